This is an optimization exercise on Yosys and OpenROAD, whose aim is small area, not a production implementation. Where RTL was checked, it was by simulation tests only, not by an equivalence proof against the original. Runs are listed by start time; runs that overlapped did not see each other's results, and the first one shown may already differ from the original design. The series may have gaps, and a smaller design here may also do less where the tests do not look. For runs 19 and 23, only the layout was checked, not whether the RTL still works. The clock cells of runs 12 to 23 come from the design's own scripts or RTL, not from TritonCTS. The flow treats the clock pin as an ideal source. Dropping or thinning the clock tree relies on that and would not hold on a real chip. No activity file was given, so power comes from the tool's default toggle rates.

`design.v`:
```
module wmtop (
	clk,
	rst,
	start,
	waterfull,
	accelerate,
	stateindic,
	index_n,
	fourdigit,
	lastdigit
);
input clk, rst;
input start;
input accelerate;
input waterfull;
output [5:0] stateindic;
output [3:0] index_n;
output [7:0] fourdigit;
output [6:0] lastdigit;
function [6:0] seg7_n;
	input [3:0] v;
	reg w, x, y, z;
	begin
		{w, x, y, z} = v;
		seg7_n[6] = ~((w | y | x & z) | (~x & ~z));
		seg7_n[5] = ~((~x | y & z) | (~y & ~z));
		seg7_n[4] = ~(x | ~y | z);
		seg7_n[3] = ~(w | (~x & ~z) | (y & ~z) | (~x & y) | (x & ~y & z));
		seg7_n[2] = ~(~z & (~x | y));
		seg7_n[1] = ~(w | (~y & ~z) | (x & ~y) | (x & ~z));
		seg7_n[0] = ~((w | (y & ~z) | x & ~y) | (~x & y));
	end
endfunction
reg reset;
always @(posedge clk)
	reset <= rst;
reg [2:0] a;
reg [2:0] z;
reg [4:0] q;
reg f1;
wire e4 = a[1] & a[0];			 
wire e40 = e4 & a[2] & z[2];		 
wire q24 = q[4] & q[3];			 
always @(posedge clk)
begin
	a[0] <= ~rst | ~a[0];
	a[1] <= ~rst | (a[1] ^ a[0]);
	a[2] <= ~rst | (a[2] ^ e4);
	z[0] <= rst & (z[0] ^ (e4 & ~z[2]));
	z[1] <= rst & (z[1] ^ (e4 & z[0]));
	z[2] <= ~rst | (z[2] ^ (e4 & (z[2] | z[1] & z[0])));
	q[0] <= rst & (q[0] ^ (e40 & ~q24));
	q[1] <= rst & (q[1] ^ (e40 & q[0]));
	q[2] <= rst & (q[2] ^ (e40 & q[0] & q[1]));
	q[3] <= ~rst | (q[3] ^ (e40 & (q[0] & q[1] & q[2] | q24)));
	q[4] <= ~rst | (q[4] ^ (e40 & (q[0] & q[1] & q[2] & q[3] | q24)));
	f1 <= ~rst | (f1 ^ (e40 & q24));
end
wire f100 = z[2] | z[1] & (z[0] | a[1]);
wire scan_tick = a[2] & ~a[1] & ~a[0];
reg clk_reg;
reg clk_reg_d;
always @(posedge clk)
begin
	clk_reg <= accelerate ? f100 : f1;
	clk_reg_d <= clk_reg;
end
wire tick = clk_reg & ~clk_reg_d;
reg [5:0] s_n;
reg done;	 
wire sclr = ~(rst & reset);
assign stateindic = s_n;
always @(posedge clk)
begin
	s_n[0] <= ~sclr & ~(~s_n[0] & start | ~s_n[5] & done);
	s_n[1] <= sclr | ~(~s_n[0] & ~start | ~s_n[1] & waterfull);
	s_n[2] <= sclr | ~(~s_n[1] & ~waterfull | ~s_n[2] & ~done);
	s_n[3] <= sclr | ~(~s_n[2] & done | ~s_n[3] & ~done);
	s_n[4] <= sclr | ~(~s_n[3] & done | ~s_n[4] & ~done);
	s_n[5] <= sclr | ~(~s_n[4] & done | ~s_n[5] & ~done);
end
reg [3:0] t;
reg [3:0] s1;
reg [2:0] st;
reg [3:0] m;
wire run = rst & s_n[0] & s_n[1];	 
wire fin = (~s_n[2] & m[3] & m[1])	 
	| (~s_n[3] & st[1] & st[0])	 
	| (~s_n[4] & m[2] & m[0])	 
	| (~s_n[5] & st[0]);		 
wire e0 = tick & ~fin;			 
wire e1 = e0 & t[3] & t[0];		 
wire e2 = e1 & s1[3] & s1[0];		 
wire e3 = e2 & st[2] & st[0];		 
wire k = run & ~(tick & fin);		 
always @(posedge clk)
begin
	done <= run & tick & fin;
	t[0] <= run & (t[0] ^ e0);
	t[1] <= run & (t[1] ^ (e0 & t[0] & ~t[3]));
	t[2] <= run & (t[2] ^ (e0 & t[0] & t[1]));
	t[3] <= run & (t[3] ^ (e0 & t[0] & (t[3] | t[1] & t[2])));
	s1[0] <= run & (s1[0] ^ e1);
	s1[1] <= run & (s1[1] ^ (e1 & s1[0] & ~s1[3]));
	s1[2] <= run & (s1[2] ^ (e1 & s1[0] & s1[1]));
	s1[3] <= run & (s1[3] ^ (e1 & s1[0] & (s1[3] | s1[1] & s1[2])));
	st[0] <= k & (st[0] ^ e2);
	st[1] <= k & (st[1] ^ (e2 & st[0] & ~st[2]));
	st[2] <= k & (st[2] ^ (e2 & st[0] & (st[1] | st[2])));
	m[0] <= k & (m[0] ^ e3);
	m[1] <= k & (m[1] ^ (e3 & m[0]));
	m[2] <= k & (m[2] ^ (e3 & m[0] & m[1]));
	m[3] <= k & (m[3] ^ (e3 & m[0] & m[1] & m[2]));
end
reg [3:0] idx_n;	 
reg [3:0] number;
wire dflt = idx_n[0] & idx_n[1] & idx_n[2];
wire [3:0] sel;
assign sel[3] = ~idx_n[1] & m[3] & ~m[1] | dflt & s1[3];
assign sel[2] = ~idx_n[0] & st[2] | ~idx_n[1] & m[2] | dflt & s1[2];
assign sel[1] = ~idx_n[0] & st[1] | ~idx_n[1] & m[1] & ~m[3] | dflt & s1[1];
assign sel[0] = ~idx_n[0] & st[0] | ~idx_n[1] & m[0] | ~idx_n[2] & m[3] & m[1] | dflt & s1[0];
assign index_n = idx_n;
assign fourdigit = {seg7_n(number), 1'b1};
assign lastdigit = seg7_n(t);
always @(posedge clk)
begin
	idx_n <= ~rst ? 4'b1111 : scan_tick ? {idx_n[2:0], ~dflt} : idx_n;
	number <= ~rst ? 4'd0 : scan_tick ? sel : number;
end
endmodule
```
`flow/run.sh`:
```
#!/bin/bash
# Standard layout, but with the smallest buffer on the ports.
set -euo pipefail
export BUFFER_PORTS_ARGS="-buffer_cell sky130_fd_sc_hd__buf_1"
bash standard.sh "BUFFER_PORTS_ARGS=-buffer_cell sky130_fd_sc_hd__buf_1" finish > standard.log 2>&1
```
`standard.sh`:
```
#!/bin/bash
# synth_recipe.tcl (not shown) runs the flow's synth.tcl, then flattens the netlist and writes it again
# the make line also repeats each setting of config.mk as NAME=value (left out here)
make -C /OpenROAD-flow-scripts/flow DESIGN_CONFIG=/design/flow/config.mk WORK_HOME=/design/flow/orfs CLKGATE_MAP_FILE= SYNTH_SCRIPT=/design/flow/synth_recipe.tcl "${@:-finish}"
```
`config.mk`:
```
export PLATFORM = sky130hd
export DESIGN_NAME = wmtop
export DESIGN_NICKNAME = wmtop
export VERILOG_FILES = /design/flow/design.v
export SDC_FILE = /design/flow/constraint.sdc
export NUM_CORES = 4
export LEC_CHECK = 0
export ABC_AREA = 1
export CAP_MARGIN = 20
export CORE_MARGIN = 2
export CORE_UTILIZATION = 40
export SLEW_MARGIN = 20
```
`constraint.sdc`:
```
create_clock -name core_clock -period 20.0 [get_ports {clk}]
set_input_delay 4.0000 -clock core_clock [delete_from_list [all_inputs] [get_ports {clk}]]
set_output_delay 4.0000 -clock core_clock [all_outputs]
set_load 0.01 [all_outputs]
```
==> run summary, run 1 <==
Cells after DPL = 364
Worst-Skew Late Latency = 290 ps
EDFF count, synth = 0
Status = no timing/DRC/antenna violations
Global-route wire length before repair = 6490 µm
Die height = 74.8 µm
CTS Buffer Depth = 2
Period utilization = 26.5%
Critical path class = register to output port
Gp weighted congestion = 0.765
Dpl cell area = 0.00217 mm²
Clock sinks = 45
Filler Cells Inserted = 515
Non-Filler Instances = 372
Critical Path, Cell by Cell = inv_1 -> nand2_1 -> nand3_1 -> o21ai_0 -> buf_1
Nets = 318
Distinct cells, synth = 28
GR Layer Usage met2 = 23.8%
Largest family of logic cells by synthesized area = simple AND/OR/NAND/NOR gates
RSZ-0062 raised after global routing = no
DRC = 0
Min-delay worst type = register to register
Post-CTS sizing = 0
M1 GR Usage = 20.2%
GRT Max-Usage Layer = met2
Gr ovfl total = 0
Startpoint Class = register
Area of the multi-input gates = 910 µm²
DR WL/cell = 10.2 µm
Simple-gate share of the synthesized area = 25.0%
Tmin final = 5300 ps
Hold Vio Cnt, Final = 0
Synth Area in XOR/XNOR = 0.874%
Max reg flops = 6
Row cnt = 25
Synth Area per Inst = 7.34 µm²
CTS tree = yes
Die footprint = 0.00559 mm²
Post-CTS setup buffers = 0
Worst setup EP type = output port
Main synth FF type = dfxtp_1
Worst stage delay on the critical path = 450 ps
Slowest cell on crit path = dfxtp_1
Worst Clk Skew = 3.82 ps
Max Cap Viol = 0
Starting Density = 41.9%
Via count = 1705
VDD IR-drop max = 0.0000465 V
Post-cts hold buffer count = 0
Number of port buffers = 28
First-pass DRT Iterations = 4
Diodes inserted = 0
FMAX = 0.189 GHz
Flops & latches, synth = 45
Synth Area in Adders = 5.62%
Cell Area, Synth = 0.00200 mm²
Root buffer cell = clkbuf_8
Setup TNS = 0 ps
Final Max Tran Viols = 0
Total GRT Usage = 15.0%
Vias in the first global route = 1532
Clock slew at reported path FFs = 80 ps
WP data required = 16000 ps
Mux cell area share after synthesis = 0%
WL final = 3780 µm
Setup violators final = 0
Initial antenna violation count = 0
Met3 usage = 3.61%
Leakage = 0.000989 µW
Area fraction in compound gates after synthesis = 13.7%
Fin area = 0.00225 mm²
Seq/Total Area, Yosys = 44.9%
Post-Synthesis Cells = 273
Synthesis Warnings = 1
Die width = 74.8 µm
Pin count of the biggest net entering global routing = 16
CP Data Arrival Time = 1300 ps
H-Tree Depth = 2
Top-level I/O count = 30
Via-to-Cell Ratio = 4.58
Sequential cell area = 901 µm²
Worst-Margin Slew = 731 ps
Biggest register = s_n
Power Dens Cells = 75.1 mW/mm²
Fraction of registers with async set/reset = 0%
Dpl hpwl = 2880 µm
Worst slew margin = 51.3%
Reg2Reg Depth = 10
Layout cells sized above 1 = 5.57%
Core area = 0.00479 mm²
Total CTS buffers = 5
Hold Crit Depth = 0
Top Registers = s_n: 6 flops, q: 5 flops
Post-DRT Antenna Nets = 0
Detailed Route Iter0 Violations = 96
Post-synthesis net count = 287
Syn-to-layout area delta = 12.3%
Crit Path Max Fanout = 7
cell families (layout without fill, tap and decap cells):
family / Yosys count / after routing
DFF: 45 / 45
and+or+nand+nor: 118 / 118
AOI/OAI and AO/OA: 49 / 49
other: 1 / 1
buffers and inverters: 49 / 81
adders and majority gates: 9 / 9
xor gates and xnor gates: 2 / 2
critical path, delay by kind of cell, from the launching register on:
kind,cells,cell delay (ps)
DFF,1,450
buffers and inverters,2,240
and+or+nand+nor,2,180
AOI/OAI and AO/OA,1,140
final cells by class:
| type | instances | area share (%) |
|---|---|---|
| clock buffers | 6 | 3.22 |
| multi-input cells | 179 | 40.4 |
| inverters | 45 | 7.50 |
| repair buffers | 28 | 4.67 |
| flip-flops and latches | 45 | 40.0 |
| well taps | 67 | 3.72 |
| clock inverters | 2 | 0.445 |
per-layer routing:
layer  part of all wire [%]  wire length [µm]
met5                      0                 0
met4                    1.0                38
met2                     45              1700
met1                     51              1910
met3                    3.4               128
synth_stat cells (2+ instances only):
cell      instances  area (µm²)
inv_2             4        15.0
nand3_1          11        55.1
xnor2_1           2        17.5
o21ai_1           6        30.0
a21oi_1          24         120
or2_1             3        18.8
inv_1            41         154
o21ai_0           8        40.0
nor3_1            5        25.0
ha_1              9         113
nand4_1           3        18.8
o22ai_1           2        12.5
nand2_2           2        12.5
nor2_1           36         135
buf_4             2        15.0
nand2_1          55         206
buf_2             2        10.0
o211ai_1          4        30.0
dfxtp_1          45         901
report_power, final:
group	internal [µW]	switching, µW	total, µW
clock network	24.2	28.3	52.5
registers	94.2	3.53	97.7
logic	6.97	11.9	18.9
path summary, 6_finish.rpt:
path	startpoint	to	slack, ps
worst max-delay path	t[0]$_DFF_P_	lastdigit[3]	14700
worst max register to register	m[1]$_DFF_P_	m[3]$_DFF_P_	18290
worst min-delay path	clk_reg$_DFF_P_	clk_reg_d$_DFF_P_	360
worst min register to register	clk_reg$_DFF_P_	clk_reg_d$_DFF_P_	360
placed cells by master, fill, tap and decap left out, types with 2 or more instances in the layout:
cell type / netlist / routed
a21oi_1: 24 / 24
buf_1: 0 / 28
clkbuf_8: 0 / 5
clkinv_2: 0 / 2
dfxtp_1: 45 / 45
ha_1: 9 / 9
inv_1: 41 / 41
inv_2: 4 / 4
nand2_1: 55 / 55
nand2_2: 2 / 2
nand3_1: 11 / 11
nand4_1: 3 / 3
nor2_1: 36 / 36
nor3_1: 5 / 5
o211ai_1: 4 / 4
o21ai_0: 8 / 8
o21ai_1: 6 / 6
o22ai_1: 2 / 2
or2_1: 3 / 3
xnor2_1: 2 / 2
metrics by stage:
| stage | total power [µW] | setup WS, ps | hold slack (ps) | util, % |
|---|---|---|---|---|
| 3_3_place_gp | 119 | 14680 | 334 | 45.3 |
| 2_1_floorplan | 114 | 15110 | 331 | - |
| 6_report | 169 | 14700 | 355 | 47.0 |
| 5_1_grt | 179 | 14500 | 362 | 47.0 |
| 3_5_place_dp | 119 | 14650 | 341 | 45.3 |
| 4_1_cts | 172 | 14670 | 357 | 47.0 |
==> run 2: changes to the inputs <==
--- a/config.mk
+++ b/config.mk
@@ -10,3 +10,4 @@
 export CORE_MARGIN = 2
 export CORE_UTILIZATION = 40
+export CTS_BUF_LIST = sky130_fd_sc_hd__clkbuf_2 sky130_fd_sc_hd__clkbuf_4
 export SLEW_MARGIN = 20
==> run 2 against run 1 <==
  * Still clean
  * Power is 5.8% lower
  * Clock power down 19%
  * Wire length is 2.0% higher
  * Critical endpoint unchanged
  * Largest cell class unchanged
  * Largest power group unchanged
==> run summary, run 2 <==
Switching share of power = 27.2% (+1.3 points)
Worst-Margin Slew = 731 ps (+0.183 ps)
Worst R2R End = m[3]$_DFF_P_
Syn-to-layout area delta = 10.9%
First-pass DRT Iterations = 4 (unchanged)
Vias in the first global route = 1536 (+0.26%)
Period utilization = 26.9% (+0.40 points)
Distinct cells, synth = 28 (unchanged)
Die footprint = 0.00559 mm² (unchanged)
Delay-heaviest family, CP = flip-flops
Buf/Inv on CP = 2 (unchanged)
Diodes inserted = 0 (unchanged)
Most frequent cell after synthesis = nand2_1
Most common cell after layout, fill and taps aside = nand2_1
Status = no timing/DRC/antenna violations
Reg-to-reg setup timing slack = 18280 ps (about the same)
Pwr Total = 159 µW (-5.8%)
Internal power = 116 µW (-7.5%)
Power Dens Cells = 71.7 mW/mm² (-4.6%)
Gr ovfl total = 0 (unchanged)
Final Max Tran Viols = 0 (unchanged)
Clock power share = 26.8% (-4.3 points)
Die width = 74.8 µm (unchanged)
Via count = 1716 (+0.65%)
Combinational Power Share = 11.8% (+0.6 points)
Post-synthesis net count = 287 (unchanged)
Detailed Route Iter0 Violations = 55 (-43%)
Worst stage delay on the critical path = 460 ps (about the same)
Seq/Total Area, Yosys = 44.9% (unchanged)
Flops & latches, synth = 45 (unchanged)
Worst Hold Path EP = clk_reg_d$_DFF_P_
FMAX = 0.186 GHz (-1.5%)
Reg2Reg Depth = 10 (unchanged)
Post-cts hold buffer count = 0 (unchanged)
Total GRT Usage = 15.2% (+0.17 points)
Hold Crit Depth = 0 (unchanged)
Area of the multi-input gates = 910 µm² (unchanged)
Worst-Skew Late Latency = 350 ps (+60 ps)
Sequential share of power = 61.4% (+3.6 points)
Critical path class = register to output port
Startpoint Class = register
Tmin final = 5380 ps (+79.9 ps)
Max reg flops = 6 (unchanged)
EDFF count, synth = 0 (unchanged)
Max Cap Viol = 0 (unchanged)
Number of port buffers = 28 (unchanged)
Clock slew at reported path FFs = 130 ps (+50 ps)
Placement Setup Slack = 14650 ps (unchanged)
Cell Area, Synth = 0.00200 mm² (unchanged)
Hold Crit Start = clk_reg$_DFF_P_
Filler Cells Inserted = 515 (unchanged)
Post-CTS sizing = 0 (unchanged)
DR WL/cell = 10.3 µm (+2.0%)
Hold Vio Cnt, Final = 0 (unchanged)
Dpl hpwl = 2880 µm (unchanged)
Top Registers = s_n: 6 flops, q: 5 flops
Worst setup margin = 14620 ps (-79.9 ps)
Leakage = 0.000980 µW (-0.96%)
Layout cells sized above 1 = 5.90% (+0.33 points)
Starting Density = 41.9% (unchanged)
CTS Buffer Depth = 2 (unchanged)
H-Tree Depth = 2 (unchanged)
Commonest cells after routing, fill and taps aside = nand2_1 (55), dfxtp_1 (45), inv_1 (41), nor2_1 (36), buf_1 (28)
Crit Path Max Fanout = 7 (unchanged)
Sequential cell area = 901 µm² (unchanged)
Via-to-Cell Ratio = 4.61 (+0.65%)
Fraction of registers with async set/reset = 0% (unchanged)
Top-level I/O count = 30 (unchanged)
Core area = 0.00479 mm² (unchanged)
Min-delay worst type = register to register
CTS tree = yes
Post-DRT Antenna Nets = 0 (unchanged)
Die height = 74.8 µm (unchanged)
Biggest register = s_n
DRC = 0 (unchanged)
WL final = 3850 µm (+2.0%)
Synth area leaders = dfxtp_1 (45%), nand2_1 (10%), inv_1 (7.7%)
Setup TNS = 0 ps (unchanged)
Row cnt = 25 (unchanged)
Total CTS buffers = 5 (unchanged)
Setup violators final = 0 (unchanged)
Top-area cell type share of the netlist area = 44.9% (unchanged)
Post-Synthesis Cells = 273 (unchanged)
Clock sinks = 45 (unchanged)
Initial antenna violation count = 0 (unchanged)
Reg2reg start = m[1]$_DFF_P_
RSZ-0062 raised after global routing = no
Nets = 318 (unchanged)
Worst slew margin = 51.3% (about the same)
Critical Path, Cell by Cell = inv_1 -> nand2_1 -> nand3_1 -> o21ai_0 -> buf_1
Slowest cell on crit path = dfxtp_1
Switching pwr = 43.3 µW (-1.0%)
Synth Area per Inst = 7.34 µm² (unchanged)
Post-CTS setup buffers = 0 (unchanged)
Main synth FF type = dfxtp_1
Global-route wire length before repair = 6530 µm (+0.63%)
Root buffer cell = clkbuf_4
Worst Clk Skew = 5.72 ps (+1.90 ps)
Synth area leader = dfxtp_1
Gp weighted congestion = 0.765 (unchanged)
CP Data Arrival Time = 1380 ps (+80 ps)
Top post-synthesis cells by count = nand2_1 (55), dfxtp_1 (45), inv_1 (41)
VDD IR-drop max = 0.0000388 V (-16%)
WP data required = 16000 ps (about the same)
Synthesis Warnings = 1 (unchanged)
Pin count of the biggest net entering global routing = 16 (unchanged)
Worst setup EP type = output port
run 2: worst max path at each step:
stage / slack, ps / start / endpoint / cells past startpoint
floorplan: 15110 / t[0]$_DFF_P_ / lastdigit[3] / 4
global placement: 14680 / rst / st[2]$_DFF_P_ / 5
detailed placement: 14650 / rst / st[2]$_DFF_P_ / 5
CTS: 14580 / t[0]$_DFF_P_ / lastdigit[3] / 5
global route: 14410 / t[0]$_DFF_P_ / lastdigit[3] / 5
finish: 14620 / t[0]$_DFF_P_ / lastdigit[3] / 5
run 2: layout make-up:
| class | instances | share of cell area [%] |
|---|---|---|
| clock buffers | 6 | 2.03 |
| clock inverters | 2 | 0.450 |
| inverters | 45 | 7.60 |
| multi-input cells | 179 | 40.9 |
| flip-flops and latches | 45 | 40.5 |
| well taps | 67 | 3.77 |
| repair buffers | 28 | 4.73 |
run 2: kinds of logic (layout without fill, tap and decap cells):
group           after synthesis  in the layout  synth area share [%]
xor+xnor                      2              2                 0.874
flops                        45             45                  44.9
compound gates               49             49                  13.7
fa+ha+maj                     9              9                  5.62
simple gates                118            118                  25.0
buf+inv                      49             81                  9.68
other cells                   1              1                 0.187
run 2: metrics by stage:
step / hold WS [ps] / utilization (%) / cell area (µm²) / cells
4_1_cts: 363 / 46.5 / 2220 / 372
6_report: 360 / 46.5 / 2220 / 372
5_1_grt: 368 / 46.5 / 2220 / 372
3_3_place_gp: 334 / 45.3 / 2170 / 364
2_1_floorplan: 331 / - / 2000 / 273
3_5_place_dp: 341 / 45.3 / 2170 / 364
run 2: worst reg2reg max path: cells and delay by family (launching register included):
kind	cells	cell delay, ps
adder cells (fa/ha/maj)	3	540
flip-flops	1	420
XOR/XNOR	1	130
AND/OR/NAND/NOR	6	530
run 2: power by group through the flow:
stage	Clock, µW	Combinational (µW)	Sequential (µW)
floorplan	0	14.4	99.4
global placement	0	18.9	99.9
detailed placement	0	19.1	99.9
CTS	44.6	19.1	97.9
global route	47.7	22.1	98.7
finish	42.7	18.9	97.8
run 2: metal layers:
layer | wire, µm | vias up | GRT usage [%] | share of wire, %
li1 | - | 937 | - | -
met1 | 1980 | 753 | 20.4 | 52
met2 | 1720 | 22 | 23.9 | 45
met3 | 103 | 4 | 3.61 | 2.7
met4 | 45 | 0 | 5.36 | 1.2
met5 | 0 | - | 0 | 0
==> run 3: changes to the inputs <==
==> flow/run.sh (replaced) <==
#!/bin/bash
# Layout flow: the standard synthesis, then the combinational logic is
# mapped again with a stronger ABC script (the flip-flops, their names and
# cell types are kept exactly as the standard synthesis made them), then the
# standard ORFS layout from that netlist, with the smallest buffer on the ports.
set -euo pipefail
W=$PWD
R=$W/orfs/results/$FLOW_PLATFORM/wmtop/base
YOSYS=$(command -v yosys || echo "$FLOW_HOME/../tools/install/yosys/bin/yosys")
LIB=$FLOW_HOME/platforms/$FLOW_PLATFORM/lib/sky130_fd_sc_hd__tt_025C_1v80.lib

bash standard.sh synth > synth.log 2>&1
cp "$R/1_2_yosys.v" std_netlist.v

printf 'set_driving_cell sky130_fd_sc_hd__buf_1\nset_load 5\n' > abc.constr
cat > resyn.ys <<EOS
read_liberty -ignore_miss_func $LIB
read_verilog std_netlist.v
hierarchy -top $FLOW_TOP
setattr -mod -set keep_hierarchy 1 sky130_fd_sc_hd__df*
flatten
opt_clean -purge
abc -script $W/flow/resyn.abc -liberty $LIB $(cat flow/dont_use.txt) -constr $W/abc.constr -D 20000
opt_clean -purge
hilomap -singleton -hicell sky130_fd_sc_hd__conb_1 HI -locell sky130_fd_sc_hd__conb_1 LO
splitnets
opt_clean -purge
select $FLOW_TOP
write_verilog -selected -noattr -noexpr -nohex -nodec $W/resyn_netlist.v
select -clear
tee -o $W/resyn_stat.txt stat -liberty $LIB
EOS
"$YOSYS" -s resyn.ys > resyn.log 2>&1

cp resyn_netlist.v "$R/1_2_yosys.v"
rm -f "$R/1_synth.odb" "$R/1_synth.sdc"
bash standard.sh "BUFFER_PORTS_ARGS=-buffer_cell sky130_fd_sc_hd__buf_1" finish > standard.log 2>&1
==> flow/dont_use.txt (new file) <==
-dont_use sky130_fd_sc_hd__lpflow_bleeder_1 -dont_use sky130_fd_sc_hd__lpflow_clkbufkapwr_1 -dont_use sky130_fd_sc_hd__lpflow_clkbufkapwr_16 -dont_use sky130_fd_sc_hd__lpflow_clkbufkapwr_2 -dont_use sky130_fd_sc_hd__lpflow_clkbufkapwr_4 -dont_use sky130_fd_sc_hd__lpflow_clkbufkapwr_8 -dont_use sky130_fd_sc_hd__lpflow_clkinvkapwr_1 -dont_use sky130_fd_sc_hd__lpflow_clkinvkapwr_16 -dont_use sky130_fd_sc_hd__lpflow_clkinvkapwr_2 -dont_use sky130_fd_sc_hd__lpflow_clkinvkapwr_4 -dont_use sky130_fd_sc_hd__lpflow_clkinvkapwr_8 -dont_use sky130_fd_sc_hd__lpflow_decapkapwr_12 -dont_use sky130_fd_sc_hd__lpflow_decapkapwr_3 -dont_use sky130_fd_sc_hd__lpflow_decapkapwr_4 -dont_use sky130_fd_sc_hd__lpflow_decapkapwr_6 -dont_use sky130_fd_sc_hd__lpflow_decapkapwr_8 -dont_use sky130_fd_sc_hd__lpflow_inputiso0n_1 -dont_use sky130_fd_sc_hd__lpflow_inputiso0p_1 -dont_use sky130_fd_sc_hd__lpflow_inputiso1n_1 -dont_use sky130_fd_sc_hd__lpflow_inputiso1p_1 -dont_use sky130_fd_sc_hd__lpflow_inputisolatch_1 -dont_use sky130_fd_sc_hd__lpflow_isobufsrc_1 -dont_use sky130_fd_sc_hd__lpflow_isobufsrc_16 -dont_use sky130_fd_sc_hd__lpflow_isobufsrc_2 -dont_use sky130_fd_sc_hd__lpflow_isobufsrc_4 -dont_use sky130_fd_sc_hd__lpflow_isobufsrc_8 -dont_use sky130_fd_sc_hd__lpflow_isobufsrckapwr_16 -dont_use sky130_fd_sc_hd__lpflow_lsbuf_lh_hl_isowell_tap_1 -dont_use sky130_fd_sc_hd__lpflow_lsbuf_lh_hl_isowell_tap_2 -dont_use sky130_fd_sc_hd__lpflow_lsbuf_lh_hl_isowell_tap_4 -dont_use sky130_fd_sc_hd__lpflow_lsbuf_lh_isowell_4 -dont_use sky130_fd_sc_hd__lpflow_lsbuf_lh_isowell_tap_1 -dont_use sky130_fd_sc_hd__lpflow_lsbuf_lh_isowell_tap_2 -dont_use sky130_fd_sc_hd__lpflow_lsbuf_lh_isowell_tap_4 -dont_use sky130_fd_sc_hd__probe_p_8 -dont_use sky130_fd_sc_hd__probec_p_8 
==> flow/resyn.abc (new file) <==
strash; &get -n; &deepsyn -T 20; &put; dch -f; amap; topo; dnsize -c
--- a/config.mk
+++ b/config.mk
@@ -10,4 +10,3 @@
 export CORE_MARGIN = 2
 export CORE_UTILIZATION = 40
-export CTS_BUF_LIST = sky130_fd_sc_hd__clkbuf_2 sky130_fd_sc_hd__clkbuf_4
 export SLEW_MARGIN = 20
==> run 3 against run 2 <==
  * Fmax down 6.1%
  * Critical endpoint unchanged
  * Critical path depth increased by 2
  * Non-clock buffer count is the same
  * Critical path type unchanged
==> run summary, run 3 <==
Reg-to-reg setup timing slack = 17140 ps (-1140 ps)
Post-Synthesis Cells = 227 (-17%)
Met2 WL = 1510 µm (-12%)
Max Cap Viol = 0 (unchanged)
CTS tree = yes
Hold Vio Cnt, Final = 0 (unchanged)
Status = no timing/DRC/antenna violations
Via count = 1527 (-11%)
Startpoint Class = register
Most common cell after layout, fill and taps aside = dfxtp_1
Gr ovfl total = 0 (unchanged)
Post-CTS setup buffers = 0 (unchanged)
Slowest cell on crit path = dfxtp_1
FMAX = 0.175 GHz (-6.1%)
Setup TNS = 0 ps (unchanged)
CTS Buffer Depth = 2 (unchanged)
Worst setup margin = 14270 ps (-349 ps)
Pin count of the biggest net entering global routing = 13 (-3)
Diodes inserted = 0 (unchanged)
Worst R2R End = m[3]$_DFF_P_
RSZ-0062 raised after global routing = no
Hold Crit Start = clk_reg$_DFF_P_
Total CTS buffers = 5 (unchanged)
Tmin final = 5730 ps (+349 ps)
Commonest cells after routing, fill and taps aside = dfxtp_1 (45), clkinv_1 (42), nor2_1 (37), buf_1 (28), nor3_1 (18)
H-Tree Depth = 2 (unchanged)
Row cnt = 24 (-4.0%)
Dpl hpwl = 2640 µm (-8.5%)
First-pass DRT Iterations = 4 (unchanged)
Delay-heaviest family, CP = simple AND/OR/NAND/NOR gates
Via-to-Cell Ratio = 4.86 (+5.4%)
Top Metal Used = met4
Vias in the first global route = 1446 (-5.9%)
Critical path depth = 7 (+2)
Post-CTS sizing = 0 (unchanged)
Synthesis Warnings = 1 (unchanged)
Worst-Skew Late Latency = 290 ps (-60 ps)
WP data required = 16000 ps (about the same)
Worst Hold Path EP = clk_reg_d$_DFF_P_
Worst Clk Skew = 4.65 ps (-1.08 ps)
Filler Cells Inserted = 451 (-12%)
Post-DRT Antenna Nets = 0 (unchanged)
Die width = 71.0 µm (-5.0%)
Cell Area, Synth = 0.00180 mm² (-10%)
Leakage = 0.000691 µW (-29%)
Top-level I/O count = 30 (unchanged)
Top Registers = s_n: 6 flops, q: 5 flops
Biggest register = s_n
Detailed Route Iter0 Violations = 89 (+62%)
Crit Path Max Fanout = 7 (unchanged)
WL final = 3400 µm (-12%)
Synth Area per Inst = 7.92 µm² (+7.8%)
Power Dens Cells = 77.8 mW/mm² (+8.6%)
Starting Density = 41.3% (-0.62 points)
Gp weighted congestion = 0.765 (about the same)
Root buffer cell = clkbuf_8
Setup violators final = 0 (unchanged)
Cells after DPL = 307 (-16%)
Period utilization = 28.6% (+1.7 points)
Syn-to-layout area delta = 14.3%
Placement Setup Slack = 14330 ps (-315 ps)
Post-cts hold buffer count = 0 (unchanged)
Post-Route M1 WL = 1730 µm (-13%)
Post-synthesis net count = 232 (-19%)
Worst stage delay on the critical path = 440 ps (-20 ps)
Critical Path, Cell by Cell = clkinv_1 -> nor2_1 -> o22ai_1 -> o21a_1 -> nor3b_1 -> nand2b_1 -> buf_1
DRC = 0 (unchanged)
Clock slew at reported path FFs = 80 ps (-50 ps)
CP Data Arrival Time = 1730 ps (+350 ps)
Met3 Routed Length = 106 µm (+2.9%)
Min-delay worst type = register to register
Reg2reg start = s_n[4]$_DFF_P_
Buf/Inv on CP = 2 (unchanged)
Critical path class = register to output port
Global-route wire length before repair = 6130 µm (-6.1%)
Max reg flops = 6 (unchanged)
VDD IR-drop max = 0.0000404 V (+4.0%)
Die height = 71.0 µm (-5.0%)
Nets = 267 (-16%)
Hold Crit Depth = 0 (unchanged)
Final Max Tran Viols = 0 (unchanged)
Layout cells sized above 1 = 2.29% (-3.6 points)
Reg2Reg Depth = 15 (+5)
Die footprint = 0.00504 mm² (-9.8%)
Number of port buffers = 28 (unchanged)
Clock sinks = 45 (unchanged)
Worst setup EP type = output port
Core area = 0.00435 mm² (-9.0%)
Non-Filler Instances = 314 (-16%)
Total GRT Usage = 15.0% (-0.19 points)
DR WL/cell = 10.8 µm (+4.5%)
Initial antenna violation count = 0 (unchanged)
[run 3: how the worst max path moves through the flow]
stage	start	endpoint
2_1_floorplan	t[1]$_DFF_P_	lastdigit[3]
4_1_cts	t[1]$_DFF_P_	lastdigit[3]
3_3_place_gp	rst	m[1]$_DFF_P_
5_1_grt	t[1]$_DFF_P_	lastdigit[3]
3_5_place_dp	rst	st[1]$_DFF_P_
6_report	t[1]$_DFF_P_	lastdigit[3]
[run 3: area by class of cell]
cell class              instances  area (µm²)  area share [%]
flip-flops and latches         45         901            43.9
multi-input cells             140         738            36.0
inverters                      42         158            7.68
repair buffers                 28         105            5.12
clock buffers                   7        86.3            4.20
well taps                      52        65.1            3.17
[run 3: metrics by stage]
stage	utilization, %	area (µm²)	total power, µW	hold WS, ps
after floorplan	-	1800	104	338
after global placement	45.2	1970	107	343
after detailed placement	45.2	1970	107	351
after CTS	47.2	2050	162	361
after global routing	47.2	2050	168	381
final	47.2	2050	160	356
[run 3: report_power, final]
part	switching, µW	internal [µW]
Clock	27.2	27.4
Combinational	6.83	3.50
Sequential	1.95	92.9
Total	36.0	124
[run 3: layer usage]
layer / GRT usage, % / up-vias
met3: 4.27 / 5
li1: - / 843
met4: 6.29 / 0
met1: 18.9 / 655
met2: 24.0 / 24
met5: 0 / -
[run 3: worst register-to-register path, delay by kind of cell, from the launching register on]
family | cells | cell delay, ps
buffers and inverters | 1 | 80
AO/OA/AOI/OAI | 3 | 360
AND/OR/NAND/NOR | 11 | 1980
flip-flops | 1 | 380
==> run 4: changes to the inputs <==
==> flow/run.sh (replaced) <==
#!/bin/bash
# Standard layout, but with the smallest buffer on the ports.
set -euo pipefail
export BUFFER_PORTS_ARGS="-buffer_cell sky130_fd_sc_hd__buf_1"
bash standard.sh "BUFFER_PORTS_ARGS=-buffer_cell sky130_fd_sc_hd__buf_1" finish > standard.log 2>&1
--- a/config.mk
+++ b/config.mk
@@ -10,3 +10,5 @@
 export CORE_MARGIN = 2
 export CORE_UTILIZATION = 40
+export CTS_BUF_LIST = sky130_fd_sc_hd__clkbuf_4
+export CTS_CLUSTER_SIZE = 10
 export SLEW_MARGIN = 20
removed: flow/dont_use.txt
removed: flow/resyn.abc
==> run 4 against run 3 <==
  * Still clean
  * Worst hold slack better by 4.5 ps
  * Wire length up 13%
  * Die area up 11%
  * Sequential cell count unchanged
  * Clock-buffer cell count down 1
  * Clock skew up 1.1 ps
  * Final area up 8.3%
  * Via count up 12%
  * Setup slack better by 350 ps
  * Sequential power up 3.2%
  * Critical path type unchanged
  * Critical endpoint unchanged
  * Largest cell class is now multi-input gates
==> run summary, run 4 <==
Status = no timing/DRC/antenna violations
Post-CTS setup buffers = 0 (unchanged)
Worst slew margin = 51.3%
H-Tree Depth = 2 (unchanged)
Top-level I/O count = 30 (unchanged)
Main synth FF type = dfxtp_1
Synthesis Warnings = 1 (unchanged)
Worst setup EP type = output port
Startpoint Class = register
Post-synthesis net count = 287 (+24%)
Worst-Skew Late Latency = 350 ps (+60 ps)
Die height = 74.8 µm (+5.3%)
Critical path class = register to output port
Flops & latches, synth = 45
Number of port buffers = 28 (unchanged)
Top-area cell type share of the netlist area = 44.9%
Distinct cells, synth = 28
Root buffer cell = clkbuf_4
DRC = 0 (unchanged)
Starting Density = 41.9% (+0.62 points)
Most common cell after layout, fill and taps aside = nand2_1
Clock sinks = 45 (unchanged)
Post-CTS sizing = 0 (unchanged)
Worst-Margin Slew = 731 ps
CP Data Arrival Time = 1380 ps (-350 ps)
Nets = 318 (+19%)
Worst Clk Skew = 5.72 ps (+1.08 ps)
Power Dens Cells = 71.7 mW/mm² (-7.9%)
Initial antenna violation count = 0 (unchanged)
Via-to-Cell Ratio = 4.61 (-5.1%)
Cells after DPL = 364 (+19%)
Pin count of the biggest net entering global routing = 16 (+3)
Mux cell area share after synthesis = 0%
Gp weighted congestion = 0.765 (about the same)
Post-DRT Antenna Nets = 0 (unchanged)
Area fraction in compound gates after synthesis = 13.7%
Crit Path Max Fanout = 7 (unchanged)
WP data required = 16000 ps (about the same)
Non-Filler Instances = 372 (+18%)
Final Max Tran Viols = 0 (unchanged)
Post-cts hold buffer count = 0 (unchanged)
Fraction of registers with async set/reset = 0%
Pwr Total = 159 µW (-0.26%)
Global-route wire length before repair = 6530 µm (+6.5%)
Simple-gate share of the synthesized area = 25.0%
Gr ovfl total = 0 (unchanged)
Leakage = 0.000980 µW (+42%)
RSZ-0062 raised after global routing = no
Max Cap Viol = 0 (unchanged)
Top Registers = s_n: 6 flops, q: 5 flops
Clock slew at reported path FFs = 130 ps (+50 ps)
Layout cells sized above 1 = 5.90% (+3.6 points)
WL final = 3850 µm (+13%)
Synth area leader = dfxtp_1
Min-delay worst type = register to register
Detailed Route Iter0 Violations = 55 (-38%)
Setup TNS = 0 ps (unchanged)
Post-Synthesis Cells = 273 (+20%)
Diodes inserted = 0 (unchanged)
First-pass DRT Iterations = 4 (unchanged)
Worst setup margin = 14620 ps (+349 ps)
Dpl hpwl = 2880 µm (+9.2%)
DR WL/cell = 10.3 µm (-4.3%)
Total GRT Usage = 15.2% (+0.19 points)
Top post-synthesis cells by count = nand2_1 (55), dfxtp_1 (45), inv_1 (41)
Post-Route Utilization = 46.5% (-0.70 points)
Biggest register = s_n
Largest family of logic cells by synthesized area = simple AND/OR/NAND/NOR gates
Die width = 74.8 µm (+5.3%)
Commonest cells after routing, fill and taps aside = nand2_1 (55), dfxtp_1 (45), inv_1 (41), nor2_1 (36), buf_1 (28)
Synth Area per Inst = 7.34 µm² (-7.2%)
Hold Vio Cnt, Final = 0 (unchanged)
Total CTS buffers = 5 (unchanged)
Setup violators final = 0 (unchanged)
Max reg flops = 6 (unchanged)
Tmin final = 5380 ps (-349 ps)
Filler Cells Inserted = 515 (+14%)
Reg-to-reg setup timing slack = 18280 ps (+1140 ps)
Period utilization = 26.9% (-1.7 points)
Die footprint = 0.00559 mm² (+11%)
VDD IR-drop max = 0.0000388 V (-3.8%)
FMAX = 0.186 GHz (+6.5%)
Core area = 0.00479 mm² (+9.9%)
EDFF count, synth = 0
Cell Area, Synth = 0.00200 mm² (+12%)
Via count = 1716 (+12%)
Synth Area in Adders = 5.62%
Most frequent cell after synthesis = nand2_1
Vias in the first global route = 1536 (+6.2%)
Synth Area in XOR/XNOR = 0.874%
Syn-to-layout area delta = 10.9%
Seq/Total Area, Yosys = 44.9%
Placement Setup Slack = 14650 ps (+315 ps)
CTS tree = yes
Synth area leaders = dfxtp_1 (45%), nand2_1 (10%), inv_1 (7.7%)
CTS Buffer Depth = 2 (unchanged)
Row cnt = 25 (+4.2%)
[run 4: worst paths after layout]
kind | from | end | cells past startpoint
setup / recovery | t[0]$_DFF_P_ | lastdigit[3] | 5
hold / removal | clk_reg$_DFF_P_ | clk_reg_d$_DFF_P_ | 0
setup reg to reg | m[1]$_DFF_P_ | m[3]$_DFF_P_ | 10
hold reg to reg | clk_reg$_DFF_P_ | clk_reg_d$_DFF_P_ | 0
[run 4: logic make-up (layout without fill, tap and decap cells)]
family                     count (synthesis)  after routing
and+or+nand+nor                          118            118
adders and majority gates                  9              9
buffers and inverters                     49             81
AOI/OAI and AO/OA                         49             49
xor gates and xnor gates                   2              2
DFF                                       45             45
other                                      1              1
[run 4: power by group]
part	internal [µW]	switching [µW]	leakage, µW
Sequential	94.3	3.52	0.000367
Clock	14.8	27.9	0.0000354
Combinational	6.97	11.9	0.000577
Total	116	43.3	0.000980
[run 4: layer usage]
metal | vias to the layer above | wire length (µm) | GRT usage, %
li1 | 937 | - | -
met5 | - | 0 | 0
met3 | 4 | 103 | 3.61
met2 | 22 | 1720 | 23.9
met4 | 0 | 45 | 5.36
met1 | 753 | 1980 | 20.4
[run 4: final cells by class]
class                      count  area, µm²  share of cell area [%]
inverter                      45        169                    7.60
clock buffer                   6       45.0                    2.03
timing repair buffer          28        105                    4.73
clock inverter                 2       10.0                   0.450
tap                           67       83.8                    3.77
multi-input combinational    179        910                    40.9
sequential                    45        901                    40.5
[run 4: stage by stage]
step                      cell area (µm²)  hold slack (ps)
after floorplan                      2000              331
after global placement               2170              334
after detailed placement             2170              341
after CTS                            2220              363
after global routing                 2220              368
final                                2220              360
[run 4: critical path: stages, from the launching register on]
cell,delay (ps)
dfxtp_1,460
inv_1,80
nand2_1,90
nand3_1,90
o21ai_0,140
buf_1,160
==> run 5: changes to the inputs <==
==> flow/run.sh (replaced) <==
#!/bin/bash
# Layout flow: the standard synthesis, then the combinational logic is
# mapped again with a stronger ABC script (the flip-flops, their names and
# cell types are kept exactly as the standard synthesis made them), then the
# standard ORFS layout from that netlist, with the smallest buffer on the ports.
set -euo pipefail
W=$PWD
R=$W/orfs/results/$FLOW_PLATFORM/wmtop/base
YOSYS=$(command -v yosys || echo "$FLOW_HOME/../tools/install/yosys/bin/yosys")
LIB=$FLOW_HOME/platforms/$FLOW_PLATFORM/lib/sky130_fd_sc_hd__tt_025C_1v80.lib

bash standard.sh synth > synth.log 2>&1
cp "$R/1_2_yosys.v" std_netlist.v

printf 'set_driving_cell sky130_fd_sc_hd__buf_1\nset_load 5\n' > abc.constr
cat > resyn.ys <<EOY
read_liberty -ignore_miss_func $LIB
read_verilog std_netlist.v
hierarchy -top $FLOW_TOP
setattr -mod -set keep_hierarchy 1 sky130_fd_sc_hd__df*
flatten
opt_clean -purge
abc -script $W/flow/resyn.abc -liberty $LIB $(cat flow/dont_use.txt) -constr $W/abc.constr -D 20000
opt_clean -purge
hilomap -singleton -hicell sky130_fd_sc_hd__conb_1 HI -locell sky130_fd_sc_hd__conb_1 LO
splitnets
opt_clean -purge
select $FLOW_TOP
write_verilog -selected -noattr -noexpr -nohex -nodec $W/resyn_netlist.v
select -clear
tee -o $W/resyn_stat.txt stat -liberty $LIB
EOY
"$YOSYS" -s resyn.ys > resyn.log 2>&1

cp resyn_netlist.v "$R/1_2_yosys.v"
rm -f "$R/1_synth.odb" "$R/1_synth.sdc"
bash standard.sh "BUFFER_PORTS_ARGS=-buffer_cell sky130_fd_sc_hd__buf_1" "CTS_ARGS=-sink_clustering_enable -repair_clock_nets -sink_clustering_size 50 -sink_clustering_max_diameter 500 -buf_list sky130_fd_sc_hd__clkbuf_8 -root_buf sky130_fd_sc_hd__clkbuf_8" finish > standard.log 2>&1
==> flow/dont_use.txt (new file) <==
-dont_use sky130_fd_sc_hd__lpflow_bleeder_1 -dont_use sky130_fd_sc_hd__lpflow_clkbufkapwr_1 -dont_use sky130_fd_sc_hd__lpflow_clkbufkapwr_16 -dont_use sky130_fd_sc_hd__lpflow_clkbufkapwr_2 -dont_use sky130_fd_sc_hd__lpflow_clkbufkapwr_4 -dont_use sky130_fd_sc_hd__lpflow_clkbufkapwr_8 -dont_use sky130_fd_sc_hd__lpflow_clkinvkapwr_1 -dont_use sky130_fd_sc_hd__lpflow_clkinvkapwr_16 -dont_use sky130_fd_sc_hd__lpflow_clkinvkapwr_2 -dont_use sky130_fd_sc_hd__lpflow_clkinvkapwr_4 -dont_use sky130_fd_sc_hd__lpflow_clkinvkapwr_8 -dont_use sky130_fd_sc_hd__lpflow_decapkapwr_12 -dont_use sky130_fd_sc_hd__lpflow_decapkapwr_3 -dont_use sky130_fd_sc_hd__lpflow_decapkapwr_4 -dont_use sky130_fd_sc_hd__lpflow_decapkapwr_6 -dont_use sky130_fd_sc_hd__lpflow_decapkapwr_8 -dont_use sky130_fd_sc_hd__lpflow_inputiso0n_1 -dont_use sky130_fd_sc_hd__lpflow_inputiso0p_1 -dont_use sky130_fd_sc_hd__lpflow_inputiso1n_1 -dont_use sky130_fd_sc_hd__lpflow_inputiso1p_1 -dont_use sky130_fd_sc_hd__lpflow_inputisolatch_1 -dont_use sky130_fd_sc_hd__lpflow_isobufsrc_1 -dont_use sky130_fd_sc_hd__lpflow_isobufsrc_16 -dont_use sky130_fd_sc_hd__lpflow_isobufsrc_2 -dont_use sky130_fd_sc_hd__lpflow_isobufsrc_4 -dont_use sky130_fd_sc_hd__lpflow_isobufsrc_8 -dont_use sky130_fd_sc_hd__lpflow_isobufsrckapwr_16 -dont_use sky130_fd_sc_hd__lpflow_lsbuf_lh_hl_isowell_tap_1 -dont_use sky130_fd_sc_hd__lpflow_lsbuf_lh_hl_isowell_tap_2 -dont_use sky130_fd_sc_hd__lpflow_lsbuf_lh_hl_isowell_tap_4 -dont_use sky130_fd_sc_hd__lpflow_lsbuf_lh_isowell_4 -dont_use sky130_fd_sc_hd__lpflow_lsbuf_lh_isowell_tap_1 -dont_use sky130_fd_sc_hd__lpflow_lsbuf_lh_isowell_tap_2 -dont_use sky130_fd_sc_hd__lpflow_lsbuf_lh_isowell_tap_4 -dont_use sky130_fd_sc_hd__probe_p_8 -dont_use sky130_fd_sc_hd__probec_p_8 
==> flow/resyn.abc (new file) <==
strash; &get -n; &deepsyn -T 10; &put; &get -n; &dch -f; &nf -R 1000; &put; topo; dnsize -c
--- a/config.mk
+++ b/config.mk
@@ -6,9 +6,6 @@
 export NUM_CORES = 4
 export LEC_CHECK = 0
-export ABC_AREA = 1
 export CAP_MARGIN = 20
 export CORE_MARGIN = 2
 export CORE_UTILIZATION = 40
-export CTS_BUF_LIST = sky130_fd_sc_hd__clkbuf_4
-export CTS_CLUSTER_SIZE = 10
 export SLEW_MARGIN = 20
==> run 5 against run 4 <==
  * Critical endpoint unchanged
  * Critical path depth rose by 2
  * Sequential power down 2%
  * Wire length is 16% lower
==> run summary, run 5 <==
Worst stage delay on the critical path = 470 ps (about the same)
Critical Path, Cell by Cell = nor2b_1 -> a21oi_1 -> o21a_1 -> nor3_1 -> nand2_1 -> nand2_1 -> buf_1
Initial antenna violation count = 0 (unchanged)
Worst slew margin = 50.5% (-0.78 points)
Post-DRT Antenna Nets = 0 (unchanged)
Layout cells sized above 1 = 2.50% (-3.4 points)
Setup TNS = 0 ps (unchanged)
Placement Setup Slack = 14280 ps (-372 ps)
Critical path class = register to output port
Hold Crit Depth = 0 (unchanged)
Most common cell after layout, fill and taps aside = dfxtp_1
Worst R2R End = m[3]$_DFF_P_
Via count = 1463 (-15%)
Max Cap Viol = 0 (unchanged)
Hold Slack = 376 ps (+15.4 ps)
Period utilization = 28.0% (+1.1 points)
Number of port buffers = 28 (unchanged)
Pin count of the biggest net entering global routing = 20 (+4)
Nets = 245 (-23%)
DRC = 0 (unchanged)
Row cnt = 24 (-4.0%)
Top-level I/O count = 30 (unchanged)
Pwr Total = 159 µW (about the same)
Slowest cell on crit path = dfxtp_1
Worst-Skew Late Latency = 290 ps (-60 ps)
Setup violators final = 0 (unchanged)
Buf/Inv on CP = 1 (-1)
Clock slew at reported path FFs = 70 ps (-60 ps)
Reg-to-reg setup timing slack = 17250 ps (-1030 ps)
Commonest cells after routing, fill and taps aside = dfxtp_1 (45), buf_1 (28), nor2_1 (27), nand2_1 (23), a21oi_1 (14)
Worst setup margin = 14400 ps (-224 ps)
WL final = 3250 µm (-16%)
CP Data Arrival Time = 1600 ps (+220 ps)
RSZ-0062 raised after global routing = no
Power Dens Cells = 78.7 mW/mm² (+9.7%)
Worst-Margin Slew = 743 ps (+11.8 ps)
Hold Vio Cnt, Final = 0 (unchanged)
Hold Crit Start = clk_reg$_DFF_P_
Synth Area per Inst = 8.64 µm² (+18%)
Root buffer cell = clkbuf_8
Vias in the first global route = 1321 (-14%)
Delay-heaviest family, CP = simple AND/OR/NAND/NOR gates
Total GRT Usage = 14.1% (-1.0 points)
CTS Buffer Depth = 2 (unchanged)
Max reg flops = 6 (unchanged)
Gp weighted congestion = 0.837 (+9.5%)
Biggest register = s_n
Diodes inserted = 0 (unchanged)
Tmin final = 5600 ps (+224 ps)
Detailed Route Iter0 Violations = 68 (+24%)
Clock sinks = 45 (unchanged)
Top Registers = s_n: 6 flops, q: 5 flops
Post-CTS setup buffers = 0 (unchanged)
Total CTS buffers = 5 (unchanged)
Synthesis Warnings = 1 (unchanged)
Die height = 70.5 µm (-5.7%)
Starting Density = 41.2% (-0.65 points)
Reg2reg start = s_n[5]$_DFF_P_
Crit path top cell by count = nand2_1
Status = no timing/DRC/antenna violations
Global-route wire length before repair = 5690 µm (-13%)
CTS tree = yes
H-Tree Depth = 2 (unchanged)
FMAX = 0.178 GHz (-4.0%)
Min-delay worst type = register to register
WP data required = 16000 ps (about the same)
Gr ovfl total = 0 (unchanged)
Final Max Tran Viols = 0 (unchanged)
Syn-to-layout area delta = 14.5%
Crit Path Max Fanout = 9 (+2)
Via-to-Cell Ratio = 5.01 (+8.6%)
Die footprint = 0.00497 mm² (-11%)
Worst Hold Path EP = clk_reg_d$_DFF_P_
Post-synthesis net count = 210 (-27%)
First-pass DRT Iterations = 4 (unchanged)
Cell Area, Synth = 0.00177 mm² (-12%)
VDD IR-drop max = 0.0000486 V (+25%)
Post-cts hold buffer count = 0 (unchanged)
Post-Route Utilization = 47.2% (+0.75 points)
DR WL/cell = 11.1 µm (+7.6%)
Core area = 0.00429 mm² (-10%)
Startpoint Class = register
Reg2Reg Depth = 12 (+2)
Post-CTS sizing = 0 (unchanged)
Worst Clk Skew = 4.38 ps (-1.35 ps)
Post-Synthesis Cells = 205 (-25%)
Dpl hpwl = 2350 µm (-19%)
Die width = 70.5 µm (-5.7%)
Leakage = 0.000738 µW (-25%)
Worst setup EP type = output port
-- run 5: final cells by class --
type | instances | area (µm²)
timing repair buffer | 28 | 105
clock buffer | 6 | 82.6
clock inverter | 1 | 3.75
fill | 434 | 2270
inverter | 7 | 26.3
tap | 52 | 65.1
sequential | 45 | 901
multi-input combinational | 153 | 843
-- run 5: power breakdown --
group          switching (µW)  internal (µW)  leakage, µW  total [µW]
clock network            27.4           26.9    0.0000485        54.3
logic                    5.33           3.89     0.000323        9.21
registers                2.81           93.1     0.000366        95.9
-- run 5: worst max path at each step --
stage | slack [ps] | startpoint | endpoint | depth (start not counted)
floorplan | 14860 | number[1]$_SDFFE_PN0P_ | fourdigit[4] | 4
global route | 14200 | t[1]$_DFF_P_ | lastdigit[3] | 7
detailed placement | 14280 | rst | m[2]$_DFF_P_ | 4
CTS | 14370 | t[1]$_DFF_P_ | lastdigit[3] | 7
global placement | 14310 | rst | m[2]$_DFF_P_ | 4
finish | 14400 | t[1]$_DFF_P_ | lastdigit[3] | 7
-- run 5: metal layers --
layer / part of all wire, % / vias up / GRT usage (%)
met5: 0 / - / 0
met4: 1.6 / 0 / 5.03
met3: 4.4 / 6 / 5.13
met2: 42 / 26 / 21.3
met1: 52 / 635 / 18.8
li1: - / 796 / -
-- run 5: stage by stage --
| step | std cells | cell area, µm² |
|---|---|---|
| 3_5_place_dp | 285 | 1940 |
| 4_1_cts | 292 | 2030 |
| 2_1_floorplan | 205 | 1770 |
| 5_1_grt | 292 | 2030 |
| 6_report | 292 | 2030 |
| 3_3_place_gp | 285 | 1940 |
==> run 6: changes to the inputs <==
--- a/flow/run.sh
+++ b/flow/run.sh
@@ -35,3 +35,3 @@
 cp resyn_netlist.v "$R/1_2_yosys.v"
 rm -f "$R/1_synth.odb" "$R/1_synth.sdc"
-bash standard.sh "BUFFER_PORTS_ARGS=-buffer_cell sky130_fd_sc_hd__buf_1" "CTS_ARGS=-sink_clustering_enable -repair_clock_nets -sink_clustering_size 50 -sink_clustering_max_diameter 500 -buf_list sky130_fd_sc_hd__clkbuf_8 -root_buf sky130_fd_sc_hd__clkbuf_8" finish > standard.log 2>&1
+bash standard.sh "BUFFER_PORTS_ARGS=-buffer_cell sky130_fd_sc_hd__buf_1" finish > standard.log 2>&1
--- a/config.mk
+++ b/config.mk
@@ -9,3 +9,5 @@
 export CORE_MARGIN = 2
 export CORE_UTILIZATION = 40
+export CTS_CLUSTER_DIAMETER = 500
+export CTS_CLUSTER_SIZE = 50
 export SLEW_MARGIN = 20
==> run 6 against run 5 <==
  * Synthesized cell count did not move
  * Highest routed layer unchanged
  * Power rose by 0.27%
  * Still clean on timing, DRC and antenna
  * Non-clock buffer count did not move
  * Sequential share of layout area did not move
  * Final cell count did not move
  * Global-route usage did not move
  * Die area did not move
  * Largest cell class unchanged
==> run summary, run 6 <==
Initial antenna violation count = 0 (unchanged)
Period utilization = 28.0% (about the same)
Die footprint = 0.00497 mm² (unchanged)
Via-to-Cell Ratio = 5.01 (about the same)
Number of port buffers = 28 (unchanged)
Synth Area per Inst = 8.64 µm² (unchanged)
Core area = 0.00429 mm² (unchanged)
Pin count of the biggest net entering global routing = 20 (unchanged)
Clock sinks = 45 (unchanged)
Max Cap Viol = 0 (unchanged)
Filler Cells Inserted = 434 (unchanged)
Sequential share of power = 60.0% (-0.2 points)
Worst-Skew Late Latency = 290 ps (about the same)
Status = no timing/DRC/antenna violations
Setup TNS = 0 ps (unchanged)
Synthesis Warnings = 1 (unchanged)
Clock slew at reported path FFs = 70 ps (about the same)
Tmin final = 5600 ps (-0.100 ps)
Syn-to-layout area delta = 14.5% (unchanged)
Worst setup EP type = output port
Leakage = 0.000734 µW (-0.56%)
Crit Path Max Fanout = 9 (unchanged)
Cell Area, Synth = 0.00177 mm² (unchanged)
Critical path class = register to output port
Post-DRT Antenna Nets = 0 (unchanged)
Via count = 1464 (+0.068%)
Commonest cells after routing, fill and taps aside = dfxtp_1 (45), buf_1 (28), nor2_1 (27), nand2_1 (23), a21oi_1 (14)
Post-Synthesis Cells = 205 (unchanged)
CTS tree = yes
Root buffer cell = clkbuf_8
Post-cts hold buffer count = 0 (unchanged)
Power Dens Cells = 78.9 mW/mm² (+0.27%)
Worst Clk Skew = 4.38 ps (-0.000120 ps)
Nets = 245 (unchanged)
Placement Setup Slack = 14280 ps (unchanged)
Gp weighted congestion = 0.837 (unchanged)
Most common cell after layout, fill and taps aside = dfxtp_1
Post-CTS setup buffers = 0 (unchanged)
Hold Vio Cnt, Final = 0 (unchanged)
Max reg flops = 6 (unchanged)
FMAX = 0.178 GHz (about the same)
H-Tree Depth = 2 (unchanged)
Post-synthesis net count = 210 (unchanged)
Final Max Tran Viols = 0 (unchanged)
Min-delay worst type = register to register
Biggest register = s_n
Global-route wire length before repair = 5690 µm (unchanged)
Internal power = 124 µW (+0.41%)
Total CTS buffers = 5 (unchanged)
First-pass DRT Iterations = 4 (unchanged)
Clock power share = 34.2% (+0.2 points)
RSZ-0062 raised after global routing = no
Vias in the first global route = 1321 (unchanged)
Pwr Total = 160 µW (+0.27%)
WP data required = 16000 ps (about the same)
Setup violators final = 0 (unchanged)
Startpoint Class = register
Layout cells sized above 1 = 2.50% (unchanged)
Die height = 70.5 µm (unchanged)
Combinational Power Share = 5.8% (about the same)
CTS Buffer Depth = 2 (unchanged)
Row cnt = 24 (unchanged)
WL final = 3250 µm (about the same)
DR WL/cell = 11.1 µm (about the same)
Gr ovfl total = 0 (unchanged)
Top Registers = s_n: 6 flops, q: 5 flops
Total GRT Usage = 14.1% (unchanged)
CP Data Arrival Time = 1600 ps (about the same)
VDD IR-drop max = 0.0000499 V (+2.6%)
DRC = 0 (unchanged)
Starting Density = 41.2% (unchanged)
Worst setup margin = 14400 ps (+0.100 ps)
Dpl hpwl = 2350 µm (unchanged)
Switching pwr = 35.5 µW (-0.21%)
Die width = 70.5 µm (unchanged)
Worst-Margin Slew = 743 ps (unchanged)
Switching share of power = 22.2% (-0.11 points)
Worst slew margin = 50.5% (unchanged)
Top-level I/O count = 30 (unchanged)
Post-CTS sizing = 0 (unchanged)
Detailed Route Iter0 Violations = 68 (unchanged)
Diodes inserted = 0 (unchanged)
run 6: layout make-up:
type,instances,area (µm²),area share (%)
sequential,45,901,44.4
multi-input combinational,153,843,41.6
timing repair buffer,28,105,5.19
clock buffer,7,86.3,4.26
tap,52,65.1,3.21
inverter,7,26.3,1.30
run 6: worst paths after layout:
check | slack (ps) | startpoint | cells after the start | end
min reg2reg | 380 | clk_reg$_DFF_P_ | 0 | clk_reg_d$_DFF_P_
min | 380 | clk_reg$_DFF_P_ | 0 | clk_reg_d$_DFF_P_
max reg2reg | 17250 | s_n[5]$_DFF_P_ | 12 | m[3]$_DFF_P_
max | 14400 | t[1]$_DFF_P_ | 7 | lastdigit[3]
run 6: critical path: stages, from the launching register on:
cell	delay, ps
dfxtp_1	470
nor2b_1	190
a21oi_1	70
o21a_1	130
nor3_1	140
nand2_1	90
nand2_1	70
buf_1	150
run 6: stage by stage:
step	util, %	area (µm²)	std cells	hold WS, ps
global placement	45.2	1940	285	357
detailed placement	45.2	1940	285	360
global route	47.2	2030	292	392
floorplan	-	1770	205	344
CTS	47.2	2030	292	372
finish	47.2	2030	292	376
run 6: layer usage:
metal / share of wire (%) / GRT usage, % / vias up
li1: - / - / 796
met1: 52 / 18.8 / 636
met2: 42 / 21.3 / 26
met3: 4.4 / 5.13 / 6
met4: 1.6 / 5.03 / 0
met5: 0 / 0 / -
run 6: power by group through the flow:
stage,sequential [µW],clock (µW),combinational (µW)
final,95.9,54.7,9.22
after global routing,96.5,60.5,10.6
after CTS,95.9,57.0,9.34
after detailed placement,98.0,0,9.30
after global placement,98.0,0,9.14
after floorplan,97.5,0,6.81
==> run 7: changes to the inputs <==
--- a/flow/run.sh
+++ b/flow/run.sh
@@ -35,3 +35,3 @@
 cp resyn_netlist.v "$R/1_2_yosys.v"
 rm -f "$R/1_synth.odb" "$R/1_synth.sdc"
-bash standard.sh "BUFFER_PORTS_ARGS=-buffer_cell sky130_fd_sc_hd__buf_1" finish > standard.log 2>&1
+bash standard.sh "BUFFER_PORTS_ARGS=-buffer_cell sky130_fd_sc_hd__buf_1" "CTS_ARGS=-sink_clustering_enable -repair_clock_nets -sink_clustering_size 50 -sink_clustering_max_diameter 500 -sink_buffer_max_cap_derate 1.0 -buf_list sky130_fd_sc_hd__clkbuf_8 -root_buf sky130_fd_sc_hd__clkbuf_8" finish > standard.log 2>&1
--- a/config.mk
+++ b/config.mk
@@ -9,5 +9,3 @@
 export CORE_MARGIN = 2
 export CORE_UTILIZATION = 40
-export CTS_CLUSTER_DIAMETER = 500
-export CTS_CLUSTER_SIZE = 50
 export SLEW_MARGIN = 20
==> run 7 against run 6 <==
  * Largest power group unchanged
  * Sequential share of layout area unchanged
  * Die area unchanged
  * Clock-buffer cell count is 1 lower
  * Worst hold slack unchanged
  * Register-to-register slack about the same
  * Wire length barely moved
  * Power fell by 0.27%
  * Clock power is 0.7% lower
  * Synthesized cell count is the same
  * Critical path depth stayed put
  * Final cell count is the same
  * Final area stayed put
==> run summary, run 7 <==
CTS tree = yes
Reg2Reg Depth = 12 (unchanged)
Biggest register = s_n
Buf/Inv on CP = 1 (unchanged)
Row cnt = 24 (unchanged)
Combinational Power Share = 5.8% (about the same)
Min-delay worst type = register to register
Crit path top cell by count = nand2_1
Critical path origin = t[1]$_DFF_P_
Hold Vio Cnt, Final = 0 (unchanged)
Internal power = 124 µW (-0.41%)
Delay-heaviest family, CP = simple AND/OR/NAND/NOR gates
Gr ovfl total = 0 (unchanged)
Switching share of power = 22.3% (+0.11 points)
Dpl hpwl = 2350 µm (unchanged)
Clock power share = 34.0% (-0.2 points)
Post-CTS sizing = 0 (unchanged)
Crit Path Max Fanout = 9 (unchanged)
DRC = 0 (unchanged)
Tmin final = 5600 ps (+0.100 ps)
Global-route wire length before repair = 5690 µm (unchanged)
Post-CTS setup buffers = 0 (unchanged)
Worst-Margin Slew = 743 ps (unchanged)
Worst-Skew Late Latency = 290 ps (about the same)
Nets = 245 (unchanged)
Detailed Route Iter0 Violations = 68 (unchanged)
Worst Clk Skew = 4.38 ps (+0.000120 ps)
Critical path class = register to output port
Max reg flops = 6 (unchanged)
Root buffer cell = clkbuf_8
VDD IR-drop max = 0.0000486 V (-2.5%)
Die height = 70.5 µm (unchanged)
Initial antenna violation count = 0 (unchanged)
Gp weighted congestion = 0.837 (unchanged)
Die footprint = 0.00497 mm² (unchanged)
Reg-to-reg setup timing slack = 17250 ps (about the same)
Critical Path, Cell by Cell = nor2b_1 -> a21oi_1 -> o21a_1 -> nor3_1 -> nand2_1 -> nand2_1 -> buf_1
Slowest cell on crit path = dfxtp_1
Post-synthesis net count = 210 (unchanged)
Post-DRT Antenna Nets = 0 (unchanged)
Reg2reg start = s_n[5]$_DFF_P_
Most common cell after layout, fill and taps aside = dfxtp_1
Syn-to-layout area delta = 14.5% (unchanged)
Via-to-Cell Ratio = 5.01 (about the same)
Starting Density = 41.2% (unchanged)
CP endpoint = lastdigit[3]
Top Registers = s_n: 6 flops, q: 5 flops
FMAX = 0.178 GHz (about the same)
Max Cap Viol = 0 (unchanged)
Total GRT Usage = 14.1% (unchanged)
DR WL/cell = 11.1 µm (about the same)
RSZ-0062 raised after global routing = no
Clock sinks = 45 (unchanged)
Clock slew at reported path FFs = 70 ps (about the same)
WL final = 3250 µm (about the same)
Leakage = 0.000738 µW (+0.56%)
Synth Area per Inst = 8.64 µm² (unchanged)
Worst stage delay on the critical path = 470 ps (about the same)
Die width = 70.5 µm (unchanged)
Sequential share of power = 60.2% (+0.2 points)
Vias in the first global route = 1321 (unchanged)
Status = no timing/DRC/antenna violations
Period utilization = 28.0% (about the same)
Via count = 1463 (-0.068%)
Power Dens Cells = 78.7 mW/mm² (-0.27%)
Synthesis Warnings = 1 (unchanged)
Cells after DPL = 285 (unchanged)
Diodes inserted = 0 (unchanged)
CTS Buffer Depth = 2 (unchanged)
WP data required = 16000 ps (about the same)
Switching pwr = 35.5 µW (+0.21%)
Pwr Total = 159 µW (-0.27%)
Top-level I/O count = 30 (unchanged)
Pin count of the biggest net entering global routing = 20 (unchanged)
Total CTS buffers = 5 (unchanged)
Post-Synthesis Cells = 205 (unchanged)
Critical path depth = 7 (unchanged)
H-Tree Depth = 2 (unchanged)
CP Data Arrival Time = 1600 ps (about the same)
Final Max Tran Viols = 0 (unchanged)
Number of port buffers = 28 (unchanged)
Startpoint Class = register
First-pass DRT Iterations = 4 (unchanged)
Commonest cells after routing, fill and taps aside = dfxtp_1 (45), buf_1 (28), nor2_1 (27), nand2_1 (23), a21oi_1 (14)
Worst setup EP type = output port
Setup TNS = 0 ps (unchanged)
Post-cts hold buffer count = 0 (unchanged)
Non-Filler Instances = 292 (unchanged)
Worst slew margin = 50.5% (unchanged)
Setup violators final = 0 (unchanged)
Core area = 0.00429 mm² (unchanged)
Cell Area, Synth = 0.00177 mm² (unchanged)
Layout cells sized above 1 = 2.50% (unchanged)
Worst R2R End = m[3]$_DFF_P_
-- run 7: power by group through the flow --
stage               sequential (µW)  combinational, µW  clock [µW]
finish                         95.9               9.21        54.3
global placement               98.0               9.14           0
floorplan                      97.5               6.81           0
CTS                            95.9               9.34        56.5
detailed placement             98.0               9.30           0
global route                   96.5               10.6        60.1
-- run 7: area by class of cell --
cell class	instances	area (µm²)
multi-input combinational	153	843
tap	52	65.1
clock inverter	1	3.75
sequential	45	901
clock buffer	6	82.6
fill	434	2270
inverter	7	26.3
timing repair buffer	28	105
-- run 7: worst min-delay path by stage --
stage	from	to	slack [ps]	depth (start not counted)
6_report	clk_reg$_DFF_P_	clk_reg_d$_DFF_P_	380	0
5_1_grt	clk_reg$_DFF_P_	clk_reg_d$_DFF_P_	390	0
4_1_cts	clk_reg$_DFF_P_	clk_reg_d$_DFF_P_	370	0
3_5_place_dp	clk_reg$_DFF_P_	clk_reg_d$_DFF_P_	360	0
3_3_place_gp	clk_reg$_DFF_P_	clk_reg_d$_DFF_P_	360	0
2_1_floorplan	clk_reg$_DFF_P_	clk_reg_d$_DFF_P_	340	0
-- run 7: through the flow --
step                      hold WS [ps]  instance area (µm²)  setup slack [ps]  util, %
after detailed placement           360                 1940             14280     45.2
after global routing               392                 2030             14200     47.2
after CTS                          372                 2030             14370     47.2
after global placement             357                 1940             14310     45.2
after floorplan                    344                 1770             14860        -
final                              376                 2030             14400     47.2
-- run 7: worst register-to-register path: cells and delay by family, from the launching register on --
kind,cells,cell delay [ps]
buffers and inverters,1,90
AND/OR/NAND/NOR,8,1740
AO/OA/AOI/OAI,2,290
flip-flops,1,360
XOR/XNOR,1,140
-- run 7: per-layer routing --
layer,global-route usage [%],part of all wire [%],vias to the layer above
met3,5.13,4.4,6
met2,21.3,42,26
met4,5.03,1.6,0
li1,-,-,796
met1,18.8,52,635
met5,0,0,-
==> run 8: changes to the inputs <==
--- a/flow/run.sh
+++ b/flow/run.sh
@@ -35,3 +35,3 @@
 cp resyn_netlist.v "$R/1_2_yosys.v"
 rm -f "$R/1_synth.odb" "$R/1_synth.sdc"
-bash standard.sh "BUFFER_PORTS_ARGS=-buffer_cell sky130_fd_sc_hd__buf_1" "CTS_ARGS=-sink_clustering_enable -repair_clock_nets -sink_clustering_size 50 -sink_clustering_max_diameter 500 -sink_buffer_max_cap_derate 1.0 -buf_list sky130_fd_sc_hd__clkbuf_8 -root_buf sky130_fd_sc_hd__clkbuf_8" finish > standard.log 2>&1
+bash standard.sh "BUFFER_PORTS_ARGS=-buffer_cell sky130_fd_sc_hd__buf_1" "CTS_ARGS=-repair_clock_nets -buf_list sky130_fd_sc_hd__clkbuf_16 -root_buf sky130_fd_sc_hd__clkbuf_16" finish > standard.log 2>&1
==> run 8 against run 7 <==
  * Via count increased by 0.21%
  * Power increased by 12%
  * Highest routed layer unchanged
  * Setup slack improved by 21 ps
  * Combinational power about the same
  * Clock power increased by 36%
  * Critical path depth unchanged
==> run summary, run 8 <==
Power Dens Cells = 86.4 mW/mm² (+9.9%)
Core area = 0.00429 mm² (unchanged)
Hold Crit Depth = 0 (unchanged)
Gr ovfl total = 0 (unchanged)
Hold Slack = 365 ps (-10.4 ps)
Die height = 70.5 µm (unchanged)
Die width = 70.5 µm (unchanged)
Clock power share = 41.3% (+7.3 points)
Clock slew at reported path FFs = 50 ps (-20 ps)
Via-to-Cell Ratio = 5.02 (+0.21%)
Top-level I/O count = 30 (unchanged)
FMAX = 0.179 GHz (+0.37%)
Syn-to-layout area delta = 17.1%
Top Registers = s_n: 6 flops, q: 5 flops
Worst R2R End = m[3]$_DFF_P_
DRC = 0 (unchanged)
Synth Area per Inst = 8.64 µm² (unchanged)
Total CTS buffers = 5 (unchanged)
Max Cap Viol = 0 (unchanged)
VDD IR-drop max = 0.0000631 V (+30%)
Biggest register = s_n
Die footprint = 0.00497 mm² (unchanged)
Worst-Margin Slew = 743 ps (-0.246 ps)
Post-synthesis net count = 210 (unchanged)
First-pass DRT Iterations = 4 (unchanged)
Nets = 245 (unchanged)
RSZ-0062 raised after global routing = no
Starting Density = 41.2% (unchanged)
Row cnt = 24 (unchanged)
Dpl hpwl = 2350 µm (unchanged)
Worst setup margin = 14420 ps (+20.8 ps)
Switching share of power = 20.9% (-1.4 points)
Detailed Route Iter0 Violations = 68 (unchanged)
Worst-Skew Late Latency = 280 ps (about the same)
Min-delay worst type = register to register
Diodes inserted = 0 (unchanged)
Critical path class = register to output port
Hold Vio Cnt, Final = 0 (unchanged)
Final Max Tran Viols = 0 (unchanged)
Leakage = 0.000758 µW (+2.7%)
Reg2reg start = s_n[5]$_DFF_P_
Max reg flops = 6 (unchanged)
Post-CTS setup buffers = 0 (unchanged)
Hold Crit Start = clk_reg$_DFF_P_
Worst Clk Skew = 3.27 ps (-1.11 ps)
Synthesis Warnings = 1 (unchanged)
Commonest cells after routing, fill and taps aside = dfxtp_1 (45), buf_1 (28), nor2_1 (27), nand2_1 (23), a21oi_1 (14)
WL final = 3260 µm (+0.25%)
Layout cells sized above 1 = 2.08% (-0.42 points)
CTS Buffer Depth = 2 (unchanged)
Startpoint Class = register
Filler Cells Inserted = 427 (-1.6%)
Worst slew margin = 50.5% (about the same)
Pin count of the biggest net entering global routing = 20 (unchanged)
Post-CTS sizing = 0 (unchanged)
DR WL/cell = 11.2 µm (+0.25%)
Setup violators final = 0 (unchanged)
Sequential share of power = 53.6% (-6.6 points)
Total GRT Usage = 14.3% (+0.15 points)
Internal power = 142 µW (+14%)
Tmin final = 5580 ps (-20.8 ps)
Post-cts hold buffer count = 0 (unchanged)
Placement Setup Slack = 14280 ps (unchanged)
Period utilization = 27.9% (-0.10 points)
Vias in the first global route = 1304 (-1.3%)
Most common cell after layout, fill and taps aside = dfxtp_1
Combinational Power Share = 5.1% (-0.7 points)
Gp weighted congestion = 0.837 (unchanged)
Setup TNS = 0 ps (unchanged)
Number of port buffers = 28 (unchanged)
Pwr Total = 179 µW (+12%)
CP Data Arrival Time = 1580 ps (-20 ps)
Via count = 1466 (+0.21%)
Status = no timing/DRC/antenna violations
Cell Area, Synth = 0.00177 mm² (unchanged)
Crit Path Max Fanout = 9 (unchanged)
Reg2Reg Depth = 12 (unchanged)
Switching pwr = 37.5 µW (+5.4%)
Root buffer cell = clkbuf_16
CTS tree = yes
Worst Hold Path EP = clk_reg_d$_DFF_P_
Clock sinks = 45 (unchanged)
Reg-to-reg setup timing slack = 17260 ps (about the same)
Worst setup EP type = output port
Post-Synthesis Cells = 205 (unchanged)
Post-DRT Antenna Nets = 0 (unchanged)
Initial antenna violation count = 0 (unchanged)
H-Tree Depth = 2 (unchanged)
WP data required = 16000 ps (about the same)
Global-route wire length before repair = 5730 µm (+0.72%)
run 8: power by group through the flow:
stage	sequential (µW)	clock [µW]	combinational, µW
floorplan	97.5	0	6.81
detailed placement	98.0	0	9.30
global placement	98.0	0	9.14
CTS	96.1	76.1	9.35
global route	96.6	80.4	10.5
finish	96.1	73.9	9.21
run 8: stage by stage:
step,cells,utilization (%),instance area (µm²)
6_report,292,48.3,2070
5_1_grt,292,48.3,2070
4_1_cts,292,48.3,2070
3_5_place_dp,285,45.2,1940
3_3_place_gp,285,45.2,1940
2_1_floorplan,205,-,1770
run 8: worst max-delay path by stage:
stage / start / end / slack [ps] / depth (start not counted)
final: t[1]$_DFF_P_ / lastdigit[3] / 14420 / 7
after global routing: t[1]$_DFF_P_ / lastdigit[3] / 14220 / 7
after CTS: t[1]$_DFF_P_ / lastdigit[3] / 14390 / 7
after detailed placement: rst / m[2]$_DFF_P_ / 14280 / 4
after global placement: rst / m[2]$_DFF_P_ / 14310 / 4
after floorplan: number[1]$_SDFFE_PN0P_ / fourdigit[4] / 14860 / 4
run 8: final cells by class:
cell class | count | area (µm²) | area share (%)
inverters | 7 | 26.3 | 1.27
clock inverters | 2 | 7.51 | 0.362
clock buffers | 5 | 125 | 6.03
repair buffers | 28 | 105 | 5.07
flip-flops and latches | 45 | 901 | 43.5
multi-input cells | 153 | 843 | 40.7
well taps | 52 | 65.1 | 3.14
run 8: worst max-delay path: stages, from the launching register on:
cell and delay (ps):
dfxtp_1 460, nor2b_1 190, a21oi_1 70, o21a_1 130, nor3_1 140, nand2_1 90, nand2_1 70, buf_1 150
run 8: routing by layer:
metal / vias to the layer above / wire length, µm / global-route usage (%)
met5: - / 0 / 0
met4: 0 / 46 / 5.03
met3: 4 / 112 / 5.13
met2: 25 / 1420 / 21.7
met1: 637 / 1680 / 18.9
li1: 800 / - / -
==> run 9: changes to the inputs <==
--- a/flow/run.sh
+++ b/flow/run.sh
@@ -35,3 +35,3 @@
 cp resyn_netlist.v "$R/1_2_yosys.v"
 rm -f "$R/1_synth.odb" "$R/1_synth.sdc"
-bash standard.sh "BUFFER_PORTS_ARGS=-buffer_cell sky130_fd_sc_hd__buf_1" "CTS_ARGS=-repair_clock_nets -buf_list sky130_fd_sc_hd__clkbuf_16 -root_buf sky130_fd_sc_hd__clkbuf_16" finish > standard.log 2>&1
+bash standard.sh "BUFFER_PORTS_ARGS=-buffer_cell sky130_fd_sc_hd__buf_1" finish > standard.log 2>&1
==> run 9 against run 8 <==
  * Utilization shrank 1.1 points
  * Fmax fell by 0.37%
  * Setup slack got worse by 21 ps
  * Critical path depth unchanged
  * Clock power decreased by 26%
  * Final area shrank 2.2%
  * Power decreased by 11%
  * Synthesized cell count unchanged
  * Die area did not move
  * Non-clock buffer count unchanged
  * Still clean
  * Combinational power about the same
  * Worst hold slack better by 10 ps
==> run summary, run 9 <==
Status = no timing/DRC/antenna violations
Worst stage delay on the critical path = 470 ps (about the same)
Post-cts hold buffer count = 0 (unchanged)
CTS Buffer Depth = 2 (unchanged)
Power Dens Cells = 78.9 mW/mm² (-8.8%)
Crit Path Max Fanout = 9 (unchanged)
Post-Synthesis Cells = 205 (unchanged)
Non-Filler Instances = 292 (unchanged)
Post-CTS setup buffers = 0 (unchanged)
Gp weighted congestion = 0.837 (unchanged)
DR WL/cell = 11.1 µm (-0.34%)
Post-Route Utilization = 47.2% (-1.1 points)
Slowest cell on crit path = dfxtp_1
Core area = 0.00429 mm² (unchanged)
CP Data Arrival Time = 1600 ps (+20 ps)
CTS tree = yes
Max Cap Viol = 0 (unchanged)
WL final = 3250 µm (-0.34%)
Commonest cells after routing, fill and taps aside = dfxtp_1 (45), buf_1 (28), nor2_1 (27), nand2_1 (23), a21oi_1 (14)
Crit path top cell by count = nand2_1
Nets = 245 (unchanged)
Vias in the first global route = 1321 (+1.3%)
Period utilization = 28.0% (+0.10 points)
Combinational Power Share = 5.8% (+0.7 points)
Filler Cells Inserted = 434 (+1.6%)
Global-route wire length before repair = 5690 µm (-0.72%)
VDD IR-drop max = 0.0000499 V (-21%)
Pin count of the biggest net entering global routing = 20 (unchanged)
Gr ovfl total = 0 (unchanged)
RSZ-0062 raised after global routing = no
Top-level I/O count = 30 (unchanged)
First-pass DRT Iterations = 4 (unchanged)
Post-DRT Antenna Nets = 0 (unchanged)
Leakage = 0.000734 µW (-3.2%)
Min-delay worst type = register to register
Final Max Tran Viols = 0 (unchanged)
Hold Vio Cnt, Final = 0 (unchanged)
Cell Area, Synth = 0.00177 mm² (unchanged)
Via count = 1464 (-0.14%)
Starting Density = 41.2% (unchanged)
Internal power = 124 µW (-12%)
Total GRT Usage = 14.1% (-0.15 points)
Dpl cell area = 0.00194 mm² (unchanged)
Worst slew margin = 50.5% (about the same)
Top Registers = s_n: 6 flops, q: 5 flops
Most common cell after layout, fill and taps aside = dfxtp_1
Worst setup EP type = output port
Setup TNS = 0 ps (unchanged)
Critical path class = register to output port
Pwr Total = 160 µW (-11%)
Dpl hpwl = 2350 µm (unchanged)
Worst-Margin Slew = 743 ps (+0.246 ps)
Tmin final = 5600 ps (+20.7 ps)
Max reg flops = 6 (unchanged)
Clock slew at reported path FFs = 70 ps (+20 ps)
Post-CTS sizing = 0 (unchanged)
Layout cells sized above 1 = 2.50% (+0.42 points)
Worst Clk Skew = 4.38 ps (+1.11 ps)
Synthesis Warnings = 1 (unchanged)
Sequential share of power = 60.0% (+6.4 points)
Clock power share = 34.2% (-7.1 points)
Number of port buffers = 28 (unchanged)
Startpoint Class = register
Via-to-Cell Ratio = 5.01 (-0.14%)
Detailed Route Iter0 Violations = 68 (unchanged)
Biggest register = s_n
WP data required = 16000 ps (about the same)
Die footprint = 0.00497 mm² (unchanged)
Diodes inserted = 0 (unchanged)
Worst-Skew Late Latency = 290 ps (about the same)
Initial antenna violation count = 0 (unchanged)
Setup violators final = 0 (unchanged)
Hold Crit Depth = 0 (unchanged)
Row cnt = 24 (unchanged)
Cells after DPL = 285 (unchanged)
Fin area = 0.00203 mm² (-2.2%)
Root buffer cell = clkbuf_8
Syn-to-layout area delta = 14.5%
Switching pwr = 35.5 µW (-5.3%)
Synth Area per Inst = 8.64 µm² (unchanged)
Switching share of power = 22.2% (+1.3 points)
H-Tree Depth = 2 (unchanged)
FMAX = 0.178 GHz (-0.37%)
Die height = 70.5 µm (unchanged)
DRC = 0 (unchanged)
Total CTS buffers = 5 (unchanged)
Post-synthesis net count = 210 (unchanged)
Clock sinks = 45 (unchanged)
Reg2Reg Depth = 12 (unchanged)
Critical Path, Cell by Cell = nor2b_1 -> a21oi_1 -> o21a_1 -> nor3_1 -> nand2_1 -> nand2_1 -> buf_1
Die width = 70.5 µm (unchanged)
run 9: power by group through the flow:
stage	clock [µW]	combinational [µW]	sequential, µW
after detailed placement	0	9.30	98.0
after global placement	0	9.14	98.0
after CTS	57.0	9.34	95.9
after floorplan	0	6.81	97.5
final	54.7	9.22	95.9
after global routing	60.5	10.6	96.5
run 9: worst paths after layout:
| kind | endpoint | slack (ps) | startpoint |
|---|---|---|---|
| max | lastdigit[3] | 14400 | t[1]$_DFF_P_ |
| min | clk_reg_d$_DFF_P_ | 380 | clk_reg$_DFF_P_ |
| max reg2reg | m[3]$_DFF_P_ | 17250 | s_n[5]$_DFF_P_ |
| min reg2reg | clk_reg_d$_DFF_P_ | 380 | clk_reg$_DFF_P_ |
run 9: metal layers:
layer | part of all wire (%) | GRT usage [%] | up-vias
met1 | 52 | 18.8 | 636
met2 | 42 | 21.3 | 26
met4 | 1.6 | 5.03 | 0
li1 | - | - | 796
met5 | 0 | 0 | -
met3 | 4.4 | 5.13 | 6
run 9: final cells by class:
type / instances / area (µm²) / share of cell area, %
Multi-Input combinational cell: 153 / 843 / 41.6
Tap cell: 52 / 65.1 / 3.21
Inverter: 7 / 26.3 / 1.30
Clock buffer: 7 / 86.3 / 4.26
Timing Repair Buffer: 28 / 105 / 5.19
Sequential cell: 45 / 901 / 44.4
run 9: per-stage QoR:
| stage | worst slack [ps] | hold WS [ps] |
|---|---|---|
| floorplan | 14860 | 344 |
| global placement | 14310 | 357 |
| detailed placement | 14280 | 360 |
| CTS | 14370 | 372 |
| global route | 14200 | 392 |
| finish | 14400 | 376 |
run 9: worst max-delay path, delay by kind of cell, from the launching register on:
family | cells | cell delay [ps]
flops | 1 | 470
buf+inv | 1 | 150
compound gates | 2 | 200
simple gates | 4 | 490
==> run 10: changes to the inputs <==
--- a/design.v
+++ b/design.v
@@ -32,7 +32,4 @@
 	end
 endfunction
-reg reset;
-always @(posedge clk)
-	reset <= rst;
 reg [2:0] a;
 reg [2:0] z;
@@ -47,7 +44,7 @@
 	a[1] <= ~rst | (a[1] ^ a[0]);
 	a[2] <= ~rst | (a[2] ^ e4);
-	z[0] <= rst & (z[0] ^ (e4 & ~z[2]));
-	z[1] <= rst & (z[1] ^ (e4 & z[0]));
-	z[2] <= ~rst | (z[2] ^ (e4 & (z[2] | z[1] & z[0])));
+	z[0] <= ~rst | (e4 ? ~(z[0] | z[2]) : z[0]);
+	z[1] <= rst & (e4 ? (z[1] ^ z[0]) & ~z[2] : z[1]);
+	z[2] <= ~rst | (e4 ? z[1] & z[0] : z[2]);
 	q[0] <= rst & (q[0] ^ (e40 & ~q24));
 	q[1] <= rst & (q[1] ^ (e40 & q[0]));
@@ -67,16 +64,19 @@
 end
 wire tick = clk_reg & ~clk_reg_d;
-reg [5:0] s_n;
+reg [2:0] b;
 reg done;	 
-wire sclr = ~(rst & reset);
-assign stateindic = s_n;
+wire sclr = ~rst | z[2] & z[0];	 
+wire st_idle  = ~b[2] & ~b[1];
+wire st_water = b[1] & b[0];
+wire st_rinse = ~b[2] & ~b[0];
+wire st_drain = b[2] & b[1];
+wire st_dry   = ~b[1] & ~b[0];
+wire st_alert = b[2] & b[0];
+assign stateindic = ~{st_alert, st_dry, st_drain, st_rinse, st_water, st_idle};
 always @(posedge clk)
 begin
-	s_n[0] <= ~sclr & ~(~s_n[0] & start | ~s_n[5] & done);
-	s_n[1] <= sclr | ~(~s_n[0] & ~start | ~s_n[1] & waterfull);
-	s_n[2] <= sclr | ~(~s_n[1] & ~waterfull | ~s_n[2] & ~done);
-	s_n[3] <= sclr | ~(~s_n[2] & done | ~s_n[3] & ~done);
-	s_n[4] <= sclr | ~(~s_n[3] & done | ~s_n[4] & ~done);
-	s_n[5] <= sclr | ~(~s_n[4] & done | ~s_n[5] & ~done);
+	b[0] <= sclr | (b[0] ? ~(st_water & ~waterfull) : st_dry & done);
+	b[1] <= ~sclr & (b[1] ? ~(st_drain & done) : st_idle & ~start);
+	b[2] <= ~sclr & (b[2] ? ~(st_alert & done) : st_rinse & done);
 end
 reg [3:0] t;
@@ -84,9 +84,9 @@
 reg [2:0] st;
 reg [3:0] m;
-wire run = rst & s_n[0] & s_n[1];	 
-wire fin = (~s_n[2] & m[3] & m[1])	 
-	| (~s_n[3] & st[1] & st[0])	 
-	| (~s_n[4] & m[2] & m[0])	 
-	| (~s_n[5] & st[0]);		 
+wire run = rst & (~b[0] | b[2]);	 
+wire fin = (st_rinse & m[3] & m[1])	 
+	| (st_drain & st[1] & st[0])	 
+	| (st_dry & m[2] & m[0])	 
+	| (st_alert & st[0]);		 
 wire e0 = tick & ~fin;			 
 wire e1 = e0 & t[3] & t[0];		 
==> run 10 against run 9 <==
  * Global-route usage up 0.61 points
  * Sequential cell count decreased by 4
  * Critical path depth decreased by 1
  * Clock-buffer cell count unchanged
  * Via count rose by 0.89%
  * Utilization up 1.5 points
  * Clock power up 5.7%
  * Setup slack lost 280 ps
  * First-iteration DRC count increased by 4.4%
  * Area after synthesis down 4.5%
  * Wire length is essentially flat
==> run summary, run 10 <==
First-pass DRT Iterations = 4 (unchanged)
FMAX = 0.170 GHz (-4.7%)
Tmin final = 5880 ps (+275 ps)
Pin count of the biggest net entering global routing = 17 (-15%)
Worst slew margin = 35.0% (-15 points)
Clock sinks = 41 (-8.9%)
Core area = 0.00403 mm² (-6.2%)
Max Cap Viol = 0 (unchanged)
RSZ-0062 raised after global routing = no
Gr ovfl total = 0 (unchanged)
Number of port buffers = 28 (unchanged)
Worst-Skew Late Latency = 280 ps (about the same)
Global-route wire length before repair = 5870 µm (+3.1%)
Critical Path, Cell by Cell = clkinv_1 -> maj3_1 -> a21boi_0 -> nor4_1 -> a21o_1 -> buf_1
Max reg flops = 5 (-1)
WL final = 3250 µm (about the same)
Worst stage delay on the critical path = 390 ps (-80 ps)
Power Dens Cells = 80.3 mW/mm² (+1.8%)
Worst setup EP type = output port
Biggest register = q
CTS tree = yes
Hold Crit Start = clk_reg$_DFF_P_
Cells after DPL = 285 (unchanged)
Worst-Margin Slew = 965 ps (+222 ps)
Post-CTS sizing = 0 (unchanged)
Synthesis Warnings = 1 (unchanged)
Post-Synthesis Cells = 207 (+0.98%)
Most common cell after layout, fill and taps aside = dfxtp_1
Crit Path Max Fanout = 5 (-4)
Final Max Tran Viols = 0 (unchanged)
Initial antenna violation count = 0 (unchanged)
Reg2Reg Depth = 12 (unchanged)
Starting Density = 42.0% (+0.76 points)
Row cnt = 23 (-4.2%)
Slowest cell on crit path = maj3_1
Leakage = 0.000750 µW (+2.2%)
Dpl hpwl = 2390 µm (+1.7%)
Worst R2R End = m[3]$_DFF_P_
Cell Area, Synth = 0.00169 mm² (-4.5%)
Sequential cell area = 821 µm² (-8.9%)
Setup TNS = 0 ps (unchanged)
Startpoint Class = register
Min-delay worst type = register to register
Detailed Route Iter0 Violations = 71 (+4.4%)
Gp weighted congestion = 0.731 (-13%)
Hold Crit Depth = 0 (unchanged)
Vias in the first global route = 1340 (+1.4%)
Delay-heaviest family, CP = adder cells
Critical path class = register to output port
Die height = 69.0 µm (-2.1%)
Setup violators final = 0 (unchanged)
Status = no timing/DRC/antenna violations
Reg-to-reg setup timing slack = 17100 ps (-150 ps)
Post-DRT Antenna Nets = 0 (unchanged)
CP Data Arrival Time = 1880 ps (+280 ps)
CTS Buffer Depth = 2 (unchanged)
Layout cells sized above 1 = 3.29% (+0.79 points)
Syn-to-layout area delta = 15.9%
Filler Cells Inserted = 402 (-7.4%)
Clock slew at reported path FFs = 70 ps (about the same)
VDD IR-drop max = 0.0000472 V (-5.5%)
Area of the multi-input gates = 845 µm² (+0.15%)
Worst Hold Path EP = clk_reg_d$_DFF_P_
Commonest cells after routing, fill and taps aside = dfxtp_1 (41), nor2_1 (40), buf_1 (28), nand2_1 (25), nor3_1 (12)
Post-Route Utilization = 48.7% (+1.5 points)
Period utilization = 29.4% (+1.4 points)
Non-Filler Instances = 293 (+0.34%)
Top-level I/O count = 30 (unchanged)
Total CTS buffers = 5 (unchanged)
Buf/Inv on CP = 2 (+1)
Worst Clk Skew = 2.49 ps (-1.89 ps)
Total GRT Usage = 14.7% (+0.61 points)
Nets = 247 (+0.82%)
Diodes inserted = 0 (unchanged)
Hold Slack = 377 ps (+1.62 ps)
H-Tree Depth = 2 (unchanged)
Hold Vio Cnt, Final = 0 (unchanged)
Die width = 69.0 µm (-2.1%)
DRC = 0 (unchanged)
Post-cts hold buffer count = 0 (unchanged)
Root buffer cell = clkbuf_8
Synth Area per Inst = 8.17 µm² (-5.4%)
Post-CTS setup buffers = 0 (unchanged)
Via count = 1477 (+0.89%)
Post-synthesis net count = 212 (+0.95%)
Die footprint = 0.00477 mm² (-4.2%)
Reg2reg start = b[0]$_DFF_P_
WP data required = 16000 ps (about the same)
Via-to-Cell Ratio = 5.04 (+0.54%)
DR WL/cell = 11.1 µm (-0.28%)
[run 10: layer usage]
layer  track usage (%)  up-vias  share of wire, %
met3              3.51        4               3.4
met5                 0        -                 0
met1              20.2      644                52
met2              22.6       25                44
met4              5.23        0               1.2
li1                  -      804                 -
[run 10: final cells by class]
cell class	count	share of cell area, %
inverter	7	1.34
clock inverter	1	0.255
tap	50	3.19
multi-input combinational	159	43.1
sequential	41	41.9
timing repair buffer	28	5.36
clock buffer	7	4.91
[run 10: worst max path at each step]
stage / startpoint / endpoint / slack (ps) / depth (start not counted)
finish: number[1]$_SDFFE_PN0P_ / fourdigit[4] / 14120 / 6
global route: number[1]$_SDFFE_PN0P_ / fourdigit[4] / 13930 / 6
CTS: number[1]$_SDFFE_PN0P_ / fourdigit[4] / 14110 / 6
detailed placement: rst / number[0]$_SDFFE_PN0P_ / 14250 / 6
global placement: rst / number[0]$_SDFFE_PN0P_ / 14300 / 6
floorplan: number[1]$_SDFFE_PN0P_ / fourdigit[4] / 14360 / 5
[run 10: power by group]
group          internal, µW  switching (µW)
clock                  31.2            26.7
combinational          4.56            6.06
sequential             85.6            3.38
total                   121            36.1
[run 10: stage by stage]
| step | setup WS [ps] | area, µm² | power (µW) |
|---|---|---|---|
| 2_1_floorplan | 14360 | 1690 | 98.2 |
| 5_1_grt | 13930 | 1960 | 165 |
| 4_1_cts | 14110 | 1960 | 159 |
| 3_3_place_gp | 14300 | 1860 | 101 |
| 3_5_place_dp | 14250 | 1860 | 101 |
| 6_report | 14120 | 1960 | 157 |
[run 10: worst register-to-register path: stages (launching register included)]
cell and delay [ps]:
dfxtp_1 460, or2_0 180, o221ai_1 160, nor3b_1 400
nand2_1 120, nor2_1 180, and2_0 340, and3_1 250
and3_1 210, and2_0 210, nand2_1 100, xor2_1 140
nor2_1 50
==> run 11: changes to the inputs <==
--- a/config.mk
+++ b/config.mk
@@ -8,4 +8,4 @@
 export CAP_MARGIN = 20
 export CORE_MARGIN = 2
-export CORE_UTILIZATION = 40
+export CORE_UTILIZATION = 70
 export SLEW_MARGIN = 20
==> run 11 against run 10 <==
  * Synthesized cell count is the same
  * Global-route usage rose by 17 points
  * Combinational power is 5% higher
  * Setup slack got worse by 200 ps
  * Die area fell by 41%
  * Highest routed layer unchanged
  * Utilization rose by 36 points
  * Critical path type unchanged
  * Sequential power is essentially flat
==> run summary, run 11 <==
Worst setup EP type = output port
Syn-to-layout area delta = 13.3%
Core area = 0.00225 mm² (-44%)
CP Data Arrival Time = 2080 ps (+200 ps)
Clock sinks = 41 (unchanged)
Detailed Route Iter0 Violations = 54 (-24%)
RSZ-0062 raised after global routing = no
Worst stage delay on the critical path = 390 ps (about the same)
Layout cells sized above 1 = 2.88% (-0.41 points)
Worst-Skew Late Latency = 360 ps (+80 ps)
Most common cell after layout, fill and taps aside = dfxtp_1
Tmin final = 6080 ps (+203 ps)
Via count = 1616 (+9.4%)
Total CTS buffers = 5 (unchanged)
Dpl cell area = 0.00183 mm² (-1.5%)
Critical Path, Cell by Cell = clkinv_1 -> maj3_1 -> a21boi_0 -> nor4_1 -> a21o_1 -> buf_1
Number of port buffers = 28 (unchanged)
Row cnt = 17 (-26%)
Vias in the first global route = 1491 (+11%)
WP data required = 16000 ps (about the same)
Diodes inserted = 0 (unchanged)
Nets = 247 (unchanged)
CTS Buffer Depth = 2 (unchanged)
Status = no timing/DRC/antenna violations
Biggest register = q
Post-synthesis net count = 212 (unchanged)
Clock slew at reported path FFs = 110 ps (+40 ps)
Global-route wire length before repair = 6290 µm (+7.2%)
H-Tree Depth = 2 (unchanged)
Max reg flops = 5 (unchanged)
Worst Clk Skew = 12.1 ps (+9.58 ps)
Worst-Margin Slew = 1040 ps (+72.3 ps)
Total GRT Usage = 31.8% (+17 points)
Post-Synthesis Cells = 207 (unchanged)
Startpoint Class = register
Cell Area, Synth = 0.00169 mm² (unchanged)
FMAX = 0.164 GHz (-3.3%)
Post-CTS sizing = 0 (unchanged)
Pin count of the biggest net entering global routing = 17 (unchanged)
Setup violators final = 0 (unchanged)
VDD IR-drop max = 0.0000754 V (+60%)
Dpl hpwl = 2720 µm (+14%)
Post-Route Utilization = 85.0% (+36 points)
Critical path class = register to output port
Fin area = 0.00192 mm² (-2.2%)
Worst slew margin = 30.1% (-4.9 points)
CTS tree = yes
Synth Area per Inst = 8.17 µm² (unchanged)
Hold Vio Cnt, Final = 0 (unchanged)
Commonest cells after routing, fill and taps aside = dfxtp_1 (41), nor2_1 (40), buf_1 (28), nand2_1 (25), nor3_1 (12)
Post-DRT Antenna Nets = 0 (unchanged)
Setup TNS = 0 ps (unchanged)
First-pass DRT Iterations = 4 (unchanged)
Via-to-Cell Ratio = 5.96 (+18%)
Gp weighted congestion = 0.867 (+19%)
Slowest cell on crit path = dfxtp_1
Root buffer cell = clkbuf_4
Starting Density = 75.0% (+33 points)
Post-cts hold buffer count = 0 (unchanged)
Period utilization = 30.4% (+1.0 points)
Die height = 53.2 µm (-23%)
Gr ovfl total = 0 (unchanged)
Final Max Tran Viols = 0 (unchanged)
Min-delay worst type = register to register
Top-level I/O count = 30 (unchanged)
Power Dens Cells = 81.5 mW/mm² (+1.5%)
DRC = 0 (unchanged)
Delay-heaviest family, CP = flip-flops
Synthesis Warnings = 1 (unchanged)
WL final = 3850 µm (+18%)
Die footprint = 0.00283 mm² (-41%)
Post-CTS setup buffers = 0 (unchanged)
Initial antenna violation count = 0 (unchanged)
DR WL/cell = 14.2 µm (+28%)
Buf/Inv on CP = 2 (unchanged)
Leakage = 0.000741 µW (-1.2%)
Crit Path Max Fanout = 5 (unchanged)
Max Cap Viol = 0 (unchanged)
Die width = 53.2 µm (-23%)
[run 11: cell types whose count changed in the layout (fill, tap and decap cells not counted), sizes merged]
cell,before,now
clkinv,8,7
bufinv,0,1
[run 11: cell type report]
| type | count | area, µm² |
|---|---|---|
| tap | 28 | 35.0 |
| inverter | 7 | 26.3 |
| timing repair buffer | 28 | 105 |
| clock buffer | 7 | 55.1 |
| clock inverter | 1 | 30.0 |
| multi-input combinational | 159 | 845 |
| fill | 137 | 338 |
| sequential | 41 | 821 |
[run 11: report_power, final]
| group | switching [µW] | internal (µW) |
|---|---|---|
| clock network | 26.1 | 29.8 |
| logic | 6.55 | 4.57 |
| registers | 3.53 | 85.6 |
[run 11: worst register-to-register path, cell delays in order (launching register included)]
cell and delay [ps]:
dfxtp_1 480, or2_0 210, o221ai_1 170, nor3b_1 400, nand2_1 130, nor2_1 180, and2_0 370, and3_1 250
and3_1 210, and2_0 210, nand2_1 100, xor2_1 160, nor2_1 50
[run 11: worst paths after layout]
path,from,to,slack (ps),cells after the start
worst min register to register,clk_reg$_DFF_P_,clk_reg_d$_DFF_P_,380,0
worst max-delay path,number[1]$_SDFFE_PN0P_,fourdigit[4],13920,6
worst min-delay path,clk_reg$_DFF_P_,clk_reg_d$_DFF_P_,380,0
worst max register to register,b[0]$_DFF_P_,m[3]$_DFF_P_,16990,12
[run 11: metrics by stage]
| step | worst slack (ps) | total power [µW] | hold WS, ps | cells |
|---|---|---|---|---|
| after detailed placement | 14220 | 102 | 361 | 263 |
| after global placement | 14400 | 101 | 355 | 263 |
| after floorplan | 14360 | 98.2 | 344 | 207 |
| after global routing | 13830 | 162 | 389 | 271 |
| final | 13920 | 156 | 380 | 271 |
| after CTS | 13970 | 157 | 376 | 271 |
[run 11: layer usage]
layer,wire length [µm],global-route usage [%],vias to the layer above
met1,1610,34.4,751
met5,0,0,-
met3,202,9.89,11
li1,-,-,795
met2,1970,55.2,59
met4,68,16.7,0
==> run 12: changes to the inputs <==
--- a/flow/run.sh
+++ b/flow/run.sh
@@ -35,3 +35,4 @@
 cp resyn_netlist.v "$R/1_2_yosys.v"
 rm -f "$R/1_synth.odb" "$R/1_synth.sdc"
+export PRE_CTS_TCL=$W/flow/pre_cts.tcl CLK_PORT_NAME=clk CLK_LEAVES=4 CLK_LEAF_CELL=sky130_fd_sc_hd__clkbuf_4 CLK_ROOT_CELL=sky130_fd_sc_hd__clkbuf_4
 bash standard.sh "BUFFER_PORTS_ARGS=-buffer_cell sky130_fd_sc_hd__buf_1" finish > standard.log 2>&1
==> flow/pre_cts.tcl (new file) <==
# Clock tree in place of TritonCTS's: the registers are split by place into
# CLK_LEAVES groups of about equal size, each driven by a CLK_LEAF_CELL at the
# centre of its group; one CLK_ROOT_CELL, driven by the clock port, drives the
# leaf buffers. Every register thus sees the same two buffers on its clock path.
rename clock_tree_synthesis triton_clock_tree_synthesis

proc cts_centre { items } {
  set sx 0; set sy 0
  foreach it $items {
    set sx [expr {$sx + [lindex $it 1]}]
    set sy [expr {$sy + [lindex $it 2]}]
  }
  set n [llength $items]
  return [list [expr {$sx / $n}] [expr {$sy / $n}]]
}

# split items ({iterm x y}) into k groups by recursive halving along the wider side
proc cts_split { items k } {
  if { $k <= 1 } { return [list $items] }
  set xs [lsort -integer [lmap it $items {lindex $it 1}]]
  set ys [lsort -integer [lmap it $items {lindex $it 2}]]
  set idx [expr {([lindex $xs end] - [lindex $xs 0]) >= ([lindex $ys end] - [lindex $ys 0]) ? 1 : 2}]
  set sorted [lsort -integer -index $idx $items]
  set k1 [expr {$k / 2}]
  set n1 [expr {([llength $items] * $k1) / $k}]
  set a [lrange $sorted 0 [expr {$n1 - 1}]]
  set b [lrange $sorted $n1 end]
  return [concat [cts_split $a $k1] [cts_split $b [expr {$k - $k1}]]]
}

proc cts_buffer { block master name innet outnet x y } {
  set inst [odb::dbInst_create $block $master $name]
  [$inst findITerm A] connect $innet
  [$inst findITerm X] connect $outnet
  $inst setLocation $x $y
  $inst setPlacementStatus PLACED
  return $inst
}

proc clock_tree_synthesis { args } {
  set block [ord::get_db_block]
  set db [ord::get_db]
  set clknet [$block findNet $::env(CLK_PORT_NAME)]
  set leaf [$db findMaster $::env(CLK_LEAF_CELL)]
  set root [$db findMaster $::env(CLK_ROOT_CELL)]
  set items {}
  foreach iterm [$clknet getITerms] {
    set bbox [[$iterm getInst] getBBox]
    lappend items [list $iterm [expr {([$bbox xMin] + [$bbox xMax]) / 2}] \
      [expr {([$bbox yMin] + [$bbox yMax]) / 2}]]
  }
  set groups [cts_split $items $::env(CLK_LEAVES)]
  set rootnet [odb::dbNet_create $block clknet_root]
  $rootnet setSigType CLOCK
  set centres {}
  set i 0
  foreach g $groups {
    set net [odb::dbNet_create $block clknet_leaf_$i]
    $net setSigType CLOCK
    foreach it $g {
      set iterm [lindex $it 0]
      $iterm disconnect
      $iterm connect $net
    }
    lassign [cts_centre $g] x y
    cts_buffer $block $leaf clkbuf_leaf_$i $rootnet $net $x $y
    lappend centres [list {} $x $y]
    puts "clock leaf $i: $::env(CLK_LEAF_CELL) drives [llength $g] registers"
    incr i
  }
  lassign [cts_centre $centres] x y
  cts_buffer $block $root clkbuf_root $clknet $rootnet $x $y
  set_propagated_clock [all_clocks]
}
--- a/config.mk
+++ b/config.mk
@@ -8,4 +8,4 @@
 export CAP_MARGIN = 20
 export CORE_MARGIN = 2
-export CORE_UTILIZATION = 70
+export CORE_UTILIZATION = 40
 export SLEW_MARGIN = 20
==> run 12 against run 11 <==
  * Setup slack improved by 120 ps
  * Synthesized cell count did not move
  * Sequential power barely moved
  * Final cell count rose by 7.0%
  * Wire length fell by 15%
  * Still clean
  * First-iteration DRC count rose by 1.9%
  * Register-to-register slack improved by 120 ps
  * Clock power fell by 35%
  * Global-route usage fell by 18 points
  * Largest cell class unchanged
  * Worst hold slack got worse by 15 ps
==> run summary, run 12 <==
Most common cell after layout, fill and taps aside = dfxtp_1
Worst-Margin Slew = 979 ps (-58.2 ps)
Post-synthesis net count = 212 (unchanged)
Filler Cells Inserted = 410 (+200%)
Gp weighted congestion = 0.731 (-16%)
Global-route wire length before repair = 5900 µm (-6.2%)
Min-delay worst type = register to register
Commonest cells after routing, fill and taps aside = dfxtp_1 (41), nor2_1 (40), buf_1 (28), nand2_1 (25), nor3_1 (12)
Number of port buffers = 28 (unchanged)
Pin count of the biggest net entering global routing = 17 (unchanged)
Die footprint = 0.00477 mm² (+69%)
Total GRT Usage = 13.9% (-18 points)
Tmin final = 5960 ps (-121 ps)
WP data required = 16000 ps (about the same)
DRC = 0 (unchanged)
Synthesis Warnings = 1 (unchanged)
Post-Route Utilization = 47.1% (-38 points)
Worst-Skew Late Latency = 350 ps (about the same)
Period utilization = 29.8% (-0.61 points)
CP Data Arrival Time = 1960 ps (-120 ps)
Reg2Reg Depth = 12 (unchanged)
Top-level I/O count = 30 (unchanged)
Worst setup EP type = output port
Crit Path Max Fanout = 5 (unchanged)
Syn-to-layout area delta = 12.1%
Status = no timing/DRC/antenna violations
Core area = 0.00403 mm² (+79%)
Reg-to-reg setup timing slack = 17110 ps (+120 ps)
Post-CTS sizing = 0 (unchanged)
Setup violators final = 0 (unchanged)
Post-DRT Antenna Nets = 0 (unchanged)
Reg2reg start = b[0]$_DFF_P_
FMAX = 0.168 GHz (+2.0%)
Worst R2R End = m[3]$_DFF_P_
Area of the multi-input gates = 845 µm² (unchanged)
Nets = 247 (unchanged)
Synth Area per Inst = 8.17 µm² (unchanged)
Cell Area, Synth = 0.00169 mm² (unchanged)
Via count = 1485 (-8.1%)
Leakage = 0.000718 µW (-3.0%)
Gr ovfl total = 0 (unchanged)
Max reg flops = 5 (unchanged)
Setup TNS = 0 ps (unchanged)
Post-Synthesis Cells = 207 (unchanged)
Fin area = 0.00190 mm² (-1.0%)
WL final = 3280 µm (-15%)
Dpl hpwl = 2390 µm (-12%)
Via-to-Cell Ratio = 5.12 (-14%)
Sequential cell area = 821 µm² (unchanged)
RSZ-0062 raised after global routing = no
Clock slew at reported path FFs = 110 ps (about the same)
DR WL/cell = 11.3 µm (-20%)
VDD IR-drop max = 0.0000536 V (-29%)
Worst slew margin = 34.0% (+3.9 points)
Die height = 69.0 µm (+30%)
First-pass DRT Iterations = 6 (+2)
Critical path class = register to output port
Biggest register = q
CP endpoint = fourdigit[4]
Power Dens Cells = 71.5 mW/mm² (-12%)
Diodes inserted = 0 (unchanged)
Worst Clk Skew = 15.7 ps (+3.67 ps)
Layout cells sized above 1 = 2.08% (-0.80 points)
Final Max Tran Viols = 0 (unchanged)
Starting Density = 42.0% (-33 points)
Max Cap Viol = 0 (unchanged)
Vias in the first global route = 1336 (-10%)
Die width = 69.0 µm (+30%)
Row cnt = 23 (+6)
Startpoint Class = register
Detailed Route Iter0 Violations = 55 (+1.9%)
Hold Vio Cnt, Final = 0 (unchanged)
Post-CTS setup buffers = 0 (unchanged)
Post-cts hold buffer count = 0 (unchanged)
Dpl cell area = 0.00186 mm² (+1.5%)
Critical path origin = number[1]$_SDFFE_PN0P_
Initial antenna violation count = 0 (unchanged)
==> run 12: area by class of cell <==
type                            instances  share of cell area (%)
Buffer                                  5                    1.98
Inverter                                7                    1.39
Sequential cell                        41                    43.3
Timing Repair Buffer                   28                    5.54
Tap cell                               50                    3.30
Multi-Input combinational cell        159                    44.5
==> run 12: through the flow <==
stage,setup slack [ps],std cells,hold WS (ps),total power [µW]
2_1_floorplan,14360,207,344,98.2
3_3_place_gp,14300,285,368,101
3_5_place_dp,14250,285,364,101
4_1_cts,14020,290,373,137
5_1_grt,13830,290,383,144
6_report,14040,290,365,136
==> run 12: power by group <==
| group | leakage [µW] | internal, µW | switching (µW) |
|---|---|---|---|
| clock | 0.0000230 | 11.8 | 24.3 |
| combinational | 0.000362 | 4.56 | 6.06 |
| sequential | 0.000334 | 85.6 | 3.42 |
==> run 12: critical path: stages (launching register included) <==
cell	delay [ps]
dfxtp_1	380
clkinv_1	150
maj3_1	390
a21boi_0	150
nor4_1	280
a21o_1	130
buf_1	140
==> run 12: how the worst min path moves through the flow <==
stage / start / endpoint / slack, ps / cells past startpoint
finish: clk_reg$_DFF_P_ / clk_reg_d$_DFF_P_ / 360 / 0
global route: clk_reg$_DFF_P_ / clk_reg_d$_DFF_P_ / 380 / 0
CTS: clk_reg$_DFF_P_ / clk_reg_d$_DFF_P_ / 370 / 0
detailed placement: clk_reg$_DFF_P_ / clk_reg_d$_DFF_P_ / 360 / 0
global placement: clk_reg$_DFF_P_ / clk_reg_d$_DFF_P_ / 370 / 0
floorplan: clk_reg$_DFF_P_ / clk_reg_d$_DFF_P_ / 340 / 0
==> run 12: routing by layer <==
| layer | track usage [%] | part of all wire (%) | vias up |
|---|---|---|---|
| met5 | 0 | 0 | - |
| li1 | - | - | 804 |
| met2 | 22.8 | 43 | 26 |
| met4 | 1.96 | 1.7 | 0 |
| met1 | 20.2 | 51 | 650 |
| met3 | 1.75 | 4.2 | 5 |
==> run 13: changes to the inputs <==
--- a/flow/run.sh
+++ b/flow/run.sh
@@ -35,4 +35,4 @@
 cp resyn_netlist.v "$R/1_2_yosys.v"
 rm -f "$R/1_synth.odb" "$R/1_synth.sdc"
-export PRE_CTS_TCL=$W/flow/pre_cts.tcl CLK_PORT_NAME=clk CLK_LEAVES=4 CLK_LEAF_CELL=sky130_fd_sc_hd__clkbuf_4 CLK_ROOT_CELL=sky130_fd_sc_hd__clkbuf_4
+export PRE_CTS_TCL=$W/flow/pre_cts.tcl CLK_PORT_NAME=clk CLK_LEAVES=5 CLK_LEAF_CELL=sky130_fd_sc_hd__clkbuf_4 CLK_ROOT_CELL=sky130_fd_sc_hd__clkbuf_4
 bash standard.sh "BUFFER_PORTS_ARGS=-buffer_cell sky130_fd_sc_hd__buf_1" finish > standard.log 2>&1
==> run 13 against run 12 <==
  * Critical endpoint unchanged
  * Power up 2.2%
  * Global-route usage up 0.092 points
  * Register-to-register slack better by 30 ps
  * Critical path type unchanged
  * Setup slack better by 6.2 ps
  * Largest power group unchanged
  * Clock skew down 0.93 ps
==> run summary, run 13 <==
Hold Crit Depth = 0 (unchanged)
Reg-to-reg setup timing slack = 17140 ps (+30 ps)
Setup violators final = 0 (unchanged)
Initial antenna violation count = 0 (unchanged)
WP data required = 16000 ps (about the same)
Worst-Margin Slew = 973 ps (-6.39 ps)
Area of the multi-input gates = 845 µm² (unchanged)
Worst Hold Path EP = clk_reg_d$_DFF_P_
Tmin final = 5950 ps (-6.20 ps)
Power Dens Cells = 72.8 mW/mm² (+1.8%)
Layout cells sized above 1 = 2.49% (+0.41 points)
Top-level I/O count = 30 (unchanged)
Filler Cells Inserted = 414 (+0.98%)
Worst setup EP type = output port
Post-Synthesis Cells = 207 (unchanged)
Gr ovfl total = 0 (unchanged)
First-pass DRT Iterations = 5 (-1)
WL final = 3300 µm (+0.85%)
Global-route wire length before repair = 5950 µm (+0.93%)
Hold Vio Cnt, Final = 0 (unchanged)
Post-cts hold buffer count = 0 (unchanged)
Total GRT Usage = 14.0% (+0.092 points)
Commonest cells after routing, fill and taps aside = dfxtp_1 (41), nor2_1 (40), buf_1 (28), nand2_1 (25), nor3_1 (12)
Die height = 69.0 µm (unchanged)
Most common cell after layout, fill and taps aside = dfxtp_1
Synthesis Warnings = 1 (unchanged)
Syn-to-layout area delta = 12.6%
Via-to-Cell Ratio = 5.11 (-0.14%)
Sequential cell area = 821 µm² (unchanged)
Final Max Tran Viols = 0 (unchanged)
Worst R2R End = m[3]$_DFF_P_
Row cnt = 23 (unchanged)
RSZ-0062 raised after global routing = no
DR WL/cell = 11.4 µm (+0.51%)
Dpl hpwl = 2390 µm (unchanged)
Post-synthesis net count = 212 (unchanged)
VDD IR-drop max = 0.0000345 V (-36%)
Die footprint = 0.00477 mm² (unchanged)
Die width = 69.0 µm (unchanged)
Biggest register = q
FMAX = 0.168 GHz (+0.10%)
Fin area = 0.00190 mm² (+0.40%)
Number of port buffers = 28 (unchanged)
Diodes inserted = 0 (unchanged)
Status = no timing/DRC/antenna violations
Dpl cell area = 0.00186 mm² (unchanged)
Pin count of the biggest net entering global routing = 17 (unchanged)
Worst-Skew Late Latency = 350 ps (about the same)
Post-DRT Antenna Nets = 0 (unchanged)
Leakage = 0.000723 µW (+0.64%)
Crit Path Max Fanout = 5 (unchanged)
Max Cap Viol = 0 (unchanged)
Synth Area per Inst = 8.17 µm² (unchanged)
Vias in the first global route = 1336 (unchanged)
Worst slew margin = 34.5% (+0.43 points)
Nets = 248 (+0.40%)
Min-delay worst type = register to register
Max reg flops = 5 (unchanged)
Starting Density = 42.0% (unchanged)
Reg2reg start = b[0]$_DFF_P_
Via count = 1488 (+0.20%)
Period utilization = 29.8% (-0.031 points)
Core area = 0.00403 mm² (unchanged)
Reg2Reg Depth = 12 (unchanged)
CP Data Arrival Time = 1950 ps (about the same)
Hold Crit Start = clk_reg$_DFF_P_
Cell Area, Synth = 0.00169 mm² (unchanged)
Post-Route Utilization = 47.3% (+0.19 points)
Clock slew at reported path FFs = 100 ps (about the same)
Post-CTS setup buffers = 0 (unchanged)
Worst Clk Skew = 14.8 ps (-0.934 ps)
Setup TNS = 0 ps (unchanged)
Detailed Route Iter0 Violations = 74 (+35%)
Gp weighted congestion = 0.731 (unchanged)
Critical path class = register to output port
Post-CTS sizing = 0 (unchanged)
DRC = 0 (unchanged)
Startpoint Class = register
-- run 13: cell type report --
class | instances | area share, %
sequential | 41 | 43.1
timing repair buffer | 28 | 5.52
tap | 50 | 3.29
buffer | 6 | 2.37
inverter | 7 | 1.38
multi-input combinational | 159 | 44.3
-- run 13: worst max-delay path by stage --
stage	from	to	slack (ps)
5_1_grt	number[1]$_SDFFE_PN0P_	fourdigit[4]	13830
2_1_floorplan	number[1]$_SDFFE_PN0P_	fourdigit[4]	14360
3_3_place_gp	rst	number[0]$_SDFFE_PN0P_	14300
3_5_place_dp	rst	number[0]$_SDFFE_PN0P_	14250
4_1_cts	number[1]$_SDFFE_PN0P_	fourdigit[4]	14020
6_report	number[1]$_SDFFE_PN0P_	fourdigit[4]	14050
-- run 13: report_power, final --
group | leakage, µW | switching (µW) | internal [µW]
clock | 0.0000276 | 25.1 | 14.0
combinational | 0.000362 | 6.09 | 4.56
sequential | 0.000334 | 3.40 | 85.5
total | 0.000723 | 34.6 | 104
-- run 13: stage by stage --
| step | hold slack (ps) | setup WS, ps | total power (µW) | instances |
|---|---|---|---|---|
| after floorplan | 344 | 14360 | 98.2 | 207 |
| after global placement | 368 | 14300 | 101 | 285 |
| after detailed placement | 364 | 14250 | 101 | 285 |
| after CTS | 369 | 14020 | 140 | 291 |
| after global routing | 390 | 13830 | 147 | 291 |
| final | 370 | 14050 | 139 | 291 |
-- run 13: worst max-delay path, cell delays in order, from the launching register on --
cell and delay (ps):
dfxtp_1 370, clkinv_1 150, maj3_1 390, a21boi_0 150, nor4_1 280, a21o_1 130, buf_1 140
-- run 13: per-layer routing --
layer / track usage, % / part of all wire (%) / vias up
met1: 20.8 / 51 / 646
met5: 0 / 0 / -
met2: 22.1 / 43 / 28
li1: - / - / 807
met3: 1.32 / 4.4 / 7
met4: 3.27 / 2.1 / 0
==> run 14: changes to the inputs <==
==> flow/resyn.abc (replaced) <==
strash; &get -n; &deepsyn -T 30; &put; &get -n; &dch -f; &nf -R 1000; &put; topo; dnsize -c
==> run 14 against run 13 <==
  * Largest power group unchanged
  * Via count is 1.3% lower
  * Sequential cell count unchanged
  * Still clean on timing, DRC and antenna
  * Highest routed layer unchanged
  * Sequential power is essentially flat
  * Largest cell class unchanged
  * Final cell count increased by 0.34%
==> run summary, run 14 <==
CP Data Arrival Time = 1590 ps (-360 ps)
Fin area = 0.00189 mm² (-0.59%)
Filler Cells Inserted = 421 (+1.7%)
Row cnt = 23 (unchanged)
Vias in the first global route = 1315 (-1.6%)
Leakage = 0.000705 µW (-2.5%)
Setup TNS = 0 ps (unchanged)
Non-Filler Instances = 292 (+0.34%)
Post-synthesis net count = 213 (+0.47%)
Syn-to-layout area delta = 12.7% (about the same)
Die footprint = 0.00474 mm² (-0.62%)
Cells after DPL = 286 (+0.35%)
Number of port buffers = 28 (unchanged)
Hold Crit Depth = 0 (unchanged)
Critical path class = register to output port
Synth Area per Inst = 8.08 µm² (-1.1%)
Post-CTS setup buffers = 0 (unchanged)
Tmin final = 5590 ps (-369 ps)
Worst-Skew Late Latency = 340 ps (about the same)
Dpl hpwl = 2370 µm (-0.66%)
Reg2reg start = b[2]$_DFF_P_
Startpoint Class = register
Reg2Reg Depth = 11 (-1)
M1 GR Usage = 20.1% (-0.71 points)
Cell Area, Synth = 0.00168 mm² (-0.67%)
Commonest cells after routing, fill and taps aside = dfxtp_1 (41), nor2_1 (38), nand2_1 (31), buf_1 (28), a21oi_1 (15)
Worst Clk Skew = 5.86 ps (-8.93 ps)
Status = no timing/DRC/antenna violations
Worst R2R End = m[3]$_DFF_P_
Hold Vio Cnt, Final = 0 (unchanged)
Nets = 249 (+0.40%)
DR WL/cell = 11.4 µm (+0.56%)
Most common cell after layout, fill and taps aside = dfxtp_1
Post-DRT Antenna Nets = 0 (unchanged)
Worst slew margin = 33.3% (-1.2 points)
Hold Crit Start = clk_reg$_DFF_P_
Gr ovfl total = 0 (unchanged)
Layout cells sized above 1 = 2.48% (-0.010 points)
Biggest register = q
Post-Synthesis Cells = 208 (+0.48%)
Max reg flops = 5 (unchanged)
DRC = 0 (unchanged)
Worst-Margin Slew = 990 ps (+17.4 ps)
Reg-to-reg setup timing slack = 17240 ps (+100 ps)
Clock slew at reported path FFs = 90 ps (about the same)
Pin count of the biggest net entering global routing = 19 (+2)
WP data required = 16000 ps (about the same)
Initial antenna violation count = 0 (unchanged)
Top-level I/O count = 30 (unchanged)
Min-delay worst type = register to register
GR Layer Usage met2 = 25.6% (+3.5 points)
Detailed Route Iter0 Violations = 93 (+26%)
Synthesis Warnings = 1 (unchanged)
Period utilization = 27.9% (-1.8 points)
Starting Density = 41.7% (-0.28 points)
Setup violators final = 0 (unchanged)
Core area = 0.00403 mm² (unchanged)
RSZ-0062 raised after global routing = no
Dpl cell area = 0.00185 mm² (-0.61%)
Gp weighted congestion = 0.725 (-0.82%)
First-pass DRT Iterations = 4 (-1)
Post-cts hold buffer count = 0 (unchanged)
GRT Max-Usage Layer = met2
Worst Hold Path EP = clk_reg_d$_DFF_P_
Post-CTS sizing = 0 (unchanged)
Global-route wire length before repair = 5640 µm (-5.2%)
Met3 usage = 1.46% (+0.15 points)
Via-to-Cell Ratio = 5.03 (-1.6%)
Die width = 68.8 µm (-0.31%)
Crit Path Max Fanout = 7 (+2)
VDD IR-drop max = 0.0000408 V (+18%)
Final Max Tran Viols = 0 (unchanged)
Die height = 68.8 µm (-0.31%)
Via count = 1469 (-1.3%)
Worst setup EP type = output port
FMAX = 0.179 GHz (+6.6%)
Total GRT Usage = 14.8% (+0.72 points)
WL final = 3330 µm (+0.91%)
Power Dens Cells = 73.4 mW/mm² (+0.78%)
Diodes inserted = 0 (unchanged)
Max Cap Viol = 0 (unchanged)
[run 14: final cells by class]
class | instances | area (µm²) | area share, %
Tap cell | 50 | 62.6 | 3.30
Multi-Input combinational cell | 163 | 845 | 44.6
Buffer | 6 | 45.0 | 2.38
Inverter | 4 | 15.0 | 0.793
Timing Repair Buffer | 28 | 105 | 5.55
Sequential cell | 41 | 821 | 43.4
[run 14: through the flow]
stage | setup WS (ps) | total power, µW | util (%) | hold slack, ps
final | 14410 | 139 | 47.0 | 375
after global routing | 14150 | 147 | 47.0 | 391
after CTS | 14390 | 141 | 47.0 | 374
after detailed placement | 14110 | 102 | 45.9 | 362
after global placement | 14190 | 102 | 45.9 | 366
after floorplan | 14790 | 98.5 | - | 344
[run 14: power breakdown]
| group | leakage (µW) | total [µW] | switching [µW] | internal, µW |
|---|---|---|---|---|
| Clock | 0.0000276 | 39.0 | 25.0 | 14.0 |
| Sequential | 0.000334 | 88.9 | 3.32 | 85.6 |
| Combinational | 0.000343 | 11.1 | 6.29 | 4.79 |
[run 14: metal layers]
| layer | up-vias | wire length (µm) |
|---|---|---|
| li1 | 793 | - |
| met1 | 636 | 1650 |
| met2 | 31 | 1460 |
| met3 | 9 | 154 |
| met4 | 0 | 71 |
| met5 | - | 0 |
[run 14: how the worst max path moves through the flow]
stage | from | to | slack [ps]
after floorplan | number[1]$_SDFFE_PN0P_ | fourdigit[4] | 14790
after global routing | rst | number[0]$_SDFFE_PN0P_ | 14150
after global placement | rst | number[1]$_SDFFE_PN0P_ | 14190
after CTS | number[1]$_SDFFE_PN0P_ | fourdigit[4] | 14390
final | number[1]$_SDFFE_PN0P_ | fourdigit[4] | 14410
after detailed placement | rst | number[1]$_SDFFE_PN0P_ | 14110
[run 14: worst max-delay path, cell delays in order (launching register included)]
cell and delay [ps]:
dfxtp_1 460, nand2_1 100, a211oi_1 370, a21o_1 170, buf_1 140
==> run 15: changes to the inputs <==
--- a/flow/run.sh
+++ b/flow/run.sh
@@ -35,4 +35,4 @@
 cp resyn_netlist.v "$R/1_2_yosys.v"
 rm -f "$R/1_synth.odb" "$R/1_synth.sdc"
-export PRE_CTS_TCL=$W/flow/pre_cts.tcl CLK_PORT_NAME=clk CLK_LEAVES=5 CLK_LEAF_CELL=sky130_fd_sc_hd__clkbuf_4 CLK_ROOT_CELL=sky130_fd_sc_hd__clkbuf_4
+export PRE_CTS_TCL=$W/flow/pre_cts.tcl CLK_PORT_NAME=clk CLK_LEAVES=4 CLK_LEAF_CELL=sky130_fd_sc_hd__clkbuf_4 CLK_ROOT_CELL=sky130_fd_sc_hd__clkbuf_2
 bash standard.sh "BUFFER_PORTS_ARGS=-buffer_cell sky130_fd_sc_hd__buf_1" finish > standard.log 2>&1
--- a/config.mk
+++ b/config.mk
@@ -8,4 +8,4 @@
 export CAP_MARGIN = 20
 export CORE_MARGIN = 2
-export CORE_UTILIZATION = 40
+export CORE_UTILIZATION = 60
 export SLEW_MARGIN = 20
==> run 15 against run 14 <==
  * Still clean
  * Power shrank 3.4%
  * Final area is 1.8% lower
  * Critical path depth is the same
  * Utilization grew 22 points
  * Highest routed layer unchanged
==> run summary, run 15 <==
Diodes inserted = 0 (unchanged)
Pin count of the biggest net entering global routing = 19 (unchanged)
Detailed Route Iter0 Violations = 82 (-12%)
Post-DRT Antenna Nets = 0 (unchanged)
Vias in the first global route = 1431 (+8.8%)
Critical path class = register to output port
Dpl cell area = 0.00182 mm² (-1.3%)
Worst Clk Skew = 11.6 ps (+5.76 ps)
Worst stage delay on the critical path = 460 ps (about the same)
Fin area = 0.00186 mm² (-1.8%)
Commonest cells after routing, fill and taps aside = dfxtp_1 (41), nor2_1 (38), nand2_1 (31), buf_1 (28), a21oi_1 (15)
Starting Density = 62.0% (+20 points)
Post-cts hold buffer count = 0 (unchanged)
Biggest register = q
Top-level I/O count = 30 (unchanged)
DRC = 0 (unchanged)
Via count = 1545 (+5.2%)
Slowest cell on crit path = dfxtp_1
Worst setup EP type = output port
WL final = 3420 µm (+2.6%)
Critical Path, Cell by Cell = nand2_1 -> a211oi_1 -> a21o_1 -> buf_1
Die width = 56.9 µm (-17%)
FMAX = 0.178 GHz (-0.83%)
WP data required = 16000 ps (about the same)
Synth Area per Inst = 8.08 µm² (unchanged)
Max Cap Viol = 0 (unchanged)
Worst slew margin = 32.7% (-0.57 points)
Met2 WL = 1710 µm (+17%)
Syn-to-layout area delta = 10.6%
Setup TNS = 0 ps (unchanged)
Crit Path Max Fanout = 7 (unchanged)
Die height = 56.9 µm (-17%)
First-pass DRT Iterations = 5 (+1)
Power Dens Cells = 72.2 mW/mm² (-1.7%)
Clock slew at reported path FFs = 110 ps (+20 ps)
Post-Route M1 WL = 1480 µm (-10%)
Synthesis Warnings = 1 (unchanged)
Post-CTS setup buffers = 0 (unchanged)
Max reg flops = 5 (unchanged)
Most common cell after layout, fill and taps aside = dfxtp_1
Top Metal Used = met4
Leakage = 0.000700 µW (-0.72%)
Layout cells sized above 1 = 2.07% (-0.40 points)
Worst-Margin Slew = 998 ps (+8.46 ps)
Die footprint = 0.00324 mm² (-32%)
Initial antenna violation count = 0 (unchanged)
Gp weighted congestion = 0.766 (+5.7%)
CP Data Arrival Time = 1630 ps (+40 ps)
Dpl hpwl = 2570 µm (+8.4%)
Cell Area, Synth = 0.00168 mm² (unchanged)
Met3 Routed Length = 127 µm (-18%)
Post-CTS sizing = 0 (unchanged)
Final Max Tran Viols = 0 (unchanged)
Row cnt = 19 (-17%)
Hold Vio Cnt, Final = 0 (unchanged)
Min-delay worst type = register to register
Number of port buffers = 28 (unchanged)
Status = no timing/DRC/antenna violations
DR WL/cell = 12.6 µm (+10%)
Total GRT Usage = 21.5% (+6.8 points)
Post-Synthesis Cells = 208 (unchanged)
Via-to-Cell Ratio = 5.68 (+13%)
RSZ-0062 raised after global routing = no
Gr ovfl total = 0 (unchanged)
Tmin final = 5630 ps (+46.5 ps)
Nets = 248 (-0.40%)
Core area = 0.00271 mm² (-33%)
VDD IR-drop max = 0.0000580 V (+42%)
Post-synthesis net count = 213 (unchanged)
Setup violators final = 0 (unchanged)
Startpoint Class = register
Worst-Skew Late Latency = 350 ps (about the same)
Global-route wire length before repair = 5890 µm (+4.3%)
Period utilization = 28.2% (+0.23 points)
[run 15: final timing paths]
kind | startpoint | slack (ps) | depth (start not counted) | endpoint
worst max register to register | b[2]$_DFF_P_ | 17230 | 11 | m[3]$_DFF_P_
worst min-delay path | clk_reg$_DFF_P_ | 370 | 0 | clk_reg_d$_DFF_P_
worst max-delay path | number[1]$_SDFFE_PN0P_ | 14370 | 4 | fourdigit[4]
worst min register to register | clk_reg$_DFF_P_ | 370 | 0 | clk_reg_d$_DFF_P_
[run 15: cell type report]
class | instances | area [µm²]
inverter | 4 | 15.0
multi-input combinational | 163 | 845
timing repair buffer | 28 | 105
fill | 227 | 851
sequential | 41 | 821
buffer | 5 | 35.0
tap | 31 | 38.8
[run 15: per-stage QoR]
stage	cells	util, %	total power [µW]	setup slack [ps]	hold slack [ps]
6_report	272	68.6	134	14370	367
5_1_grt	272	68.6	139	14240	389
4_1_cts	272	68.6	135	14400	369
3_5_place_dp	267	67.3	102	14090	361
3_3_place_gp	267	67.3	101	14250	355
2_1_floorplan	208	-	98.5	14790	344
[run 15: critical path: cells and delay by family (launching register included)]
kind | cells | cell delay (ps)
simple gates | 1 | 110
buf+inv | 1 | 140
compound gates | 2 | 560
flops | 1 | 460
[run 15: report_power, final]
part           switching, µW  internal [µW]
sequential              3.50           85.6
clock                   23.2           10.7
combinational           6.42           4.79
[run 15: layer usage]
metal | up-vias | global-route usage (%)
li1 | 794 | -
met3 | 13 | 1.84
met4 | 0 | 6.64
met1 | 704 | 25.3
met2 | 34 | 40.9
met5 | - | 0
==> run 16: changes to the inputs <==
--- a/design.v
+++ b/design.v
@@ -84,25 +84,26 @@
 reg [2:0] st;
 reg [3:0] m;
-wire run = rst & (~b[0] | b[2]);	 
-wire fin = (st_rinse & m[3] & m[1])	 
+wire run = ~b[0] | b[2];		 
+wire fin = (m[3] & m[1])		 
 	| (st_drain & st[1] & st[0])	 
 	| (st_dry & m[2] & m[0])	 
 	| (st_alert & st[0]);		 
-wire e0 = tick & ~fin;			 
+wire e0 = tick;				 
 wire e1 = e0 & t[3] & t[0];		 
 wire e2 = e1 & s1[3] & s1[0];		 
 wire e3 = e2 & st[2] & st[0];		 
 wire k = run & ~(tick & fin);		 
+wire kt = rst & k;
 always @(posedge clk)
 begin
 	done <= run & tick & fin;
-	t[0] <= run & (t[0] ^ e0);
-	t[1] <= run & (t[1] ^ (e0 & t[0] & ~t[3]));
-	t[2] <= run & (t[2] ^ (e0 & t[0] & t[1]));
-	t[3] <= run & (t[3] ^ (e0 & t[0] & (t[3] | t[1] & t[2])));
-	s1[0] <= run & (s1[0] ^ e1);
-	s1[1] <= run & (s1[1] ^ (e1 & s1[0] & ~s1[3]));
-	s1[2] <= run & (s1[2] ^ (e1 & s1[0] & s1[1]));
-	s1[3] <= run & (s1[3] ^ (e1 & s1[0] & (s1[3] | s1[1] & s1[2])));
+	t[0] <= kt & (t[0] ^ e0);
+	t[1] <= kt & (t[1] ^ (e0 & t[0] & ~t[3]));
+	t[2] <= kt & (t[2] ^ (e0 & t[0] & t[1]));
+	t[3] <= kt & (t[3] ^ (e0 & t[0] & (t[3] | t[1] & t[2])));
+	s1[0] <= k & (s1[0] ^ e1);
+	s1[1] <= k & (s1[1] ^ (e1 & s1[0] & ~s1[3]));
+	s1[2] <= k & (s1[2] ^ (e1 & s1[0] & s1[1]));
+	s1[3] <= k & (s1[3] ^ (e1 & s1[0] & (s1[3] | s1[1] & s1[2])));
 	st[0] <= k & (st[0] ^ e2);
 	st[1] <= k & (st[1] ^ (e2 & st[0] & ~st[2]));
--- a/config.mk
+++ b/config.mk
@@ -8,4 +8,4 @@
 export CAP_MARGIN = 20
 export CORE_MARGIN = 2
-export CORE_UTILIZATION = 60
+export CORE_UTILIZATION = 40
 export SLEW_MARGIN = 20
==> run 16 against run 15 <==
  * Synthesized cell count down 1.4%
  * Area after synthesis down 0.67%
  * Via count decreased by 3.1%
  * Wire length fell by 2.3%
  * Sequential cell count did not move
  * Combinational power is 9.8% lower
  * Highest routed layer unchanged
==> run summary, run 16 <==
Pin count of the biggest net entering global routing = 18 (-1)
Setup TNS = 0 ps (unchanged)
Slowest cell on crit path = maj3_1
Hold Vio Cnt, Final = 0 (unchanged)
Dpl hpwl = 2400 µm (-6.7%)
Worst setup EP type = output port
VDD IR-drop max = 0.0000273 V (-53%)
Hold Crit Depth = 0 (unchanged)
RSZ-0062 raised after global routing = no
Pwr Total = 133 µW (-1.1%)
Area of the multi-input gates = 807 µm² (-4.4%)
Critical path class = register to output port
Nets = 246 (-0.81%)
Period utilization = 30.0% (+1.8 points)
Vias in the first global route = 1294 (-9.6%)
Power Dens Cells = 70.6 mW/mm² (-2.2%)
Via count = 1497 (-3.1%)
Post-DRT Antenna Nets = 0 (unchanged)
Die width = 68.6 µm (+21%)
WL final = 3340 µm (-2.3%)
Setup violators final = 0 (unchanged)
DR WL/cell = 11.6 µm (-8.0%)
Worst slew margin = 57.4% (+25 points)
Die footprint = 0.00471 mm² (+45%)
Hold Crit Start = clk_reg$_DFF_P_
Layout cells sized above 1 = 2.51% (+0.44 points)
Worst Hold Path EP = clk_reg_d$_DFF_P_
Worst-Skew Late Latency = 380 ps (+30 ps)
Core area = 0.00400 mm² (+48%)
Commonest cells after routing, fill and taps aside = dfxtp_1 (41), nor2_1 (29), buf_1 (28), nand2_1 (27), a21oi_1 (16)
Synth Area per Inst = 8.14 µm² (+0.78%)
WP data required = 16000 ps (about the same)
Reg-to-reg setup timing slack = 17950 ps (+720 ps)
CP Data Arrival Time = 1990 ps (+360 ps)
Sequential cell area = 821 µm² (unchanged)
Delay-heaviest family, CP = adder cells
Via-to-Cell Ratio = 5.18 (-8.8%)
Filler Cells Inserted = 427 (+88%)
Top-level I/O count = 30 (unchanged)
Post-synthesis net count = 210 (-1.4%)
Row cnt = 23 (+4)
Worst Clk Skew = 9.63 ps (-1.99 ps)
Die height = 68.6 µm (+21%)
Post-CTS setup buffers = 0 (unchanged)
Reg2reg start = clk_reg$_DFF_P_
Worst-Margin Slew = 639 ps (-359 ps)
Gp weighted congestion = 0.784 (+2.4%)
Reg2Reg Depth = 8 (-3)
Critical Path, Cell by Cell = clkinv_1 -> maj3_1 -> a21boi_0 -> nor4_1 -> a21o_1 -> buf_1
Final Max Tran Viols = 0 (unchanged)
Buf/Inv on CP = 2 (+1)
Leakage = 0.000680 µW (-2.8%)
Gr ovfl total = 0 (unchanged)
Status = no timing/DRC/antenna violations
Number of port buffers = 28 (unchanged)
Worst R2R End = m[3]$_DFF_P_
Initial antenna violation count = 0 (unchanged)
Most common cell after layout, fill and taps aside = dfxtp_1
Clock slew at reported path FFs = 110 ps (about the same)
Post-Synthesis Cells = 205 (-1.4%)
Max reg flops = 5 (unchanged)
Diodes inserted = 0 (unchanged)
Total GRT Usage = 15.1% (-6.4 points)
DRC = 0 (unchanged)
FMAX = 0.167 GHz (-6.0%)
Post-CTS sizing = 0 (unchanged)
Global-route wire length before repair = 5760 µm (-2.1%)
Syn-to-layout area delta = 12.6%
Crit Path Max Fanout = 5 (-2)
Synthesis Warnings = 1 (unchanged)
Cell Area, Synth = 0.00167 mm² (-0.67%)
Biggest register = q
Max Cap Viol = 0 (unchanged)
Starting Density = 41.7% (-20 points)
Min-delay worst type = register to register
Worst stage delay on the critical path = 390 ps (-70 ps)
Startpoint Class = register
Hold Slack = 355 ps (-11.7 ps)
First-pass DRT Iterations = 4 (-1)
Tmin final = 5990 ps (+359 ps)
Detailed Route Iter0 Violations = 72 (-12%)
Post-cts hold buffer count = 0 (unchanged)
-- run 16: through the flow --
step	cell area (µm²)	instances	setup slack, ps	util (%)
after global placement	1840	284	14270	46.1
after floorplan	1670	205	14360	-
after detailed placement	1840	284	14230	46.1
after CTS	1880	289	14000	47.0
final	1880	289	14010	47.0
after global routing	1880	289	13880	47.0
-- run 16: how the worst max path moves through the flow --
stage | startpoint | to | slack (ps) | depth (start not counted)
floorplan | number[1]$_SDFFE_PN0P_ | fourdigit[4] | 14360 | 5
global route | number[1]$_SDFFE_PN0P_ | fourdigit[4] | 13880 | 6
detailed placement | rst | number[2]$_SDFFE_PN0P_ | 14230 | 5
CTS | number[1]$_SDFFE_PN0P_ | fourdigit[4] | 14000 | 6
finish | number[1]$_SDFFE_PN0P_ | fourdigit[4] | 14010 | 6
global placement | rst | number[2]$_SDFFE_PN0P_ | 14270 | 5
-- run 16: layout make-up --
| cell class | count | share of cell area, % |
|---|---|---|
| buffer | 5 | 1.86 |
| tap | 50 | 3.33 |
| timing repair buffer | 29 | 5.99 |
| sequential | 41 | 43.7 |
| inverter | 11 | 2.20 |
| multi-input combinational | 153 | 42.9 |
-- run 16: where the power goes --
part / internal (µW) / switching, µW / total (µW)
Sequential: 85.1 / 2.74 / 87.8
Clock: 10.7 / 24.1 / 34.8
Combinational: 4.05 / 6.03 / 10.1
-- run 16: metal layers --
layer  vias up  track usage (%)  share of wire (%)
met5         -                0                  0
met3         8             1.30                3.5
li1        793                -                  -
met4         0             3.00                2.3
met2        25             25.1                 43
met1       671             21.5                 52
-- run 16: worst register-to-register path, delay by kind of cell (launching register included) --
| kind | cells | cell delay, ps |
|---|---|---|
| and+or+nand+nor | 8 | 1670 |
| DFF | 1 | 330 |
==> run 17: changes to the inputs <==
--- a/flow/run.sh
+++ b/flow/run.sh
@@ -35,4 +35,4 @@
 cp resyn_netlist.v "$R/1_2_yosys.v"
 rm -f "$R/1_synth.odb" "$R/1_synth.sdc"
-export PRE_CTS_TCL=$W/flow/pre_cts.tcl CLK_PORT_NAME=clk CLK_LEAVES=4 CLK_LEAF_CELL=sky130_fd_sc_hd__clkbuf_4 CLK_ROOT_CELL=sky130_fd_sc_hd__clkbuf_2
+export PRE_CTS_TCL=$W/flow/pre_cts.tcl CLK_PORT_NAME=clk CLK_LEAVES=4 CLK_LEAF_CELL=sky130_fd_sc_hd__buf_4 CLK_ROOT_CELL=sky130_fd_sc_hd__clkbuf_2
 bash standard.sh "BUFFER_PORTS_ARGS=-buffer_cell sky130_fd_sc_hd__buf_1" finish > standard.log 2>&1
==> run 17 against run 16 <==
  * Global-route usage stayed put
  * Wire length increased by 0.21%
  * Sequential power about the same
  * Via count decreased by 0.13%
  * Sequential share of layout area unchanged
  * Clock skew decreased by 1.1 ps
  * First-iteration DRC count grew 18%
  * Critical path type unchanged
==> run summary, run 17 <==
Worst-Margin Slew = 639 ps (-0.00113 ps)
Max Cap Viol = 0 (unchanged)
Cell Area, Synth = 0.00167 mm² (unchanged)
Initial antenna violation count = 0 (unchanged)
Diodes inserted = 0 (unchanged)
Final Max Tran Viols = 0 (unchanged)
Die footprint = 0.00471 mm² (unchanged)
Clock slew at reported path FFs = 100 ps (about the same)
Worst R2R End = m[3]$_DFF_P_
Worst Hold Path EP = clk_reg_d$_DFF_P_
Reg2reg start = clk_reg$_DFF_P_
Hold Crit Start = clk_reg$_DFF_P_
Most common cell after layout, fill and taps aside = dfxtp_1
DRC = 0 (unchanged)
Total GRT Usage = 15.1% (unchanged)
First-pass DRT Iterations = 4 (unchanged)
WP data required = 16000 ps (about the same)
Core area = 0.00400 mm² (unchanged)
Detailed Route Iter0 Violations = 85 (+18%)
Hold Crit Depth = 0 (unchanged)
Starting Density = 41.7% (unchanged)
Row cnt = 23 (unchanged)
WL final = 3350 µm (+0.21%)
VDD IR-drop max = 0.0000279 V (+2.3%)
Global-route wire length before repair = 5760 µm (unchanged)
Leakage = 0.000681 µW (+0.12%)
Gp weighted congestion = 0.784 (unchanged)
Post-Synthesis Cells = 205 (unchanged)
Reg2Reg Depth = 8 (unchanged)
Pwr Total = 134 µW (+0.86%)
Pin count of the biggest net entering global routing = 18 (unchanged)
Startpoint Class = register
DR WL/cell = 11.6 µm (+0.21%)
Commonest cells after routing, fill and taps aside = dfxtp_1 (41), nor2_1 (29), buf_1 (28), nand2_1 (27), a21oi_1 (16)
Hold Vio Cnt, Final = 0 (unchanged)
Synth Area per Inst = 8.14 µm² (unchanged)
Max reg flops = 5 (unchanged)
Worst-Skew Late Latency = 350 ps (-30 ps)
Post-DRT Antenna Nets = 0 (unchanged)
Die height = 68.6 µm (unchanged)
Worst Clk Skew = 8.55 ps (-1.08 ps)
Post-CTS setup buffers = 0 (unchanged)
Top-level I/O count = 30 (unchanged)
Reg-to-reg setup timing slack = 17950 ps (about the same)
Nets = 246 (unchanged)
RSZ-0062 raised after global routing = no
Layout cells sized above 1 = 2.51% (unchanged)
Die width = 68.6 µm (unchanged)
Crit Path Max Fanout = 5 (unchanged)
Number of port buffers = 28 (unchanged)
Critical Path, Cell by Cell = clkinv_1 -> maj3_1 -> a21boi_0 -> nor4_1 -> a21o_1 -> buf_1
Gr ovfl total = 0 (unchanged)
Post-synthesis net count = 210 (unchanged)
Biggest register = q
Synthesis Warnings = 1 (unchanged)
Status = no timing/DRC/antenna violations
Setup TNS = 0 ps (unchanged)
Period utilization = 29.8% (-0.14 points)
Critical path class = register to output port
Min-delay worst type = register to register
Vias in the first global route = 1294 (unchanged)
FMAX = 0.168 GHz (+0.45%)
CP Data Arrival Time = 1960 ps (-30 ps)
Worst setup EP type = output port
Filler Cells Inserted = 427 (unchanged)
Worst stage delay on the critical path = 390 ps (about the same)
Setup violators final = 0 (unchanged)
Tmin final = 5960 ps (-27.1 ps)
Dpl hpwl = 2400 µm (unchanged)
Worst slew margin = 57.4% (about the same)
Power Dens Cells = 71.2 mW/mm² (+0.86%)
Syn-to-layout area delta = 12.6% (unchanged)
Slowest cell on crit path = maj3_1
Post-cts hold buffer count = 0 (unchanged)
Via-to-Cell Ratio = 5.17 (-0.13%)
Critical path origin = number[1]$_SDFFE_PN0P_
Via count = 1495 (-0.13%)
Post-CTS sizing = 0 (unchanged)
## run 17: how the worst max path moves through the flow
stage,to
2_1_floorplan,fourdigit[4]
3_3_place_gp,number[2]$_SDFFE_PN0P_
3_5_place_dp,number[2]$_SDFFE_PN0P_
4_1_cts,fourdigit[4]
5_1_grt,fourdigit[4]
6_report,fourdigit[4]
## run 17: report_power, final
group / switching [µW] / internal [µW] / leakage (µW)
logic: 6.04 / 4.05 / 0.000324
registers: 2.74 / 85.1 / 0.000334
clock network: 24.4 / 11.5 / 0.0000234
total: 33.2 / 101 / 0.000681
## run 17: critical path: cells and delay by family (launching register included)
kind                     cells  cell delay [ps]
AO/OA/AOI/OAI                2              270
adder cells (fa/ha/maj)      1              390
buffers and inverters        2              300
flip-flops                   1              370
AND/OR/NAND/NOR              1              260
## run 17: cell type report
type,instances,area [µm²],share of cell area (%)
multi-input combinational,153,807,42.9
buffer,5,35.0,1.86
timing repair buffer,29,113,5.99
inverter,11,41.3,2.20
tap,50,62.6,3.33
sequential,41,821,43.7
## run 17: per-stage QoR
step                cells  cell area (µm²)  utilization, %  hold WS (ps)  setup WS, ps
floorplan             205             1670               -           324         14360
global placement      284             1840            46.1           333         14270
detailed placement    284             1840            46.1           337         14230
CTS                   289             1880            47.0           357         14030
global route          289             1880            47.0           365         13910
finish                289             1880            47.0           354         14040
## run 17: per-layer routing
metal	global-route usage [%]	vias to the layer above	part of all wire (%)	routed length, µm
met1	21.5	671	52	1730
met5	0	-	0	0
met4	3.00	0	2.3	78
met3	1.30	8	3.5	116
li1	-	791	-	-
met2	25.1	25	43	1430
==> run 18: changes to the inputs <==
--- a/flow/run.sh
+++ b/flow/run.sh
@@ -14,5 +14,8 @@
 
 printf 'set_driving_cell sky130_fd_sc_hd__buf_1\nset_load 5\n' > abc.constr
-cat > resyn.ys <<EOY
+# map the logic with each script in flow/, in parallel, and keep the smallest
+for S in flow/resyn*.abc; do
+  B=$(basename $S .abc)
+  cat > $B.ys <<EOY
 read_liberty -ignore_miss_func $LIB
 read_verilog std_netlist.v
@@ -21,5 +24,5 @@
 flatten
 opt_clean -purge
-abc -script $W/flow/resyn.abc -liberty $LIB $(cat flow/dont_use.txt) -constr $W/abc.constr -D 20000
+abc -script $W/$S -liberty $LIB $(cat flow/dont_use.txt) -constr $W/abc.constr -D 20000
 opt_clean -purge
 hilomap -singleton -hicell sky130_fd_sc_hd__conb_1 HI -locell sky130_fd_sc_hd__conb_1 LO
@@ -27,9 +30,14 @@
 opt_clean -purge
 select $FLOW_TOP
-write_verilog -selected -noattr -noexpr -nohex -nodec $W/resyn_netlist.v
+write_verilog -selected -noattr -noexpr -nohex -nodec $W/$B.v
 select -clear
-tee -o $W/resyn_stat.txt stat -liberty $LIB
+tee -o $W/$B.stat stat -liberty $LIB
 EOY
-"$YOSYS" -s resyn.ys > resyn.log 2>&1
+  "$YOSYS" -s $B.ys > $B.log 2>&1 &
+done
+wait
+BEST=$(for S in flow/resyn*.abc; do B=$(basename $S .abc); A=$(grep -o "Chip area for module.*: [0-9.]*" $B.stat | awk '{print $NF}'); [ -n "$A" ] && echo "$A $B"; done | sort -n | head -1 | awk '{print $2}')
+echo "smallest mapping: $BEST" > resyn_choice.txt
+cp $BEST.v resyn_netlist.v
 
 cp resyn_netlist.v "$R/1_2_yosys.v"
==> flow/resyn0.abc (new file) <==
strash; &get -n; &deepsyn -T 30; &put; &get -n; &dch -f; &nf -R 1000; &put; topo; dnsize -c
==> flow/resyn1.abc (new file) <==
strash; &get -n; &deepsyn -T 30 -S 7; &put; &get -n; &dch -f; &nf -R 1000; &put; topo; dnsize -c
==> flow/resyn2.abc (new file) <==
strash; &get -n; &deepsyn -T 10; &put; &get -n; &dch -f; &nf -R 1000; &put; topo; dnsize -c
removed: flow/resyn.abc
==> run 18 against run 17 <==
  * Fmax unchanged
  * Die area unchanged
  * Critical path depth did not move
  * Worst hold slack did not move
  * First-iteration DRC count stayed put
  * Final area is the same
  * Critical path type unchanged
  * Register-to-register slack about the same
  * Wire length unchanged
  * Global-route usage stayed put
==> run summary, run 18 <==
Status = no timing/DRC/antenna violations
RSZ-0062 raised after global routing = no
VDD IR-drop max = 0.0000279 V (unchanged)
Global-route wire length before repair = 5760 µm (unchanged)
Worst setup EP type = output port
Die footprint = 0.00471 mm² (unchanged)
Vias in the first global route = 1294 (unchanged)
Commonest cells after routing, fill and taps aside = dfxtp_1 (41), nor2_1 (29), buf_1 (28), nand2_1 (27), a21oi_1 (16)
Gp weighted congestion = 0.784 (unchanged)
Leakage = 0.000681 µW (unchanged)
Top-level I/O count = 30 (unchanged)
Reg2Reg Depth = 8 (unchanged)
Clock power share = 26.9% (about the same)
Setup violators final = 0 (unchanged)
Max Cap Viol = 0 (unchanged)
Switching share of power = 24.8% (unchanged)
Synth Area per Inst = 8.14 µm² (unchanged)
Period utilization = 29.8% (unchanged)
DRC = 0 (unchanged)
Reg-to-reg setup timing slack = 17950 ps (about the same)
Worst stage delay on the critical path = 390 ps (about the same)
Power Dens Cells = 71.2 mW/mm² (unchanged)
Sequential cell area = 821 µm² (unchanged)
Post-cts hold buffer count = 0 (unchanged)
Via-to-Cell Ratio = 5.17 (unchanged)
Hold Vio Cnt, Final = 0 (unchanged)
Hold Crit Depth = 0 (unchanged)
Post-Synthesis Cells = 205 (unchanged)
Detailed Route Iter0 Violations = 85 (unchanged)
Slowest cell on crit path = maj3_1
Most common cell after layout, fill and taps aside = dfxtp_1
Post-CTS sizing = 0 (unchanged)
Crit Path Max Fanout = 5 (unchanged)
Dpl hpwl = 2400 µm (unchanged)
Post-Route Utilization = 47.0% (unchanged)
Syn-to-layout area delta = 12.6% (unchanged)
FMAX = 0.168 GHz (unchanged)
Die height = 68.6 µm (unchanged)
Combinational Power Share = 7.5% (about the same)
Post-synthesis net count = 210 (unchanged)
Nets = 246 (unchanged)
Post-CTS setup buffers = 0 (unchanged)
Internal power = 101 µW (unchanged)
Filler Cells Inserted = 427 (unchanged)
Biggest register = q
Post-DRT Antenna Nets = 0 (unchanged)
Worst-Margin Slew = 639 ps (unchanged)
Critical path origin = number[1]$_SDFFE_PN0P_
WP data required = 16000 ps (about the same)
Critical path class = register to output port
Starting Density = 41.7% (unchanged)
Switching pwr = 33.2 µW (unchanged)
WL final = 3350 µm (unchanged)
CP Data Arrival Time = 1960 ps (about the same)
Via count = 1495 (unchanged)
Critical Path, Cell by Cell = clkinv_1 -> maj3_1 -> a21boi_0 -> nor4_1 -> a21o_1 -> buf_1
Worst Hold Path EP = clk_reg_d$_DFF_P_
Worst slew margin = 57.4% (unchanged)
Diodes inserted = 0 (unchanged)
Gr ovfl total = 0 (unchanged)
Tmin final = 5960 ps (unchanged)
Hold Crit Start = clk_reg$_DFF_P_
Final Max Tran Viols = 0 (unchanged)
Synthesis Warnings = 1 (unchanged)
Startpoint Class = register
Row cnt = 23 (unchanged)
Layout cells sized above 1 = 2.51% (unchanged)
Worst R2R End = m[3]$_DFF_P_
Total GRT Usage = 15.1% (unchanged)
Worst Clk Skew = 8.55 ps (unchanged)
First-pass DRT Iterations = 4 (unchanged)
Pin count of the biggest net entering global routing = 18 (unchanged)
Area of the multi-input gates = 807 µm² (unchanged)
Cell Area, Synth = 0.00167 mm² (unchanged)
Worst-Skew Late Latency = 350 ps (about the same)
Clock slew at reported path FFs = 100 ps (about the same)
Sequential share of power = 65.6% (about the same)
Max reg flops = 5 (unchanged)
Number of port buffers = 28 (unchanged)
Die width = 68.6 µm (unchanged)
Min-delay worst type = register to register
DR WL/cell = 11.6 µm (unchanged)
Core area = 0.00400 mm² (unchanged)
Initial antenna violation count = 0 (unchanged)
Setup TNS = 0 ps (unchanged)
Reg2reg start = clk_reg$_DFF_P_
-- run 18: cell counts in the layout (fill, tap and decap cells not counted) --
No cell type changed its count.
-- run 18: through the flow --
stage / instance area (µm²) / hold slack, ps / instances / setup WS (ps) / total power, µW
after CTS: 1880 / 357 / 289 / 14030 / 136
after global routing: 1880 / 365 / 289 / 13910 / 142
after floorplan: 1670 / 324 / 205 / 14360 / 96.6
after global placement: 1840 / 333 / 284 / 14270 / 99.6
after detailed placement: 1840 / 337 / 284 / 14230 / 99.7
final: 1880 / 354 / 289 / 14040 / 134
-- run 18: worst max-delay path by stage --
stage | endpoint | cells after the start
final | fourdigit[4] | 6
after global routing | fourdigit[4] | 6
after CTS | fourdigit[4] | 6
after detailed placement | number[2]$_SDFFE_PN0P_ | 5
after global placement | number[2]$_SDFFE_PN0P_ | 5
after floorplan | fourdigit[4] | 5
-- run 18: routing by layer --
layer	up-vias	share of wire, %	track usage, %
met4	0	2.3	3.00
li1	791	-	-
met2	25	43	25.1
met1	671	52	21.5
met5	-	0	0
met3	8	3.5	1.30
-- run 18: worst max-delay path: cells and delay by family, from the launching register on --
family          cells  cell delay (ps)
compound gates      2              270
fa+ha+maj           1              390
flops               1              370
buf+inv             2              300
simple gates        1              260
-- run 18: power groups by stage --
stage / clock, µW / sequential [µW] / combinational [µW]
after global routing: 41.4 / 88.3 / 11.8
after CTS: 37.8 / 87.7 / 10.2
after detailed placement: 0 / 89.6 / 10.1
after global placement: 0 / 89.6 / 10.0
after floorplan: 0 / 89.0 / 7.56
final: 36.0 / 87.8 / 10.1
-- run 18: area by class of cell --
type                       count  share of cell area (%)
buffer                         5                    1.86
inverter                      11                    2.20
multi-input combinational    153                    42.9
sequential                    41                    43.7
tap                           50                    3.33
timing repair buffer          29                    5.99
==> run 19: changes to the inputs <==
--- a/design.v
+++ b/design.v
@@ -114,18 +114,17 @@
 	m[3] <= k & (m[3] ^ (e3 & m[0] & m[1] & m[2]));
 end
-reg [3:0] idx_n;	 
+reg [2:0] c;
 reg [3:0] number;
-wire dflt = idx_n[0] & idx_n[1] & idx_n[2];
-wire [3:0] sel;
-assign sel[3] = ~idx_n[1] & m[3] & ~m[1] | dflt & s1[3];
-assign sel[2] = ~idx_n[0] & st[2] | ~idx_n[1] & m[2] | dflt & s1[2];
-assign sel[1] = ~idx_n[0] & st[1] | ~idx_n[1] & m[1] & ~m[3] | dflt & s1[1];
-assign sel[0] = ~idx_n[0] & st[0] | ~idx_n[1] & m[0] | ~idx_n[2] & m[3] & m[1] | dflt & s1[0];
-assign index_n = idx_n;
+assign index_n = ~{c[2] & c[1], ~c[2] & ~c[0], c[1] & c[0], ~c[2] & ~c[1]};
+wire m10 = m[3] & m[1];
+wire [3:0] m_ones = {m[3] & ~m[1], m[2], m[1] & ~m[3], m[0]};
+wire [3:0] sel = c[2] ? s1 : c[1] ? (c[0] ? m_ones : {3'b000, m10}) : {1'b0, st};
 assign fourdigit = {seg7_n(number), 1'b1};
 assign lastdigit = seg7_n(t);
 always @(posedge clk)
 begin
-	idx_n <= ~rst ? 4'b1111 : scan_tick ? {idx_n[2:0], ~dflt} : idx_n;
+	c[0] <= ~rst | (scan_tick ? c[0] & ~c[1] | c[2] & c[1] : c[0]);
+	c[1] <= rst & (scan_tick ? ~c[2] : c[1]);
+	c[2] <= ~rst | (scan_tick ? ~c[2] & ~c[0] : c[2]);
 	number <= ~rst ? 4'd0 : scan_tick ? sel : number;
 end
==> flow/resyn3.abc (new file) <==
strash; &get -n; &deepsyn -T 30; &put; &get -n; &dch -f; &nf -a -A 4 -p -R 1000; &put; topo; dnsize -c
==> run 19 against run 18 <==
  * Still clean
  * Register-to-register slack worse by 60 ps
  * Final area grew 0.27%
  * Die area up 0.29%
  * Fmax rose by 2.3%
  * Wire length shrank 2.8%
  * Combinational power hardly changed
  * Sequential cell count decreased by 1
  * Synthesized cell count increased by 2.9%
  * First-iteration DRC count fell by 20%
  * Worst hold slack barely moved
==> run summary, run 19 <==
Post-Route Utilization = 47.1% (+0.13 points)
Hold Slack = 353 ps (-0.0800 ps)
Die footprint = 0.00472 mm² (+0.29%)
Post-DRT Antenna Nets = 0 (unchanged)
Slowest cell on crit path = dfxtp_1
Setup violators final = 0 (unchanged)
Leakage = 0.000661 µW (-2.8%)
Buf/Inv on CP = 1 (-1)
Dpl hpwl = 2410 µm (+0.33%)
Detailed Route Iter0 Violations = 68 (-20%)
FMAX = 0.172 GHz (+2.3%)
Synthesis Warnings = 1 (unchanged)
Via-to-Cell Ratio = 5.11 (-1.3%)
Nets = 252 (+2.4%)
Worst-Skew Late Latency = 350 ps (about the same)
Critical path class = register to output port
Die height = 68.7 µm (+0.15%)
Post-CTS setup buffers = 0 (unchanged)
Status = no timing/DRC/antenna violations
Tmin final = 5830 ps (-135 ps)
Row cnt = 23 (unchanged)
Final Max Tran Viols = 0 (unchanged)
Worst stage delay on the critical path = 380 ps (about the same)
Worst R2R End = m[3]$_DFF_P_
DR WL/cell = 11.0 µm (-4.8%)
Diodes inserted = 0 (unchanged)
Commonest cells after routing, fill and taps aside = dfxtp_1 (40), nand2_1 (29), nor2_1 (28), buf_1 (28), a21oi_1 (17)
RSZ-0062 raised after global routing = no
Pin count of the biggest net entering global routing = 20 (+2)
Post-cts hold buffer count = 0 (unchanged)
Number of port buffers = 28 (unchanged)
Hold Vio Cnt, Final = 0 (unchanged)
Gr ovfl total = 0 (unchanged)
CP endpoint = lastdigit[0]
Sequential cell area = 801 µm² (-2.4%)
Power Dens Cells = 69.8 mW/mm² (-2.0%)
Area of the multi-input gates = 825 µm² (+2.2%)
Initial antenna violation count = 0 (unchanged)
Post-synthesis net count = 216 (+2.9%)
Reg2Reg Depth = 8 (unchanged)
Max Cap Viol = 0 (unchanged)
Worst setup EP type = output port
Pwr Total = 132 µW (-1.7%)
Cell Area, Synth = 0.00167 mm² (+0.30%)
Die width = 68.7 µm (+0.15%)
Vias in the first global route = 1286 (-0.62%)
Top-level I/O count = 30 (unchanged)
Post-CTS sizing = 0 (unchanged)
Clock slew at reported path FFs = 90 ps (about the same)
Critical path origin = t[2]$_DFF_P_
Worst-Margin Slew = 691 ps (+51.3 ps)
VDD IR-drop max = 0.0000428 V (+53%)
Core area = 0.00400 mm² (unchanged)
WP data required = 16000 ps (about the same)
Filler Cells Inserted = 431 (+0.94%)
Gp weighted congestion = 0.748 (-4.7%)
Total GRT Usage = 14.8% (-0.34 points)
Startpoint Class = register
Min-delay worst type = register to register
Via count = 1506 (+0.74%)
Reg2reg start = clk_reg$_DFF_P_
Critical path depth = 6 (unchanged)
DRC = 0 (unchanged)
Max reg flops = 5 (unchanged)
WL final = 3250 µm (-2.8%)
Post-Synthesis Cells = 211 (+2.9%)
Delay-heaviest family, CP = simple AND/OR/NAND/NOR gates
Period utilization = 29.1% (-0.68 points)
Global-route wire length before repair = 5620 µm (-2.5%)
Reg-to-reg setup timing slack = 17890 ps (-60 ps)
Most common cell after layout, fill and taps aside = dfxtp_1
Synth Area per Inst = 7.93 µm² (-2.6%)
Crit Path Max Fanout = 5 (unchanged)
First-pass DRT Iterations = 6 (+2)
Worst slew margin = 54.0% (-3.4 points)
Syn-to-layout area delta = 12.6% (about the same)
Worst Clk Skew = 11.8 ps (+3.30 ps)
Critical Path, Cell by Cell = nor2b_1 -> or2_0 -> nand2_1 -> and2_0 -> nor4_1 -> buf_1
CP Data Arrival Time = 1830 ps (-130 ps)
Setup TNS = 0 ps (unchanged)
Hold Crit Start = clk_reg$_DFF_P_
Biggest register = q
Layout cells sized above 1 = 2.45% (-0.061 points)
Starting Density = 41.9% (+0.13 points)
-- run 19: cell type report --
| type | count | share of cell area, % |
|---|---|---|
| multi-input cells | 158 | 43.8 |
| flip-flops and latches | 40 | 42.5 |
| repair buffers | 29 | 5.98 |
| well taps | 50 | 3.32 |
| inverters | 13 | 2.59 |
| plain buffers | 5 | 1.86 |
-- run 19: worst min-delay path by stage --
stage | to | slack (ps) | depth (start not counted)
finish | clk_reg_d$_DFF_P_ | 350 | 0
global route | clk_reg_d$_DFF_P_ | 360 | 0
CTS | clk_reg_d$_DFF_P_ | 360 | 0
detailed placement | clk_reg_d$_DFF_P_ | 340 | 0
global placement | clk_reg_d$_DFF_P_ | 330 | 0
floorplan | clk_reg_d$_DFF_P_ | 320 | 0
-- run 19: per-stage QoR --
stage	instance area, µm²	cells	setup slack (ps)
after global routing	1880	295	14000
after floorplan	1670	211	14460
after CTS	1880	295	14130
after global placement	1850	290	14420
after detailed placement	1850	290	14390
final	1880	295	14170
-- run 19: routing by layer --
metal	global-route usage (%)	wire length [µm]	vias up
met5	0	0	-
met4	3.43	80	0
met3	1.62	157	8
met2	25.0	1390	32
met1	20.3	1620	663
li1	-	-	803
-- run 19: power breakdown --
| group | internal, µW | total (µW) | switching (µW) |
|---|---|---|---|
| combinational | 4.19 | 10.4 | 6.22 |
| clock | 11.5 | 35.2 | 23.7 |
| sequential | 83.1 | 85.9 | 2.78 |
-- run 19: worst reg2reg max path, stage by stage (launching register included) --
cell and delay, ps:
dfxtp_1 330, nor2b_1 240, and2_0 350, and3_1 340
and3_1 230, and3_1 250, and3_1 200, nor2_1 50
nor2_1 80
==> run 20: changes to the inputs <==
--- a/design.v
+++ b/design.v
@@ -114,17 +114,18 @@
 	m[3] <= k & (m[3] ^ (e3 & m[0] & m[1] & m[2]));
 end
-reg [2:0] c;
+reg [3:0] idx_n;	 
 reg [3:0] number;
-assign index_n = ~{c[2] & c[1], ~c[2] & ~c[0], c[1] & c[0], ~c[2] & ~c[1]};
-wire m10 = m[3] & m[1];
-wire [3:0] m_ones = {m[3] & ~m[1], m[2], m[1] & ~m[3], m[0]};
-wire [3:0] sel = c[2] ? s1 : c[1] ? (c[0] ? m_ones : {3'b000, m10}) : {1'b0, st};
+wire dflt = idx_n[0] & idx_n[1] & idx_n[2];
+wire [3:0] sel;
+assign sel[3] = ~idx_n[1] & m[3] & ~m[1] | dflt & s1[3];
+assign sel[2] = ~idx_n[0] & st[2] | ~idx_n[1] & m[2] | dflt & s1[2];
+assign sel[1] = ~idx_n[0] & st[1] | ~idx_n[1] & m[1] & ~m[3] | dflt & s1[1];
+assign sel[0] = ~idx_n[0] & st[0] | ~idx_n[1] & m[0] | ~idx_n[2] & m[3] & m[1] | dflt & s1[0];
+assign index_n = idx_n;
 assign fourdigit = {seg7_n(number), 1'b1};
 assign lastdigit = seg7_n(t);
 always @(posedge clk)
 begin
-	c[0] <= ~rst | (scan_tick ? c[0] & ~c[1] | c[2] & c[1] : c[0]);
-	c[1] <= rst & (scan_tick ? ~c[2] : c[1]);
-	c[2] <= ~rst | (scan_tick ? ~c[2] & ~c[0] : c[2]);
+	idx_n <= ~rst ? 4'b1111 : scan_tick ? {idx_n[2:0], ~dflt} : idx_n;
 	number <= ~rst ? 4'd0 : scan_tick ? sel : number;
 end
==> flow/resyn1.abc (replaced) <==
strash; &get -n; &deepsyn -T 10; &put; &get -n; &dch -f; &nf -R 1000; &put; topo; dnsize -c
==> flow/resyn2.abc (replaced) <==
strash; &get -n; &deepsyn -T 30; &put; &get -n; &dch -f; &nf -a -A 4 -p -R 1000; &put; topo; dnsize -c
==> flow/resyn3.abc (replaced) <==
strash; &get -n; &deepsyn -T 30; &put; &get -n; &dch -f; &nf -p -F 8 -R 1000; &put; topo; dnsize -c
==> flow/resyn4.abc (new file) <==
strash; &get -n; &deepsyn -T 30 -S 7; &put; &get -n; &dch -f; &nf -R 1000; &put; topo; dnsize -c
==> run 20 against run 19 <==
  * Still clean on timing, DRC and antenna
  * Final cell count down 2.4%
  * Die area down 0.64%
  * Sequential cell count up 1
  * Wire length up 0.58%
  * Register-to-register slack better by 40 ps
  * Setup slack worse by 100 ps
  * Critical endpoint is now fourdigit[4]
  * Largest cell class is now flip-flops and latches
==> run summary, run 20 <==
Clock slew at reported path FFs = 100 ps (about the same)
Global-route wire length before repair = 5480 µm (-2.5%)
Hold Crit Depth = 0 (unchanged)
Min-delay worst type = register to register
Row cnt = 23 (unchanged)
Worst slew margin = 54.5% (+0.55 points)
Hold Vio Cnt, Final = 0 (unchanged)
Setup TNS = 0 ps (unchanged)
Final Max Tran Viols = 0 (unchanged)
Post-DRT Antenna Nets = 0 (unchanged)
Post-CTS setup buffers = 0 (unchanged)
Total GRT Usage = 14.4% (-0.37 points)
Syn-to-layout area delta = 12.6% (about the same)
WL final = 3270 µm (+0.58%)
Die width = 68.5 µm (-0.32%)
Leakage = 0.000671 µW (+1.5%)
Reg2reg start = clk_reg$_DFF_P_
Tmin final = 5930 ps (+104 ps)
Number of port buffers = 28 (unchanged)
DR WL/cell = 11.4 µm (+3.0%)
Area of the multi-input gates = 805 µm² (-2.4%)
Initial antenna violation count = 0 (unchanged)
Die footprint = 0.00469 mm² (-0.64%)
Commonest cells after routing, fill and taps aside = dfxtp_1 (41), nand2_1 (29), nor2_1 (29), buf_1 (28), a21oi_1 (15)
Post-synthesis net count = 209 (-3.2%)
Startpoint Class = register
Dpl hpwl = 2370 µm (-1.3%)
Via count = 1476 (-2.0%)
Post-Synthesis Cells = 204 (-3.3%)
Cell Area, Synth = 0.00166 mm² (-0.67%)
Post-cts hold buffer count = 0 (unchanged)
Worst stage delay on the critical path = 390 ps (about the same)
Dpl cell area = 0.00184 mm² (-0.61%)
Detailed Route Iter0 Violations = 55 (-19%)
Reg2Reg Depth = 8 (unchanged)
Worst setup EP type = output port
Most common cell after layout, fill and taps aside = dfxtp_1
FMAX = 0.169 GHz (-1.8%)
Hold Crit Start = clk_reg$_DFF_P_
Max Cap Viol = 0 (unchanged)
Worst-Skew Late Latency = 350 ps (about the same)
Pin count of the biggest net entering global routing = 19 (-5.0%)
Period utilization = 29.7% (+0.52 points)
Worst Hold Path EP = clk_reg_d$_DFF_P_
Gp weighted congestion = 0.767 (+2.6%)
Core area = 0.00400 mm² (unchanged)
Critical path depth = 6 (unchanged)
Delay-heaviest family, CP = adder cells
RSZ-0062 raised after global routing = no
Crit Path Max Fanout = 5 (unchanged)
DRC = 0 (unchanged)
Sequential cell area = 821 µm² (+2.5%)
Layout cells sized above 1 = 2.52% (+0.072 points)
Worst R2R End = m[3]$_DFF_P_
Fin area = 0.00187 mm² (-0.60%)
Buf/Inv on CP = 2 (+1)
VDD IR-drop max = 0.0000494 V (+15%)
Slowest cell on crit path = maj3_1
Filler Cells Inserted = 401 (-7.0%)
Max reg flops = 5 (unchanged)
Synthesis Warnings = 1 (unchanged)
Critical path class = register to output port
Reg-to-reg setup timing slack = 17930 ps (+40 ps)
Via-to-Cell Ratio = 5.13 (+0.39%)
Vias in the first global route = 1270 (-1.2%)
Setup violators final = 0 (unchanged)
CP Data Arrival Time = 1930 ps (+100 ps)
Starting Density = 41.6% (-0.28 points)
Status = no timing/DRC/antenna violations
WP data required = 16000 ps (about the same)
Worst-Margin Slew = 682 ps (-8.29 ps)
Biggest register = q
Power Dens Cells = 71.3 mW/mm² (+2.2%)
Post-CTS sizing = 0 (unchanged)
Diodes inserted = 0 (unchanged)
Hold Slack = 352 ps (-1.67 ps)
Gr ovfl total = 0 (unchanged)
Nets = 245 (-2.8%)
Top-level I/O count = 30 (unchanged)
First-pass DRT Iterations = 5 (-1)
Worst Clk Skew = 11.4 ps (-0.485 ps)
Die height = 68.5 µm (-0.32%)
Synth Area per Inst = 8.15 µm² (+2.7%)
Critical Path, Cell by Cell = clkinv_1 -> maj3_1 -> a21boi_0 -> nor4_1 -> nand2b_1 -> buf_1
[run 20: changes by cell type in the layout (fill, tap and decap cells not counted), moves of 2 or more]
cell	before	now
or2_0	3	1
a22oi_1	0	2
a21oi_1	17	15
nor2b_1	7	5
o22ai_1	2	0
and3_1	8	6
clkinv_1	13	10
[run 20: how the worst max path moves through the flow]
stage                                  end                   start
global route                  fourdigit[4]  number[1]$_SDFFE_PN0P_
floorplan                     fourdigit[4]  number[1]$_SDFFE_PN0P_
finish                        fourdigit[4]  number[1]$_SDFFE_PN0P_
CTS                           fourdigit[4]  number[1]$_SDFFE_PN0P_
detailed placement  number[2]$_SDFFE_PN0P_                     rst
global placement    number[2]$_SDFFE_PN0P_                     rst
[run 20: routing by layer]
| metal | part of all wire (%) | GRT usage, % |
|---|---|---|
| met2 | 45 | 25.1 |
| met3 | 3.8 | 1.48 |
| met4 | 2.1 | 2.75 |
| met5 | 0 | 0 |
| met1 | 49 | 19.3 |
[run 20: final cells by class]
cell class	count	area share [%]
sequential	41	43.8
multi-input combinational	153	43.0
timing repair buffer	29	6.01
tap	50	3.34
inverter	10	2.00
buffer	5	1.87
[run 20: report_power, final]
group          switching [µW]  internal [µW]
Clock                    24.3           11.5
Sequential               2.49           85.1
Combinational            6.25           3.98
[run 20: through the flow]
stage / util, % / power [µW] / setup WS (ps) / cells
after CTS: 46.8 / 136 / 14050 / 288
after detailed placement: 45.9 / 99.6 / 14160 / 283
after global placement: 45.9 / 99.5 / 14240 / 283
after global routing: 46.8 / 141 / 13870 / 288
final: 46.8 / 134 / 14070 / 288
after floorplan: - / 96.6 / 14350 / 204
==> run 21: changes to the inputs <==
--- a/config.mk
+++ b/config.mk
@@ -9,3 +9,4 @@
 export CORE_MARGIN = 2
 export CORE_UTILIZATION = 40
+export GPL_TIMING_DRIVEN = 0
 export SLEW_MARGIN = 20
==> run 21 against run 20 <==
  * Sequential cell count is the same
  * Worst hold slack gained 1.7 ps
  * Fmax shrank 0.21%
  * Highest routed layer unchanged
  * Register-to-register slack is essentially flat
  * Sequential power grew 1%
  * Critical path type unchanged
  * Power grew 0.75%
  * Global-route usage shrank 0.63 points
  * Wire length shrank 2.5%
==> run summary, run 21 <==
Die footprint = 0.00470 mm² (+0.22%)
Pwr Total = 135 µW (+0.75%)
Hold Vio Cnt, Final = 0 (unchanged)
Pin count of the biggest net entering global routing = 19 (unchanged)
Reg2reg start = clk_reg$_DFF_P_
Leakage = 0.000682 µW (+1.6%)
Period utilization = 29.7% (+0.062 points)
Gp weighted congestion = 0.744 (-2.9%)
Critical path class = register to output port
Gr ovfl total = 0 (unchanged)
Clock slew at reported path FFs = 90 ps (about the same)
Final Max Tran Viols = 0 (unchanged)
WL final = 3190 µm (-2.5%)
FMAX = 0.168 GHz (-0.21%)
Commonest cells after routing, fill and taps aside = dfxtp_1 (41), nand2_1 (34), nor2_1 (32), buf_1 (28), a21oi_1 (17)
Row cnt = 23 (unchanged)
Max reg flops = 5 (unchanged)
VDD IR-drop max = 0.0000392 V (-21%)
Number of port buffers = 28 (unchanged)
Post-CTS setup buffers = 0 (unchanged)
Worst-Margin Slew = 818 ps (+135 ps)
Combinational Power Share = 8.0% (+0.3 points)
Synthesis Warnings = 1 (unchanged)
Diodes inserted = 0 (unchanged)
Nets = 248 (+1.2%)
Die width = 68.6 µm (+0.11%)
RSZ-0062 raised after global routing = no
Crit Path Max Fanout = 7 (+2)
Dpl hpwl = 2280 µm (-3.9%)
Core area = 0.00400 mm² (unchanged)
Switching pwr = 33.3 µW (+0.67%)
Cell Area, Synth = 0.00167 mm² (+0.23%)
Post-Synthesis Cells = 208 (+2.0%)
Via count = 1477 (+0.068%)
CP Data Arrival Time = 1950 ps (+20 ps)
First-pass DRT Iterations = 4 (-1)
Starting Density = 41.7% (+0.094 points)
Layout cells sized above 1 = 2.07% (-0.45 points)
DR WL/cell = 11.0 µm (-3.5%)
Non-Filler Instances = 291 (+1.0%)
Fin area = 0.00187 mm² (-0.20%)
Setup violators final = 0 (unchanged)
Global-route wire length before repair = 5180 µm (-5.4%)
Post-CTS sizing = 0 (unchanged)
Dpl cell area = 0.00183 mm² (-0.20%)
Die height = 68.6 µm (+0.11%)
Post-DRT Antenna Nets = 0 (unchanged)
Top-level I/O count = 30 (unchanged)
Status = no timing/DRC/antenna violations
Vias in the first global route = 1206 (-5.0%)
Reg-to-reg setup timing slack = 17940 ps (about the same)
Startpoint Class = register
Worst-Skew Late Latency = 350 ps (about the same)
Worst Clk Skew = 12.0 ps (+0.661 ps)
Worst slew margin = 45.1% (-9.4 points)
Tmin final = 5950 ps (+12.5 ps)
Buf/Inv on CP = 1 (-1)
Hold Crit Start = clk_reg$_DFF_P_
WP data required = 16000 ps (about the same)
Worst setup margin = 14050 ps (-12.5 ps)
Biggest register = q
Cells after DPL = 286 (+1.1%)
Switching share of power = 24.7% (about the same)
Delay-heaviest family, CP = simple AND/OR/NAND/NOR gates
Min-delay worst type = register to register
Detailed Route Iter0 Violations = 84 (+53%)
Initial antenna violation count = 0 (unchanged)
Most common cell after layout, fill and taps aside = dfxtp_1
Sequential share of power = 65.7% (+0.2 points)
Setup TNS = 0 ps (unchanged)
Critical path origin = t[1]$_DFF_P_
DRC = 0 (unchanged)
Internal power = 101 µW (+0.77%)
Max Cap Viol = 0 (unchanged)
Power Dens Cells = 72.0 mW/mm² (+0.95%)
Syn-to-layout area delta = 12.2%
Synth Area per Inst = 8.01 µm² (-1.7%)
Slowest cell on crit path = dfxtp_1
Placement Setup Slack = 14040 ps (-126 ps)
Worst stage delay on the critical path = 460 ps (+70 ps)
Via-to-Cell Ratio = 5.08 (-0.96%)
Worst setup EP type = output port
Post-synthesis net count = 213 (+1.9%)
Clock power share = 26.3% (-0.5 points)
Total GRT Usage = 13.8% (-0.63 points)
Post-cts hold buffer count = 0 (unchanged)
Critical Path, Cell by Cell = nor2b_1 -> o21bai_1 -> o21a_1 -> or3_1 -> nor3_1 -> buf_1
==> run 21: cell count changes in the layout (fill, tap and decap cells not counted), moves of 2 or more <==
cell / before / now
a22oi_1: 2 / 0
nor2_1: 29 / 32
nand2_1: 29 / 34
a21oi_1: 15 / 17
a21boi_0: 3 / 1
nor3_1: 13 / 10
a222oi_1: 1 / 3
clkinv_1: 10 / 8
==> run 21: layout make-up <==
cell class | count | area (µm²)
fill | 440 | 2130
sequential | 41 | 821
timing repair buffer | 28 | 105
multi-input combinational | 159 | 816
inverter | 8 | 30.0
tap | 50 | 62.6
buffer | 5 | 35.0
==> run 21: final timing paths <==
check,cells past startpoint,end
max,6,lastdigit[6]
min,0,clk_reg_d$_DFF_P_
max reg2reg,7,m[2]$_DFF_P_
min reg2reg,0,clk_reg_d$_DFF_P_
==> run 21: routing by layer <==
layer / vias up / GRT usage [%] / wire length, µm
met4: 0 / 3.00 / 73
met5: - / 0 / 0
met3: 8 / 1.46 / 137
met2: 22 / 24.2 / 1380
li1: 787 / - / -
met1: 660 / 18.2 / 1610
==> run 21: metrics by stage <==
stage	utilization, %	hold slack, ps
2_1_floorplan	-	324
3_3_place_gp	45.9	331
3_5_place_dp	45.9	337
4_1_cts	46.7	356
5_1_grt	46.7	361
6_report	46.7	353
==> run 21: worst register-to-register path, cell delays in order, from the launching register on <==
cell and delay, ps:
dfxtp_1 330, nor2b_1 190, and2_0 310, and3_1 350, and3_1 240, and3_1 250
and3_1 200, nor3_1 50
==> run 21: power by group through the flow <==
stage | combinational (µW) | clock (µW) | sequential [µW]
after detailed placement | 10.9 | 0 | 90.3
after global routing | 12.6 | 40.0 | 89.1
after CTS | 10.9 | 37.4 | 88.4
after global placement | 10.9 | 0 | 90.2
final | 10.8 | 35.4 | 88.4
after floorplan | 8.31 | 0 | 89.7
==> run 22: changes to the inputs <==
--- a/flow/run.sh
+++ b/flow/run.sh
@@ -43,4 +43,4 @@
 cp resyn_netlist.v "$R/1_2_yosys.v"
 rm -f "$R/1_synth.odb" "$R/1_synth.sdc"
-export PRE_CTS_TCL=$W/flow/pre_cts.tcl CLK_PORT_NAME=clk CLK_LEAVES=4 CLK_LEAF_CELL=sky130_fd_sc_hd__buf_4 CLK_ROOT_CELL=sky130_fd_sc_hd__clkbuf_2
+export PRE_CTS_TCL=$W/flow/pre_cts.tcl CLK_PORT_NAME=clk CLK_LEAVES=4 CLK_LEAF_CELL=sky130_fd_sc_hd__buf_4 CLK_ROOT_CELL=none
 bash standard.sh "BUFFER_PORTS_ARGS=-buffer_cell sky130_fd_sc_hd__buf_1" finish > standard.log 2>&1
--- a/flow/pre_cts.tcl
+++ b/flow/pre_cts.tcl
@@ -1,6 +1,2 @@
-# Clock tree in place of TritonCTS's: the registers are split by place into
-# CLK_LEAVES groups of about equal size, each driven by a CLK_LEAF_CELL at the
-# centre of its group; one CLK_ROOT_CELL, driven by the clock port, drives the
-# leaf buffers. Every register thus sees the same two buffers on its clock path.
 rename clock_tree_synthesis triton_clock_tree_synthesis
 
@@ -43,5 +39,5 @@
   set clknet [$block findNet $::env(CLK_PORT_NAME)]
   set leaf [$db findMaster $::env(CLK_LEAF_CELL)]
-  set root [$db findMaster $::env(CLK_ROOT_CELL)]
+  set direct [expr {$::env(CLK_ROOT_CELL) eq "none"}]
   set items {}
   foreach iterm [$clknet getITerms] {
@@ -51,6 +47,10 @@
   }
   set groups [cts_split $items $::env(CLK_LEAVES)]
-  set rootnet [odb::dbNet_create $block clknet_root]
-  $rootnet setSigType CLOCK
+  if { $direct } {
+    set rootnet $clknet
+  } else {
+    set rootnet [odb::dbNet_create $block clknet_root]
+    $rootnet setSigType CLOCK
+  }
   set centres {}
   set i 0
@@ -69,6 +69,8 @@
     incr i
   }
-  lassign [cts_centre $centres] x y
-  cts_buffer $block $root clkbuf_root $clknet $rootnet $x $y
+  if { !$direct } {
+    lassign [cts_centre $centres] x y
+    cts_buffer $block [$db findMaster $::env(CLK_ROOT_CELL)] clkbuf_root $clknet $rootnet $x $y
+  }
   set_propagated_clock [all_clocks]
 }
==> run 22 against run 21 <==
  * Sequential power shrank 0.9%
  * Final cell count is 1.7% lower
  * Clock skew is 0.62 ps lower
  * Synthesized cell count decreased by 1.9%
  * Die area is 0.22% lower
  * Setup slack improved by 170 ps
  * Sequential share of layout area is 0.21 points higher
  * Power shrank 4.4%
  * Utilization decreased by 0.22 points
  * Critical endpoint is now number[2]$_SDFFE_PN0P_
  * Wire length down 0.44%
  * Critical path type is now input port to register
  * Still clean
==> run summary, run 22 <==
Combinational Power Share = 7.9% (about the same)
Max Cap Viol = 0 (unchanged)
Die width = 68.5 µm (-0.11%)
Worst setup EP type = register
Critical path depth = 5 (-1)
WL final = 3180 µm (-0.44%)
DR WL/cell = 11.1 µm (+1.3%)
Buf/Inv on CP = 1 (unchanged)
Worst Clk Skew = 11.4 ps (-0.623 ps)
Gr ovfl total = 0 (unchanged)
Leakage = 0.000663 µW (-2.8%)
Post-CTS sizing = 0 (unchanged)
Biggest register = q
Detailed Route Iter0 Violations = 53 (-37%)
Via count = 1461 (-1.1%)
Sequential cell area = 821 µm² (unchanged)
Area of the multi-input gates = 805 µm² (-1.4%)
Filler Cells Inserted = 418 (-5.0%)
First-pass DRT Iterations = 4 (unchanged)
Worst slew margin = 44.4% (-0.70 points)
Critical path origin = rst
Critical Path, Cell by Cell = buf_1 -> nand4_1 -> and2_0 -> a222oi_1 -> nand2_1
Nets = 243 (-2.0%)
Slowest cell on crit path = buf_1
Worst setup margin = 14220 ps (+168 ps)
Initial antenna violation count = 0 (unchanged)
CP endpoint = number[2]$_SDFFE_PN0P_
Starting Density = 41.6% (-0.094 points)
Power Dens Cells = 69.2 mW/mm² (-4.0%)
Cell Area, Synth = 0.00166 mm² (-0.23%)
Vias in the first global route = 1173 (-2.7%)
VDD IR-drop max = 0.0000429 V (+9.2%)
Top-level I/O count = 30 (unchanged)
RSZ-0062 raised after global routing = no
Total GRT Usage = 13.6% (-0.14 points)
Max reg flops = 5 (unchanged)
Commonest cells after routing, fill and taps aside = dfxtp_1 (41), nand2_1 (29), nor2_1 (29), buf_1 (28), a21oi_1 (15)
Placement Setup Slack = 14070 ps (+30.1 ps)
Status = no timing/DRC/antenna violations
Internal power = 99.5 µW (-1.8%)
Period utilization = 28.9% (-0.84 points)
Crit Path Max Fanout = 18 (+11)
Die footprint = 0.00469 mm² (-0.22%)
FMAX = 0.173 GHz (+2.9%)
Delay-heaviest family, CP = simple AND/OR/NAND/NOR gates
Final Max Tran Viols = 0 (unchanged)
Pin count of the biggest net entering global routing = 19 (unchanged)
Worst-Margin Slew = 828 ps (+10.5 ps)
Tmin final = 5780 ps (-168 ps)
Via-to-Cell Ratio = 5.11 (+0.65%)
Number of port buffers = 28 (unchanged)
Critical path class = input port to register
Worst-Skew Late Latency = 140 ps (-210 ps)
Global-route wire length before repair = 5120 µm (-1.2%)
Syn-to-layout area delta = 11.9%
Reg2reg start = clk_reg$_DFF_P_
Reg2Reg Depth = 7 (unchanged)
Worst stage delay on the critical path = 560 ps (+100 ps)
Dpl hpwl = 2340 µm (+2.6%)
Setup violators final = 0 (unchanged)
Switching share of power = 22.7% (-2.1 points)
Core area = 0.00400 mm² (unchanged)
Synth Area per Inst = 8.15 µm² (+1.7%)
Clock slew at reported path FFs = 100 ps (about the same)
Die height = 68.5 µm (-0.11%)
Post-cts hold buffer count = 0 (unchanged)
Sequential share of power = 68.0% (+2.3 points)
Most common cell after layout, fill and taps aside = dfxtp_1
Gp weighted congestion = 0.749 (+0.62%)
Post-DRT Antenna Nets = 0 (unchanged)
WP data required = 20040 ps (+4040 ps)
Post-CTS setup buffers = 0 (unchanged)
Layout cells sized above 1 = 1.69% (-0.38 points)
Worst R2R End = m[2]$_DFF_P_
Post-Synthesis Cells = 204 (-1.9%)
Row cnt = 23 (unchanged)
Diodes inserted = 0 (unchanged)
Synthesis Warnings = 1 (unchanged)
Setup TNS = 0 ps (unchanged)
Startpoint Class = input port
Clock power share = 24.1% (-2.2 points)
Switching pwr = 29.2 µW (-12%)
Hold Vio Cnt, Final = 0 (unchanged)
DRC = 0 (unchanged)
CP Data Arrival Time = 5820 ps (+3870 ps)
Min-delay worst type = register to register
Reg-to-reg setup timing slack = 17900 ps (-40 ps)
Post-synthesis net count = 209 (-1.9%)
run 22: stage by stage:
| stage | hold slack [ps] | total power (µW) | util, % | instance area, µm² | instances |
|---|---|---|---|---|---|
| floorplan | 324 | 96.6 | - | 1660 | 204 |
| global placement | 332 | 99.6 | 45.8 | 1830 | 282 |
| detailed placement | 332 | 99.7 | 45.8 | 1830 | 282 |
| CTS | 353 | 131 | 46.5 | 1860 | 286 |
| global route | 365 | 136 | 46.5 | 1860 | 286 |
| finish | 352 | 129 | 46.5 | 1860 | 286 |
run 22: routing by layer:
metal  GRT usage [%]  share of wire, %  vias up  routed length [µm]
met5               0                 0        -                   0
met4            3.25               2.4        0                  75
met3           0.987               3.0        7                  96
met2            22.6                45       20                1420
met1            19.2                50      650                1580
li1                -                 -      784                   -
run 22: worst min-delay path by stage:
stage,slack (ps),to,cells past startpoint,from
2_1_floorplan,320,clk_reg_d$_DFF_P_,0,clk_reg$_DFF_P_
3_3_place_gp,330,clk_reg_d$_DFF_P_,0,clk_reg$_DFF_P_
3_5_place_dp,330,clk_reg_d$_DFF_P_,0,clk_reg$_DFF_P_
4_1_cts,350,clk_reg_d$_DFF_P_,0,clk_reg$_DFF_P_
5_1_grt,370,clk_reg_d$_DFF_P_,0,clk_reg$_DFF_P_
6_report,350,clk_reg_d$_DFF_P_,0,clk_reg$_DFF_P_
run 22: layout make-up:
type	count	area share (%)
sequential	41	44.1
multi-input combinational	153	43.2
timing repair buffer	28	5.65
tap	50	3.36
inverter	10	2.02
buffer	4	1.61
run 22: power by group through the flow:
stage                     combinational (µW)  clock [µW]  sequential, µW
final                                   10.2        31.0            87.6
after global routing                    11.7        36.3            88.1
after CTS                               10.3        32.6            87.6
after detailed placement                10.3           0            89.5
after global placement                  10.2           0            89.4
after floorplan                         7.67           0            88.9
==> run 23: changes to the inputs <==
--- a/design.v
+++ b/design.v
@@ -114,18 +114,17 @@
 	m[3] <= k & (m[3] ^ (e3 & m[0] & m[1] & m[2]));
 end
-reg [3:0] idx_n;	 
+reg [2:0] c;
 reg [3:0] number;
-wire dflt = idx_n[0] & idx_n[1] & idx_n[2];
-wire [3:0] sel;
-assign sel[3] = ~idx_n[1] & m[3] & ~m[1] | dflt & s1[3];
-assign sel[2] = ~idx_n[0] & st[2] | ~idx_n[1] & m[2] | dflt & s1[2];
-assign sel[1] = ~idx_n[0] & st[1] | ~idx_n[1] & m[1] & ~m[3] | dflt & s1[1];
-assign sel[0] = ~idx_n[0] & st[0] | ~idx_n[1] & m[0] | ~idx_n[2] & m[3] & m[1] | dflt & s1[0];
-assign index_n = idx_n;
+assign index_n = ~{c[2] & c[1], ~c[2] & ~c[0], c[1] & c[0], ~c[2] & ~c[1]};
+wire m10 = m[3] & m[1];
+wire [3:0] m_ones = {m[3] & ~m[1], m[2], m[1] & ~m[3], m[0]};
+wire [3:0] sel = c[2] ? s1 : c[1] ? (c[0] ? m_ones : {3'b000, m10}) : {1'b0, st};
 assign fourdigit = {seg7_n(number), 1'b1};
 assign lastdigit = seg7_n(t);
 always @(posedge clk)
 begin
-	idx_n <= ~rst ? 4'b1111 : scan_tick ? {idx_n[2:0], ~dflt} : idx_n;
+	c[0] <= ~rst | (scan_tick ? c[0] & ~c[1] | c[2] & c[1] : c[0]);
+	c[1] <= rst & (scan_tick ? ~c[2] : c[1]);
+	c[2] <= ~rst | (scan_tick ? ~c[2] & ~c[0] : c[2]);
 	number <= ~rst ? 4'd0 : scan_tick ? sel : number;
 end
==> run 23 against run 22 <==
  * Still clean on timing, DRC and antenna
  * Die area up 0.64%
  * Power down 1.9%
  * Sequential share of layout area down 1.3 points
  * Register-to-register slack better by 90 ps
  * Final cell count up 2.4%
  * Via count up 2.7%
  * Global-route usage up 0.60 points
  * Utilization up 0.28 points
  * Critical path type is now register to output port
==> run summary, run 23 <==
Worst setup EP type = output port
Min-delay worst type = register to register
RSZ-0062 raised after global routing = no
Via-to-Cell Ratio = 5.12 (+0.22%)
Setup TNS = 0 ps (unchanged)
Clock slew at reported path FFs = 100 ps (about the same)
Worst slew margin = 43.2% (-1.2 points)
Core area = 0.00400 mm² (unchanged)
Delay-heaviest family, CP = simple AND/OR/NAND/NOR gates
Nets = 250 (+2.9%)
Diodes inserted = 0 (unchanged)
Post-CTS sizing = 0 (unchanged)
Post-DRT Antenna Nets = 0 (unchanged)
Gr ovfl total = 0 (unchanged)
Leakage = 0.000653 µW (-1.5%)
Worst Clk Skew = 12.0 ps (+0.570 ps)
Critical Path, Cell by Cell = nor2b_1 -> or2_0 -> nand2_1 -> and2_0 -> nor4_1 -> buf_1
Worst Hold Path EP = clk_reg_d$_DFF_P_
Layout cells sized above 1 = 1.65% (-0.049 points)
Pin count of the biggest net entering global routing = 20 (+1)
Via count = 1500 (+2.7%)
Hold Crit Start = clk_reg$_DFF_P_
Dpl hpwl = 2320 µm (-0.92%)
DRC = 0 (unchanged)
Synthesis Warnings = 1 (unchanged)
Post-CTS setup buffers = 0 (unchanged)
Post-synthesis net count = 216 (+3.3%)
Die height = 68.7 µm (+0.32%)
Area of the multi-input gates = 825 µm² (+2.5%)
Critical path class = register to output port
Most common cell after layout, fill and taps aside = dfxtp_1
WP data required = 16000 ps (-4040 ps)
Row cnt = 23 (unchanged)
Slowest cell on crit path = dfxtp_1
Global-route wire length before repair = 5380 µm (+5.1%)
Reg2Reg Depth = 7 (unchanged)
WL final = 3120 µm (-2.0%)
Synth Area per Inst = 7.93 µm² (-2.7%)
Tmin final = 5610 ps (-165 ps)
Reg-to-reg setup timing slack = 17990 ps (+90 ps)
Total GRT Usage = 14.2% (+0.60 points)
Die width = 68.7 µm (+0.32%)
Vias in the first global route = 1291 (+10%)
Worst R2R End = m[2]$_DFF_P_
Post-cts hold buffer count = 0 (unchanged)
Post-Route Utilization = 46.8% (+0.28 points)
Max reg flops = 5 (unchanged)
Commonest cells after routing, fill and taps aside = dfxtp_1 (40), nand2_1 (29), nor2_1 (28), buf_1 (28), a21oi_1 (17)
Number of port buffers = 28 (unchanged)
Status = no timing/DRC/antenna violations
Syn-to-layout area delta = 11.8% (about the same)
Final Max Tran Viols = 0 (unchanged)
Cell Area, Synth = 0.00167 mm² (+0.68%)
VDD IR-drop max = 0.0000400 V (-6.8%)
Worst stage delay on the critical path = 390 ps (-170 ps)
Initial antenna violation count = 0 (unchanged)
Filler Cells Inserted = 425 (+1.7%)
Max Cap Viol = 0 (unchanged)
Worst-Margin Slew = 846 ps (+17.7 ps)
FMAX = 0.178 GHz (+2.9%)
CP Data Arrival Time = 1610 ps (-4210 ps)
Biggest register = q
DR WL/cell = 10.6 µm (-4.3%)
Sequential cell area = 801 µm² (-2.4%)
Worst-Skew Late Latency = 140 ps (about the same)
First-pass DRT Iterations = 4 (unchanged)
Die footprint = 0.00472 mm² (+0.64%)
Post-Synthesis Cells = 211 (+3.4%)
Power Dens Cells = 67.4 mW/mm² (-2.5%)
Crit Path Max Fanout = 5 (-13)
Buf/Inv on CP = 1 (unchanged)
Detailed Route Iter0 Violations = 85 (+60%)
Startpoint Class = register
Reg2reg start = clk_reg$_DFF_P_
Hold Vio Cnt, Final = 0 (unchanged)
Period utilization = 28.1% (-0.83 points)
Gp weighted congestion = 0.750 (+0.20%)
Setup violators final = 0 (unchanged)
Top-level I/O count = 30 (unchanged)
Hold Crit Depth = 0 (unchanged)
Starting Density = 41.9% (+0.28 points)
## run 23: how the worst max path moves through the flow
| stage | startpoint | slack, ps | depth (start not counted) | to |
|---|---|---|---|---|
| 2_1_floorplan | t[2]$_DFF_P_ | 14460 | 5 | lastdigit[0] |
| 3_3_place_gp | rst | 14270 | 5 | number[3]$_SDFFE_PN0P_ |
| 3_5_place_dp | rst | 14260 | 5 | number[3]$_SDFFE_PN0P_ |
| 4_1_cts | t[2]$_DFF_P_ | 14370 | 6 | lastdigit[0] |
| 5_1_grt | t[2]$_DFF_P_ | 14180 | 6 | lastdigit[0] |
| 6_report | t[2]$_DFF_P_ | 14390 | 6 | lastdigit[0] |
## run 23: cell type report
cell class	count	share of cell area, %
Multi-Input combinational cell	158	44.1
Sequential cell	40	42.8
Timing Repair Buffer	28	5.61
Tap cell	50	3.34
Inverter	13	2.61
Buffer	4	1.60
## run 23: metrics by stage
stage          hold WS [ps]  worst slack [ps]  cell area, µm²  instances  power (µW)
2_1_floorplan           324             14460            1670        211        94.8
3_3_place_gp            332             14270            1840        289        97.9
3_5_place_dp            335             14260            1840        289        98.0
4_1_cts                 354             14370            1870        293         127
5_1_grt                 370             14180            1870        293         134
6_report                350             14390            1870        293         126
## run 23: power breakdown
group | switching, µW | internal [µW] | total (µW) | leakage [µW]
Clock | 19.6 | 10.5 | 30.1 | 0.0000192
Combinational | 6.19 | 4.12 | 10.3 | 0.000308
Sequential | 2.73 | 83.1 | 85.8 | 0.000326
## run 23: per-layer routing
metal	track usage, %	vias to the layer above	share of wire [%]
met1	19.2	668	51
met4	3.19	0	1.2
li1	-	800	-
met5	0	-	0
met3	0.974	4	4.5
met2	25.0	28	44

## separate check: timing with driven ports
Ports are ideal in the flow. The routed layouts listed here were re-timed in OpenROAD. Step 1, drivers: a clkbuf_16 drives clk and a buf_2 each remaining input, both assumed. Step 2 also shifts input and output timing later by t, the mid clock arrival at the registers, as if the neighbouring blocks saw the same clock. Slacks: ideal ports / drivers / drivers and shift; pairs: ideal ports / drivers.
run	t, ns	setup slack, ns	clock arrival spread, ns
run 1	0.311	14.700 / 14.673 / 14.647	0.004 / 0.004
run 2	0.371	14.620 / 14.595 / 14.658	0.006 / 0.006
run 3	0.311	14.271 / 14.245 / 14.347	0.004 / 0.004
run 4	0.371	14.620 / 14.595 / 14.658	0.006 / 0.006
run 5	0.315	14.396 / 14.370 / 14.277	0.004 / 0.005
run 6	0.314	14.396 / 14.371 / 14.277	0.004 / 0.004
run 7	0.315	14.396 / 14.370 / 14.277	0.004 / 0.005
run 8	0.304	14.417 / 14.387 / 14.274	0.003 / 0.004
run 9	0.314	14.396 / 14.371 / 14.277	0.004 / 0.004
run 10	0.308	14.121 / 14.096 / 14.231	0.003 / 0.003
run 11	0.371	13.918 / 13.897 / 14.190	0.012 / 0.012
run 12	0.366	14.039 / 14.017 / 14.253	0.016 / 0.016
run 13	0.365	14.045 / 14.023 / 14.239	0.015 / 0.015
run 14	0.366	14.415 / 14.390 / 14.147	0.006 / 0.006
run 15	0.370	14.368 / 14.346 / 14.087	0.012 / 0.011
run 16	0.396	14.010 / 13.987 / 14.234	0.010 / 0.009
run 17	0.372	14.037 / 14.014 / 14.231	0.008 / 0.009
run 18	0.372	14.037 / 14.014 / 14.231	0.008 / 0.009
run 19	0.370	14.172 / 14.147 / 14.396	0.012 / 0.012
run 20	0.368	14.067 / 14.045 / 14.168	0.011 / 0.011
run 21	0.371	14.055 / 14.031 / 14.064	0.012 / 0.012
run 22	0.181	14.223 / 14.245 / 14.063	0.011 / 0.011
run 23	0.178	14.388 / 14.343 / 14.251	0.012 / 0.012
After both steps setup and hold are still met in every run listed. The setup slack of run 15, which loses most, moves by -0.022 ns with the drivers and by -0.281 ns with both steps.
